From an optimization exercise on the open Yosys and OpenROAD flow, aimed at small area; shortcuts taken in it are not production practice.
Where RTL was checked, it was by simulation tests only, not by an equivalence proof against the original.
Order is by start time. A run may have started before the one above it ended, and the first run may already hold edits.
The series may have gaps, and a smaller design here may also do less where the tests do not look.
Only the layout flow was run in runs 2 to 5; the RTL was not checked for function there.
No driver is modelled on the clock port, so clocking that relies on it looks cheaper here than on a real chip.

<file path="flow/design.v">
`timescale 1ns / 1ps
module FIFO #(
	parameter WIDTH = 8,
	parameter DEPTH = 8
	)(
	input clk,
	input rst_n,
	input [WIDTH - 1:0] writeData,
	input writeEn,
	output [WIDTH - 1:0] readData,
	input readEn,
	output full,
	output empty
	);
	logic [WIDTH - 1:0] readDataReg;
	assign readData = readDataReg;
	logic [$clog2(DEPTH):0] readPtr, writePtr;
	logic [WIDTH - 1:0] mem [DEPTH - 1:0];
	assign full = (writePtr[$clog2(DEPTH) - 1:0] == readPtr[$clog2(DEPTH) - 1:0]) && (writePtr[$clog2(DEPTH)] != readPtr[$clog2(DEPTH)]);
	assign empty = writePtr == readPtr;
	always @(posedge clk) begin
		if (~rst_n) begin
			readPtr <= 0;
			writePtr <= 0;
			readDataReg <= 0;
		end else begin
		if (writeEn) begin  
			writePtr <= writePtr + 1;
			mem[writePtr[$clog2(DEPTH) - 1:0]] <= writeData;
		end
		if (readEn) begin
			readPtr <= readPtr + 1;
			readDataReg <= mem[readPtr[$clog2(DEPTH) - 1:0]];
		end
		end
	end
endmodule
`timescale 1ns / 1ps
module clkPrescale (
		input clk,
		input rst_n,
		input prescaleEn,
		input [7:0] prescale1,
		input [7:0] prescale2,
		output SCKTick
	);
	logic [7:0] count1, count2;
	logic SCKTickReg;
	assign SCKTick = SCKTickReg;
	always @(posedge clk) begin
		if (~rst_n) begin
			count1 <= 0;
			count2 <= 0;
			SCKTickReg <= 0;
		end else begin
		if (~prescaleEn) begin
			count1 <= 0;
			count2 <= 0;
			SCKTickReg <= 0;
		end else begin
			if (count1 == prescale1) begin  
				count1 <= 0;
				if (count2 == prescale2) begin
					count2 <= 0;
					SCKTickReg <= 1;
				end else begin
					SCKTickReg <= 0;
					count2 <= count2 + 1;
				end
			end else begin
				SCKTickReg <= 0;
				count1 <= count1 + 1;
			end
		end
		end
	end
endmodule
`timescale 1ns / 1ps
module SPIMaster #(
	parameter WIDTH = 8,
	parameter TxFIFODepth = 8,
	parameter RxFIFODepth = 8
	)(
	input clk,
	input rst_n,
    output CS_n,
    output SCK,
    output MOSI,
    input MISO,
	output [WIDTH - 1:0] RXdata,
	input readEn,
	output RXFIFOempty,
	output RXFIFOfull,
	output TXFIFOempty,
	output TXFIFOfull,
	input [WIDTH - 1:0] TXdata,
	input writeEn,
	input startTransaction,
	output doneTransaction,
	input [7:0] prescale1,
	input [7:0] prescale2
	);
	logic [WIDTH - 1:0] shiftIn;
	logic [WIDTH - 1:0] shiftOut;
	logic chipSelect;
	logic SCKReg;
	assign MOSI = shiftOut[WIDTH - 1];
	assign CS_n = chipSelect;
	assign SCK = SCKReg;
	logic [$clog2(WIDTH):0] bitCount;  
	localparam IDLE = 3'b000;
	localparam START = 3'b001;
	localparam LOAD_FIFO_DATA = 3'b010;
	localparam SEND_DATA = 3'b011;
	localparam END_TRANSACTION = 3'b100;
	logic [2:0] transactionState;
	logic transactionDone;
	assign transactionDone = bitCount == WIDTH;
	logic doneTransactionReg;
	assign doneTransaction = doneTransactionReg;
	logic writeRXFIFO;
	FIFO #(.WIDTH(WIDTH), .DEPTH(RxFIFODepth)) RXFIFO (
		.clk(clk),
		.rst_n(rst_n),
		.writeData(shiftIn),
		.writeEn(writeRXFIFO),
		.readData(RXdata),
		.readEn(readEn),
		.full(RXFIFOfull),
		.empty(RXFIFOempty)
	);
	logic readTXFIFO;
	logic [WIDTH - 1:0] TXFIFOdata;
	FIFO #(.WIDTH(WIDTH), .DEPTH(TxFIFODepth)) TXFIFO (
		.clk(clk),
		.rst_n(rst_n),
		.writeData(TXdata),
		.writeEn(writeEn),
		.readData(TXFIFOdata),
		.readEn(readTXFIFO),
		.full(TXFIFOfull),
		.empty(TXFIFOempty)
	);
	logic SCKTick;
	logic enSCK;
	clkPrescale prescaler (
		.clk(clk),
		.rst_n(rst_n),
		.prescaleEn(enSCK),
		.prescale1(prescale1),
		.prescale2(prescale2),
		.SCKTick(SCKTick)
	);
    always @ (posedge clk) begin
		if (~rst_n) begin
			shiftIn <= 0;
			shiftOut <= 0;
			chipSelect <= 1'b1;
			SCKReg <= 1'b0;
			enSCK <= 1'b0;
			bitCount <= 0;
			writeRXFIFO <= 1'b0;
			readTXFIFO <= 1'b0;
			transactionState <= IDLE;
			doneTransactionReg <= 1;
		end else begin
		case (transactionState)
			IDLE: begin
				if (startTransaction) begin
					readTXFIFO <= 1'b1;
					transactionState <= START;
					chipSelect <= 1'b0;
					doneTransactionReg <= 0;
				end
			end
			START: begin
				transactionState <= LOAD_FIFO_DATA;
				readTXFIFO <= 1'b0;
			end
			LOAD_FIFO_DATA: begin
				shiftOut <= TXFIFOdata;
				transactionState <= SEND_DATA;
				enSCK <= 1'b1;
			end
			SEND_DATA: begin
				if (~transactionDone) begin
					if (SCKTick) begin
						SCKReg <= ~SCKReg;
						if (SCKReg) begin  
							shiftOut <= {shiftOut[WIDTH - 2:0], 1'b0};
						end else begin  
							shiftIn <= {shiftIn[WIDTH - 2:0], MISO};
							bitCount <= bitCount + 1'd1;
						end
					end
				end else begin  
					writeRXFIFO <= 1'b1;
					transactionState <= END_TRANSACTION;
				end
			end
			END_TRANSACTION: begin
				writeRXFIFO <= 1'b0;
				if (SCKTick) begin  
					chipSelect <= 1'b1;
					enSCK <= 1'b0;
					SCKReg <= 1'b0;  
					shiftOut <= 0;
					bitCount <= 0;
					doneTransactionReg <= 1;
					transactionState <= IDLE;
				end
			end
			default: transactionState <= IDLE;
		endcase
		end
    end
endmodule
</file>
<file path="flow/run.sh">
#!/bin/bash
# synth_recipe.tcl (not shown) runs the flow's synth.tcl, then flattens the netlist and writes it again
# the make line also repeats each setting of config.mk as NAME=value (left out here)
make -C /OpenROAD-flow-scripts/flow DESIGN_CONFIG=/design/flow/config.mk WORK_HOME=/design/flow/orfs CLKGATE_MAP_FILE= SYNTH_SCRIPT=/design/flow/synth_recipe.tcl finish
</file>
<file path="flow/config.mk">
export PLATFORM = sky130hd
export DESIGN_NAME = SPIMaster
export DESIGN_NICKNAME = SPIMaster
export VERILOG_FILES = /design/flow/design.v
export SDC_FILE = /design/flow/constraint.sdc
export NUM_CORES = 4
export LEC_CHECK = 0
export CAP_MARGIN = 20
export CORE_MARGIN = 2
export CORE_UTILIZATION = 40
export SLEW_MARGIN = 20
</file>
<file path="flow/constraint.sdc">
create_clock -name core_clock -period 5.0 [get_ports {clk}]
set_input_delay 1.0000 -clock core_clock [delete_from_list [all_inputs] [get_ports {clk}]]
set_output_delay 1.0000 -clock core_clock [all_outputs]
set_load 0.01 [all_outputs]
</file>
==> impl_results.md, run 1 <==
- Hold crit path type: flip-flop to flip-flop
- Worst rel slew slack: 0.273
- # clock sinks: 205
- Worst-skew pair later-pin latency: 0.49 ns
- Post-CTS resize count: 0
- Post-route ant nets: 0
- Ports: 46
- Tightest Pin Transition: 1.08 ns
- Post-synthesis cell count: 623
- Main synth FF type: edfxtp_1
- Crit path largest cell delay: 0.93 ns
- Ratio of cells with drive above 1 in the final layout: 0.137
- Initial DRC Count: 298
- Final Skew: 0.0107 ns
- RSZ-0062 raised after global routing: false
- Critical path class: flip-flop to primary output
- CTS buffer count: 22
- FP Rows: 53
- Largest family of logic cells by synthesized area: multiplexers
- Final WL: 15.9 mm
- Mapped Nets: 661
- Final HPWL DP: 10.8 mm
- Vias after detailed routing: 4948
- Seq cells post-synth: 205
- Multiplexer share of the synthesized area: 0.119
- Die height: 150 microns
- Largest area contributor in the netlist: edfxtp_1
- Initial Utilization: 0.406
- WP buf/inv: 1
- FILL cells: 1812
- Worst Hold Slack: 0.498 ns
- DR pass1 iterations: 4
- Cell Count, Final, Fillers Out: 954
- CP arrival: 2.47 ns
- Largest cells by area after synthesis: edfxtp_1 (45%), dfxtp_1 (18%), mux4_2 (8.5%)
- Final hold vios: 0
- Post-Synthesis Cell Area: 0.00847 sq mm
- CTS H-tree depth: 1
- Register area share after synthesis: 0.636
- Post-Synth XOR/XNOR Area: 0.0414
- Final nets: 701
- Pre-CTS setup slack: 1.84 ns
- First-pass GRT wire length: 26.1 mm
- Ys async rst share: 0
- Delay-heaviest family, CP: flip-flops
- Sequential cell area: 0.00539 sq mm
- Via/cell ratio: 5.19
- Commonest non-fill, non-tap cells in the layout: edfxtp_1 (128), dfxtp_1 (77), nand2_1 (55)
- CTS tree: built
- Gpl congestion: 0.781
- CP startpoint kind: flip-flop
- Max cap viols: 0
- Crit Path Max Fanout: 19
- IO Port Bufs: 45
- CTS clk-pin slew, worst paths: 0.07 ns
- Ant diodes: 0
- Grt ovf: 0
- Post-Synth Simple-Gate Area: 0.110
- Pins Over Slew Limit: 0
- Syn_area_per_cell: 13.6 sq um
- Post-synth EDFFs: 128
- Core Box Area: 0.0209 sq mm
- Tcrit/Tclk final: 0.694
- Area of the multi-input gates: 0.00296 sq mm
- Commonest non-fill, non-tap cell in the layout: edfxtp_1
- Post-Route Setup TNS: 0 ns
- Post-CTS Hold Fix Bufs: 0
- Initial antenna violation count: 0
- Die area: 0.0224 sq mm
- Layout area overhead: 18.4%
- Status: no timing/DRC/antenna violations
- Clock Root Buffer: clkbuf_16
- Slowest cell on the critical path: dfxtp_1
- Largest net degree at the start of global routing: 42
- DRC: 0
- Post-Place Cells: 914
- FMAX: 0.288 GHz
- Compound-Gate Fraction of Synth Area: 0.0632
- CP Cell Sequence: xnor2_1 > nand3_1 > nor2b_1 > clkdlybuf4s50_1
- Die W: 150 microns
- Critical path capture point type: primary output
- Worst EP required: 4.00 ns
- Fin worst setup slack: 1.53 ns
- Setup-failing EPs final: 0
- Tmin final: 3.47 ns
- Post-synthesis adder-cell area fraction: 0.0118
- Distinct cell type count after synthesis: 42
- Clock buffer depth: 3
- Share of the synthesized area in the top cell type: 0.454
- Post-CTS Setup Bufs: 0
- Total Routing Usage GR: 0.146
- DR WL/cell: 16.6 microns
- YS warnings: 3
- Via count of the first global-routing pass: 5021
-- sequential cells by signal (all words and copies together) (netlist names), 8 cells and up --
name	flops
prescaler.count2	8
TXFIFO.readDataReg	8
RXFIFO.mem	64
shiftOut	8
TXFIFO.mem	64
RXFIFO.readDataReg	8
shiftIn	8
prescaler.count1	8
-- Yosys cell counts, types with 2 or more instances --
cell type and number:
dfxtp_1 77, and2_1 15, nor4_2 2, xnor2_1 23
a31oi_1 2, nor3_1 15, clkbuf_1 24, o21ai_0 23
nor2b_1 17, nor2_1 26, a21boi_0 12, nor3b_1 2
nand2b_1 7, xor2_1 17, buf_2 6, nand4_1 7
nand3b_1 5, and3_1 7, inv_1 4, or2_2 3
buf_1 4, nand2_1 55, ha_1 8, edfxtp_1 128
mux4_2 32, mux2i_1 29, nand3_1 16, a21oi_1 35
o22ai_1 9
-- per-stage QoR --
stage	instance area [sq um]	util
final	10000	0.480
after global routing	10000	0.480
after CTS	9990	0.478
after detailed placement	9160	0.439
after global placement	9160	0.439
after floorplan	8470	-
-- worst paths after layout --
check                      start  cells past startpoint                   to  slack, ns
max            TXFIFO.readPtr[2]                      4           TXFIFOfull       1.53
min          prescaler.count2[1]                      2  prescaler.count2[1]       0.50
max reg2reg  transactionState[2]                      5          bitCount[2]       2.84
min reg2reg  prescaler.count2[1]                      2  prescaler.count2[1]       0.50
-- logic make-up after synthesis --
family	count (synthesis)
compound gates	88
xor+xnor	40
fa+ha+maj	8
buf+inv	39
flops	205
mux	61
simple gates	182
-- cell type report --
| class | instances | share of cell area |
|---|---|---|
| Multi-Input combinational cell | 379 | 0.296 |
| Clock buffer | 26 | 0.0595 |
| Inverter | 4 | 0.00150 |
| Tap cell | 275 | 0.0343 |
| Sequential cell | 205 | 0.537 |
| Timing Repair Buffer | 51 | 0.0489 |
| Clock inverter | 14 | 0.0232 |
-- tightest hold or removal path: stages, from the launching register on --
cell	delay, ns
dfxtp_1	0.34
nand2_1	0.06
a21oi_1	0.05
-- metal layers --
layer / part of all wire / track usage / wire length, microns / vias up
met5: 0 / 0 / 0 / -
met4: 0.020 / 0.0362 / 315 / 0
met3: 0.040 / 0.0280 / 641 / 26
li1: - / - / - / 2381
met1: 0.45 / 0.195 / 7170 / 2448
met2: 0.49 / 0.247 / 7740 / 93
Power of run 1 is not shown: the default activity estimate is doubtful for this run.
==> run 2, diff against run 1 <==
==> flow/design.v (replaced) <==
`timescale 1ns / 1ps
module FIFO #(
	parameter WIDTH = 8,
	parameter DEPTH = 8
	)(
	input clk,
	input rst_n,
	input [WIDTH - 1:0] writeData,
	input writeEn,
	output [WIDTH - 1:0] readData,
	input readEn,
	output full,
	output empty
	);
	localparam AW = $clog2(DEPTH);
	logic [AW:0] readPtr, writePtr;
	logic [WIDTH - 1:0] mem [DEPTH - 1:0];
	assign readData = mem[readPtr[AW - 1:0]];
	assign full = (writePtr[AW - 1:0] == readPtr[AW - 1:0]) && (writePtr[AW] != readPtr[AW]);
	assign empty = writePtr == readPtr;
	always @(posedge clk) begin
		if (~rst_n) begin
			readPtr <= 0;
			writePtr <= 0;
		end else begin
			if (writeEn) writePtr <= writePtr + 1'd1;
			if (readEn) readPtr <= readPtr + 1'd1;
		end
	end
	always @(posedge clk) begin
		if (writeEn) mem[writePtr[AW - 1:0]] <= writeData;
	end
endmodule
module RXFIFO #(
	parameter WIDTH = 8,
	parameter DEPTH = 8
	)(
	input clk,
	input rst_n,
	input shiftBit,
	input shiftEn,
	input commit,
	output [WIDTH - 1:0] readData,
	input readEn,
	output full,
	output empty
	);
	localparam AW = $clog2(DEPTH);
	logic [WIDTH - 1:0] readDataReg;
	logic [AW:0] readPtr, writePtr;
	logic [WIDTH - 1:0] mem [DEPTH - 1:0];
	assign readData = readDataReg;
	assign full = (writePtr[AW - 1:0] == readPtr[AW - 1:0]) && (writePtr[AW] != readPtr[AW]);
	assign empty = writePtr == readPtr;
	always @(posedge clk) begin
		if (~rst_n) begin
			readPtr <= 0;
			writePtr <= 0;
			readDataReg <= 0;
		end else begin
			if (commit) writePtr <= writePtr + 1'd1;
			if (readEn) begin
				readPtr <= readPtr + 1'd1;
				readDataReg <= mem[readPtr[AW - 1:0]];
			end
		end
	end
	genvar i;
	generate
		for (i = 0; i < DEPTH; i = i + 1) begin : slot
			always @(posedge clk) begin
				if (shiftEn && writePtr[AW - 1:0] == i) mem[i] <= {mem[i][WIDTH - 2:0], shiftBit};
			end
		end
	endgenerate
endmodule
`timescale 1ns / 1ps
module clkPrescale (
		input clk,
		input rst_n,
		input prescaleEn,
		input [7:0] prescale1,
		input [7:0] prescale2,
		output SCKTick
	);
	logic [7:0] down1, down2;
	logic SCKTickReg;
	assign SCKTick = SCKTickReg;
	wire zero1 = down1 == 8'd0;
	wire zero2 = down2 == 8'd0;
	always @(posedge clk) begin
		if (~rst_n || ~prescaleEn) begin
			down1 <= prescale1;
			down2 <= prescale2;
			SCKTickReg <= 0;
		end else begin
			SCKTickReg <= zero1 & zero2;
			if (zero1) begin
				down1 <= prescale1;
				down2 <= zero2 ? prescale2 : down2 - 1'd1;
			end else begin
				down1 <= down1 - 1'd1;
			end
		end
	end
endmodule
`timescale 1ns / 1ps
module SPIMaster #(
	parameter WIDTH = 8,
	parameter TxFIFODepth = 8,
	parameter RxFIFODepth = 8
	)(
	input clk,
	input rst_n,
    output CS_n,
    output SCK,
    output MOSI,
    input MISO,
	output [WIDTH - 1:0] RXdata,
	input readEn,
	output RXFIFOempty,
	output RXFIFOfull,
	output TXFIFOempty,
	output TXFIFOfull,
	input [WIDTH - 1:0] TXdata,
	input writeEn,
	input startTransaction,
	output doneTransaction,
	input [7:0] prescale1,
	input [7:0] prescale2
	);
	localparam [4:0] IDLE = 5'b00000;
	localparam [4:0] START = 5'b00010;
	localparam [4:0] LOAD = 5'b00100;
	localparam [4:0] END1 = 5'b00001;
	localparam [4:0] END2 = 5'b00011;
	localparam [4:0] SEND0 = 5'b10000;
	localparam [4:0] SENDLAST = 5'b11111;
	logic [4:0] state;
	logic [WIDTH - 1:0] shiftOut;
	wire idle = state == IDLE;
	wire sending = state[4];
	wire active = state[4] | state[0];
	wire lastBit = state == SENDLAST;
	assign CS_n = idle;
	assign doneTransaction = idle;
	assign SCK = state[0];
	assign MOSI = shiftOut[WIDTH - 1] & active;
	logic SCKTick;
	clkPrescale prescaler (
		.clk(clk),
		.rst_n(rst_n),
		.prescaleEn(active),
		.prescale1(prescale1),
		.prescale2(prescale2),
		.SCKTick(SCKTick)
	);
	logic [WIDTH - 1:0] TXFIFOdata;
	FIFO #(.WIDTH(WIDTH), .DEPTH(TxFIFODepth)) TXFIFO (
		.clk(clk),
		.rst_n(rst_n),
		.writeData(TXdata),
		.writeEn(writeEn),
		.readData(TXFIFOdata),
		.readEn(state == START),
		.full(TXFIFOfull),
		.empty(TXFIFOempty)
	);
	RXFIFO #(.WIDTH(WIDTH), .DEPTH(RxFIFODepth)) RXFIFO (
		.clk(clk),
		.rst_n(rst_n),
		.shiftBit(MISO),
		.shiftEn(SCKTick & sending & ~state[0]),
		.commit(state == END1),
		.readData(RXdata),
		.readEn(readEn),
		.full(RXFIFOfull),
		.empty(RXFIFOempty)
	);
	always @(posedge clk) begin
		if (state == START)
			shiftOut <= TXFIFOdata;
		else if (SCKTick & sending & state[0] & ~lastBit)
			shiftOut <= {shiftOut[WIDTH - 2:0], 1'b0};
	end
	always @(posedge clk) begin
		if (~rst_n) begin
			state <= IDLE;
		end else begin
			case (state)
				IDLE: if (startTransaction) state <= START;
				START: state <= LOAD;
				LOAD: state <= SEND0;
				END1, END2: state <= SCKTick ? IDLE : END2;
				SENDLAST: state <= END1;
				default: if (sending & SCKTick) state <= state + 1'd1;
			endcase
		end
	end
endmodule
==> run 2 against run 1 <==
Effect of this change:
- die area fell by 7.6%
- fmax rose by 1.0%
- via count fell by 8.9%
- largest cell class unchanged
==> impl_results.md, run 2 <==
- Post-synthesis cell count: 551
- CTS buffer count: 17
- Register area share after synthesis: 0.659
- Worst R2R Start: RXFIFO.readPtr[1]
- RSZ-0062 raised after global routing: false
- Tcrit/Tclk final: 0.687
- Hold path cells: 0
- Ratio of cells with drive above 1 in the final layout: 0.118
- Worst r2r dst: RXFIFO.readDataReg[0]
- Initial DRC Count: 299
- Ant diodes: 0
- Gpl congestion: 0.801
- Seq cells post-synth: 185
- Status: no timing/DRC/antenna violations
- Die area: 0.0207 sq mm
- Initial antenna violation count: 0
- Ports: 46
- FP Rows: 51
- Post-Synthesis Cell Area: 0.00781 sq mm
- Critical Path Start: state[0]
- Die W: 144 microns
- Hold crit path type: flip-flop to flip-flop
- Critical path class: flip-flop to primary output
- Core Box Area: 0.0193 sq mm
- DR pass1 iterations: 5
- Setup-failing EPs final: 0
- Min-delay src: RXFIFO.mem[0][3]
- Share of the synthesized area in the top cell type: 0.554
- First-pass GRT wire length: 24.3 mm
- Via/cell ratio: 5.20
- Ys async rst share: 0
- FILL cells: 1709
- YS warnings: 5
- Max cap viols: 0
- Distinct cell type count after synthesis: 59
- DRC: 0
- CTS tree: built
- Die height: 144 microns
- Crit Path Max Fanout: 10
- Initial Utilization: 0.404
- Final Skew: 0.0105 ns
- Commonest non-fill, non-tap cell in the layout: edfxtp_1
- CP arrival: 2.44 ns
- Syn_area_per_cell: 14.2 sq um
- Post-CTS Hold Fix Bufs: 0
- Reg2Reg Depth: 5
- Largest cells by area after synthesis: edfxtp_1 (55%), dfxtp_1 (11%), mux4_2 (4.6%)
- Post-CTS Setup Bufs: 0
- # clock sinks: 185
- Clock buffer depth: 2
- DR WL/cell: 17.2 microns
- Post-Route Setup TNS: 0 ns
- Post-synth EDFFs: 144
- Pins Over Slew Limit: 0
- Largest area contributor in the netlist: edfxtp_1
- Post-CTS resize count: 0
- Total Routing Usage GR: 0.156
- Hold Crit Endpoint: RXFIFO.mem[0][4]
- Worst EP required: 4.00 ns
- Grt ovf: 0
- Commonest non-fill, non-tap cells in the layout: edfxtp_1 (144), nor2_1 (48), clkdlybuf4s50_1 (45)
- Mapped Nets: 604
- Most frequent cell after synthesis: edfxtp_1
- Vias after detailed routing: 4510
- Tmin final: 3.44 ns
- Largest net degree at the start of global routing: 26
- Final hold vios: 0
- Tightest Pin Transition: 0.920 ns
- Via count of the first global-routing pass: 4626
- Main synth FF type: edfxtp_1
- Layout area overhead: 16.5%
- FMAX: 0.291 GHz
- R2r setup slk: 2.76 ns
- CTS clk-pin slew, worst paths: 0.07 ns
- Final nets: 643
- Critical path capture point type: primary output
- CTS H-tree depth: 4
- IO Port Bufs: 45
- Worst rel slew slack: 0.385
- Synth cell count leaders: edfxtp_1 (144), nor2_1 (48), dfxtp_1 (41), nand2_1 (33), a21oi_1 (27)
- Post-route ant nets: 0
- Final HPWL DP: 10.4 mm
- Clock Root Buffer: clkbuf_16
- Worst-skew pair later-pin latency: 0.44 ns
- Final WL: 15.0 mm
- CP startpoint kind: flip-flop
-- run 2: cell types whose count changed in the layout (fill, tap and decap cells not counted), sizes merged, moves of 10 or more --
cell / before / now
dfxtp: 77 / 41
nor2: 27 / 50
nand2: 55 / 33
inv: 4 / 24
mux2i: 29 / 12
edfxtp: 128 / 144
mux4: 32 / 16
ha: 8 / 23
nor2b: 17 / 4
a21boi: 12 / 0
a22oi: 0 / 12
and2: 15 / 5
-- run 2: layout make-up --
cell class / instances / area (sq um) / area share
Sequential cell: 185 / 5150 / 0.566
Multi-Input combinational cell: 319 / 2440 / 0.268
Timing Repair Buffer: 49 / 480 / 0.0528
Clock buffer: 17 / 425 / 0.0468
Tap cell: 265 / 332 / 0.0365
Clock inverter: 15 / 206 / 0.0227
Inverter: 18 / 67.6 / 0.00743
-- run 2: how the worst max path moves through the flow --
stage                               to  slack [ns]  cells past startpoint
global placement    prescaler.down2[0]        1.98                      5
CTS                    doneTransaction        1.54                      5
finish                 doneTransaction        1.56                      5
floorplan              doneTransaction        2.51                      5
detailed placement  prescaler.down2[0]        1.95                      5
global route           doneTransaction        1.44                      5
-- run 2: routing by layer --
layer	track usage	wire, microns	vias to the layer above
li1	-	-	2155
met1	0.194	6660	2260
met2	0.270	7610	76
met3	0.0313	479	19
met4	0.0542	212	0
met5	0	0	-
-- run 2: critical path: stages, from the launching register on --
cell and delay [ns]:
dfxtp_1 0.40, inv_1 0.19, ha_1 0.26, or4b_4 0.52, inv_1 0.09, clkdlybuf4s50_1 0.54
-- run 2: cells by family (layout without fill, tap and decap cells) --
logic type,after synthesis,in the layout,share of synthesized area
AOI/OAI and AO/OA,96,96,0.0845
xor gates and xnor gates,28,28,0.0314
adders and majority gates,23,23,0.0369
buffers and inverters,47,99,0.0287
DFF,185,185,0.659
muxes,30,30,0.0644
and+or+nand+nor,142,142,0.0952
-- run 2: stage by stage --
stage	area, sq um	cells	utilization	hold WS [ns]	setup slack [ns]
2_1_floorplan	7810	551	-	0.417	2.51
3_3_place_gp	8460	836	0.438	0.424	1.98
3_5_place_dp	8460	836	0.438	0.429	1.95
4_1_cts	9090	868	0.470	0.444	1.54
5_1_grt	9100	868	0.470	0.458	1.44
6_report	9100	868	0.470	0.441	1.56
Power of run 2 is not shown: the default activity estimate is doubtful for this run.
==> run 3, diff against run 2 <==
--- a/flow/design.v
+++ b/flow/design.v
@@ -85,20 +85,30 @@
 	);
-	logic [7:0] down1, down2;
+	logic [7:0] count1, count2;
 	logic SCKTickReg;
 	assign SCKTick = SCKTickReg;
-	wire zero1 = down1 == 8'd0;
-	wire zero2 = down2 == 8'd0;
-	always @(posedge clk) begin
-		if (~rst_n || ~prescaleEn) begin
-			down1 <= prescale1;
-			down2 <= prescale2;
+	always @(posedge clk) begin
+		if (~rst_n) begin
+			count1 <= 0;
+			count2 <= 0;
 			SCKTickReg <= 0;
 		end else begin
-			SCKTickReg <= zero1 & zero2;
-			if (zero1) begin
-				down1 <= prescale1;
-				down2 <= zero2 ? prescale2 : down2 - 1'd1;
+		if (~prescaleEn) begin
+			count1 <= 0;
+			count2 <= 0;
+			SCKTickReg <= 0;
+		end else begin
+			if (count1 == prescale1) begin  
+				count1 <= 0;
+				if (count2 == prescale2) begin
+					count2 <= 0;
+					SCKTickReg <= 1;
+				end else begin
+					SCKTickReg <= 0;
+					count2 <= count2 + 1;
+				end
 			end else begin
-				down1 <= down1 - 1'd1;
+				SCKTickReg <= 0;
+				count1 <= count1 + 1;
 			end
+		end
 		end
==> flow/flow/run.sh (new file) <==
#!/bin/bash
# Standard ORFS layout with smaller port buffers and a clock tree without dummy loads.
set -euo pipefail
export BUFFER_PORTS_ARGS="-buffer_cell sky130_fd_sc_hd__buf_1"
export CTS_ARGS="-sink_clustering_enable -repair_clock_nets -dont_use_dummy_load -sink_clustering_size 100 -sink_clustering_max_diameter 500 -buf_list sky130_fd_sc_hd__clkbuf_16"
bash standard.sh > standard_flow.log 2>&1
==> flow/standard.sh (new file) <==
#!/bin/bash
# synth_recipe.tcl (not shown) runs the flow's synth.tcl, then flattens the netlist and writes it again
# the make line also repeats each setting of config.mk as NAME=value (left out here)
make -C /OpenROAD-flow-scripts/flow DESIGN_CONFIG=/design/flow/config.mk WORK_HOME=/design/flow/orfs CLKGATE_MAP_FILE= SYNTH_SCRIPT=/design/flow/synth_recipe.tcl "${@:-finish}"
removed: flow/run.sh
==> run 3 against run 2 <==
Effect of this change:
- flip-flop and latch count unchanged
- sequential share of layout area up 2.5 points
- synthesized cell count shrank 0.73%
- non-clock buffer count down 1
- register-to-register slack got worse by 0.45 ns
- first-iteration DRC count rose by 3.3%
- critical path depth decreased by 1
- die area fell by 0.59%
- global-route usage fell by 0.51 points
- hold slack better by 0.0021 ns
==> impl_results.md, run 3 <==
- Die height: 143 microns
- Total Routing Usage GR: 0.151
- Delay-heaviest family, CP: flip-flops
- Crit Path Max Fanout: 24
- CP startpoint kind: flip-flop
- Critical path capture point type: primary output
- Register area share after synthesis: 0.653
- CTS H-tree depth: 4
- WP buf/inv: 1
- Ant diodes: 0
- Final Skew: 0.0234 ns
- Largest area contributor in the netlist: edfxtp_1
- Final HPWL DP: 10.0 mm
- Most frequent cell after synthesis: edfxtp_1
- Distinct cell type count after synthesis: 58
- Worst EP required: 4.00 ns
- IO Port Bufs: 45
- Crit path largest cell delay: 0.90 ns
- FP Rows: 50
- Worst rel slew slack: 0.357
- Via/cell ratio: 5.25
- Largest cells by area after synthesis: edfxtp_1 (53%), dfxtp_1 (13%), mux4_2 (4.6%)
- Post-Place Cells: 828
- Syn_area_per_cell: 14.2 sq um
- CTS buffer count: 17
- Synth cell count leaders: edfxtp_1 (136), dfxtp_1 (49), nor2_1 (36), nand2_1 (30), xor2_1 (29)
- Vias after detailed routing: 4437
- Tmin final: 2.95 ns
- Ports: 46
- Pins Over Slew Limit: 0
- Ratio of cells with drive above 1 in the final layout: 0.0838
- First-pass GRT wire length: 23.5 mm
- Clock Root Buffer: clkbuf_16
- Initial DRC Count: 309
- FMAX: 0.339 GHz
- Final WL: 14.6 mm
- Setup-failing EPs final: 0
- CTS clk-pin slew, worst paths: 0.06 ns
- CP arrival: 1.95 ns
- Tcrit/Tclk final: 0.590
- Layout area overhead: 10.5%
- Final nets: 638
- Die area: 0.0205 sq mm
- Post-Route Setup TNS: 0 ns
- Seq cells post-synth: 185
- Largest net degree at the start of global routing: 28
- Critical path class: flip-flop to primary output
- Mapped Nets: 598
- Commonest non-fill, non-tap cells in the layout: edfxtp_1 (136), dfxtp_1 (48), buf_1 (45)
- DR WL/cell: 17.2 microns
- Core Box Area: 0.0189 sq mm
- CTS tree: built
- Ys async rst share: 0
- Gpl congestion: 0.776
- RSZ-0062 raised after global routing: false
- Via count of the first global-routing pass: 4518
- Worst-skew pair later-pin latency: 0.44 ns
- Slowest cell on the critical path: dfxtp_1
- Post-synthesis cell count: 547
- Max cap viols: 0
- Initial Utilization: 0.411
- Clock buffer depth: 2
- Post-route ant nets: 0
- Status: no timing/DRC/antenna violations
- DRC: 0
- Post-synth EDFFs: 136
- Die W: 143 microns
- Tightest Pin Transition: 0.961 ns
- Commonest non-fill, non-tap cell in the layout: edfxtp_1
- Initial antenna violation count: 0
- Cell Count, Final, Fillers Out: 845
- Post-Synthesis Cell Area: 0.00776 sq mm
- Final hold vios: 0
- Post-CTS Setup Bufs: 0
- YS warnings: 5
- Main synth FF type: edfxtp_1
- # clock sinks: 185
- Post-CTS resize count: 0
- CP Cell Sequence: xnor2_1 > nand3_1 > nor2b_1 > buf_1
- Hold crit path type: flip-flop to flip-flop
- Grt ovf: 0
- Post-CTS Hold Fix Bufs: 0
- DR pass1 iterations: 4
- Share of the synthesized area in the top cell type: 0.526
==> run 3: area by class of cell <==
cell class                      count  area, sq um
Sequential cell                   185         5070
Clock buffer                       17          425
Multi-Input combinational cell    323         2520
Fill cell                        1748        10300
Tap cell                          260          325
Inverter                           12         45.0
Timing Repair Buffer               48          191
==> run 3: worst paths after layout <==
| check | startpoint | end | slack (ns) | depth (start not counted) |
|---|---|---|---|---|
| max | RXFIFO.readPtr[2] | RXFIFOfull | 2.05 | 4 |
| min | RXFIFO.mem[0][1] | RXFIFO.mem[0][2] | 0.44 | 0 |
| max reg2reg | RXFIFO.readPtr[2] | RXFIFO.readDataReg[1] | 2.31 | 7 |
| min reg2reg | RXFIFO.mem[0][1] | RXFIFO.mem[0][2] | 0.44 | 0 |
==> run 3: stage by stage <==
step                utilization  setup WS, ns  cell area [sq um]  hold slack [ns]
finish                    0.454          2.05               8580            0.443
global route              0.454          1.86               8580            0.450
CTS                       0.454          2.01               8580            0.444
detailed placement        0.431          2.15               8150            0.435
global placement          0.431          2.25               8150            0.428
floorplan                     -          2.57               7760            0.426
==> run 3: layer usage <==
| layer | GRT usage | vias up | wire length, microns | part of all wire |
|---|---|---|---|---|
| met5 | 0 | - | 0 | 0 |
| met1 | 0.181 | 2195 | 6260 | 0.43 |
| met3 | 0.0382 | 19 | 489 | 0.034 |
| li1 | - | 2150 | - | - |
| met4 | 0.0578 | 0 | 225 | 0.015 |
| met2 | 0.261 | 73 | 7580 | 0.52 |
==> run 3: logic make-up (layout without fill, tap and decap cells) <==
logic type | Yosys count | in the layout | share of synthesized area
adders and majority gates | 21 | 21 | 0.0339
xor gates and xnor gates | 40 | 40 | 0.0451
and+or+nand+nor | 143 | 143 | 0.0990
muxes | 28 | 28 | 0.0622
DFF | 185 | 185 | 0.653
AOI/OAI and AO/OA | 91 | 91 | 0.0850
buffers and inverters | 39 | 77 | 0.0221
Power of run 3 is not shown: the default activity estimate is doubtful for this run.
==> run 4, diff against run 3 <==
==> flow/flow/run.sh (replaced) <==
#!/bin/bash
# Standard ORFS layout with smaller port buffers and a clock tree without dummy loads.
set -euo pipefail
export BUFFER_PORTS_ARGS="-buffer_cell sky130_fd_sc_hd__buf_1"
export CTS_ARGS="-sink_clustering_enable -repair_clock_nets -dont_use_dummy_load -sink_clustering_size 100 -sink_clustering_max_diameter 500 -buf_list sky130_fd_sc_hd__clkbuf_8"
bash standard.sh > standard_flow.log 2>&1
--- a/flow/config.mk
+++ b/flow/config.mk
@@ -9,3 +9,3 @@
 export CORE_MARGIN = 2
-export CORE_UTILIZATION = 40
+export CORE_UTILIZATION = 60
 export SLEW_MARGIN = 20
==> run 4 against run 3 <==
Effect of this change:
- critical path depth is the same
- global-route usage grew 6.8 points
- first-iteration DRC count grew 10%
- register-to-register slack gained 0.09 ns
- highest routed layer unchanged
==> impl_results.md, run 4 <==
- Share of the synthesized area in the top cell type: 0.526
- Clock buffer depth: 2
- Ant diodes: 0
- Area of the multi-input gates: 0.00253 sq mm
- Post-synthesis adder-cell area fraction: 0.0339
- Distinct cell type count after synthesis: 58
- FP Rows: 41
- Design Area, Final: 0.00828 sq mm
- Die W: 118 microns
- Post-Synthesis Cell Area: 0.00776 sq mm
- Largest family of logic cells by synthesized area: simple AND/OR/NAND/NOR gates
- Core Box Area: 0.0126 sq mm
- Tcrit/Tclk final: 0.593
- Tightest Pin Transition: 0.960 ns
- CTS tree: built
- Post-CTS Hold Fix Bufs: 0
- Die area: 0.0139 sq mm
- CTS H-tree depth: 4
- Ports: 46
- Post-synthesis cell count: 547
- CP startpoint kind: flip-flop
- Final Skew: 0.0177 ns
- Pins Over Slew Limit: 0
- Grt ovf: 0
- Commonest non-fill, non-tap cell in the layout: edfxtp_1
- Synth cell count leaders: edfxtp_1 (136), dfxtp_1 (49), nor2_1 (36), nand2_1 (30), xor2_1 (29)
- Hold crit path type: flip-flop to flip-flop
- Initial Utilization: 0.615
- Final HPWL DP: 10.1 mm
- Via/cell ratio: 5.91
- Syn_area_per_cell: 14.2 sq um
- Worst Hold Slack: 0.451 ns
- Largest area contributor in the netlist: edfxtp_1
- Post-Synth Simple-Gate Area: 0.0990
- Post-route ant nets: 0
- FILL cells: 935
- Seq cells post-synth: 185
- Max cap viols: 0
- Ratio of cells with drive above 1 in the final layout: 0.0838
- Tmin final: 2.96 ns
- DR pass1 iterations: 7
- DR WL/cell: 18.8 microns
- Largest cells by area after synthesis: edfxtp_1 (53%), dfxtp_1 (13%), mux4_2 (4.6%)
- First-pass GRT wire length: 23.1 mm
- RSZ-0062 raised after global routing: false
- Area post-placement: 0.00805 sq mm
- Worst rel slew slack: 0.357
- Total Routing Usage GR: 0.219
- Post-CTS resize count: 0
- Clock Root Buffer: clkbuf_8
- FMAX: 0.337 GHz
- Multiplexer share of the synthesized area: 0.0622
- Crit Path Max Fanout: 24
- Most frequent cell after synthesis: edfxtp_1
- CP arrival: 1.96 ns
- YS warnings: 5
- Worst-skew pair later-pin latency: 0.46 ns
- Post-CTS Setup Bufs: 0
- Via count of the first global-routing pass: 4459
- Gpl congestion: 0.827
- Largest net degree at the start of global routing: 28
- Compound-Gate Fraction of Synth Area: 0.0850
- DRC: 0
- Worst EP required: 4.00 ns
- Commonest non-fill, non-tap cells in the layout: edfxtp_1 (136), dfxtp_1 (49), buf_1 (45)
- Post-Route Setup TNS: 0 ns
- Main synth FF type: edfxtp_1
- CTS buffer count: 17
- Final hold vios: 0
- Initial antenna violation count: 0
- Register area share after synthesis: 0.653
- Critical path capture point type: primary output
- Final WL: 14.2 mm
- Setup-failing EPs final: 0
- Vias after detailed routing: 4477
- # clock sinks: 185
- Initial DRC Count: 340
- Post-synth EDFFs: 136
- Post-Synth XOR/XNOR Area: 0.0451
- Mapped Nets: 598
- Final nets: 638
- Status: no timing/DRC/antenna violations
- Critical path class: flip-flop to primary output
- IO Port Bufs: 45
- Layout area overhead: 6.69%
- Die height: 118 microns
- Sequential cell area: 0.00506 sq mm
- CTS clk-pin slew, worst paths: 0.07 ns
- Ys async rst share: 0
-- run 4: cell counts after synthesis --
Identical to the previous run, type by type.
-- run 4: final timing paths --
| check | end | slack, ns | depth (start not counted) | start |
|---|---|---|---|---|
| setup / recovery | RXFIFOempty | 2.04 | 4 | RXFIFO.readPtr[2] |
| hold / removal | RXFIFO.mem[6][3] | 0.45 | 0 | RXFIFO.mem[6][2] |
| hold reg to reg | RXFIFO.mem[6][3] | 0.45 | 0 | RXFIFO.mem[6][2] |
| setup reg to reg | RXFIFO.readDataReg[1] | 2.40 | 7 | RXFIFO.readPtr[2] |
-- run 4: metrics by stage --
stage               setup WS, ns  cells  utilization
floorplan                   2.57    547            -
global placement            2.30    740        0.637
detailed placement          2.24    740        0.638
CTS                         2.02    757        0.656
global route                1.90    757        0.656
finish                      2.04    757        0.656
-- run 4: cell type report --
| type | instances | share of cell area |
|---|---|---|
| clock buffers | 17 | 0.0283 |
| inverters | 12 | 0.00544 |
| flip-flops and latches | 185 | 0.612 |
| well taps | 172 | 0.0260 |
| repair buffers | 48 | 0.0231 |
| multi-input cells | 323 | 0.305 |
-- run 4: logic make-up (layout without fill, tap and decap cells) --
| kind of cell | after synthesis | count (layout) |
|---|---|---|
| buf+inv | 39 | 77 |
| compound gates | 91 | 91 |
| xor+xnor | 40 | 40 |
| simple gates | 143 | 143 |
| mux | 28 | 28 |
| fa+ha+maj | 21 | 21 |
| flops | 185 | 185 |
-- run 4: metal layers --
layer | global-route usage | up-vias | share of wire
li1 | - | 2143 | -
met1 | 0.276 | 2231 | 0.43
met2 | 0.372 | 88 | 0.51
met3 | 0.0547 | 15 | 0.041
met4 | 0.0693 | 0 | 0.014
met5 | 0 | - | 0
-- run 4: worst max-delay path, stage by stage (launching register included) --
cell and delay, ns:
dfxtp_1 0.87, xnor2_1 0.19, nand3_1 0.16, nor2_1 0.14, buf_1 0.16
Power of run 4 is not shown: the default activity estimate is doubtful for this run.
==> run 5, diff against run 4 <==
==> flow/flow/run.sh (replaced) <==
#!/bin/bash
# Standard ORFS layout with smaller port buffers and a clock tree without dummy loads.
set -euo pipefail
export BUFFER_PORTS_ARGS="-buffer_cell sky130_fd_sc_hd__buf_1"
export CTS_ARGS="-sink_clustering_enable -repair_clock_nets -dont_use_dummy_load -sink_clustering_size 100 -sink_clustering_max_diameter 500 -buf_list sky130_fd_sc_hd__clkbuf_4 -root_buf sky130_fd_sc_hd__clkbuf_16"
export LEAF_MAX=10
export POST_CTS_TCL="$PWD/flow/post_cts.tcl"
bash standard.sh > standard_flow.log 2>&1
==> flow/flow/post_cts.tcl (new file) <==
# After CTS: a clkbuf_4 that drives more than LEAF_MAX sinks is upsized to clkbuf_8,
# since the extracted wiring makes its sinks' slew exceed what CTS estimated.
set leaf_max $::env(LEAF_MAX)
set changed 0
foreach inst [[ord::get_db_block] getInsts] {
  if {[[$inst getMaster] getName] eq "sky130_fd_sc_hd__clkbuf_4"} {
    set net [[$inst findITerm X] getNet]
    set n [expr {[llength [$net getITerms]] - 1}]
    if {$n > $leaf_max} {
      puts "post_cts: [$inst getName] drives $n sinks, upsizing to clkbuf_8"
      replace_cell [$inst getName] sky130_fd_sc_hd__clkbuf_8
      incr changed
    }
  }
}
if {$changed} {
  detailed_placement
  check_placement -verbose
}
==> run 5 against run 4 <==
Effect of this change:
- synthesized area did not move
- clock-buffer cell count did not move
- critical path depth did not move
- synthesized cell count did not move
- register-to-register slack barely moved
- hold slack got worse by 0.011 ns
- final area fell by 0.32%
==> impl_results.md, run 5 <==
- Status: no timing/DRC/antenna violations
- Pins Over Slew Limit: 0
- Critical Path Start: RXFIFO.readPtr[2]
- CTS tree: built
- Gpl congestion: 0.827
- Worst rel slew slack: 0.358
- Ratio of cells with drive above 1 in the final layout: 0.0838
- Slowest cell on the critical path: dfxtp_1
- Setup-failing EPs final: 0
- DR pass1 iterations: 8
- Reg2Reg Depth: 7
- Total Routing Usage GR: 0.218
- Delay-heaviest family, CP: flip-flops
- Worst-skew pair later-pin latency: 0.39 ns
- Final Skew: 0.0369 ns
- Mapped Nets: 598
- Commonest non-fill, non-tap cells in the layout: edfxtp_1 (136), dfxtp_1 (49), buf_1 (45)
- Most frequent cell after synthesis: edfxtp_1
- Tmin final: 2.93 ns
- Vias after detailed routing: 4480
- DR WL/cell: 18.9 microns
- CTS clk-pin slew, worst paths: 0.10 ns
- Worst R2R Start: RXFIFO.readPtr[2]
- Initial Utilization: 0.615
- Share of the synthesized area in the top cell type: 0.526
- Syn_area_per_cell: 14.2 sq um
- Die area: 0.0139 sq mm
- Min-delay src: RXFIFO.mem[6][6]
- Tcrit/Tclk final: 0.585
- IO Port Bufs: 45
- CP startpoint kind: flip-flop
- Largest net degree at the start of global routing: 28
- Crit Path Max Fanout: 24
- YS warnings: 5
- Ant diodes: 0
- Ys async rst share: 0
- Via count of the first global-routing pass: 4484
- Initial DRC Count: 360
- Die W: 118 microns
- Final HPWL DP: 10.1 mm
- Largest area contributor in the netlist: edfxtp_1
- Layout area overhead: 6.35%
- Final nets: 638
- Tightest Pin Transition: 0.960 ns
- Distinct cell type count after synthesis: 58
- Post-Route Setup TNS: 0 ns
- FP Rows: 41
- First-pass GRT wire length: 23.3 mm
- WP buf/inv: 1
- R2r setup slk: 2.40 ns
- CP arrival: 1.93 ns
- Initial antenna violation count: 0
- Hold crit path type: flip-flop to flip-flop
- Post-Synthesis Cell Area: 0.00776 sq mm
- Seq cells post-synth: 185
- Grt ovf: 0
- Core Box Area: 0.0126 sq mm
- Hold path cells: 0
- Synth cell count leaders: edfxtp_1 (136), dfxtp_1 (49), nor2_1 (36), nand2_1 (30), xor2_1 (29)
- DRC: 0
- Register area share after synthesis: 0.653
- Post-route ant nets: 0
- Post-synth EDFFs: 136
- Ports: 46
- Cell Count, Final, Fillers Out: 757
- Main synth FF type: edfxtp_1
- CP Cell Sequence: xnor2_1 > nand3_1 > nor2_1 > buf_1
- Largest cells by area after synthesis: edfxtp_1 (53%), dfxtp_1 (13%), mux4_2 (4.6%)
- Hold Crit Endpoint: RXFIFO.mem[6][7]
- Die height: 118 microns
- FMAX: 0.342 GHz
- Util after Layout: 0.654
- RSZ-0062 raised after global routing: false
- Critical path capture point type: primary output
- Critical path class: flip-flop to primary output
- Post-synthesis cell count: 547
- Via/cell ratio: 5.92
- Max cap viols: 0
- Worst r2r dst: RXFIFO.readDataReg[1]
- # clock sinks: 185
- Final hold vios: 0
- Post-Place Cells: 740
- Final WL: 14.3 mm
- Worst EP required: 4.00 ns
- Commonest non-fill, non-tap cell in the layout: edfxtp_1
- Crit path largest cell delay: 0.90 ns
## run 5: routing by layer
| metal | track usage | wire [microns] |
|---|---|---|
| met1 | 0.278 | 6240 |
| met2 | 0.376 | 7310 |
| met3 | 0.0518 | 581 |
| met4 | 0.0557 | 172 |
| met5 | 0 | 0 |
## run 5: kinds of logic after synthesis
group	after synthesis	synth area share
compound gates	91	0.0850
simple gates	143	0.0990
buf+inv	39	0.0221
xor+xnor	40	0.0451
flops	185	0.653
fa+ha+maj	21	0.0339
mux	28	0.0622
## run 5: area by class of cell
type / count / area [sq um]
sequential: 185 / 5060
fill: 944 / 4370
multi-input combinational: 323 / 2530
tap: 172 / 215
clock buffer: 17 / 208
timing repair buffer: 48 / 191
inverter: 12 / 45.0
## run 5: how the worst max path moves through the flow
stage | to | slack, ns | cells past startpoint
2_1_floorplan | doneTransaction | 2.57 | 5
3_3_place_gp | state[2] | 2.30 | 4
3_5_place_dp | state[2] | 2.24 | 4
5_1_grt | RXFIFOempty | 1.96 | 4
6_report | RXFIFOempty | 2.07 | 4
## run 5: metrics by stage
| stage | instance area (sq um) | hold WS, ns | worst slack [ns] |
|---|---|---|---|
| global route | 8250 | 0.455 | 1.96 |
| global placement | 8040 | 0.430 | 2.30 |
| finish | 8250 | 0.441 | 2.07 |
| floorplan | 7760 | 0.426 | 2.57 |
| detailed placement | 8050 | 0.436 | 2.24 |
## run 5: worst reg2reg max path: stages, from the launching register on
cell,delay (ns)
dfxtp_1,0.90
inv_1,0.11
ha_1,0.34
nor4_1,0.26
nand2b_1,0.36
o211ai_1,0.22
o221ai_1,0.14
a21oi_1,0.19
Power of run 5 is not shown: the default activity estimate is doubtful for this run.
==> run 6, diff against run 5 <==
--- a/flow/design.v
+++ b/flow/design.v
@@ -9,2 +9,4 @@
 	input writeEn,
+	input [$clog2(DEPTH) - 1:0] readPtr,
+	input [$clog2(DEPTH) - 1:0] readSel,
 	output [WIDTH - 1:0] readData,
@@ -15,18 +17,26 @@
 	localparam AW = $clog2(DEPTH);
-	logic [AW:0] readPtr, writePtr;
+	logic [AW - 1:0] writePtr;
+	logic lastWrite;
 	logic [WIDTH - 1:0] mem [DEPTH - 1:0];
-	assign readData = mem[readPtr[AW - 1:0]];
-	assign full = (writePtr[AW - 1:0] == readPtr[AW - 1:0]) && (writePtr[AW] != readPtr[AW]);
-	assign empty = writePtr == readPtr;
+	wire same = writePtr == readPtr;
+	assign full = same & lastWrite;
+	assign empty = same & ~lastWrite;
+	logic [WIDTH - 1:0] readMux;
+	always_comb begin
+		readMux = 0;
+		for (int k = 0; k < DEPTH; k++)
+			readMux = readMux | (mem[k] & {WIDTH{readSel == k}});
+	end
+	assign readData = readMux;
 	always @(posedge clk) begin
 		if (~rst_n) begin
-			readPtr <= 0;
 			writePtr <= 0;
+			lastWrite <= 0;
 		end else begin
 			if (writeEn) writePtr <= writePtr + 1'd1;
-			if (readEn) readPtr <= readPtr + 1'd1;
-		end
-	end
-	always @(posedge clk) begin
-		if (writeEn) mem[writePtr[AW - 1:0]] <= writeData;
+			if (writeEn | readEn) lastWrite <= writeEn;
+		end
+	end
+	always @(posedge clk) begin
+		if (writeEn) mem[writePtr] <= writeData;
 	end
@@ -42,2 +52,3 @@
 	input commit,
+	output [$clog2(DEPTH) - 1:0] writePtrOut,
 	output [WIDTH - 1:0] readData,
@@ -49,7 +60,16 @@
 	logic [WIDTH - 1:0] readDataReg;
-	logic [AW:0] readPtr, writePtr;
+	logic [AW - 1:0] readPtr, writePtr;
+	logic lastWrite;
 	logic [WIDTH - 1:0] mem [DEPTH - 1:0];
+	wire same = writePtr == readPtr;
+	assign full = same & lastWrite;
+	assign empty = same & ~lastWrite;
 	assign readData = readDataReg;
-	assign full = (writePtr[AW - 1:0] == readPtr[AW - 1:0]) && (writePtr[AW] != readPtr[AW]);
-	assign empty = writePtr == readPtr;
+	assign writePtrOut = writePtr;
+	logic [WIDTH - 1:0] readMux;
+	always_comb begin
+		readMux = 0;
+		for (int k = 0; k < DEPTH; k++)
+			readMux = readMux | (mem[k] & {WIDTH{readPtr == k}});
+	end
 	always @(posedge clk) begin
@@ -58,2 +78,3 @@
 			writePtr <= 0;
+			lastWrite <= 0;
 			readDataReg <= 0;
@@ -61,5 +82,6 @@
 			if (commit) writePtr <= writePtr + 1'd1;
+			if (commit | readEn) lastWrite <= commit;
 			if (readEn) begin
 				readPtr <= readPtr + 1'd1;
-				readDataReg <= mem[readPtr[AW - 1:0]];
+				readDataReg <= readMux;
 			end
@@ -71,3 +93,3 @@
 			always @(posedge clk) begin
-				if (shiftEn && writePtr[AW - 1:0] == i) mem[i] <= {mem[i][WIDTH - 2:0], shiftBit};
+				if (shiftEn && writePtr == i) mem[i] <= {mem[i][WIDTH - 2:0], shiftBit};
 			end
@@ -88,27 +110,19 @@
 	assign SCKTick = SCKTickReg;
-	always @(posedge clk) begin
-		if (~rst_n) begin
-			count1 <= 0;
-			count2 <= 0;
+	wire [8:0] next1 = count1 + 1'd1;
+	wire [8:0] next2 = count2 + 1'd1;
+	wire match1 = next1[8];
+	wire match2 = next2[8];
+	always @(posedge clk) begin
+		if (~rst_n || ~prescaleEn) begin
+			count1 <= ~prescale1;
+			count2 <= ~prescale2;
 			SCKTickReg <= 0;
 		end else begin
-		if (~prescaleEn) begin
-			count1 <= 0;
-			count2 <= 0;
-			SCKTickReg <= 0;
-		end else begin
-			if (count1 == prescale1) begin  
-				count1 <= 0;
-				if (count2 == prescale2) begin
-					count2 <= 0;
-					SCKTickReg <= 1;
-				end else begin
-					SCKTickReg <= 0;
-					count2 <= count2 + 1;
-				end
+			SCKTickReg <= match1 & match2;
+			if (match1) begin
+				count1 <= ~prescale1;
+				count2 <= match2 ? ~prescale2 : next2[7:0];
 			end else begin
-				SCKTickReg <= 0;
-				count1 <= count1 + 1;
+				count1 <= next1[7:0];
 			end
-		end
 		end
@@ -144,3 +158,3 @@
 	localparam [4:0] LOAD = 5'b00100;
-	localparam [4:0] END1 = 5'b00001;
+	localparam [4:0] END1 = 5'b00101;
 	localparam [4:0] END2 = 5'b00011;
@@ -153,2 +167,3 @@
 	wire active = state[4] | state[0];
+	wire inFlight = state[4] | state[2];
 	wire lastBit = state == SENDLAST;
@@ -167,2 +182,3 @@
 	);
+	logic [$clog2(RxFIFODepth) - 1:0] rxWritePtr;
 	logic [WIDTH - 1:0] TXFIFOdata;
@@ -173,2 +189,4 @@
 		.writeEn(writeEn),
+		.readPtr(rxWritePtr + inFlight),
+		.readSel(rxWritePtr),
 		.readData(TXFIFOdata),
@@ -184,2 +202,3 @@
 		.commit(state == END1),
+		.writePtrOut(rxWritePtr),
 		.readData(RXdata),
@@ -190,3 +209,3 @@
 	always @(posedge clk) begin
-		if (state == START)
+		if (idle)
 			shiftOut <= TXFIFOdata;
==> run 6 against run 5 <==
Effect of this change:
- still clean
- via count is 1.8% lower
- fmax is 10% lower
- clock skew is 0.0044 ns lower
- register-to-register slack better by 0.11 ns
- first-iteration DRC count is 1.4% lower
- cell count is 7.1% lower
- critical endpoint is now TXFIFOfull
==> impl_results.md, run 6 <==
- Worst rel slew slack: 0.366
- Initial antenna violation count: 0
- R2r setup slk: 2.51 ns
- Final HPWL DP: 9.82 mm
- YS warnings: 5
- Largest cells by area after synthesis: edfxtp_1 (58%), dfxtp_1 (8.9%), ha_1 (3.7%)
- CP arrival: 2.27 ns
- Syn_area_per_cell: 14.2 sq um
- Ant diodes: 0
- Post-Place Cells: 686
- Setup-failing EPs final: 0
- Largest family of logic cells by synthesized area: compound AO/OA/AOI/OAI gates
- Post-synthesis adder-cell area fraction: 0.0372
- Largest net degree at the start of global routing: 27
- Seq cells post-synth: 177
- DR pass1 iterations: 5
- CTS tree: built
- Layout area overhead: 5.84%
- Final Skew: 0.0325 ns
- Ports: 46
- Final WL: 14.4 mm
- First-pass GRT wire length: 22.8 mm
- Post-Route Setup TNS: 0 ns
- Post-Synthesis Cell Area: 0.00739 sq mm
- Die height: 115 microns
- Vias after detailed routing: 4401
- Via count of the first global-routing pass: 4361
- CTS clk-pin slew, worst paths: 0.10 ns
- Commonest non-fill, non-tap cells in the layout: edfxtp_1 (144), buf_1 (45), dfxtp_1 (33)
- # clock sinks: 177
- Grt ovf: 0
- Area of the multi-input gates: 0.00221 sq mm
- RSZ-0062 raised after global routing: false
- Worst-skew pair later-pin latency: 0.38 ns
- Hold crit path type: flip-flop to flip-flop
- Compound-Gate Fraction of Synth Area: 0.121
- Top layer in use: met4
- Status: no timing/DRC/antenna violations
- Final hold vios: 0
- Die area: 0.0132 sq mm
- Sequential cell area: 0.00498 sq mm
- Tcrit/Tclk final: 0.653
- Post-route ant nets: 0
- FP Rows: 40
- Critical Path Start: state[4]
- Synth cell count leaders: edfxtp_1 (144), dfxtp_1 (33), nand2_1 (28), nor2_1 (24)
- Tmin final: 3.27 ns
- IO Port Bufs: 45
- DRC: 0
- Worst r2r dst: state[2]
- Worst EP required: 4.00 ns
- Multiplexer share of the synthesized area: 0.0266
- Post-Synth Simple-Gate Area: 0.0885
- Pins Over Slew Limit: 0
- Cell Count, Final, Fillers Out: 703
- Tightest Pin Transition: 0.947 ns
- Area post-placement: 0.00763 sq mm
- CP startpoint kind: flip-flop
- Worst Setup EP: TXFIFOfull
- Via/cell ratio: 6.26
- Worst R2R Start: state[0]
- Die W: 115 microns
- WL met1: 5.93 mm
- Mapped Nets: 574
- Core Box Area: 0.0120 sq mm
- Post-Synth XOR/XNOR Area: 0.0261
- Met3 wire len: 707 microns
- Gpl congestion: 0.890
- Initial DRC Count: 355
- Largest area contributor in the netlist: edfxtp_1
- Critical path class: flip-flop to primary output
- Most frequent cell after synthesis: edfxtp_1
- Final nets: 610
- Total Routing Usage GR: 0.232
- Ratio of cells with drive above 1 in the final layout: 0.0755
- Post-synthesis cell count: 522
- Initial Utilization: 0.616
- Register area share after synthesis: 0.674
- Max cap viols: 0
- DR WL/cell: 20.5 microns
- Main synth FF type: edfxtp_1
- Reg2Reg Depth: 7
- Distinct cell type count after synthesis: 56
- FILL cells: 905
- Ys async rst share: 0
- Design Area, Final: 0.00783 sq mm
- FMAX: 0.306 GHz
- Crit Path Max Fanout: 12
- Post-synth EDFFs: 144
- Critical path capture point type: primary output
- Commonest non-fill, non-tap cell in the layout: edfxtp_1
- Metal2 WL: 7.51 mm
- Share of the synthesized area in the top cell type: 0.585
==> run 6: cell types whose count changed after synthesis, moves of 8 or more <==
cell      change
nand2b_1      -9
xor2_1       -18
edfxtp_1      +8
clkbuf_1      +9
nor2_1       -12
mux4_2       -16
a21oi_1       -9
dfxtp_1      -16
a22oi_1      +10
==> run 6: layout make-up <==
cell class | count | area share
flip-flops and latches | 177 | 0.637
multi-input cells | 300 | 0.282
repair buffers | 50 | 0.0264
inverters | 12 | 0.00576
clock buffers | 17 | 0.0249
well taps | 147 | 0.0235
==> run 6: how the worst min path moves through the flow <==
stage,startpoint,to,depth (start not counted)
3_3_place_gp,RXFIFO.mem[1][4],RXFIFO.mem[1][5],0
2_1_floorplan,RXFIFO.mem[5][0],RXFIFO.mem[5][1],0
5_1_grt,RXFIFO.mem[6][4],RXFIFO.mem[6][5],0
6_report,RXFIFO.mem[6][4],RXFIFO.mem[6][5],0
3_5_place_dp,RXFIFO.mem[6][0],RXFIFO.mem[6][1],0
==> run 6: layer usage <==
| metal | up-vias | track usage |
|---|---|---|
| li1 | 2081 | - |
| met2 | 129 | 0.405 |
| met1 | 2169 | 0.282 |
| met5 | - | 0 |
| met3 | 22 | 0.0590 |
| met4 | 0 | 0.0779 |
==> run 6: critical path, stage by stage, from the launching register on <==
cell     delay [ns]
dfxtp_1        0.44
or2_2          0.33
ha_1           0.19
ha_1           0.19
xnor2_1        0.14
xnor2_1        0.15
nor4b_1        0.27
buf_1          0.18
==> run 6: per-stage QoR <==
stage,hold slack (ns),setup WS [ns],util
after detailed placement,0.434,2.13,0.635
final,0.437,1.73,0.652
after floorplan,0.420,2.16,-
after global placement,0.427,2.18,0.635
after global routing,0.439,1.55,0.652
==> run 6: cells by family after synthesis <==
kind of cell / after synthesis
flops: 177
buf+inv: 45
compound gates: 112
mux: 19
simple gates: 125
fa+ha+maj: 22
xor+xnor: 22
Power of run 6 is not shown: the default activity estimate is doubtful for this run.
==> run 7, diff against run 6 <==
--- a/flow/design.v
+++ b/flow/design.v
@@ -111,5 +111,5 @@
 	wire [8:0] next1 = count1 + 1'd1;
-	wire [8:0] next2 = count2 + 1'd1;
 	wire match1 = next1[8];
-	wire match2 = next2[8];
+	wire [8:0] next2 = count2 + match1;
+	wire match = next2[8];
 	always @(posedge clk) begin
@@ -120,9 +120,5 @@
 		end else begin
-			SCKTickReg <= match1 & match2;
-			if (match1) begin
-				count1 <= ~prescale1;
-				count2 <= match2 ? ~prescale2 : next2[7:0];
-			end else begin
-				count1 <= next1[7:0];
-			end
+			SCKTickReg <= match;
+			count1 <= match1 ? ~prescale1 : next1[7:0];
+			count2 <= match ? ~prescale2 : next2[7:0];
 		end
==> run 7 against run 6 <==
Effect of this change:
- sequential share of layout area shrank 0.067 points
- highest routed layer unchanged
- clock skew up 0.0030 ns
- critical path type unchanged
- routed wire length shrank 2.5%
- critical endpoint unchanged
- register-to-register slack got worse by 0.13 ns
- flip-flop and latch count stayed put
- final area decreased by 1.5%
==> impl_results.md, run 7 <==
- Hold path cells: 0
- Main synth FF type: edfxtp_1
- Final HPWL DP: 9.63 mm
- Setup-failing EPs final: 0
- Area of the multi-input gates: 0.00216 sq mm
- Critical path class: flip-flop to primary output
- Compound-Gate Fraction of Synth Area: 0.120
- Largest cells by area after synthesis: edfxtp_1 (56%), dfxtp_1 (11%), ha_1 (4.0%)
- Ports: 46
- Core Box Area: 0.0119 sq mm
- Grt ovf: 0
- Crit Path Max Fanout: 13
- RSZ-0062 raised after global routing: false
- Post-synthesis adder-cell area fraction: 0.0396
- Vias after detailed routing: 4394
- Total Routing Usage GR: 0.231
- Critical path capture point type: primary output
- CTS tree: built
- IO Port Bufs: 45
- Final nets: 615
- Share of the synthesized area in the top cell type: 0.562
- Final hold vios: 0
- Post-Synth XOR/XNOR Area: 0.0229
- Commonest non-fill, non-tap cell in the layout: edfxtp_1
- R2r setup slk: 2.38 ns
- Ant diodes: 0
- Initial Utilization: 0.610
- Tightest Pin Transition: 0.961 ns
- FMAX: 0.306 GHz
- Worst rel slew slack: 0.357
- Worst EP required: 4.00 ns
- Largest net degree at the start of global routing: 28
- Mapped Nets: 580
- Crit path largest cell delay: 0.44 ns
- Commonest non-fill, non-tap cells in the layout: edfxtp_1 (136), buf_1 (45), dfxtp_1 (41)
- YS warnings: 5
- Final WL: 14.0 mm
- Post-synth EDFFs: 136
- FP Rows: 40
- Post-synthesis cell count: 527
- Reg2Reg Depth: 5
- Initial antenna violation count: 0
- Multiplexer share of the synthesized area: 0.0201
- Final Skew: 0.0355 ns
- Register area share after synthesis: 0.675
- CP arrival: 2.26 ns
- Initial DRC Count: 421
- DR WL/cell: 19.9 microns
- Via count of the first global-routing pass: 4349
- Die W: 114 microns
- Ys async rst share: 0
- Post-Route Setup TNS: 0 ns
- Pins Over Slew Limit: 0
- Tcrit/Tclk final: 0.653
- DRC: 0
- Post-Synthesis Cell Area: 0.00727 sq mm
- # clock sinks: 177
- Syn_area_per_cell: 13.8 sq um
- Status: no timing/DRC/antenna violations
- Distinct cell type count after synthesis: 57
- Synth cell count leaders: edfxtp_1 (136), dfxtp_1 (41), nand2_1 (39), clkbuf_1 (25), nor2_1 (25)
- Seq cells post-synth: 177
- Die height: 114 microns
- Post-route ant nets: 0
- Via/cell ratio: 6.21
- Gpl congestion: 0.909
- FILL cells: 914
- CP startpoint kind: flip-flop
- Util after Layout: 0.647
- Layout area overhead: 6.08%
- First-pass GRT wire length: 22.5 mm
- Slowest cell on the critical path: dfxtp_1
- Hold crit path type: flip-flop to flip-flop
- Worst-skew pair later-pin latency: 0.38 ns
- CTS clk-pin slew, worst paths: 0.11 ns
- DR pass1 iterations: 6
- Post-Synth Simple-Gate Area: 0.0942
- Ratio of cells with drive above 1 in the final layout: 0.0750
- Tmin final: 3.26 ns
- CP Cell Sequence: or2_2 > ha_1 > ha_1 > xnor2_1 > xnor2_1 > nor4b_1 > buf_1
- Max cap viols: 0
- Most frequent cell after synthesis: edfxtp_1
- Largest family of logic cells by synthesized area: compound AO/OA/AOI/OAI gates
- Largest area contributor in the netlist: edfxtp_1
- Die area: 0.0130 sq mm
- Sequential cell area: 0.00490 sq mm
-- run 7: cell count changes after synthesis, moves of 6 or more --
cell	delta
a222oi_1	+13
edfxtp_1	-8
a21oi_1	+6
dfxtp_1	+8
xor2_1	-6
nand2_1	+11
-- run 7: final cells by class --
| cell class | instances | area share |
|---|---|---|
| Clock buffer | 17 | 0.0261 |
| Multi-Input combinational cell | 302 | 0.280 |
| Timing Repair Buffer | 50 | 0.0268 |
| Tap cell | 147 | 0.0239 |
| Sequential cell | 177 | 0.636 |
| Inverter | 14 | 0.00682 |
-- run 7: kinds of logic after synthesis --
| logic type | Yosys count |
|---|---|
| muxes | 14 |
| xor gates and xnor gates | 19 |
| adders and majority gates | 23 |
| DFF | 177 |
| and+or+nand+nor | 136 |
| buffers and inverters | 48 |
| AOI/OAI and AO/OA | 110 |
-- run 7: final timing paths --
check | start | to
worst min register to register | RXFIFO.mem[5][3] | RXFIFO.mem[5][4]
worst max-delay path | state[4] | TXFIFOfull
worst max register to register | RXFIFO.writePtr[2] | shiftOut[4]
worst min-delay path | RXFIFO.mem[5][3] | RXFIFO.mem[5][4]
-- run 7: stage by stage --
| step | instances | hold WS [ns] | cell area [sq um] | worst slack, ns |
|---|---|---|---|---|
| 6_report | 707 | 0.435 | 7710 | 1.74 |
| 5_1_grt | 707 | 0.437 | 7710 | 1.57 |
| 3_5_place_dp | 690 | 0.438 | 7510 | 2.15 |
| 3_3_place_gp | 690 | 0.430 | 7510 | 2.17 |
| 2_1_floorplan | 527 | 0.420 | 7270 | 2.12 |
-- run 7: routing by layer --
layer  global-route usage  part of all wire  wire length [microns]  vias to the layer above
li1                     -                 -                      -                     2097
met1                0.284              0.42                   5850                     2155
met2                0.395              0.52                   7240                      116
met3               0.0561             0.044                    616                       26
met4               0.0927             0.024                    336                        0
met5                    0                 0                      0                        -
-- run 7: critical path, delay by kind of cell (launching register included) --
| kind | cells | cell delay [ns] |
|---|---|---|
| xor gates and xnor gates | 2 | 0.30 |
| buffers and inverters | 1 | 0.18 |
| adders and majority gates | 2 | 0.37 |
| and+or+nand+nor | 2 | 0.59 |
| DFF | 1 | 0.44 |
Power of run 7 is not shown: the default activity estimate is doubtful for this run.
==> run 8, diff against run 7 <==
--- a/flow/design.v
+++ b/flow/design.v
@@ -11,2 +11,3 @@
 	input [$clog2(DEPTH) - 1:0] readSel,
+	input readGate,
 	output [WIDTH - 1:0] readData,
@@ -27,3 +28,3 @@
 		for (int k = 0; k < DEPTH; k++)
-			readMux = readMux | (mem[k] & {WIDTH{readSel == k}});
+			readMux = readMux | (mem[k] & {WIDTH{readGate & (readSel == k)}});
 	end
@@ -187,2 +188,3 @@
 		.readSel(rxWritePtr),
+		.readGate(idle),
 		.readData(TXFIFOdata),
@@ -204,8 +206,6 @@
 	);
-	always @(posedge clk) begin
-		if (idle)
-			shiftOut <= TXFIFOdata;
-		else if (SCKTick & sending & state[0] & ~lastBit)
-			shiftOut <= {shiftOut[WIDTH - 2:0], 1'b0};
-	end
+	wire shiftNow = SCKTick & sending & state[0] & ~lastBit;
+	wire holdNow = ~idle & ~shiftNow;
+	always @(posedge clk)
+		shiftOut <= TXFIFOdata | ({shiftOut[WIDTH - 2:0], 1'b0} & {WIDTH{shiftNow}}) | (shiftOut & {WIDTH{holdNow}});
 	always @(posedge clk) begin
==> run 8 against run 7 <==
Effect of this change:
- clock skew decreased by 0.012 ns
- flip-flop and latch count unchanged
- sequential share of layout area decreased by 0.40 points
- worst setup slack improved by 0.033 ns
- routed wire length decreased by 1.1%
==> impl_results.md, run 8 <==
- Status: no timing/DRC/antenna violations
- Initial DRC Count: 482
- Final WL: 13.9 mm
- RSZ-0062 raised after global routing: false
- CTS tree: built
- Worst rel slew slack: 0.381
- Core Box Area: 0.0119 sq mm
- Worst EP required: 4.00 ns
- Critical path capture point type: primary output
- Die area: 0.0129 sq mm
- Seq cells post-synth: 177
- Tcrit/Tclk final: 0.646
- Hold crit path type: flip-flop to flip-flop
- Crit Path Max Fanout: 13
- FP Rows: 40
- DR pass1 iterations: 5
- Mapped Nets: 576
- Worst-skew pair later-pin latency: 0.37 ns
- Initial antenna violation count: 0
- Synth cell count leaders: edfxtp_1 (128), dfxtp_1 (49), nand2_1 (27), a222oi_1 (24), ha_1 (23)
- Worst r2r dst: prescaler.count2[7]
- Critical path class: flip-flop to primary output
- Via/cell ratio: 6.19
- Ratio of cells with drive above 1 in the final layout: 0.0613
- Ant diodes: 0
- IO Port Bufs: 45
- Final nets: 610
- Min-delay src: RXFIFO.mem[5][2]
- Largest cells by area after synthesis: edfxtp_1 (53%), dfxtp_1 (14%), ha_1 (4.0%)
- CP arrival: 2.23 ns
- FMAX: 0.310 GHz
- Area post-placement: 0.00744 sq mm
- Largest net degree at the start of global routing: 28
- Reg2Reg Depth: 9
- CP Cell Sequence: or2_2 > ha_1 > ha_1 > xnor2_1 > xnor2_1 > nor4b_1 > buf_1
- Hold path cells: 0
- Largest area contributor in the netlist: edfxtp_1
- Ports: 46
- Layout area overhead: 5.85%
- FILL cells: 899
- Via count of the first global-routing pass: 4431
- Vias after detailed routing: 4348
- Tmin final: 3.23 ns
- Post-synth EDFFs: 128
- YS warnings: 5
- CTS clk-pin slew, worst paths: 0.09 ns
- Util after Layout: 0.643
- R2r setup slk: 2.56 ns
- Commonest non-fill, non-tap cell in the layout: edfxtp_1
- Total Routing Usage GR: 0.233
- DRC: 0
- CP startpoint kind: flip-flop
- Post-synthesis cell count: 523
- # clock sinks: 177
- Worst R2R Start: prescaler.count1[0]
- Grt ovf: 0
- Gpl congestion: 0.876
- Slowest cell on the critical path: dfxtp_1
- Most frequent cell after synthesis: edfxtp_1
- Final hold vios: 0
- Pins Over Slew Limit: 0
- Die height: 114 microns
- DR WL/cell: 19.8 microns
- Die W: 114 microns
- Hold Crit Endpoint: RXFIFO.mem[5][3]
- Register area share after synthesis: 0.669
- Crit path largest cell delay: 0.43 ns
- Post-Route Setup TNS: 0 ns
- Design Area, Final: 0.00763 sq mm
- Final Skew: 0.0240 ns
- Final HPWL DP: 9.42 mm
- Tightest Pin Transition: 0.927 ns
- Initial Utilization: 0.608
- Post-route ant nets: 0
- Commonest non-fill, non-tap cells in the layout: edfxtp_1 (128), dfxtp_1 (49), buf_1 (45)
- Main synth FF type: edfxtp_1
- Setup-failing EPs final: 0
- First-pass GRT wire length: 22.7 mm
- Distinct cell type count after synthesis: 54
- Post-Synthesis Cell Area: 0.00721 sq mm
- Ys async rst share: 0
- Share of the synthesized area in the top cell type: 0.533
- Max cap viols: 0
- Syn_area_per_cell: 13.8 sq um
## run 8: critical path: cells and delay by family, from the launching register on
kind | cells | cell delay [ns]
DFF | 1 | 0.43
xor gates and xnor gates | 2 | 0.29
and+or+nand+nor | 2 | 0.59
buffers and inverters | 1 | 0.19
adders and majority gates | 2 | 0.37
## run 8: kinds of logic (layout without fill, tap and decap cells)
kind of cell	after synthesis	count (layout)	share of synthesized area
fa+ha+maj	23	23	0.0399
flops	177	177	0.669
xor+xnor	20	20	0.0243
compound gates	124	124	0.137
simple gates	118	118	0.0840
buf+inv	49	81	0.0286
mux	12	12	0.0168
## run 8: cell type report
type / instances / area [sq um] / share of cell area
Inverter: 15 / 56.3 / 0.00738
Multi-Input combinational cell: 297 / 2180 / 0.285
Clock buffer: 17 / 189 / 0.0248
Timing Repair Buffer: 49 / 199 / 0.0261
Sequential cell: 177 / 4820 / 0.632
Tap cell: 147 / 184 / 0.0241
## run 8: metrics by stage
stage | hold slack, ns | setup slack, ns | cells
finish | 0.441 | 1.77 | 702
detailed placement | 0.433 | 2.16 | 685
global placement | 0.430 | 2.17 | 685
global route | 0.458 | 1.61 | 702
floorplan | 0.425 | 2.17 | 523
## run 8: metal layers
layer	track usage	wire, microns	vias to the layer above
li1	-	-	2102
met1	0.297	5900	2109
met2	0.397	7150	124
met3	0.0526	675	13
met4	0.0789	154	0
met5	0	0	-
## run 8: worst max-delay path by stage
stage / startpoint / slack [ns] / cells past startpoint / end
global route: state[4] / 1.61 / 7 / TXFIFOfull
global placement: state[4] / 2.17 / 6 / TXFIFOfull
floorplan: state[4] / 2.17 / 6 / TXFIFOfull
detailed placement: state[4] / 2.16 / 7 / TXFIFOfull
finish: state[4] / 1.77 / 7 / TXFIFOfull
Power of run 8 is not shown: the default activity estimate is doubtful for this run.
==> run 9, diff against run 8 <==
--- a/flow/design.v
+++ b/flow/design.v
@@ -161,3 +161,3 @@
 	logic [WIDTH - 1:0] shiftOut;
-	wire idle = state == IDLE;
+	wire idle = ~(state[4] | state[2] | state[1] | state[0]);
 	wire sending = state[4];
@@ -166,2 +166,5 @@
 	wire lastBit = state == SENDLAST;
+	wire isStart = ~state[4] & state[1] & ~state[0];
+	wire isLoad = ~state[4] & state[2] & ~state[0];
+	wire isEnd = ~state[4] & state[0];
 	assign CS_n = idle;
@@ -190,3 +193,3 @@
 		.readData(TXFIFOdata),
-		.readEn(state == START),
+		.readEn(isStart),
 		.full(TXFIFOfull),
@@ -199,3 +202,3 @@
 		.shiftEn(SCKTick & sending & ~state[0]),
-		.commit(state == END1),
+		.commit(~state[4] & state[2] & state[0]),
 		.writePtrOut(rxWritePtr),
@@ -210,16 +213,15 @@
 		shiftOut <= TXFIFOdata | ({shiftOut[WIDTH - 2:0], 1'b0} & {WIDTH{shiftNow}}) | (shiftOut & {WIDTH{holdNow}});
-	always @(posedge clk) begin
-		if (~rst_n) begin
-			state <= IDLE;
-		end else begin
-			case (state)
-				IDLE: if (startTransaction) state <= START;
-				START: state <= LOAD;
-				LOAD: state <= SEND0;
-				END1, END2: state <= SCKTick ? IDLE : END2;
-				SENDLAST: state <= END1;
-				default: if (sending & SCKTick) state <= state + 1'd1;
-			endcase
-		end
-	end
-endmodule
+	wire t = SCKTick;
+	wire h15 = &state[3:0];
+	wire [4:0] stateNext;
+	assign stateNext[4] = isLoad | (sending & ~h15);
+	assign stateNext[3] = sending & ~h15 & (state[3] ^ (t & state[0] & state[1] & state[2]));
+	assign stateNext[2] = sending ? (h15 | (state[2] ^ (t & state[0] & state[1]))) : isStart;
+	assign stateNext[1] = sending ? (~h15 & (state[1] ^ (t & state[0])))
+	                              : ((idle & startTransaction) | (isEnd & ~t));
+	assign stateNext[0] = sending ? (h15 | (state[0] ^ t)) : (isEnd & ~t);
+	always @(posedge clk) begin
+		if (~rst_n) state <= IDLE;
+		else state <= stateNext;
+	end
+endmodule
==> flow/flow/run.sh (replaced) <==
#!/bin/bash
# The standard ORFS layout (standard.sh), with these changes:
#  - synthesis maps the logic with an area-oriented ABC script (flow/abc_area.script in
#    place of ORFS's abc_speed.script); everything before ABC, the flip-flop mapping
#    included, is unchanged, so the registers are the standard synthesis's;
#  - port buffers are buf_1;
#  - the clock tree is clkbuf_4 leaves under a clkbuf_16 root with no dummy loads, and
#    flow/post_cts.tcl upsizes a leaf that drives more than LEAF_MAX sinks to clkbuf_8.
# Each step's full output goes to a log file in this folder (and ORFS's own logs under orfs/logs).
set -euo pipefail
WORK=$PWD

rm -rf "$WORK/synth_scripts"
cp -r "$FLOW_HOME/scripts" "$WORK/synth_scripts"
cp "$WORK/flow/abc_area.script" "$WORK/synth_scripts/abc_speed.script"

export BUFFER_PORTS_ARGS="-buffer_cell sky130_fd_sc_hd__buf_1"
export CTS_ARGS="-sink_clustering_enable -repair_clock_nets -dont_use_dummy_load -sink_clustering_size 100 -sink_clustering_max_diameter 500 -buf_list sky130_fd_sc_hd__clkbuf_4 -root_buf sky130_fd_sc_hd__clkbuf_16"
export LEAF_MAX=10
export POST_CTS_TCL="$WORK/flow/post_cts.tcl"

bash standard.sh SCRIPTS_DIR="$WORK/synth_scripts" synth > synth.log 2>&1
bash standard.sh finish > layout.log 2>&1
==> flow/flow/abc_area.script (new file) <==
strash
&get -n
&fraig -x
&put
scorr
dc2
strash
dch -f
amap -m -F 4 -A 8
topo
stime -c
dnsize -c
==> run 9 against run 8 <==
Effect of this change:
- non-clock buffer count grew 6
- hold slack lost 0.0098 ns
- clock-buffer cell count is the same
- critical path type is now flip-flop to flip-flop
==> impl_results.md, run 9 <==
- Die W: 109 microns
- Distinct cell type count after synthesis: 27
- # clock sinks: 177
- Fin worst setup slack: 1.74 ns
- Syn_area_per_cell: 14.1 sq um
- Via count of the first global-routing pass: 4112
- Final HPWL DP: 9.65 mm
- FP Rows: 38
- First-pass GRT wire length: 21.7 mm
- Pre-CTS setup slack: 1.75 ns
- Commonest non-fill, non-tap cell in the layout: edfxtp_1
- Seq cells post-synth: 177
- IO Port Bufs: 45
- Worst rel slew slack: 0.329
- Grt ovf: 0
- Pins Over Slew Limit: 0
- Largest cells by area after synthesis: edfxtp_1 (58%), dfxtp_1 (15%), a222oi_1 (5.0%)
- CP arrival: 3.52 ns
- Hold crit path type: flip-flop to flip-flop
- DR WL/cell: 20.6 microns
- Critical path capture point type: flip-flop
- Layout area overhead: 10.1%
- FMAX: 0.306 GHz
- Post-Route Setup TNS: 0 ns
- Final nets: 597
- Reg2Reg Depth: 16
- Worst r2r dst: prescaler.count2[0]
- Register area share after synthesis: 0.725
- Total Routing Usage GR: 0.252
- CTS tree: built
- Post-Synthesis Cell Area: 0.00666 sq mm
- Slowest cell on the critical path: o21ai_0
- Hold path cells: 0
- Final hold vios: 0
- Gpl congestion: 0.823
- Max cap viols: 0
- Initial Utilization: 0.614
- Worst R2R Start: prescaler.count1[0]
- Core Box Area: 0.0108 sq mm
- RSZ-0062 raised after global routing: false
- CP startpoint kind: flip-flop
- YS warnings: 5
- FILL cells: 805
- Hold Crit Endpoint: RXFIFO.mem[2][4]
- Mapped Nets: 524
- Critical Path Most Common Cell: nand2_1
- Final WL: 14.1 mm
- Share of the synthesized area in the top cell type: 0.578
- Commonest non-fill, non-tap cells in the layout: edfxtp_1 (128), dfxtp_1 (49), buf_1 (45)
- Largest net degree at the start of global routing: 20
- Ports: 46
- Initial DRC Count: 428
- Post-route ant nets: 0
- Ratio of cells with drive above 1 in the final layout: 0.0717
- Util after Layout: 0.676
- CTS clk-pin slew, worst paths: 0.10 ns
- Die height: 109 microns
- Tightest Pin Transition: 1.00 ns
- Worst-skew pair later-pin latency: 0.38 ns
- Post-synthesis cell count: 473
- Synth cell count leaders: edfxtp_1 (128), dfxtp_1 (49), nor2_1 (43), clkinv_1 (38), a222oi_1 (33)
- Largest area contributor in the netlist: edfxtp_1
- Via/cell ratio: 6.21
- Final Skew: 0.0291 ns
- Critical path class: flip-flop to flip-flop
- Post-synth EDFFs: 128
- Status: no timing/DRC/antenna violations
- Worst EP required: 5.26 ns
- DRC: 0
- Crit Path Max Fanout: 10
- Vias after detailed routing: 4251
- Setup-failing EPs final: 0
- Tmin final: 3.26 ns
- Crit path largest cell delay: 0.38 ns
- R2r setup slk: 1.74 ns
- Min-delay src: RXFIFO.mem[2][3]
- Ant diodes: 0
- Main synth FF type: edfxtp_1
- Die area: 0.0120 sq mm
- Tcrit/Tclk final: 0.653
- CP Cell Sequence: ha_1 > nand2_1 > nor2_1 > nand2_1 > nor2_1 > and2_0 > ha_1 > ha_1 > clkinv_1 > nor3_1 > and3_1 > nand2_1 > o21ai_0 > clkinv_1 > nand2_1 > o21ai_0
- Most frequent cell after synthesis: edfxtp_1
- Ys async rst share: 0
- DR pass1 iterations: 5
- Initial antenna violation count: 0
run 9: critical path: cells and delay by family, from the launching register on:
family | cells | cell delay, ns
buf+inv | 2 | 0.44
compound gates | 2 | 0.46
flops | 1 | 0.37
simple gates | 9 | 1.32
fa+ha+maj | 3 | 0.54
run 9: layer usage:
layer | share of wire | routed length (microns) | track usage
met5 | 0 | 0 | 0
met4 | 0.021 | 294 | 0.0931
met3 | 0.048 | 679 | 0.0480
met2 | 0.53 | 7400 | 0.443
met1 | 0.40 | 5690 | 0.311
run 9: area by class of cell:
| type | instances | area [sq um] | area share |
|---|---|---|---|
| Multi-Input combinational cell | 257 | 1740 | 0.238 |
| Timing Repair Buffer | 55 | 241 | 0.0330 |
| Tap cell | 140 | 175 | 0.0239 |
| Clock buffer | 17 | 201 | 0.0275 |
| Sequential cell | 177 | 4820 | 0.659 |
| Inverter | 38 | 143 | 0.0195 |
run 9: cells by family after synthesis:
group | after synthesis | share of synthesized area
and+or+nand+nor | 110 | 0.0731
DFF | 177 | 0.725
AOI/OAI and AO/OA | 126 | 0.140
adders and majority gates | 21 | 0.0395
buffers and inverters | 39 | 0.0226
run 9: through the flow:
step	std cells	area [sq um]	hold slack, ns
after floorplan	473	6660	0.421
after global placement	666	7080	0.432
after detailed placement	666	7090	0.436
after global routing	684	7330	0.446
final	684	7330	0.431
run 9: worst max path at each step:
stage                        startpoint                  end  slack [ns]  depth (start not counted)
finish              prescaler.count1[0]  prescaler.count2[0]        1.74                         16
global route        prescaler.count1[0]  prescaler.count2[0]        1.31                         16
detailed placement  prescaler.count1[0]  prescaler.count2[0]        1.75                         16
global placement    prescaler.count1[0]  prescaler.count2[1]        1.91                         16
floorplan           prescaler.count1[0]  prescaler.count2[0]        2.21                         16
Power of run 9 is not shown: the default activity estimate is doubtful for this run.
==> run 10, diff against run 9 <==
--- a/flow/flow/run.sh
+++ b/flow/flow/run.sh
@@ -5,2 +5,3 @@
 #    included, is unchanged, so the registers are the standard synthesis's;
+#  - no half/full adder cells (ADDER_MAP_FILE empty): ABC maps adders with the rest;
 #  - port buffers are buf_1;
@@ -21,3 +22,3 @@
 
-bash standard.sh SCRIPTS_DIR="$WORK/synth_scripts" synth > synth.log 2>&1
+bash standard.sh SCRIPTS_DIR="$WORK/synth_scripts" ADDER_MAP_FILE= synth > synth.log 2>&1
 bash standard.sh finish > layout.log 2>&1
--- a/flow/config.mk
+++ b/flow/config.mk
@@ -7,5 +7,5 @@
 export LEC_CHECK = 0
-export CAP_MARGIN = 20
+export CAP_MARGIN = 0
 export CORE_MARGIN = 2
 export CORE_UTILIZATION = 60
-export SLEW_MARGIN = 20
+export SLEW_MARGIN = 0
==> run 10 against run 9 <==
Effect of this change:
- still clean on timing, DRC and antenna
- worst setup slack better by 0.13 ns
- synthesized cell count fell by 4.9%
- first-iteration DRC count is 1.4% lower
- critical path depth shrank 9
- final area fell by 4.0%
- register-to-register slack better by 0.18 ns
- core utilization is 0.21 points higher
- die area down 3.2%
- global-route usage down 0.33 points
- fmax increased by 4.1%
- critical endpoint is now TXFIFOfull
==> impl_results.md, run 10 <==
- Final hold vios: 0
- Post-route ant nets: 0
- Gpl congestion: 0.889
- Post-Place Cells: 638
- Worst EP required: 4.00 ns
- FMAX: 0.319 GHz
- Layout area overhead: 9.21%
- Post-Route Setup TNS: 0 ns
- Core Box Area: 0.0104 sq mm
- Die area: 0.0116 sq mm
- M1 GR Usage: 0.346
- Syn_area_per_cell: 14.3 sq um
- Initial antenna violation count: 0
- Max cap viols: 0
- Ratio of cells with drive above 1 in the final layout: 0.0482
- DRC: 0
- YS warnings: 5
- Most frequent cell after synthesis: edfxtp_1
- Pins Over Slew Limit: 0
- Die W: 108 microns
- Largest area contributor in the netlist: edfxtp_1
- Tightest Pin Transition: 1.20 ns
- Hold Crit Endpoint: RXFIFO.mem[3][2]
- GR Util met2: 0.380
- Cell Count, Final, Fillers Out: 655
- Met3 GRT Util: 0.0726
- Reg2Reg Depth: 8
- Mapped Nets: 480
- R2r setup slk: 1.92 ns
- Worst r2r dst: shiftOut[0]
- Largest net degree at the start of global routing: 19
- Via/cell ratio: 6.39
- Min-delay src: RXFIFO.mem[3][1]
- Post-synthesis cell count: 450
- Commonest non-fill, non-tap cell in the layout: edfxtp_1
- Final HPWL DP: 9.34 mm
- Worst-skew pair later-pin latency: 0.39 ns
- Tcrit/Tclk final: 0.627
- Pre-CTS setup slack: 1.96 ns
- Post-synth EDFFs: 128
- Critical path class: flip-flop to primary output
- Critical Path Start: RXFIFO.writePtr[0]
- Final Skew: 0.0323 ns
- Post-synthesis adder-cell area fraction: 0
- Distinct cell type count after synthesis: 28
- Multiplexer share of the synthesized area: 0
- Share of the synthesized area in the top cell type: 0.597
- RSZ-0062 raised after global routing: false
- Commonest non-fill, non-tap cells in the layout: edfxtp_1 (128), dfxtp_1 (49), nor2_1 (49)
- Final WL: 13.4 mm
- Post-Synthesis Cell Area: 0.00644 sq mm
- Largest family of logic cells by synthesized area: compound AO/OA/AOI/OAI gates
- IO Port Bufs: 45
- FP Rows: 37
- Final nets: 551
- Synth cell count leaders: edfxtp_1 (128), dfxtp_1 (49), nor2_1 (49), clkinv_1 (27), a222oi_1 (25)
- Setup-failing EPs final: 0
- Compound-Gate Fraction of Synth Area: 0.150
- Ant diodes: 0
- CTS tree: built
- Crit Path Max Fanout: 10
- Total Routing Usage GR: 0.249
- Seq cells post-synth: 177
- Via count of the first global-routing pass: 4087
- Initial DRC Count: 422
- Worst Hold Slack: 0.438 ns
- CP startpoint kind: flip-flop
- Main synth FF type: edfxtp_1
- Initial Utilization: 0.621
- # clock sinks: 177
- Vias after detailed routing: 4187
- Critical path capture point type: primary output
- Grt ovf: 0
- DR WL/cell: 20.4 microns
- Post-Synth XOR/XNOR Area: 0
- Ys async rst share: 0
- Die height: 108 microns
- Largest cells by area after synthesis: edfxtp_1 (60%), dfxtp_1 (15%), a222oi_1 (3.9%)
- Ports: 46
- Register area share after synthesis: 0.750
- Worst R2R Start: state[4]
- CP arrival: 2.13 ns
- Post-Synth Simple-Gate Area: 0.0830
- DR pass1 iterations: 7
- GRT busiest layer: met2
- First-pass GRT wire length: 21.0 mm
- Worst rel slew slack: 0.195
- Tmin final: 3.13 ns
- Status: no timing/DRC/antenna violations
- Fin worst setup slack: 1.87 ns
- CTS clk-pin slew, worst paths: 0.10 ns
- Hold path cells: 0
- Hold crit path type: flip-flop to flip-flop
## run 10: changes by cell type after synthesis, moves of 5 or more
| cell | before | now |
|---|---|---|
| a211oi_1 | 1 | 6 |
| ha_1 | 21 | 0 |
| o32ai_1 | 2 | 13 |
| nand2_1 | 22 | 16 |
| and3_1 | 1 | 9 |
| nor2_1 | 43 | 49 |
| a222oi_1 | 33 | 25 |
| a21oi_1 | 20 | 14 |
| clkinv_1 | 38 | 27 |
| nand3_1 | 5 | 10 |
| a221oi_1 | 6 | 11 |
| o22ai_1 | 15 | 4 |
## run 10: area by class of cell
class,instances,area [sq um]
fill,752,3340
timing repair buffer,53,229
multi-input combinational,245,1500
clock buffer,17,201
tap,136,170
sequential,177,4820
inverter,27,101
## run 10: worst max-delay path by stage
stage	end	slack [ns]
after detailed placement	shiftOut[0]	1.96
after global placement	shiftOut[1]	2.21
after global routing	TXFIFOfull	1.55
after floorplan	shiftOut[0]	2.56
final	TXFIFOfull	1.87
## run 10: worst max-delay path, stage by stage (launching register included)
cell and delay (ns):
dfxtp_1 0.52, clkinv_1 0.27, nor2_1 0.22, nand2_1 0.10
o21ai_0 0.19, o2111ai_1 0.15, nor2b_1 0.13, buf_1 0.16
## run 10: cell families (layout without fill, tap and decap cells)
kind of cell / Yosys count / in the layout
and+or+nand+nor: 118 / 118
AOI/OAI and AO/OA: 127 / 127
buffers and inverters: 28 / 97
DFF: 177 / 177
## run 10: through the flow
stage / util / cell area, sq um
2_1_floorplan: - / 6440
5_1_grt: 0.678 / 7030
3_3_place_gp: 0.658 / 6830
3_5_place_dp: 0.658 / 6830
6_report: 0.678 / 7030
## run 10: metal layers
metal / up-vias / wire [microns] / part of all wire
met2: 165 / 6310 / 0.47
met4: 0 / 184 / 0.014
li1: 1969 / - / -
met1: 2031 / 5900 / 0.44
met3: 22 / 995 / 0.074
met5: - / 0 / 0
Power of run 10 is not shown: the default activity estimate is doubtful for this run.
==> run 11, diff against run 10 <==
--- a/flow/config.mk
+++ b/flow/config.mk
@@ -9,3 +9,3 @@
 export CORE_MARGIN = 2
-export CORE_UTILIZATION = 60
+export CORE_UTILIZATION = 70
 export SLEW_MARGIN = 0
==> run 11 against run 10 <==
Effect of this change:
- final area shrank 0.78%
- die area shrank 14%
- routed wire length shrank 1.4%
- critical path type is now flip-flop to flip-flop
- hold slack lost 0.0060 ns
- still clean
==> impl_results.md, run 11 <==
- DR pass1 iterations: 5
- Largest area contributor in the netlist: edfxtp_1
- Share of the synthesized area in the top cell type: 0.597
- Gpl congestion: 0.872
- Commonest non-fill, non-tap cell in the layout: edfxtp_1
- Grt ovf: 0
- DRC: 0
- Syn_area_per_cell: 14.3 sq um
- CTS clk-pin slew, worst paths: 0.09 ns
- Post-synthesis cell count: 450
- Register area share after synthesis: 0.750
- FILL cells: 515
- Ports: 46
- CP startpoint kind: flip-flop
- Seq cells post-synth: 177
- First-pass GRT wire length: 20.7 mm
- # clock sinks: 177
- Final WL: 13.2 mm
- Worst rel slew slack: 0.132
- Post-Synthesis Cell Area: 0.00644 sq mm
- FP Rows: 34
- Final hold vios: 0
- Ys async rst share: 0
- Final nets: 550
- Most frequent cell after synthesis: edfxtp_1
- Area of the multi-input gates: 0.00150 sq mm
- Tmin final: 3.08 ns
- Initial Utilization: 0.731
- Vias after detailed routing: 4265
- YS warnings: 5
- Die W: 99.9 microns
- Ratio of cells with drive above 1 in the final layout: 0.0463
- Post-synth EDFFs: 128
- DR WL/cell: 21.1 microns
- Critical path class: flip-flop to flip-flop
- Layout area overhead: 8.36%
- Tcrit/Tclk final: 0.616
- Hold crit path type: flip-flop to flip-flop
- CP arrival: 3.37 ns
- Commonest non-fill, non-tap cells in the layout: edfxtp_1 (128), dfxtp_1 (49), nor2_1 (49)
- FMAX: 0.324 GHz
- Post-route ant nets: 0
- Main synth FF type: edfxtp_1
- Total Routing Usage GR: 0.279
- Sequential cell area: 0.00482 sq mm
- Via count of the first global-routing pass: 4169
- Largest cells by area after synthesis: edfxtp_1 (60%), dfxtp_1 (15%), a222oi_1 (3.9%)
- Post-Route Setup TNS: 0 ns
- Tightest Pin Transition: 1.29 ns
- Setup-failing EPs final: 0
- Die area: 0.00998 sq mm
- Core Box Area: 0.00881 sq mm
- Mapped Nets: 480
- Max cap viols: 0
- Die height: 99.9 microns
- Worst Hold Slack: 0.432 ns
- Largest net degree at the start of global routing: 19
- Synth cell count leaders: edfxtp_1 (128), dfxtp_1 (49), nor2_1 (49), clkinv_1 (27), a222oi_1 (25)
- Via/cell ratio: 6.81
- Worst EP required: 5.28 ns
- Ant diodes: 0
- Critical path capture point type: flip-flop
- Final Skew: 0.0248 ns
- Worst-skew pair later-pin latency: 0.37 ns
- IO Port Bufs: 45
- Crit Path Max Fanout: 8
- CTS tree: built
- Distinct cell type count after synthesis: 28
- RSZ-0062 raised after global routing: false
- Initial DRC Count: 421
- Status: no timing/DRC/antenna violations
- Pins Over Slew Limit: 0
- Initial antenna violation count: 0
- Final HPWL DP: 9.27 mm
[run 11: cell counts after synthesis]
No cell type changed its count.
[run 11: per-stage QoR]
step / setup WS, ns / cell area, sq um / cells / utilization
finish: 1.92 / 6970 / 626 / 0.792
global route: 1.72 / 6970 / 626 / 0.792
detailed placement: 2.08 / 6790 / 609 / 0.771
global placement: 2.34 / 6790 / 609 / 0.771
floorplan: 2.56 / 6440 / 450 / -
[run 11: worst paths after layout]
path,start,slack (ns),end,depth (start not counted)
max,state[4],1.92,shiftOut[1],7
min,RXFIFO.mem[4][4],0.43,RXFIFO.mem[4][5],0
max reg2reg,state[4],1.92,shiftOut[1],7
min reg2reg,RXFIFO.mem[4][4],0.43,RXFIFO.mem[4][5],0
[run 11: cells by family (layout without fill, tap and decap cells)]
| kind of cell | Yosys count | count (layout) | synth area share |
|---|---|---|---|
| DFF | 177 | 177 | 0.750 |
| AOI/OAI and AO/OA | 127 | 127 | 0.150 |
| and+or+nand+nor | 118 | 118 | 0.0830 |
| buffers and inverters | 28 | 96 | 0.0169 |
[run 11: final cells by class]
class                           count  area share
Sequential cell                   177       0.692
Multi-Input combinational cell    245       0.215
Timing Repair Buffer               52      0.0318
Clock buffer                       17      0.0271
Tap cell                          108      0.0194
Inverter                           27      0.0145
[run 11: per-layer routing]
| metal | wire length [microns] | global-route usage |
|---|---|---|
| met3 | 1230 | 0.0696 |
| met2 | 6370 | 0.442 |
| met5 | 0 | 0 |
| met4 | 286 | 0.116 |
| met1 | 5310 | 0.377 |
[run 11: critical path, stage by stage, from the launching register on]
cell and delay, ns:
dfxtp_1 0.38, nor2_1 0.22, clkinv_1 0.19, nor3_1 0.49, clkinv_1 0.35, nor3_1 0.90, a222oi_1 0.30, o2111ai_1 0.17
Power of run 11 is not shown: the default activity estimate is doubtful for this run.
==> run 12, diff against run 11 <==
--- a/flow/flow/run.sh
+++ b/flow/flow/run.sh
@@ -8,3 +8,3 @@
 #  - the clock tree is clkbuf_4 leaves under a clkbuf_16 root with no dummy loads, and
-#    flow/post_cts.tcl upsizes a leaf that drives more than LEAF_MAX sinks to clkbuf_8.
+#    flow/post_cts.tcl upsizes a leaf that drives more than LEAF_MAX sinks to buf_6.
 # Each step's full output goes to a log file in this folder (and ORFS's own logs under orfs/logs).
==> flow/flow/abc_area.script (replaced) <==
strash
&get -n
&fraig -x
&put
scorr
dc2
strash
if -K 4
mfs2 -W 4
strash
dc2
dch -f
amap -m -F 4 -A 8
topo
stime -c
dnsize -c
--- a/flow/flow/post_cts.tcl
+++ b/flow/flow/post_cts.tcl
@@ -1,2 +1,3 @@
-# After CTS: a clkbuf_4 that drives more than LEAF_MAX sinks is upsized to clkbuf_8,
+# After CTS: a clkbuf_4 that drives more than LEAF_MAX sinks is upsized to buf_6
+# (about the drive of clkbuf_8 in less area),
 # since the extracted wiring makes its sinks' slew exceed what CTS estimated.
@@ -9,4 +10,4 @@
     if {$n > $leaf_max} {
-      puts "post_cts: [$inst getName] drives $n sinks, upsizing to clkbuf_8"
-      replace_cell [$inst getName] sky130_fd_sc_hd__clkbuf_8
+      puts "post_cts: [$inst getName] drives $n sinks, upsizing to buf_6"
+      replace_cell [$inst getName] sky130_fd_sc_hd__buf_6
       incr changed
==> run 12 against run 11 <==
Effect of this change:
- clock skew grew 0.027 ns
- via count is 0.45% lower
- still clean
- critical endpoint is now TXFIFOfull
- critical path depth is the same
- first-iteration DRC count shrank 11%
- die area down 0.32%
- global-route usage is 0.52 points higher
- highest routed layer unchanged
- synthesized cell count is 1.8% lower
- routed wire length up 0.64%
- synthesized area is 0.33% lower
- critical path type is now flip-flop to primary output
==> impl_results.md, run 12 <==
- Status: no timing/DRC/antenna violations
- WP buf/inv: 2
- Ys async rst share: 0
- Setup-failing EPs final: 0
- CTS tree: built
- CTS clk-pin slew, worst paths: 0.10 ns
- Final HPWL DP: 9.25 mm
- Pre-CTS setup slack: 1.93 ns
- RSZ-0062 raised after global routing: false
- Post-synthesis adder-cell area fraction: 0
- Largest net degree at the start of global routing: 19
- Main synth FF type: edfxtp_1
- Tmin final: 3.32 ns
- Mapped Nets: 472
- Via/cell ratio: 6.79
- Worst rel slew slack: 0.125
- Share of the synthesized area in the top cell type: 0.599
- Largest family of logic cells by synthesized area: compound AO/OA/AOI/OAI gates
- Total Routing Usage GR: 0.284
- Final hold vios: 0
- Post-synthesis cell count: 442
- Tcrit/Tclk final: 0.664
- Post-Synthesis Cell Area: 0.00641 sq mm
- Post-Synth XOR/XNOR Area: 0
- Multiplexer share of the synthesized area: 0
- Die area: 0.00995 sq mm
- Ports: 46
- Synth cell count leaders: edfxtp_1 (128), dfxtp_1 (49), nor2_1 (44), a222oi_1 (34), clkinv_1 (26)
- Initial Utilization: 0.728
- Max cap viols: 0
- Ant diodes: 0
- Crit path largest cell delay: 0.61 ns
- Delay-heaviest family, CP: compound AO/OA/AOI/OAI gates
- Worst R2R Start: state[4]
- DR WL/cell: 21.3 microns
- CP arrival: 2.32 ns
- Critical Path Start: RXFIFO.writePtr[2]
- Commonest non-fill, non-tap cell in the layout: edfxtp_1
- Gpl congestion: 0.834
- CP Cell Sequence: clkinv_1 > o22ai_1 > nor2_1 > a211oi_1 > o21ai_0 > nor2b_1 > buf_1
- Worst EP required: 4.00 ns
- First-pass GRT wire length: 21.1 mm
- Post-route ant nets: 0
- Vias after detailed routing: 4246
- Layout area overhead: 8.82%
- Die W: 99.7 microns
- Commonest non-fill, non-tap cells in the layout: edfxtp_1 (128), dfxtp_1 (49), buf_1 (45)
- Post-Route Setup TNS: 0 ns
- Grt ovf: 0
- Syn_area_per_cell: 14.5 sq um
- DR pass1 iterations: 7
- Pins Over Slew Limit: 0
- Seq cells post-synth: 177
- Critical path capture point type: primary output
- Compound-Gate Fraction of Synth Area: 0.141
- FMAX: 0.301 GHz
- Post-synth EDFFs: 128
- FILL cells: 523
- Largest cells by area after synthesis: edfxtp_1 (60%), dfxtp_1 (15%), a222oi_1 (5.3%)
- Distinct cell type count after synthesis: 28
- Core Box Area: 0.00881 sq mm
- Hold crit path type: flip-flop to flip-flop
- Register area share after synthesis: 0.752
- Post-Synth Simple-Gate Area: 0.0905
- Initial DRC Count: 373
- Slowest cell on the critical path: dfxtp_1
- Final Skew: 0.0514 ns
- FP Rows: 34
- IO Port Bufs: 45
- Most frequent cell after synthesis: edfxtp_1
- Worst-skew pair later-pin latency: 0.36 ns
- DRC: 0
- Final WL: 13.3 mm
- Crit Path Max Fanout: 13
- YS warnings: 5
- Die height: 99.7 microns
- Fin worst setup slack: 1.68 ns
- Ratio of cells with drive above 1 in the final layout: 0.0600
- Tightest Pin Transition: 1.30 ns
- Via count of the first global-routing pass: 4143
- Critical path class: flip-flop to primary output
- Final nets: 549
- Largest area contributor in the netlist: edfxtp_1
- # clock sinks: 177
- Min-delay src: RXFIFO.mem[1][2]
- CP startpoint kind: flip-flop
- Initial antenna violation count: 0
run 12: cell count changes in the layout (fill, tap and decap cells not counted), moves of 3 or more:
cell,delta
a221oi_1,-3
buf_4,+7
nand3_1,-4
a22oi_1,-9
nor2_1,-5
buf_6,+5
a222oi_1,+9
a21oi_1,-5
clkbuf_8,-7
nand4_1,+4
nor4_1,+6
o2111ai_1,-4
run 12: kinds of logic after synthesis:
family	Yosys count
compound gates	115
simple gates	123
flops	177
buf+inv	27
run 12: routing by layer:
| layer | part of all wire | vias up | GRT usage |
|---|---|---|---|
| met2 | 0.48 | 219 | 0.442 |
| met3 | 0.089 | 21 | 0.0717 |
| met4 | 0.017 | 0 | 0.105 |
| met1 | 0.42 | 2044 | 0.396 |
| li1 | - | 1962 | - |
| met5 | 0 | - | 0 |
run 12: worst reg2reg max path: stages, from the launching register on:
cell and delay (ns):
dfxtp_1 0.39, nor2_1 0.19, clkinv_1 0.19, nor3_1 0.53, clkinv_1 0.26, nor3_1 1.04, a222oi_1 0.24, nand2_1 0.13
a21oi_1 0.05, nand3_1 0.11
run 12: final timing paths:
check | end | slack, ns | cells after the start
worst max-delay path | TXFIFOfull | 1.68 | 7
worst min-delay path | RXFIFO.mem[1][3] | 0.42 | 0
worst max register to register | shiftOut[5] | 1.84 | 9
worst min register to register | RXFIFO.mem[1][3] | 0.42 | 0
run 12: area by class of cell:
cell class,instances,area (sq um),share of cell area
multi-input combinational,238,1490,0.213
inverter,26,97.6,0.0140
sequential,177,4820,0.691
tap,108,135,0.0194
clock buffer,17,164,0.0235
timing repair buffer,59,274,0.0393
run 12: per-stage QoR:
step	hold WS (ns)	std cells	instance area [sq um]	utilization
2_1_floorplan	0.421	442	6410	-
3_3_place_gp	0.427	608	6820	0.774
6_report	0.417	625	6980	0.793
5_1_grt	0.436	625	6980	0.793
3_5_place_dp	0.435	608	6820	0.774
Power of run 12 is not shown: the default activity estimate is doubtful for this run.
==> run 13, diff against run 12 <==
--- a/flow/flow/run.sh
+++ b/flow/flow/run.sh
@@ -6,2 +6,3 @@
 #  - no half/full adder cells (ADDER_MAP_FILE empty): ABC maps adders with the rest;
+#  - nor3_1 and nor4_1 are not used;
 #  - port buffers are buf_1;
@@ -17,2 +18,5 @@
 
+# nor3_1 and nor4_1 have small max-capacitance limits; when ABC uses them to drive the
+# 8 bits of a FIFO slot the resizer must add a buffer. The platform's list is appended to this.
+export DONT_USE_CELLS="sky130_fd_sc_hd__nor3_1 sky130_fd_sc_hd__nor4_1"
 export BUFFER_PORTS_ARGS="-buffer_cell sky130_fd_sc_hd__buf_1"
==> run 13 against run 12 <==
Effect of this change:
- synthesized area unchanged
- via count unchanged
- critical path depth unchanged
- sequential share of layout area unchanged
- core utilization unchanged
- routed wire length unchanged
- fmax unchanged
- hold slack unchanged
==> impl_results.md, run 13 <==
- Final Skew: 0.0514 ns
- IO Port Bufs: 45
- Tcrit/Tclk final: 0.664
- RSZ-0062 raised after global routing: false
- Hold crit path type: flip-flop to flip-flop
- Share of the synthesized area in the top cell type: 0.599
- Seq cells post-synth: 177
- Die height: 99.7 microns
- CTS tree: built
- Largest area contributor in the netlist: edfxtp_1
- Sequential cell area: 0.00482 sq mm
- Layout area overhead: 8.82%
- Post-Synth XOR/XNOR Area: 0
- Critical path class: flip-flop to primary output
- Largest family of logic cells by synthesized area: compound AO/OA/AOI/OAI gates
- Hold path cells: 0
- Total Routing Usage GR: 0.284
- Largest net degree at the start of global routing: 19
- DR pass1 iterations: 7
- DR WL/cell: 21.3 microns
- Most frequent cell after synthesis: edfxtp_1
- Tightest Pin Transition: 1.30 ns
- # clock sinks: 177
- FP Rows: 34
- Ant diodes: 0
- Critical path capture point type: primary output
- Via count of the first global-routing pass: 4143
- Tmin final: 3.32 ns
- Pins Over Slew Limit: 0
- Register area share after synthesis: 0.752
- DRC: 0
- Grt ovf: 0
- Main synth FF type: edfxtp_1
- Post-synthesis adder-cell area fraction: 0
- Distinct cell type count after synthesis: 28
- Multiplexer share of the synthesized area: 0
- Post-synth EDFFs: 128
- CTS clk-pin slew, worst paths: 0.10 ns
- Initial antenna violation count: 0
- Post-synthesis cell count: 442
- CP arrival: 2.32 ns
- Synth cell count leaders: edfxtp_1 (128), dfxtp_1 (49), nor2_1 (44), a222oi_1 (34), clkinv_1 (26)
- Post-Synthesis Cell Area: 0.00641 sq mm
- Util after Layout: 0.793
- Die area: 0.00995 sq mm
- Ys async rst share: 0
- Status: no timing/DRC/antenna violations
- Vias after detailed routing: 4246
- Worst-skew pair later-pin latency: 0.36 ns
- Die W: 99.7 microns
- FMAX: 0.301 GHz
- Final hold vios: 0
- Compound-Gate Fraction of Synth Area: 0.141
- Crit Path Max Fanout: 13
- FILL cells: 523
- Setup-failing EPs final: 0
- Mapped Nets: 472
- Final WL: 13.3 mm
- First-pass GRT wire length: 21.1 mm
- CP startpoint kind: flip-flop
- Commonest non-fill, non-tap cells in the layout: edfxtp_1 (128), dfxtp_1 (49), buf_1 (45)
- Final nets: 549
- Commonest non-fill, non-tap cell in the layout: edfxtp_1
- Post-Route Setup TNS: 0 ns
- Post-route ant nets: 0
- Largest cells by area after synthesis: edfxtp_1 (60%), dfxtp_1 (15%), a222oi_1 (5.3%)
- Reg2Reg Depth: 9
- Gpl congestion: 0.834
- Syn_area_per_cell: 14.5 sq um
- Area of the multi-input gates: 0.00149 sq mm
- Worst rel slew slack: 0.125
- YS warnings: 5
- Via/cell ratio: 6.79
- Core Box Area: 0.00881 sq mm
- Ports: 46
- Max cap viols: 0
- Initial DRC Count: 373
- Worst EP required: 4.00 ns
- Post-Synth Simple-Gate Area: 0.0905
- Ratio of cells with drive above 1 in the final layout: 0.0600
- Final HPWL DP: 9.25 mm
- Initial Utilization: 0.728
==> run 13: cell counts after synthesis <==
No cell type changed its count.
==> run 13: final cells by class <==
type / instances / share of cell area
clock buffers: 17 / 0.0235
repair buffers: 59 / 0.0393
well taps: 108 / 0.0194
multi-input cells: 238 / 0.213
inverters: 26 / 0.0140
flip-flops and latches: 177 / 0.691
==> run 13: metrics by stage <==
step / setup WS [ns] / hold WS, ns / std cells / cell area [sq um]
2_1_floorplan: 2.38 / 0.421 / 442 / 6410
3_3_place_gp: 2.03 / 0.427 / 608 / 6820
3_5_place_dp: 1.93 / 0.435 / 608 / 6820
5_1_grt: 1.50 / 0.436 / 625 / 6980
6_report: 1.68 / 0.417 / 625 / 6980
==> run 13: kinds of logic (layout without fill, tap and decap cells) <==
family          after synthesis  in the layout
flops                       177            177
simple gates                123            123
compound gates              115            115
buf+inv                      27            102
==> run 13: worst max-delay path, stage by stage (launching register included) <==
cell      delay (ns)
dfxtp_1         0.61
clkinv_1        0.32
o22ai_1         0.29
nor2_1          0.06
a211oi_1        0.21
o21ai_0         0.17
nor2b_1         0.14
buf_1           0.16
==> run 13: path summary, 6_finish.rpt <==
kind	from	endpoint	slack (ns)
setup / recovery	RXFIFO.writePtr[2]	TXFIFOfull	1.68
hold / removal	RXFIFO.mem[1][2]	RXFIFO.mem[1][3]	0.42
setup reg to reg	state[4]	shiftOut[5]	1.84
hold reg to reg	RXFIFO.mem[1][2]	RXFIFO.mem[1][3]	0.42
==> run 13: metal layers <==
layer,share of wire,track usage,up-vias
met5,0,0,-
met4,0.017,0.105,0
met3,0.089,0.0717,21
met2,0.48,0.442,219
met1,0.42,0.396,2044
li1,-,-,1962
Power of run 13 is not shown: the default activity estimate is doubtful for this run.
==> run 14, diff against run 13 <==
--- a/flow/flow/run.sh
+++ b/flow/flow/run.sh
@@ -6,3 +6,3 @@
 #  - no half/full adder cells (ADDER_MAP_FILE empty): ABC maps adders with the rest;
-#  - nor3_1 and nor4_1 are not used;
+#  - synthesis does not use nor3_1 and nor4_1;
 #  - port buffers are buf_1;
@@ -18,5 +18,6 @@
 
-# nor3_1 and nor4_1 have small max-capacitance limits; when ABC uses them to drive the
-# 8 bits of a FIFO slot the resizer must add a buffer. The platform's list is appended to this.
-export DONT_USE_CELLS="sky130_fd_sc_hd__nor3_1 sky130_fd_sc_hd__nor4_1"
+# Synthesis's don't-use list: the platform's, plus nor3_1 and nor4_1, whose small
+# max-capacitance limits make the resizer buffer them when ABC has them drive the
+# 8 bits of a FIFO slot.
+SYNTH_DONT_USE="$(tr '\n' ' ' < "$WORK/flow/synth_dont_use.txt")"
 export BUFFER_PORTS_ARGS="-buffer_cell sky130_fd_sc_hd__buf_1"
@@ -26,3 +27,3 @@
 
-bash standard.sh SCRIPTS_DIR="$WORK/synth_scripts" ADDER_MAP_FILE= synth > synth.log 2>&1
+bash standard.sh SCRIPTS_DIR="$WORK/synth_scripts" ADDER_MAP_FILE= DONT_USE_CELLS="$SYNTH_DONT_USE" synth > synth.log 2>&1
 bash standard.sh finish > layout.log 2>&1
==> flow/flow/synth_dont_use.txt (new file) <==
sky130_fd_sc_hd__lpflow_bleeder_1
sky130_fd_sc_hd__lpflow_clkbufkapwr_1
sky130_fd_sc_hd__lpflow_clkbufkapwr_16
sky130_fd_sc_hd__lpflow_clkbufkapwr_2
sky130_fd_sc_hd__lpflow_clkbufkapwr_4
sky130_fd_sc_hd__lpflow_clkbufkapwr_8
sky130_fd_sc_hd__lpflow_clkinvkapwr_1
sky130_fd_sc_hd__lpflow_clkinvkapwr_16
sky130_fd_sc_hd__lpflow_clkinvkapwr_2
sky130_fd_sc_hd__lpflow_clkinvkapwr_4
sky130_fd_sc_hd__lpflow_clkinvkapwr_8
sky130_fd_sc_hd__lpflow_decapkapwr_12
sky130_fd_sc_hd__lpflow_decapkapwr_3
sky130_fd_sc_hd__lpflow_decapkapwr_4
sky130_fd_sc_hd__lpflow_decapkapwr_6
sky130_fd_sc_hd__lpflow_decapkapwr_8
sky130_fd_sc_hd__lpflow_inputiso0n_1
sky130_fd_sc_hd__lpflow_inputiso0p_1
sky130_fd_sc_hd__lpflow_inputiso1n_1
sky130_fd_sc_hd__lpflow_inputiso1p_1
sky130_fd_sc_hd__lpflow_inputisolatch_1
sky130_fd_sc_hd__lpflow_isobufsrc_1
sky130_fd_sc_hd__lpflow_isobufsrc_16
sky130_fd_sc_hd__lpflow_isobufsrc_2
sky130_fd_sc_hd__lpflow_isobufsrc_4
sky130_fd_sc_hd__lpflow_isobufsrc_8
sky130_fd_sc_hd__lpflow_isobufsrckapwr_16
sky130_fd_sc_hd__lpflow_lsbuf_lh_hl_isowell_tap_1
sky130_fd_sc_hd__lpflow_lsbuf_lh_hl_isowell_tap_2
sky130_fd_sc_hd__lpflow_lsbuf_lh_hl_isowell_tap_4
sky130_fd_sc_hd__lpflow_lsbuf_lh_isowell_4
sky130_fd_sc_hd__lpflow_lsbuf_lh_isowell_tap_1
sky130_fd_sc_hd__lpflow_lsbuf_lh_isowell_tap_2
sky130_fd_sc_hd__lpflow_lsbuf_lh_isowell_tap_4
sky130_fd_sc_hd__probe_p_8
sky130_fd_sc_hd__probec_p_8
sky130_fd_sc_hd__nor3_1
sky130_fd_sc_hd__nor4_1
==> run 14 against run 13 <==
Effect of this change:
- still clean on timing, DRC and antenna
- hold slack lost 0.0062 ns
- worst setup slack gained 0.20 ns
- core utilization shrank 0.75 points
- cell count shrank 2.1%
- non-clock buffer count shrank 14
- final area shrank 0.95%
- synthesized cell count grew 0.23%
- flip-flop and latch count is the same
- via count grew 0.54%
- critical path type unchanged
==> impl_results.md, run 14 <==
- Status: no timing/DRC/antenna violations
- Critical path class: flip-flop to primary output
- Ys async rst share: 0
- RSZ-0062 raised after global routing: false
- Gpl congestion: 0.864
- Initial antenna violation count: 0
- First-pass GRT wire length: 21.4 mm
- Tcrit/Tclk final: 0.625
- FP Rows: 34
- Die W: 99.9 microns
- Ratio of cells with drive above 1 in the final layout: 0.0337
- Total Routing Usage GR: 0.288
- Final hold vios: 0
- DR pass1 iterations: 8
- Final HPWL DP: 9.26 mm
- DR WL/cell: 22.4 microns
- Most frequent cell after synthesis: edfxtp_1
- Register area share after synthesis: 0.749
- Worst rel slew slack: 0.344
- Hold crit path type: flip-flop to flip-flop
- Largest cells by area after synthesis: edfxtp_1 (60%), dfxtp_1 (15%), a222oi_1 (5.3%)
- Initial Utilization: 0.731
- Largest net degree at the start of global routing: 20
- Via count of the first global-routing pass: 4163
- Worst-skew pair later-pin latency: 0.38 ns
- Commonest non-fill, non-tap cells in the layout: edfxtp_1 (128), nor2_1 (51), dfxtp_1 (49)
- Tightest Pin Transition: 0.980 ns
- Final Skew: 0.0595 ns
- Initial DRC Count: 491
- FMAX: 0.320 GHz
- Syn_area_per_cell: 14.5 sq um
- Die area: 0.00998 sq mm
- Metal2 WL: 6.29 mm
- Crit Path Max Fanout: 9
- Post-Synthesis Cell Area: 0.00644 sq mm
- YS warnings: 5
- Pre-CTS setup slack: 2.08 ns
- Mapped Nets: 473
- Ant diodes: 0
- IO Port Bufs: 45
- CP startpoint kind: flip-flop
- Post-Route Setup TNS: 0 ns
- Post-route ant nets: 0
- Fin worst setup slack: 1.88 ns
- Vias after detailed routing: 4269
- Max cap viols: 0
- Worst EP required: 4.00 ns
- Ports: 46
- Final nets: 536
- CTS tree: built
- Post-synthesis cell count: 443
- Main synth FF type: edfxtp_1
- Final WL: 13.7 mm
- Commonest non-fill, non-tap cell in the layout: edfxtp_1
- Top layer in use: met4
- Share of the synthesized area in the top cell type: 0.597
- WL met1: 5.66 mm
- CTS clk-pin slew, worst paths: 0.10 ns
- Distinct cell type count after synthesis: 27
- Critical path capture point type: primary output
- Post-synth EDFFs: 128
- # clock sinks: 177
- Layout area overhead: 7.38%
- Grt ovf: 0
- CP arrival: 2.12 ns
- Largest area contributor in the netlist: edfxtp_1
- Met3 wire len: 1.34 mm
- Core Box Area: 0.00881 sq mm
- Seq cells post-synth: 177
- Via/cell ratio: 6.98
- Synth cell count leaders: edfxtp_1 (128), nor2_1 (51), dfxtp_1 (49), a222oi_1 (34)
- Setup-failing EPs final: 0
- Pins Over Slew Limit: 0
- Die height: 99.9 microns
- DRC: 0
- Tmin final: 3.12 ns
-- run 14: cells by family after synthesis --
kind of cell    after synthesis  share of synthesized area
compound gates              117                      0.144
buf+inv                      27                     0.0163
flops                       177                      0.749
simple gates                122                     0.0900
-- run 14: cell type report --
class | instances | area (sq um)
Tap cell | 108 | 135
Sequential cell | 177 | 4820
Timing Repair Buffer | 45 | 169
Clock buffer | 17 | 179
Fill cell | 533 | 1890
Multi-Input combinational cell | 239 | 1510
Inverter | 26 | 97.6
-- run 14: path summary, 6_finish.rpt --
kind	depth (start not counted)	startpoint	slack, ns	endpoint
min	0	RXFIFO.mem[4][2]	0.41	RXFIFO.mem[4][3]
min reg2reg	0	RXFIFO.mem[4][2]	0.41	RXFIFO.mem[4][3]
max	7	RXFIFO.writePtr[2]	1.88	TXFIFOfull
max reg2reg	9	prescaler.count1[0]	2.39	prescaler.count2[4]
-- run 14: worst max-delay path: stages, from the launching register on --
cell and delay [ns]:
dfxtp_1 0.49, clkinv_1 0.27, o22ai_1 0.27, nor2_1 0.06, a211oi_1 0.21, o21ai_0 0.15
nor2b_1 0.14, buf_1 0.16
-- run 14: layer usage --
metal / up-vias / global-route usage
li1: 1938 / -
met1: 2026 / 0.408
met4: 0 / 0.125
met2: 265 / 0.433
met5: - / 0
met3: 40 / 0.0710
-- run 14: stage by stage --
stage                util  cell area, sq um  hold WS [ns]  instances
detailed placement  0.765              6740         0.433        595
global placement    0.765              6740         0.429        595
global route        0.785              6910         0.422        612
finish              0.785              6910         0.411        612
floorplan               -              6440         0.421        443
Power of run 14 is not shown: the default activity estimate is doubtful for this run.
==> run 15, diff against run 14 <==
--- a/flow/flow/run.sh
+++ b/flow/flow/run.sh
@@ -9,3 +9,3 @@
 #  - the clock tree is clkbuf_4 leaves under a clkbuf_16 root with no dummy loads, and
-#    flow/post_cts.tcl upsizes a leaf that drives more than LEAF_MAX sinks to buf_6.
+#    flow/post_cts.tcl upsizes a leaf whose estimated sink slew is over LEAF_SLEW_NS to buf_6.
 # Each step's full output goes to a log file in this folder (and ORFS's own logs under orfs/logs).
@@ -24,3 +24,3 @@
 export CTS_ARGS="-sink_clustering_enable -repair_clock_nets -dont_use_dummy_load -sink_clustering_size 100 -sink_clustering_max_diameter 500 -buf_list sky130_fd_sc_hd__clkbuf_4 -root_buf sky130_fd_sc_hd__clkbuf_16"
-export LEAF_MAX=10
+export LEAF_SLEW_NS=0.110
 export POST_CTS_TCL="$WORK/flow/post_cts.tcl"
==> flow/flow/post_cts.tcl (replaced) <==
set limit $::env(LEAF_SLEW_NS)
set_propagated_clock [all_clocks]
estimate_parasitics -placement
set changed 0
foreach inst [[ord::get_db_block] getInsts] {
  if {[[$inst getMaster] getName] ne "sky130_fd_sc_hd__clkbuf_4"} { continue }
  set net [[$inst findITerm X] getNet]
  set worst 0.0
  set n 0
  foreach it [$net getITerms] {
    if {[$it isOutputSignal]} { continue }
    set pin [get_pins [$it getName]]
    incr n
    foreach e {slew_max_rise slew_max_fall} {
      set s [get_property $pin $e]
      if {$s > $worst} { set worst $s }
    }
  }
  if {$worst > $limit} {
    puts "post_cts: [$inst getName] drives $n sinks at [format %.3f $worst] ns, upsizing to buf_6"
    replace_cell [$inst getName] sky130_fd_sc_hd__buf_6
    incr changed
  } else {
    puts "post_cts: [$inst getName] drives $n sinks at [format %.3f $worst] ns, kept"
  }
}
if {$changed} {
  detailed_placement
  check_placement -verbose
}
==> run 15 against run 14 <==
Effect of this change:
- still clean
- register-to-register slack is essentially flat
- clock-buffer cell count is the same
- critical path depth unchanged
- hold slack gained 0.00099 ns
==> impl_results.md, run 15 <==
- Worst rel slew slack: 0.345
- Ratio of cells with drive above 1 in the final layout: 0.0337
- Worst-skew pair later-pin latency: 0.37 ns
- Total Routing Usage GR: 0.286
- Delay-heaviest family, CP: compound AO/OA/AOI/OAI gates
- Most frequent cell after synthesis: edfxtp_1
- RSZ-0062 raised after global routing: false
- Core Box Area: 0.00881 sq mm
- Largest area contributor in the netlist: edfxtp_1
- Initial antenna violation count: 0
- Slowest cell on the critical path: dfxtp_1
- Final Skew: 0.0533 ns
- Tightest Pin Transition: 0.979 ns
- Multiplexer share of the synthesized area: 0
- Crit Path Max Fanout: 9
- Pins Over Slew Limit: 0
- Post-Synth Simple-Gate Area: 0.0900
- Worst Hold Slack: 0.412 ns
- Gpl congestion: 0.864
- Post-Synth XOR/XNOR Area: 0
- Via/cell ratio: 6.99
- Vias after detailed routing: 4278
- YS warnings: 5
- Post-Synthesis Cell Area: 0.00644 sq mm
- Ant diodes: 0
- Hold crit path type: flip-flop to flip-flop
- Grt ovf: 0
- Reg2Reg Depth: 9
- CTS tree: built
- Tmin final: 3.11 ns
- Die area: 0.00998 sq mm
- Via count of the first global-routing pass: 4163
- Layout area overhead: 7.21%
- FMAX: 0.322 GHz
- Commonest non-fill, non-tap cells in the layout: edfxtp_1 (128), nor2_1 (51), dfxtp_1 (49)
- Synth cell count leaders: edfxtp_1 (128), nor2_1 (51), dfxtp_1 (49), a222oi_1 (34)
- CP Cell Sequence: clkinv_1 > o22ai_1 > nor2_1 > a211oi_1 > o21ai_0 > nor2b_1 > buf_1
- First-pass GRT wire length: 21.3 mm
- Ys async rst share: 0
- Ports: 46
- Worst R2R Start: prescaler.count1[0]
- CTS clk-pin slew, worst paths: 0.10 ns
- Post-synth EDFFs: 128
- Final nets: 536
- Main synth FF type: edfxtp_1
- Largest net degree at the start of global routing: 20
- Final WL: 13.6 mm
- Seq cells post-synth: 177
- Initial DRC Count: 484
- Largest cells by area after synthesis: edfxtp_1 (60%), dfxtp_1 (15%), a222oi_1 (5.3%)
- DR pass1 iterations: 8
- Final hold vios: 0
- # clock sinks: 177
- DRC: 0
- WP buf/inv: 2
- Syn_area_per_cell: 14.5 sq um
- Post-synthesis adder-cell area fraction: 0
- Final HPWL DP: 9.26 mm
- Worst r2r dst: prescaler.count2[4]
- Status: no timing/DRC/antenna violations
- Setup-failing EPs final: 0
- Compound-Gate Fraction of Synth Area: 0.144
- Max cap viols: 0
- Register area share after synthesis: 0.749
- Die W: 99.9 microns
- Critical Path Start: RXFIFO.writePtr[2]
- Worst EP required: 4.00 ns
- Mapped Nets: 473
- DR WL/cell: 22.2 microns
- Critical path depth: 7
- CP arrival: 2.11 ns
- Critical path class: flip-flop to primary output
- R2r setup slk: 2.39 ns
- CP startpoint kind: flip-flop
- Tcrit/Tclk final: 0.622
- Share of the synthesized area in the top cell type: 0.597
- Post-route ant nets: 0
- Initial Utilization: 0.731
- Post-Route Setup TNS: 0 ns
- IO Port Bufs: 45
- Post-synthesis cell count: 443
- FP Rows: 34
- Worst Setup EP: TXFIFOfull
- Critical path capture point type: primary output
- Crit path largest cell delay: 0.49 ns
- Commonest non-fill, non-tap cell in the layout: edfxtp_1
- Die height: 99.9 microns
- Distinct cell type count after synthesis: 27
- Largest family of logic cells by synthesized area: compound AO/OA/AOI/OAI gates
run 15: cell counts after synthesis:
Identical to the previous run, type by type.
run 15: logic make-up after synthesis:
logic type | after synthesis
flops | 177
compound gates | 117
simple gates | 122
buf+inv | 27
run 15: cell type report:
class	count	area, sq um
tap	108	135
clock buffer	17	168
sequential	177	4820
inverter	26	97.6
multi-input combinational	239	1510
fill	531	1900
timing repair buffer	45	169
run 15: worst min-delay path by stage:
stage,startpoint,end,cells past startpoint
6_report,RXFIFO.mem[4][2],RXFIFO.mem[4][3],0
5_1_grt,RXFIFO.mem[4][2],RXFIFO.mem[4][3],0
3_5_place_dp,RXFIFO.mem[3][5],RXFIFO.mem[3][6],0
3_3_place_gp,RXFIFO.mem[1][1],RXFIFO.mem[1][2],0
2_1_floorplan,TXFIFO.mem[5][3],shiftOut[3],2
run 15: layer usage:
metal | global-route usage | share of wire | up-vias
met5 | 0 | 0 | -
met2 | 0.433 | 0.47 | 264
met1 | 0.406 | 0.40 | 2038
li1 | - | - | 1938
met3 | 0.0710 | 0.10 | 38
met4 | 0.117 | 0.026 | 0
run 15: stage by stage:
stage	cells	setup WS, ns	cell area [sq um]	util
2_1_floorplan	443	2.62	6440	-
3_3_place_gp	595	2.15	6740	0.765
3_5_place_dp	595	2.08	6740	0.765
5_1_grt	612	1.71	6900	0.784
6_report	612	1.89	6900	0.784
Power of run 15 is not shown: the default activity estimate is doubtful for this run.
==> run 16, diff against run 15 <==
--- a/flow/flow/run.sh
+++ b/flow/flow/run.sh
@@ -8,3 +8,4 @@
 #  - port buffers are buf_1;
-#  - the clock tree is clkbuf_4 leaves under a clkbuf_16 root with no dummy loads, and
+#  - the clock tree is buf_4 leaves under a buf_4 root with no dummy loads (buf_4 drives
+#    a little better than clkbuf_4 in the same area), and
 #    flow/post_cts.tcl upsizes a leaf whose estimated sink slew is over LEAF_SLEW_NS to buf_6.
@@ -23,3 +24,3 @@
 export BUFFER_PORTS_ARGS="-buffer_cell sky130_fd_sc_hd__buf_1"
-export CTS_ARGS="-sink_clustering_enable -repair_clock_nets -dont_use_dummy_load -sink_clustering_size 100 -sink_clustering_max_diameter 500 -buf_list sky130_fd_sc_hd__clkbuf_4 -root_buf sky130_fd_sc_hd__clkbuf_16"
+export CTS_ARGS="-sink_clustering_enable -repair_clock_nets -dont_use_dummy_load -sink_clustering_size 100 -sink_clustering_max_diameter 500 -buf_list sky130_fd_sc_hd__buf_4 -root_buf sky130_fd_sc_hd__buf_4"
 export LEAF_SLEW_NS=0.110
--- a/flow/flow/post_cts.tcl
+++ b/flow/flow/post_cts.tcl
@@ -5,3 +5,4 @@
 foreach inst [[ord::get_db_block] getInsts] {
-  if {[[$inst getMaster] getName] ne "sky130_fd_sc_hd__clkbuf_4"} { continue }
+  if {[[$inst getMaster] getName] ne "sky130_fd_sc_hd__buf_4"} { continue }
+  if {[[[$inst findITerm A] getNet] getName] eq "clk"} { continue }
   set net [[$inst findITerm X] getNet]
==> run 16 against run 15 <==
Effect of this change:
- non-clock buffer count unchanged
- fmax down 3.6%
- hold slack gained 0.024 ns
- synthesized cell count unchanged
- clock-buffer cell count unchanged
==> impl_results.md, run 16 <==
- Status: no timing/DRC/antenna violations
- Met3 wire len: 1.38 mm
- Syn_area_per_cell: 14.5 sq um
- Seq cells post-synth: 177
- Largest area contributor in the netlist: edfxtp_1
- Ratio of cells with drive above 1 in the final layout: 0.0337
- CP startpoint kind: flip-flop
- Worst rel slew slack: 0.339
- Post-synth EDFFs: 128
- Mapped Nets: 473
- Via count of the first global-routing pass: 4159
- Metal2 WL: 6.34 mm
- Synth cell count leaders: edfxtp_1 (128), nor2_1 (51), dfxtp_1 (49), a222oi_1 (34)
- Ant diodes: 0
- Most frequent cell after synthesis: edfxtp_1
- # clock sinks: 177
- Die W: 99.9 microns
- Commonest non-fill, non-tap cells in the layout: edfxtp_1 (128), nor2_1 (51), dfxtp_1 (49)
- Total Routing Usage GR: 0.287
- Final Skew: 0.0430 ns
- DRC: 0
- Ys async rst share: 0
- Critical path class: flip-flop to primary output
- FP Rows: 34
- Commonest non-fill, non-tap cell in the layout: edfxtp_1
- Tmin final: 3.23 ns
- Post-Synthesis Cell Area: 0.00644 sq mm
- Final nets: 536
- Via/cell ratio: 6.96
- Post-route ant nets: 0
- Final hold vios: 0
- Post-Route Setup TNS: 0 ns
- CTS tree: built
- CP arrival: 2.23 ns
- CTS clk-pin slew, worst paths: 0.09 ns
- Post-synthesis cell count: 443
- Initial Utilization: 0.731
- WL met1: 5.54 mm
- Vias after detailed routing: 4262
- Top layer in use: met4
- IO Port Bufs: 45
- FMAX: 0.310 GHz
- Register area share after synthesis: 0.749
- Gpl congestion: 0.864
- Max cap viols: 0
- Grt ovf: 0
- Crit Path Max Fanout: 9
- Final HPWL DP: 9.26 mm
- Hold crit path type: flip-flop to flip-flop
- Initial antenna violation count: 0
- DR WL/cell: 22.2 microns
- First-pass GRT wire length: 21.3 mm
- Die area: 0.00998 sq mm
- Ports: 46
- Layout area overhead: 6.88%
- Share of the synthesized area in the top cell type: 0.597
- Tightest Pin Transition: 0.987 ns
- Setup-failing EPs final: 0
- Initial DRC Count: 545
- Pins Over Slew Limit: 0
- Distinct cell type count after synthesis: 27
- Final WL: 13.6 mm
- Main synth FF type: edfxtp_1
- Worst EP required: 4.00 ns
- Tcrit/Tclk final: 0.645
- YS warnings: 5
- DR pass1 iterations: 6
- Largest net degree at the start of global routing: 20
- Critical path capture point type: primary output
- Worst-skew pair later-pin latency: 0.48 ns
- RSZ-0062 raised after global routing: false
- Largest cells by area after synthesis: edfxtp_1 (60%), dfxtp_1 (15%), a222oi_1 (5.3%)
- Core Box Area: 0.00881 sq mm
- Die height: 99.9 microns
==> run 16: final timing paths <==
kind | start | to | slack, ns | depth (start not counted)
max | RXFIFO.writePtr[2] | TXFIFOfull | 1.77 | 7
min | RXFIFO.mem[2][1] | RXFIFO.mem[2][2] | 0.44 | 0
max reg2reg | prescaler.count1[0] | prescaler.count2[4] | 2.41 | 9
min reg2reg | RXFIFO.mem[2][1] | RXFIFO.mem[2][2] | 0.44 | 0
==> run 16: cell families (layout without fill, tap and decap cells) <==
group	count (synthesis)	in the layout	synth area share
and+or+nand+nor	122	122	0.0900
buffers and inverters	27	88	0.0163
DFF	177	177	0.749
AOI/OAI and AO/OA	117	117	0.144
==> run 16: metrics by stage <==
step           worst slack [ns]   util  std cells  cell area, sq um  hold WS (ns)
3_3_place_gp               2.15  0.765        595              6740         0.429
3_5_place_dp               2.08  0.765        595              6740         0.433
6_report                   1.77  0.781        612              6880         0.436
5_1_grt                    1.59  0.781        612              6880         0.444
2_1_floorplan              2.62      -        443              6440         0.421
==> run 16: layout make-up <==
class	instances	area [sq um]
well taps	108	135
repair buffers	45	169
clock buffers	17	146
multi-input cells	239	1510
flip-flops and latches	177	4820
inverters	26	97.6
fillers	533	1920
==> run 16: critical path: stages, from the launching register on <==
cell and delay (ns):
dfxtp_1 0.49, clkinv_1 0.27, o22ai_1 0.29, nor2_1 0.06, a211oi_1 0.21, o21ai_0 0.15
nor2b_1 0.14, buf_1 0.16
==> run 16: layer usage <==
metal,GRT usage,vias up
li1,-,1929
met1,0.406,2027
met2,0.436,276
met3,0.0766,30
met4,0.110,0
met5,0,-
Power of run 16 is not shown: the default activity estimate is doubtful for this run.
==> run 17, diff against run 16 <==
--- a/flow/flow/abc_area.script
+++ b/flow/flow/abc_area.script
@@ -16 +16,7 @@
 dnsize -c
+strash
+dch -f
+amap -m -F 4 -A 8
+topo
+stime -c
+dnsize -c
--- a/flow/flow/post_cts.tcl
+++ b/flow/flow/post_cts.tcl
@@ -5,2 +5,3 @@
 foreach inst [[ord::get_db_block] getInsts] {
+  if {![string match clkbuf* [$inst getName]]} { continue }
   if {[[$inst getMaster] getName] ne "sky130_fd_sc_hd__buf_4"} { continue }
==> run 17 against run 16 <==
Effect of this change:
- sequential share of layout area grew 0.14 points
- final area decreased by 0.20%
- first-iteration DRC count shrank 13%
- synthesized area shrank 0.27%
- cell count grew 1.5%
- core utilization shrank 0.16 points
- critical path depth is 20 higher
- worst setup slack improved by 0.095 ns
- flip-flop and latch count is the same
- fmax is 3.0% higher
- die area is 0.26% lower
- register-to-register slack worse by 0.54 ns
- largest cell class unchanged
==> impl_results.md, run 17 <==
- Critical path capture point type: flip-flop
- First-pass GRT wire length: 20.4 mm
- Worst-skew pair later-pin latency: 0.48 ns
- Initial DRC Count: 472
- Status: no timing/DRC/antenna violations
- Ys async rst share: 0
- RSZ-0062 raised after global routing: false
- Hold crit path type: flip-flop to flip-flop
- Area of the multi-input gates: 0.00145 sq mm
- Cell Count, Final, Fillers Out: 621
- Total Routing Usage GR: 0.275
- IO Port Bufs: 45
- Initial Utilization: 0.729
- Final WL: 13.0 mm
- Die W: 99.8 microns
- Delay-heaviest family, CP: simple AND/OR/NAND/NOR gates
- Tightest Pin Transition: 0.966 ns
- FILL cells: 540
- FP Rows: 34
- Max cap viols: 0
- DRC: 0
- Via count of the first global-routing pass: 4051
- Main synth FF type: edfxtp_1
- Post-synth EDFFs: 128
- YS warnings: 5
- Crit Path Max Fanout: 8
- CP startpoint kind: flip-flop
- Commonest non-fill, non-tap cell in the layout: edfxtp_1
- Sequential cell area: 0.00482 sq mm
- Worst EP required: 5.34 ns
- Register area share after synthesis: 0.751
- WP buf/inv: 12
- Pre-CTS setup slack: 1.52 ns
- Final nets: 545
- Post-Place Cells: 604
- Seq cells post-synth: 177
- Final hold vios: 0
- Setup-failing EPs final: 0
- Vias after detailed routing: 4168
- Ports: 46
- Final Skew: 0.0321 ns
- Grt ovf: 0
- Most frequent cell after synthesis: edfxtp_1
- Die height: 99.8 microns
- Via/cell ratio: 6.71
- Mapped Nets: 482
- # clock sinks: 177
- Post-synthesis cell count: 452
- Share of the synthesized area in the top cell type: 0.599
- Fin worst setup slack: 1.87 ns
- Pins Over Slew Limit: 0
- Post-Synthesis Cell Area: 0.00642 sq mm
- DR WL/cell: 20.9 microns
- Core Box Area: 0.00881 sq mm
- Final HPWL DP: 9.04 mm
- Post-Route Setup TNS: 0 ns
- Largest net degree at the start of global routing: 19
- Initial antenna violation count: 0
- Tmin final: 3.13 ns
- Layout area overhead: 6.96%
- Gpl congestion: 0.812
- Die area: 0.00996 sq mm
- Ant diodes: 0
- Critical path class: flip-flop to flip-flop
- FMAX: 0.319 GHz
- DR pass1 iterations: 7
- Synth cell count leaders: edfxtp_1 (128), dfxtp_1 (49), nor2_1 (45), a222oi_1 (37), clkinv_1 (36)
- CTS clk-pin slew, worst paths: 0.10 ns
- Commonest non-fill, non-tap cells in the layout: edfxtp_1 (128), dfxtp_1 (49), nor2_1 (45), buf_1 (45), a222oi_1 (37)
- Syn_area_per_cell: 14.2 sq um
- CP arrival: 3.47 ns
- Post-route ant nets: 0
- Largest cells by area after synthesis: edfxtp_1 (60%), dfxtp_1 (15%), a222oi_1 (5.8%)
- CTS tree: built
- Crit path largest cell delay: 0.47 ns
- Tcrit/Tclk final: 0.626
- Ratio of cells with drive above 1 in the final layout: 0.0331
- Largest area contributor in the netlist: edfxtp_1
- Slowest cell on the critical path: a21oi_1
- Worst rel slew slack: 0.353
- Distinct cell type count after synthesis: 25
run 17: cell types whose count changed in the layout (fill, tap and decap cells not counted), sizes merged, moves of 6 or more:
| cell | previous run | this run |
|---|---|---|
| o22ai | 6 | 16 |
| o21ai | 14 | 26 |
| nand2 | 17 | 28 |
| o32ai | 14 | 0 |
| and3 | 26 | 20 |
| nor2 | 51 | 45 |
| clkinv | 26 | 36 |
run 17: metrics by stage:
stage               cell area, sq um   util  hold slack [ns]
floorplan                       6420      -            0.421
global placement                6720  0.763            0.427
detailed placement              6720  0.763            0.433
global route                    6870  0.780            0.459
finish                          6870  0.780            0.443
run 17: worst paths after layout:
kind / startpoint / endpoint / slack (ns) / cells past startpoint
max: prescaler.count1[0] / prescaler.count2[5] / 1.87 / 27
max reg2reg: prescaler.count1[0] / prescaler.count2[5] / 1.87 / 27
min reg2reg: RXFIFO.mem[1][2] / RXFIFO.mem[1][3] / 0.44 / 0
min: RXFIFO.mem[1][2] / RXFIFO.mem[1][3] / 0.44 / 0
run 17: layer usage:
metal / global-route usage / wire length (microns) / share of wire / vias up
met1: 0.397 / 5460 / 0.42 / 1965
met3: 0.0655 / 1260 / 0.098 / 29
li1: - / - / - / 1936
met5: 0 / 0 / 0 / -
met2: 0.418 / 5960 / 0.46 / 238
met4: 0.104 / 263 / 0.020 / 0
run 17: logic make-up (layout without fill, tap and decap cells):
family,Yosys count,count (layout),synth area share
flip-flops,177,177,0.751
AO/OA/AOI/OAI,124,124,0.145
AND/OR/NAND/NOR,114,114,0.0813
buffers and inverters,37,98,0.0222
run 17: cell type report:
type                            instances  area share
Clock buffer                           17      0.0219
Inverter                               36      0.0197
Multi-Input combinational cell        238       0.212
Sequential cell                       177       0.702
Tap cell                              108      0.0197
Timing Repair Buffer                   45      0.0246
Power of run 17 is not shown: the default activity estimate is doubtful for this run.
==> run 18, diff against run 17 <==
--- a/flow/design.v
+++ b/flow/design.v
@@ -158,3 +158,2 @@
 	localparam [4:0] SEND0 = 5'b10000;
-	localparam [4:0] SENDLAST = 5'b11111;
 	logic [4:0] state;
@@ -165,3 +164,2 @@
 	wire inFlight = state[4] | state[2];
-	wire lastBit = state == SENDLAST;
 	wire isStart = ~state[4] & state[1] & ~state[0];
@@ -209,6 +207,6 @@
 	);
-	wire shiftNow = SCKTick & sending & state[0] & ~lastBit;
+	wire shiftNow = SCKTick & state[0];
 	wire holdNow = ~idle & ~shiftNow;
 	always @(posedge clk)
-		shiftOut <= TXFIFOdata | ({shiftOut[WIDTH - 2:0], 1'b0} & {WIDTH{shiftNow}}) | (shiftOut & {WIDTH{holdNow}});
+		shiftOut <= TXFIFOdata | ({shiftOut[WIDTH - 2:0], shiftOut[0]} & {WIDTH{shiftNow}}) | (shiftOut & {WIDTH{holdNow}});
 	wire t = SCKTick;
==> run 18 against run 17 <==
Effect of this change:
- worst setup slack worse by 0.088 ns
- fmax down 2.7%
- via count up 2.3%
- die area about the same
- clock-buffer cell count unchanged
- sequential share of layout area about the same
- synthesized cell count down 2.4%
- final area about the same
- core utilization about the same
- critical path type is now flip-flop to primary output
==> impl_results.md, run 18 <==
- Status: no timing/DRC/antenna violations
- Largest cells by area after synthesis: edfxtp_1 (60%), dfxtp_1 (15%), a222oi_1 (5.1%)
- Tcrit/Tclk final: 0.644
- Worst rel slew slack: 0.364
- Initial DRC Count: 487
- DRC: 0
- Post-synthesis cell count: 441
- Worst Setup EP: TXFIFOfull
- Via count of the first global-routing pass: 4131
- # clock sinks: 177
- Tightest Pin Transition: 0.950 ns
- Largest area contributor in the netlist: edfxtp_1
- Seq cells post-synth: 177
- CTS tree: built
- Final hold vios: 0
- Layout area overhead: 6.96%
- Distinct cell type count after synthesis: 24
- R2r setup slk: 2.46 ns
- Die area: 0.00995 sq mm
- Commonest non-fill, non-tap cell in the layout: edfxtp_1
- Critical path class: flip-flop to primary output
- Vias after detailed routing: 4264
- FMAX: 0.311 GHz
- Commonest non-fill, non-tap cells in the layout: edfxtp_1 (128), dfxtp_1 (49), buf_1 (45)
- Via/cell ratio: 6.98
- DR pass1 iterations: 5
- Post-Synthesis Cell Area: 0.00642 sq mm
- YS warnings: 5
- Register area share after synthesis: 0.752
- Reg2Reg Depth: 12
- Final WL: 13.6 mm
- RSZ-0062 raised after global routing: false
- Worst-skew pair later-pin latency: 0.48 ns
- DR WL/cell: 22.2 microns
- Total Routing Usage GR: 0.283
- Final nets: 535
- Hold crit path type: flip-flop to flip-flop
- Post-route ant nets: 0
- FP Rows: 34
- Max cap viols: 0
- Syn_area_per_cell: 14.6 sq um
- First-pass GRT wire length: 20.9 mm
- Worst R2R Start: prescaler.count1[0]
- Die height: 99.8 microns
- CTS clk-pin slew, worst paths: 0.11 ns
- Final HPWL DP: 9.27 mm
- Share of the synthesized area in the top cell type: 0.599
- Ports: 46
- Die W: 99.8 microns
- Worst EP required: 4.00 ns
- CP arrival: 2.22 ns
- Initial antenna violation count: 0
- Pins Over Slew Limit: 0
- Main synth FF type: edfxtp_1
- Ant diodes: 0
- Post-Route Setup TNS: 0 ns
- Largest net degree at the start of global routing: 17
- Core Box Area: 0.00881 sq mm
- Final Skew: 0.0403 ns
- Grt ovf: 0
- CP startpoint kind: flip-flop
- Synth cell count leaders: edfxtp_1 (128), dfxtp_1 (49), nor2_1 (44), a222oi_1 (33), and3_1 (29)
- IO Port Bufs: 45
- Crit Path Max Fanout: 11
- Critical path capture point type: primary output
- Initial Utilization: 0.729
- Mapped Nets: 471
- Critical Path Start: RXFIFO.writePtr[0]
- Most frequent cell after synthesis: edfxtp_1
- Tmin final: 3.22 ns
- Ys async rst share: 0
- Post-synth EDFFs: 128
- Setup-failing EPs final: 0
- Worst r2r dst: prescaler.count2[5]
- Gpl congestion: 0.830
- Ratio of cells with drive above 1 in the final layout: 0.0358
run 18: cell type report:
| class | count | area [sq um] |
|---|---|---|
| fillers | 533 | 1940 |
| multi-input cells | 236 | 1490 |
| repair buffers | 46 | 176 |
| well taps | 108 | 135 |
| inverters | 27 | 101 |
| clock buffers | 17 | 143 |
| flip-flops and latches | 177 | 4820 |
run 18: critical path, stage by stage (launching register included):
cell      delay [ns]
dfxtp_1         0.34
clkinv_1        0.24
nor2_1          0.27
a21oi_1         0.09
a221oi_1        0.30
o221ai_1        0.22
nor2b_1         0.15
buf_1           0.16
run 18: kinds of logic (layout without fill, tap and decap cells):
logic type | Yosys count | after routing | share of synthesized area
compound gates | 128 | 128 | 0.149
simple gates | 108 | 108 | 0.0826
buf+inv | 28 | 90 | 0.0170
flops | 177 | 177 | 0.752
run 18: how the worst min path moves through the flow:
stage	start	endpoint	slack, ns	cells after the start
global placement	RXFIFO.mem[2][1]	RXFIFO.mem[2][2]	0.43	0
floorplan	RXFIFO.mem[0][0]	RXFIFO.mem[0][1]	0.43	0
detailed placement	RXFIFO.mem[5][4]	RXFIFO.mem[5][5]	0.44	0
finish	RXFIFO.mem[6][5]	RXFIFO.mem[6][6]	0.43	0
global route	RXFIFO.mem[4][5]	RXFIFO.mem[4][6]	0.44	0
run 18: per-stage QoR:
| step | instances | worst slack [ns] | hold slack [ns] | util | instance area (sq um) |
|---|---|---|---|---|---|
| after detailed placement | 594 | 1.59 | 0.435 | 0.764 | 6720 |
| final | 611 | 1.78 | 0.433 | 0.780 | 6870 |
| after floorplan | 441 | 2.55 | 0.425 | - | 6420 |
| after global routing | 611 | 1.59 | 0.442 | 0.780 | 6870 |
| after global placement | 594 | 1.84 | 0.428 | 0.764 | 6720 |
run 18: metal layers:
metal,wire (microns),track usage
met1,5510,0.395
met2,6560,0.448
met3,1330,0.0773
met4,164,0.0822
met5,0,0
Power of run 18 is not shown: the default activity estimate is doubtful for this run.
==> run 19, diff against run 18 <==
--- a/flow/flow/abc_area.script
+++ b/flow/flow/abc_area.script
@@ -22 +22,7 @@
 dnsize -c
+strash
+dch -f
+amap -m -F 4 -A 8
+topo
+stime -c
+dnsize -c
==> run 19 against run 18 <==
Effect of this change:
- still clean on timing, DRC and antenna
- sequential share of layout area grew 0.12 points
- via count shrank 0.89%
- hold slack gained 0.0030 ns
- clock skew shrank 0.0055 ns
- final area shrank 0.16%
- cell count shrank 0.16%
- register-to-register slack gained 0.04 ns
- synthesized area shrank 0.18%
- critical path type unchanged
- largest cell class unchanged
==> impl_results.md, run 19 <==
- # clock sinks: 177
- Die height: 99.7 microns
- Worst EP required: 4.00 ns
- Syn_area_per_cell: 14.6 sq um
- Tmin final: 3.18 ns
- Worst rel slew slack: 0.362
- Worst-skew pair later-pin latency: 0.48 ns
- Initial antenna violation count: 0
- Ports: 46
- Initial Utilization: 0.728
- Final hold vios: 0
- Vias after detailed routing: 4226
- CP arrival: 2.18 ns
- Pins Over Slew Limit: 0
- Via/cell ratio: 6.93
- Setup-failing EPs final: 0
- Hold crit path type: flip-flop to flip-flop
- Max cap viols: 0
- Seq cells post-synth: 177
- Core Box Area: 0.00881 sq mm
- First-pass GRT wire length: 20.9 mm
- Crit Path Max Fanout: 9
- FMAX: 0.315 GHz
- Share of the synthesized area in the top cell type: 0.600
- Critical path capture point type: primary output
- Post-route ant nets: 0
- Final nets: 534
- CTS clk-pin slew, worst paths: 0.10 ns
- Ys async rst share: 0
- Grt ovf: 0
- Critical path class: flip-flop to primary output
- CTS tree: built
- Hold path cells: 0
- Mapped Nets: 470
- Distinct cell type count after synthesis: 25
- Die area: 0.00994 sq mm
- CP startpoint kind: flip-flop
- Largest area contributor in the netlist: edfxtp_1
- Main synth FF type: edfxtp_1
- Crit path largest cell delay: 0.48 ns
- Ratio of cells with drive above 1 in the final layout: 0.0359
- Synth cell count leaders: edfxtp_1 (128), dfxtp_1 (49), nor2_1 (42), a222oi_1 (33), and3_1 (29)
- DR WL/cell: 21.7 microns
- CP Cell Sequence: clkinv_1 > o22ai_1 > xor2_1 > o2111ai_1 > nor2b_1 > buf_1
- Tightest Pin Transition: 0.953 ns
- RSZ-0062 raised after global routing: false
- DRC: 0
- Total Routing Usage GR: 0.282
- Post-Route Setup TNS: 0 ns
- Commonest non-fill, non-tap cells in the layout: edfxtp_1 (128), dfxtp_1 (49), buf_1 (45)
- Ant diodes: 0
- Final HPWL DP: 9.08 mm
- Status: no timing/DRC/antenna violations
- FP Rows: 34
- Final Skew: 0.0348 ns
- Largest net degree at the start of global routing: 18
- Slowest cell on the critical path: dfxtp_1
- Post-Synthesis Cell Area: 0.00641 sq mm
- Final WL: 13.2 mm
- Layout area overhead: 6.97%
- Commonest non-fill, non-tap cell in the layout: edfxtp_1
- Gpl congestion: 0.860
- Reg2Reg Depth: 12
- Tcrit/Tclk final: 0.635
- Post-synth EDFFs: 128
- DR pass1 iterations: 6
- Most frequent cell after synthesis: edfxtp_1
- Largest cells by area after synthesis: edfxtp_1 (60%), dfxtp_1 (15%), a222oi_1 (5.2%)
- Post-synthesis cell count: 440
- Via count of the first global-routing pass: 4182
- YS warnings: 5
- Initial DRC Count: 488
- Die W: 99.7 microns
- Register area share after synthesis: 0.753
- IO Port Bufs: 45
[run 19: final timing paths]
| check | start | end | slack (ns) |
|---|---|---|---|
| hold / removal | RXFIFO.mem[6][4] | RXFIFO.mem[6][5] | 0.44 |
| setup / recovery | RXFIFO.writePtr[2] | TXFIFOfull | 1.82 |
| setup reg to reg | prescaler.count1[0] | prescaler.count2[5] | 2.50 |
| hold reg to reg | RXFIFO.mem[6][4] | RXFIFO.mem[6][5] | 0.44 |
[run 19: per-stage QoR]
stage / setup WS [ns] / hold WS [ns] / utilization / instance area, sq um / instances
after detailed placement: 1.69 / 0.432 / 0.762 / 6710 / 593
after global routing: 1.65 / 0.458 / 0.778 / 6860 / 610
final: 1.82 / 0.436 / 0.778 / 6860 / 610
after global placement: 1.81 / 0.429 / 0.762 / 6710 / 593
after floorplan: 2.54 / 0.425 / - / 6410 / 440
[run 19: logic make-up (layout without fill, tap and decap cells)]
kind of cell / after synthesis / after routing / share of synthesized area
AO/OA/AOI/OAI: 128 / 128 / 0.148
XOR/XNOR: 1 / 1 / 0.00137
buffers and inverters: 27 / 89 / 0.0164
flip-flops: 177 / 177 / 0.753
AND/OR/NAND/NOR: 107 / 107 / 0.0814
[run 19: critical path: cells and delay by family, from the launching register on]
family                 cells  cell delay, ns
buffers and inverters      2            0.43
AND/OR/NAND/NOR            1            0.17
XOR/XNOR                   1            0.18
AO/OA/AOI/OAI              2            0.44
flip-flops                 1            0.48
[run 19: final cells by class]
class | count | area (sq um)
multi-input cells | 236 | 1480
clock buffers | 17 | 143
flip-flops and latches | 177 | 4820
well taps | 108 | 135
repair buffers | 46 | 176
inverters | 26 | 97.6
fillers | 532 | 1950
[run 19: per-layer routing]
layer | part of all wire | wire [microns] | GRT usage
met4 | 0.019 | 255 | 0.101
met3 | 0.095 | 1250 | 0.0618
met1 | 0.40 | 5320 | 0.396
met5 | 0 | 0 | 0
met2 | 0.48 | 6400 | 0.445
Power of run 19 is not shown: the default activity estimate is doubtful for this run.

## static timing again, ports no longer ideal
The flow's constraints put no driver on any port. The routed layouts listed below were extracted and timed again, unchanged, in two steps. Step 1 assumes that a clkbuf_16 drives the clock port and a buf_2 every other input. Step 2 also shifts input and output timing later by t, the mid clock arrival at the registers, as if the neighbouring blocks saw the same clock. Slacks: ideal / step 1 / step 2; pairs: ideal / step 1.
run	t, ns	slack for setup (ns)	worst register clock-pin slew, ns
run 1	0.533	1.528 / 1.483 / 1.857	0.07 / 0.07
run 2	0.471	1.564 / 1.524 / 1.950	0.07 / 0.07
run 3	0.472	2.049 / 2.004 / 2.172	0.08 / 0.08
run 4	0.489	2.036 / 1.998 / 2.263	0.09 / 0.09
run 5	0.407	2.073 / 2.033 / 2.264	0.11 / 0.11
run 6	0.403	1.733 / 1.690 / 2.094	0.11 / 0.11
run 7	0.411	1.736 / 1.691 / 2.102	0.11 / 0.11
run 8	0.403	1.769 / 1.728 / 2.131	0.10 / 0.10
run 9	0.406	1.737 / 1.737 / 1.737	0.10 / 0.10
run 10	0.409	1.865 / 1.828 / 1.915	0.10 / 0.10
run 11	0.395	1.918 / 1.903 / 1.918	0.10 / 0.10
run 12	0.373	1.678 / 1.639 / 1.840	0.11 / 0.11
run 13	0.373	1.678 / 1.639 / 1.840	0.11 / 0.11
run 14	0.385	1.876 / 1.840 / 2.038	0.10 / 0.10
run 15	0.380	1.892 / 1.856 / 2.048	0.10 / 0.10
run 16	0.490	1.775 / 1.745 / 2.052	0.11 / 0.11
run 17	0.494	1.870 / 1.846 / 1.462	0.10 / 0.10
run 18	0.490	1.782 / 1.749 / 1.562	0.11 / 0.11
run 19	0.494	1.823 / 1.788 / 1.652	0.10 / 0.10
After both steps every run listed still meets setup and hold. The setup slack of run 17, which loses most, moves by -0.024 ns with the drivers and by -0.408 ns with both steps.
